This is an optimization exercise on Yosys and OpenROAD, whose aim is small area, a short achievable clock period and few clock cycles per item, not a production implementation.
Where RTL was checked, it was by simulation tests only, not by an equivalence proof against the original.
The runs stand in the order in which they began. Some may have run side by side, so a run need not build on the results above it, and the first need not be the original design.
Some runs may be left out. An edit can pass the tests and still lose a function that they never use.
The RTL of run 3 was laid out without a check of its function.

**config.mk**
```make
export PLATFORM = sky130hd
export DESIGN_NAME = layernorm
export DESIGN_NICKNAME = layernorm
export VERILOG_FILES = /design/flow/design.v
export SDC_FILE = /design/flow/constraint.sdc
export NUM_CORES = 4
export LEC_CHECK = 0
export CAP_MARGIN = 20
export CELL_PAD_IN_SITES_DETAIL_PLACEMENT = 1
export CELL_PAD_IN_SITES_GLOBAL_PLACEMENT = 2
export CORE_MARGIN = 2
export CORE_UTILIZATION = 25
export PLACE_DENSITY = 0.35
export SETUP_SLACK_MARGIN = 3
export SLEW_MARGIN = 20
export SYNTH_MEMORY_MAX_BITS = 16384
```
**constraint.sdc**
```tcl
create_clock -name core_clock -period 65.0 [get_ports {clk_i}]
set_input_delay 13.0000 -clock core_clock [delete_from_list [all_inputs] [get_ports {clk_i}]]
set_output_delay 13.0000 -clock core_clock [all_outputs]
set_load 0.01 [all_outputs]
```
**design.v**
```verilog
module fp16_add_comb (
  input  wire [15:0] a_i,
  input  wire [15:0] b_i,
  output wire [15:0] sum_o
);
  wire        a_sign = a_i[15];
  wire [4:0]  a_exp  = a_i[14:10];
  wire [9:0]  a_mant = a_i[9:0];
  wire        b_sign = b_i[15];
  wire [4:0]  b_exp  = b_i[14:10];
  wire [9:0]  b_mant = b_i[9:0];
  wire a_is_zero = (a_exp == 5'd0);
  wire b_is_zero = (b_exp == 5'd0);
  wire a_is_inf  = (a_exp == 5'd31) && (a_mant == 10'd0);
  wire b_is_inf  = (b_exp == 5'd31) && (b_mant == 10'd0);
  wire a_is_nan  = (a_exp == 5'd31) && (a_mant != 10'd0);
  wire b_is_nan  = (b_exp == 5'd31) && (b_mant != 10'd0);
  wire [10:0] a_full = a_is_zero ? 11'd0 : {1'b1, a_mant};
  wire [10:0] b_full = b_is_zero ? 11'd0 : {1'b1, b_mant};
  wire a_ge_b = (a_exp > b_exp) || ((a_exp == b_exp) && (a_full >= b_full));
  wire        lg_sign = a_ge_b ? a_sign : b_sign;
  wire [4:0]  lg_exp  = a_ge_b ? a_exp  : b_exp;
  wire [10:0] lg_mant = a_ge_b ? a_full : b_full;
  wire        sm_sign = a_ge_b ? b_sign : a_sign;
  wire [10:0] sm_mant = a_ge_b ? b_full : a_full;
  wire [4:0]  sm_exp  = a_ge_b ? b_exp  : a_exp;
  wire [4:0] exp_diff = lg_exp - sm_exp;
  wire [13:0] lg_ext = {1'b0, lg_mant, 2'b00};
  wire [26:0] sm_wide = {1'b0, sm_mant, 2'b00, 13'b0};
  wire [26:0] sm_shifted = sm_wide >> exp_diff;
  wire [13:0] sm_ext = sm_shifted[26:13];
  wire        sticky  = |sm_shifted[12:0];
  wire eff_sub = lg_sign ^ sm_sign;
  wire [14:0] mant_sum = eff_sub ? ({1'b0, lg_ext} - {1'b0, sm_ext}) :
                                   ({1'b0, lg_ext} + {1'b0, sm_ext});
  reg [3:0] lod;
  reg       sum_is_zero;
  integer i;
  always @(*) begin
    lod = 4'd0;
    sum_is_zero = (mant_sum[14:0] == 15'd0);
    for (i = 0; i < 15; i = i + 1) begin
      if (mant_sum[i]) lod = i[3:0];
    end
  end
  wire overflow = (lod == 4'd13) || (lod == 4'd14);
  wire [3:0] rshift_amt = (lod > 4'd12) ? (lod - 4'd12) : 4'd0;
  wire [3:0] lshift_amt = (lod < 4'd12) ? (4'd12 - lod) : 4'd0;
  wire [14:0] norm_mant = sum_is_zero ? 15'd0 :
                          overflow    ? (mant_sum >> rshift_amt) :
                                        (mant_sum << lshift_amt);
  wire signed [6:0] lg_exp_s = $signed({2'b0, lg_exp});
  wire signed [6:0] rsh_s    = $signed({3'b0, rshift_amt});
  wire signed [6:0] lsh_s    = $signed({3'b0, lshift_amt});
  wire signed [6:0] exp_adj_s = sum_is_zero ? 7'sd0 :
                                overflow    ? (lg_exp_s + rsh_s) :
                                              (lg_exp_s - lsh_s);
  wire [9:0] trunc_mant = norm_mant[11:2];
  wire       guard_bit  = norm_mant[1];
  wire       round_bit  = norm_mant[0];
  wire       extra_sticky = overflow ? |mant_sum[0] : 1'b0;
  wire       sticky_bit   = sticky | extra_sticky;
  wire       use_sticky = sticky_bit & ~eff_sub;
  wire       round_up = guard_bit & (round_bit | use_sticky | trunc_mant[0]);
  wire [10:0] rounded_mant = {1'b0, trunc_mant} + {10'd0, round_up};
  wire        round_ovf = rounded_mant[10];
  wire signed [6:0] final_exp_s = round_ovf ? (exp_adj_s + 7'sd1) : exp_adj_s;
  wire [15:0] normal_result = {lg_sign, final_exp_s[4:0], rounded_mant[9:0]};
  wire exp_overflow = (final_exp_s >= 7'sd31);
  wire [15:0] inf_result = {lg_sign, 5'd31, 10'd0};
  wire exp_underflow = (final_exp_s <= 7'sd0) && !sum_is_zero;
  wire [15:0] zero_result = {lg_sign, 15'd0};
  wire [15:0] nan_result = 16'h7E00;
  reg [15:0] result;
  always @(*) begin
    if (a_is_nan || b_is_nan) begin
      result = nan_result;
    end else if (a_is_inf && b_is_inf && eff_sub) begin
      result = nan_result;
    end else if (a_is_inf || b_is_inf) begin
      result = a_is_inf ? {a_sign, 5'd31, 10'd0} : {b_sign, 5'd31, 10'd0};
    end else if (a_is_zero && b_is_zero) begin
      result = {a_sign & b_sign, 15'd0};
    end else if (a_is_zero) begin
      result = b_i;
    end else if (b_is_zero) begin
      result = a_i;
    end else if (sum_is_zero) begin
      result = 16'd0;
    end else if (exp_underflow) begin
      result = zero_result;
    end else if (exp_overflow) begin
      result = inf_result;
    end else begin
      result = normal_result;
    end
  end
  assign sum_o = result;
endmodule
module fp16_mul_comb (
  input  wire [15:0] a_i,
  input  wire [15:0] b_i,
  output wire [15:0] prod_o
);
  wire        a_sign = a_i[15];
  wire [4:0]  a_exp  = a_i[14:10];
  wire [9:0]  a_mant = a_i[9:0];
  wire        b_sign = b_i[15];
  wire [4:0]  b_exp  = b_i[14:10];
  wire [9:0]  b_mant = b_i[9:0];
  wire res_sign = a_sign ^ b_sign;
  wire a_is_zero = (a_exp == 5'd0);
  wire b_is_zero = (b_exp == 5'd0);
  wire a_is_inf  = (a_exp == 5'd31) && (a_mant == 10'd0);
  wire b_is_inf  = (b_exp == 5'd31) && (b_mant == 10'd0);
  wire a_is_nan  = (a_exp == 5'd31) && (a_mant != 10'd0);
  wire b_is_nan  = (b_exp == 5'd31) && (b_mant != 10'd0);
  wire [10:0] a_full = {1'b1, a_mant};
  wire [10:0] b_full = {1'b1, b_mant};
  wire [21:0] mant_prod = a_full * b_full;
  wire signed [7:0] exp_raw = $signed({1'b0, a_exp}) + $signed({1'b0, b_exp}) - 8'sd15;
  wire norm_shift = mant_prod[21];
  wire [9:0] trunc_mant = norm_shift ? mant_prod[20:11] : mant_prod[19:10];
  wire       guard_bit  = norm_shift ? mant_prod[10]     : mant_prod[9];
  wire       round_bit  = norm_shift ? mant_prod[9]      : mant_prod[8];
  wire       sticky_bit = norm_shift ? |mant_prod[8:0]   : |mant_prod[7:0];
  wire round_up = guard_bit & (round_bit | sticky_bit | trunc_mant[0]);
  wire [10:0] rounded = {1'b0, trunc_mant} + {10'd0, round_up};
  wire round_ovf = rounded[10];
  wire signed [7:0] final_exp = exp_raw + {7'd0, norm_shift} + {7'd0, round_ovf};
  wire [15:0] normal_result = {res_sign, final_exp[4:0], rounded[9:0]};
  wire [15:0] inf_result    = {res_sign, 5'd31, 10'd0};
  wire [15:0] nan_result    = 16'h7E00;
  wire [15:0] zero_result   = {res_sign, 15'd0};
  wire exp_overflow  = (final_exp >= 8'sd31);
  wire exp_underflow = (final_exp <= 8'sd0);
  reg [15:0] result;
  always @(*) begin
    if (a_is_nan || b_is_nan) begin
      result = nan_result;
    end else if ((a_is_inf && b_is_zero) || (b_is_inf && a_is_zero)) begin
      result = nan_result;
    end else if (a_is_inf || b_is_inf) begin
      result = inf_result;
    end else if (a_is_zero || b_is_zero) begin
      result = zero_result;
    end else if (exp_underflow) begin
      result = zero_result;
    end else if (exp_overflow) begin
      result = inf_result;
    end else begin
      result = normal_result;
    end
  end
  assign prod_o = result;
endmodule
module fp16_from_int8 (
  input  wire [7:0]  val_i,
  output wire [15:0] fp16_o
);
  wire       is_neg = val_i[7];
  wire [7:0] abs_val = is_neg ? (~val_i + 8'd1) : val_i;
  wire       is_zero = (val_i == 8'd0);
  reg [3:0] lod;
  integer i;
  always @(*) begin
    lod = 4'd0;
    for (i = 0; i < 8; i = i + 1) begin
      if (abs_val[i]) lod = i[3:0];
    end
  end
  wire [4:0] exp_val = lod[3:0] + 5'd15;
  wire [3:0] mant_shift = 4'd10 - lod;
  wire [9:0] mant_val = (abs_val << mant_shift) & 10'h3FF;  
  assign fp16_o = is_zero ? 16'd0 : {is_neg, exp_val, mant_val};
endmodule
module fp16_rsqrt_comb (
  input  wire [15:0] val_i,
  output reg  [15:0] result_o
);
  wire [4:0] e = val_i[14:10];
  wire [9:0] f = val_i[9:0];
  wire is_zero = (e == 5'd0);
  wire is_inf  = (e == 5'd31);
  wire parity = ~e[0];
  reg [15:0] lut_mem [0:511];
  initial $readmemh("inv_sqrt_lut.hex", lut_mem);
  wire [15:0] lut_out = lut_mem[{parity, f[9:2]}];
  wire k_is_15 = lut_out[15];
  wire signed [6:0] base = $signed({2'b0, 5'd15}) -
                            $signed({2'b0, e}) +
                            $signed({6'd0, parity});
  wire signed [6:0] half_base = base >>> 1;
  wire signed [6:0] out_e_s = half_base + (k_is_15 ? 7'sd15 : 7'sd14);
  wire [9:0] raw_frac   = lut_out[13:4];
  wire       guard       = lut_out[3];
  wire       round_bit   = lut_out[2];
  wire       sticky      = |lut_out[1:0];
  wire       round_up    = guard & (round_bit | sticky | raw_frac[0]);
  wire [10:0] rounded    = {1'b0, raw_frac} + {10'd0, round_up};
  wire        round_ovf  = rounded[10];
  wire [9:0] out_frac = k_is_15   ? 10'd0 :
                         round_ovf ? 10'd0 : rounded[9:0];
  wire signed [6:0] out_e_adj = round_ovf ? (out_e_s + 7'sd1) : out_e_s;
  always @(*) begin
    if (is_zero) begin
      result_o = 16'h7C00;
    end else if (is_inf) begin
      result_o = 16'h0000;
    end else if (out_e_adj <= 7'sd0) begin
      result_o = 16'h0000;
    end else if (out_e_adj >= 7'sd31) begin
      result_o = 16'h7C00;
    end else begin
      result_o = {1'b0, out_e_adj[4:0], out_frac};
    end
  end
endmodule
module layernorm #(
  parameter DIM = 64
) (
  input  wire        clk_i,
  input  wire        rst_i,
  input  wire        start_i,
  input  wire [DIM*16-1:0] x_i,
  output reg  [5:0]  w_sel_o,
  output reg  [6:0]  w_addr_o,
  input  wire [7:0]  w_data_i,
  input  wire [5:0]  gamma_sel_i,
  input  wire [15:0] gamma_scale_i,
  input  wire [15:0] beta_scale_i,
  output reg  [DIM*16-1:0] y_o,
  output reg               done_o,
  output reg               busy_o
);
  localparam [4:0]  INV_N_EXP = 5'd15 - $clog2(DIM);
  localparam [15:0] INV_N = {1'b0, INV_N_EXP, 10'd0};
  reg  [7:0]  k;
  reg  [4:0]  jsel;
  reg         sum_ph;     
  reg         norm_ph;    
  reg         gam_ph;     
  reg  [15:0] xr_a, xr_b;
  reg  [15:0] acc;
  reg  [15:0] sq_a, sq_b;
  reg  [15:0] neg_mean;
  reg  [15:0] inv_std;
  reg  [15:0] scale_r;
  reg  [7:0]  wd_r;
  wire [15:0] x_a = x_i[jsel*32      +: 16];
  wire [15:0] x_b = x_i[jsel*32 + 16 +: 16];
  wire [15:0] d_a, d_b;
  fp16_add_comb u_sub_a (.a_i(xr_a), .b_i(neg_mean), .sum_o(d_a));
  fp16_add_comb u_sub_b (.a_i(xr_b), .b_i(neg_mean), .sum_o(d_b));
  wire [15:0] gamma_tap = y_o[31:16];
  wire [15:0] m_a, m_b;
  fp16_mul_comb u_mul_a (.a_i(norm_ph ? sq_a : d_a), .b_i(norm_ph ? inv_std : d_a), .prod_o(m_a));
  fp16_mul_comb u_mul_b (.a_i(norm_ph ? m_a : d_b), .b_i(norm_ph ? gamma_tap : d_b), .prod_o(m_b));
  wire [15:0] deq_fp16;
  fp16_from_int8 u_deq (.val_i(wd_r), .fp16_o(deq_fp16));
  wire [15:0] deq;
  fp16_mul_comb u_mul_g (.a_i(deq_fp16), .b_i(scale_r), .prod_o(deq));
  wire [15:0] p_a = sum_ph ? xr_a : sq_a;
  wire [15:0] p_b = sum_ph ? xr_b : sq_b;
  wire [15:0] c1, c2;
  fp16_add_comb u_add1 (.a_i(acc), .b_i(p_a), .sum_o(c1));
  fp16_add_comb u_add2 (.a_i(norm_ph ? deq : c1), .b_i(p_b), .sum_o(c2));
  wire [15:0] mean_w;
  fp16_mul_comb u_mean (.a_i(c2), .b_i(INV_N), .prod_o(mean_w));
  wire [15:0] var_w;
  fp16_mul_comb u_var (.a_i(acc), .b_i(INV_N), .prod_o(var_w));
  wire [15:0] rsq;
  fp16_rsqrt_comb u_rsqrt (.val_i(var_w), .result_o(rsq));
  always @(posedge clk_i) begin
    y_o <= {(gam_ph ? deq : c2), y_o[DIM*16-1:16]};
  end
  always @(posedge clk_i) begin
    xr_a <= x_a;
    xr_b <= x_b;
    wd_r <= w_data_i;
    if (k == 8'd0 || k == 8'd32 || k == 8'd33) acc <= 16'd0;
    else acc <= c2;
    if (k == 8'd32) neg_mean <= {~mean_w[15], mean_w[14:0]};
    if (k == 8'd66) inv_std <= rsq;
    sq_a <= norm_ph ? (k[0] ? d_b : d_a) : m_a;
    sq_b <= m_b;
    if (k == 8'd0) scale_r <= gamma_scale_i;
    else if (k == 8'd67) scale_r <= beta_scale_i;
  end
  always @(posedge clk_i) begin
    if (rst_i) begin
      k       <= 8'd0;
      done_o  <= 1'b0;
      busy_o  <= 1'b0;
    end else begin
      done_o <= 1'b0;
      if (k == 8'd0) begin
        if (start_i) begin
          k      <= 8'd1;
          busy_o <= 1'b1;
        end
      end else if (k == 8'd131) begin
        k      <= 8'd0;
        done_o <= 1'b1;
        busy_o <= 1'b0;
      end else begin
        k <= k + 8'd1;
      end
    end
  end
  always @(posedge clk_i) begin
    if (rst_i) begin
      jsel    <= 5'd0;
      sum_ph  <= 1'b1;
      norm_ph <= 1'b0;
      gam_ph  <= 1'b1;
      w_sel_o <= 6'd0;
      w_addr_o <= 7'd0;
    end else begin
      if (k == 8'd0 || k == 8'd131) begin
        jsel    <= start_i && k == 8'd0 ? 5'd1 : 5'd0;
        sum_ph  <= 1'b1;
        norm_ph <= 1'b0;
        gam_ph  <= 1'b1;
        w_sel_o <= gamma_sel_i;
        w_addr_o <= 7'd0;
      end else begin
        if (k < 8'd63) jsel <= k[4:0] + 5'd1;
        else jsel <= k[5:1];           
        sum_ph  <= (k + 8'd1) <= 8'd32;
        norm_ph <= (k + 8'd1) >= 8'd66;
        gam_ph  <= (k + 8'd1) <= 8'd67;
        w_addr_o <= {1'b0, k[5:0] - 6'd1};
        if (k == 8'd65) w_sel_o <= w_sel_o + 6'd1;
      end
    end
  end
endmodule
```
**inv_sqrt_lut.hex**
```
8000
7fc0
7f81
7f42
7f03
7ec5
7e87
7e49
7e0c
7dcf
7d92
7d56
7d1a
7cde
7ca3
7c68
7c2e
7bf3
7bb9
7b80
7b46
7b0d
7ad5
7a9c
7a64
7a2c
79f5
79be
7987
7950
791a
78e4
78ae
7878
7843
780e
77da
77a5
7771
773d
770a
76d6
76a3
7670
763e
760b
75d9
75a8
7576
7545
7514
74e3
74b2
7482
7452
7422
73f2
73c3
7393
7364
7336
7307
72d9
72aa
727d
724f
7221
71f4
71c7
719a
716e
7141
7115
70e9
70bd
7091
7066
703b
7010
6fe5
6fba
6f90
6f66
6f3b
6f12
6ee8
6ebe
6e95
6e6c
6e43
6e1a
6df1
6dc9
6da0
6d78
6d50
6d29
6d01
6cda
6cb2
6c8b
6c64
6c3d
6c17
6bf0
6bca
6ba4
6b7e
6b58
6b32
6b0d
6ae8
6ac2
6a9d
6a78
6a54
6a2f
6a0b
69e6
69c2
699e
697a
6956
6933
690f
68ec
68c9
68a6
6883
6860
683e
681b
67f9
67d6
67b4
6792
6771
674f
672d
670c
66ea
66c9
66a8
6687
6666
6646
6625
6605
65e4
65c4
65a4
6584
6564
6544
6525
6505
64e6
64c7
64a7
6488
6469
644a
642c
640d
63ef
63d0
63b2
6394
6376
6358
633a
631c
62fe
62e1
62c3
62a6
6289
626c
624f
6232
6215
61f8
61db
61bf
61a2
6186
616a
614e
6132
6116
60fa
60de
60c2
60a7
608b
6070
6054
6039
601e
6003
5fe8
5fcd
5fb2
5f98
5f7d
5f63
5f48
5f2e
5f13
5ef9
5edf
5ec5
5eab
5e91
5e78
5e5e
5e44
5e2b
5e11
5df8
5ddf
5dc5
5dac
5d93
5d7a
5d61
5d49
5d30
5d17
5cff
5ce6
5cce
5cb5
5c9d
5c85
5c6d
5c55
5c3d
5c25
5c0d
5bf5
5bde
5bc6
5bae
5b97
5b7f
5b68
5b51
5b3a
5b23
5b0b
5af4
5ade
5ac7
5ab0
5a99
5a82
5a55
5a28
59fc
59d0
59a3
5978
594c
5921
58f6
58cb
58a0
5876
584c
5822
57f8
57cf
57a5
577c
5754
572b
5703
56db
56b3
568b
5664
563d
5615
55ef
55c8
55a2
557b
5555
5530
550a
54e4
54bf
549a
5475
5451
542c
5408
53e4
53c0
539c
5378
5355
5332
530f
52ec
52c9
52a7
5284
5262
5240
521e
51fc
51db
51b9
5198
5177
5156
5135
5115
50f4
50d4
50b4
5094
5074
5054
5035
5015
4ff6
4fd7
4fb8
4f99
4f7a
4f5c
4f3d
4f1f
4f01
4ee3
4ec5
4ea7
4e8a
4e6c
4e4f
4e31
4e14
4df7
4dda
4dbe
4da1
4d85
4d68
4d4c
4d30
4d14
4cf8
4cdc
4cc1
4ca5
4c8a
4c6e
4c53
4c38
4c1d
4c02
4be7
4bcd
4bb2
4b98
4b7e
4b63
4b49
4b2f
4b15
4afc
4ae2
4ac8
4aaf
4a95
4a7c
4a63
4a4a
4a31
4a18
49ff
49e7
49ce
49b6
499d
4985
496d
4955
493d
4925
490d
48f5
48dd
48c6
48ae
4897
4880
4868
4851
483a
4823
480c
47f6
47df
47c8
47b2
479b
4785
476f
4758
4742
472c
4716
4700
46eb
46d5
46bf
46aa
4694
467f
4669
4654
463f
462a
4615
4600
45eb
45d6
45c1
45ad
4598
4583
456f
455b
4546
4532
451e
450a
44f6
44e2
44ce
44ba
44a6
4492
447f
446b
4458
4444
4431
441e
440a
43f7
43e4
43d1
43be
43ab
4398
4385
4373
4360
434d
433b
4328
4316
4303
42f1
42df
42cc
42ba
42a8
4296
4284
4272
4260
424e
423d
422b
4219
4208
41f6
41e5
41d3
41c2
41b1
419f
418e
417d
416c
415b
414a
4139
4128
4117
4106
40f5
40e5
40d4
40c3
40b3
40a2
4092
4082
4071
4061
4051
4040
4030
4020
4010
```
**run.sh**
```bash
#!/bin/bash
# synth_recipe.tcl (not shown) runs the flow's synth.tcl, then flattens the netlist and writes it again
# the make line also repeats each setting of config.mk as NAME=value (left out here)
make -C /OpenROAD-flow-scripts/flow DESIGN_CONFIG=/design/flow/config.mk WORK_HOME=/design/flow/orfs CLKGATE_MAP_FILE= SYNTH_SCRIPT=/design/flow/synth_recipe.tcl finish
```
==> results.toml, run 1 <==
[run_status]
result_of_the_run = "aborted with a tool error"
failing_step = "I/O pin placement (3_2_place_iop)"
run.stop_error = "[ERROR PPL-0024] Number of IO pins (2112) exceeds maximum number of available positions (2076). Increase the die perimeter from 2291.70um to 2872.32um."

[yosys]
synth-main-ff-cell = "dfxtp_1"
muxShareOfSynthArea_pct = 12.7
syn_inst = 9021
ys.warnings.count = 5
synthXorXnorAreaFrac_pct = 3.28
synth_sequential_area_ratio_pct = 30.0
ys_types = 131
syn_area_per_cell_um2 = 8.97
mappedNetlistNets = 10800
simple_gate_share_of_the_synthesized_area_pct = 16.4
synthesis.area_um2 = 80900
synthAdderAreaFrac_pct = 14.0
synth-edff-count = 47
ys_seq_elements = 1189
asyncSetResetFlopFracSynth_pct = 0
synth_top_family_by_area = "compound AO/OA/AOI/OAI gates"
compound_gate_portion_of_the_synthesized_area_pct = 18.5

[floorplanning]
floorplan.die.height_um = 573
row_count = 208
initial_core_util_pct = 25.2
chipWidth_um = 573
synthesized netlist by cell type (52+ instances only):
cell type | instances | area [um^2]
or3_1 | 53 | 332
and2_1 | 132 | 826
nand2_1 | 842 | 3160
inv_1 | 578 | 2170
clkbuf_1 | 395 | 1480
o22ai_1 | 61 | 382
a21o_1 | 103 | 773
nor3_1 | 184 | 921
and3_1 | 66 | 413
nand2b_1 | 77 | 482
nor2_1 | 903 | 3390
nor2b_1 | 65 | 407
mux2_2 | 88 | 991
nand4_1 | 74 | 463
buf_1 | 59 | 221
mux4_2 | 332 | 7480
a21oi_1 | 566 | 2830
fa_1 | 261 | 5230
dfxtp_1 | 1142 | 22900
xor2_1 | 102 | 893
o211ai_1 | 109 | 818
o21ai_0 | 479 | 2400
a211oi_1 | 135 | 1010
o21bai_1 | 74 | 556
mux2i_1 | 171 | 1710
nand3_1 | 183 | 916
nor4_1 | 65 | 407
ha_1 | 490 | 6130
xnor2_1 | 199 | 1740
o21a_1 | 52 | 390
a31oi_1 | 93 | 582
kinds of logic after synthesis:
family	count (synthesis)
XOR/XNOR	302
multiplexers	596
AND/OR/NAND/NOR	2837
AO/OA/AOI/OAI	2254
other	1
adder cells (fa/ha/maj)	752
buffers and inverters	1090
flip-flops	1189
Testbench counts, summed over its fixed seeds: cycles 33,800, items 256.
==> inputs of run 2 (changes only) <==
--- a/design.v
+++ b/design.v
@@ -238,6 +238,7 @@
   reg  [7:0]  k;
   reg  [4:0]  jsel;
   reg         sum_ph;     
+  reg         d_ph;       
   reg         norm_ph;    
   reg         gam_ph;     
   reg  [15:0] xr_a, xr_b;
@@ -252,19 +253,18 @@
   wire [15:0] d_a, d_b;
   fp16_add_comb u_sub_a (.a_i(xr_a), .b_i(neg_mean), .sum_o(d_a));
   fp16_add_comb u_sub_b (.a_i(xr_b), .b_i(neg_mean), .sum_o(d_b));
-  wire [15:0] gamma_tap = y_o[31:16];
-  wire [15:0] m_a, m_b;
-  fp16_mul_comb u_mul_a (.a_i(norm_ph ? sq_a : d_a), .b_i(norm_ph ? inv_std : d_a), .prod_o(m_a));
-  fp16_mul_comb u_mul_b (.a_i(norm_ph ? m_a : d_b), .b_i(norm_ph ? gamma_tap : d_b), .prod_o(m_b));
   wire [15:0] deq_fp16;
   fp16_from_int8 u_deq (.val_i(wd_r), .fp16_o(deq_fp16));
-  wire [15:0] deq;
-  fp16_mul_comb u_mul_g (.a_i(deq_fp16), .b_i(scale_r), .prod_o(deq));
+  wire [15:0] gamma_tap = y_o[15:0];
+  wire [15:0] m_g, m_a, m_b;
+  fp16_mul_comb u_mul_g (.a_i(norm_ph ? acc : deq_fp16), .b_i(norm_ph ? inv_std : scale_r), .prod_o(m_g));
+  fp16_mul_comb u_mul_a (.a_i(norm_ph ? m_g : d_a), .b_i(norm_ph ? gamma_tap : d_a), .prod_o(m_a));
+  fp16_mul_comb u_mul_b (.a_i(norm_ph ? deq_fp16 : d_b), .b_i(norm_ph ? scale_r : d_b), .prod_o(m_b));
   wire [15:0] p_a = sum_ph ? xr_a : sq_a;
   wire [15:0] p_b = sum_ph ? xr_b : sq_b;
   wire [15:0] c1, c2;
   fp16_add_comb u_add1 (.a_i(acc), .b_i(p_a), .sum_o(c1));
-  fp16_add_comb u_add2 (.a_i(norm_ph ? deq : c1), .b_i(p_b), .sum_o(c2));
+  fp16_add_comb u_add2 (.a_i(norm_ph ? sq_a : c1), .b_i(p_b), .sum_o(c2));
   wire [15:0] mean_w;
   fp16_mul_comb u_mean (.a_i(c2), .b_i(INV_N), .prod_o(mean_w));
   wire [15:0] var_w;
@@ -272,20 +272,21 @@
   wire [15:0] rsq;
   fp16_rsqrt_comb u_rsqrt (.val_i(var_w), .result_o(rsq));
   always @(posedge clk_i) begin
-    y_o <= {(gam_ph ? deq : c2), y_o[DIM*16-1:16]};
+    y_o <= {(gam_ph ? m_g : c2), y_o[DIM*16-1:16]};
   end
   always @(posedge clk_i) begin
     xr_a <= x_a;
     xr_b <= x_b;
     wd_r <= w_data_i;
     if (k == 8'd0 || k == 8'd32 || k == 8'd33) acc <= 16'd0;
+    else if (d_ph) acc <= k[0] ? d_b : d_a;
     else acc <= c2;
     if (k == 8'd32) neg_mean <= {~mean_w[15], mean_w[14:0]};
     if (k == 8'd66) inv_std <= rsq;
-    sq_a <= norm_ph ? (k[0] ? d_b : d_a) : m_a;
+    sq_a <= m_a;
     sq_b <= m_b;
     if (k == 8'd0) scale_r <= gamma_scale_i;
-    else if (k == 8'd67) scale_r <= beta_scale_i;
+    else if (k == 8'd66) scale_r <= beta_scale_i;
   end
   always @(posedge clk_i) begin
     if (rst_i) begin
@@ -311,6 +312,7 @@
   always @(posedge clk_i) begin
     if (rst_i) begin
       jsel    <= 5'd0;
+      d_ph    <= 1'b0;
       sum_ph  <= 1'b1;
       norm_ph <= 1'b0;
       gam_ph  <= 1'b1;
@@ -319,6 +321,7 @@
     end else begin
       if (k == 8'd0 || k == 8'd131) begin
         jsel    <= start_i && k == 8'd0 ? 5'd1 : 5'd0;
+        d_ph    <= 1'b0;
         sum_ph  <= 1'b1;
         norm_ph <= 1'b0;
         gam_ph  <= 1'b1;
@@ -328,10 +331,11 @@
         if (k < 8'd63) jsel <= k[4:0] + 5'd1;
         else jsel <= k[5:1];           
         sum_ph  <= (k + 8'd1) <= 8'd32;
-        norm_ph <= (k + 8'd1) >= 8'd66;
-        gam_ph  <= (k + 8'd1) <= 8'd67;
-        w_addr_o <= {1'b0, k[5:0] - 6'd1};
-        if (k == 8'd65) w_sel_o <= w_sel_o + 6'd1;
+        d_ph    <= (k + 8'd1) >= 8'd66;
+        norm_ph <= (k + 8'd1) >= 8'd67;
+        gam_ph  <= (k + 8'd1) <= 8'd66;
+        w_addr_o <= {1'b0, k[5:0]};
+        if (k == 8'd64) w_sel_o <= w_sel_o + 6'd1;
       end
     end
   end
--- a/config.mk
+++ b/config.mk
@@ -8,8 +8,8 @@
 export CAP_MARGIN = 20
 export CELL_PAD_IN_SITES_DETAIL_PLACEMENT = 1
 export CELL_PAD_IN_SITES_GLOBAL_PLACEMENT = 2
-export CORE_MARGIN = 2
-export CORE_UTILIZATION = 25
+export CORE_AREA = 4 4 1096 341
+export DIE_AREA = 0 0 1100 345
 export PLACE_DENSITY = 0.35
 export SETUP_SLACK_MARGIN = 3
 export SLEW_MARGIN = 20
==> results.toml, run 2 <==
[timing]
unrepaired_setup_endpoints_after_global_routing = "false"
final.hold.worst_slack_ns = 0.288
min_period_ns = 34.22
layout_worst_path_cycle_share_pct = 52.6
timing.slew.headroom_pct = 9.78
timing_worst_slew_pin_value_ns = 1.35
report.final.slew_viol_count = 0
max_freq_mhz = 29.2
fin_tns_setup_ns = 0
final-setup-viol-count = 0
finClkSkew_ns = 0.113
hold_viol = 0

[clock_tree]
cts_buffers = 112
holdBufCountCts = 0
cts.path.max_buffers = 4
cts.sink_count = 1190
clk_pin_slew_worst_paths_ns = 0.08
clkLatencyLatePin_ns = 0.96
clock-root-buffer = "clkbuf_16"
cts.repair.resized = 0
htree_levels = 3
postCtsSetupBuffers = 0
cts_tree = "yes"

[yosys]
synth_top_cell_area_share_pct = 28.4
asyncSetResetFlopFracSynth_pct = 0
synth.top_cells.by_count = "dfxtp_1 (1143), nand2_1 (900), nor2_1 (846), inv_1 (669), a21oi_1 (601)"
syn_inst = 8978
synth-main-ff-cell = "dfxtp_1"
syn_area_per_cell_um2 = 8.97
synth.most_common_cell = "dfxtp_1"
ys_seq_elements = 1190
synth_sequential_area_ratio_pct = 30.2
mappedNetlistNets = 10800
synth-edff-count = 47
ys_types = 133
ys.warnings.count = 5
post_synthesis_cell_type_with_the_largest_combined_area = "dfxtp_1"
synthesis.area_um2 = 80500
netlist_top_cells_area = "dfxtp_1 (28%), mux4_2 (9.5%), ha_1 (7.6%), fa_1 (6.5%), nand2_1 (4.2%)"

[cells_and_area]
stdcell_count = 16100
fin_nets = 12800
stdcell_area_um2 = 112000
layout-area-overhead-vs-synth_pct = 39.6
top_library_cells_by_usage_in_the_layout_fill_and_taps_aside = "clkdlybuf4s50_1 (2110), dfxtp_1 (1133), nand2_1 (899)"
largest_register_ffs = 1024
final_layout_size_suffix_gt1_share_pct = 10.1
regMostFlops = "y_o"
final_common_cell = "clkdlybuf4s50_1"
fill_cells = 41700

[setup_path]
worstSetupEndpointType = "flip-flop"
critPathSlowestCell = "nor4_1"
worstPathArrival_ns = 34.81
rr_worst_depth = 130
timing.critical_path.from = "acc[10]$_SDFF_PP0_"
rrSetupSlack_ns = 30.78
critPathMaxFanout = 26
r2r_end = "neg_mean[3]$_SDFFCE_PP0P_"
r2r_start = "acc[10]$_SDFF_PP0_"
cp_data_required_time_ns = 65.59
timing.critical_path.from_type = "flip-flop"
worst_path_largest_cell_delay_ns = 0.88
cell_repeated_most_along_the_worst_path = "nor2_1"
critical_path_class = "reg2reg"

[global_routing]
antenna_found_initial = 141
via_count_of_the_first_global_routing_pass = 80900
grt_start_max_net_pins = 95
grt_first_pass_wirelength_mm = 785
gr-usage-all-layers_pct = 29.9
grt_remaining_overflow = 0

[worst_hold_path]
worst_hold_startpoint = "y_o[978]$_DFF_P_"
holdCritPathClass = "reg2reg"
worst_hold_path_ep = "y_o[962]$_DFF_P_"
min_delay_path_depth = 0

[placement]
gp_routability_congestion = 1.02
place_inst = 15800
io_buffers = 2110
dpl-instance-area_um2 = 108000
place_hpwl_mm = 509

[routing]
wire_length_after_detailed_routing_mm = 594
post_drt_wl_per_cell_um = 36.9
vias = 84000
route.antenna.remaining_nets = 0
post-route-drc-count = 0
drt_pre_antenna_iters = 7
dr.first_iter.drc_count = 9756
post_drt_via_cell_ratio = 5.22

[run_status]
result_of_the_run = "finished clean"

[floorplanning]
row_count = 123
die_area_um2 = 380000
chipWidth_mm = 1.10
core-area_um2 = 365000
initial_core_util_pct = 22.1
i_o_pin_cnt = 2112
floorplan.die.height_um = 345

[flow_run]
max_cap_violations = 0
==> run 2: worst max path at each step <==
stage	to	slack (ns)
after global routing	neg_mean[4]$_SDFFCE_PP0P_	28.72
after CTS	neg_mean[3]$_SDFFCE_PP0P_	31.68
after global placement	neg_mean[9]$_SDFFCE_PP1P_	32.62
after detailed placement	neg_mean[9]$_SDFFCE_PP1P_	31.84
final	neg_mean[3]$_SDFFCE_PP0P_	30.78
after floorplan	neg_mean[9]$_SDFFCE_PP1P_	36.49
==> run 2: logic make-up (layout without fill, tap and decap cells) <==
group,Yosys count,count (layout),share of synthesized area [%]
XOR/XNOR,298,298,3.25
AO/OA/AOI/OAI,2147,2147,17.6
other,1,75,0.00466
AND/OR/NAND/NOR,2774,2774,15.8
adder cells (fa/ha/maj),752,752,14.1
flip-flops,1190,1190,30.2
multiplexers,644,644,13.4
buffers and inverters,1172,3282,5.59
==> run 2: layout make-up <==
type	count	area [um^2]	share of cell area [%]
Antenna cell	74	185	0.165
Inverter	698	2620	2.33
Clock buffer	146	3150	2.80
Multi-Input combinational cell	6616	52100	46.3
Tap cell	4937	6180	5.49
Clock inverter	57	719	0.640
Sequential cell	1190	24300	21.6
Timing Repair Buffer	2381	23200	20.6
==> run 2: stage by stage <==
step | worst slack [ns] | util, %
2_1_floorplan | 36.49 | -
3_3_place_gp | 32.62 | 29.7
3_5_place_dp | 31.84 | 29.7
4_1_cts | 31.68 | 30.7
5_1_grt | 28.72 | 30.7
6_report | 30.78 | 30.8
==> run 2: layer usage <==
| layer | track usage, % | up-vias | wire (um) |
|---|---|---|---|
| met5 | 0 | - | 710 |
| met4 | 3.44 | 42 | 7960 |
| met3 | 11.4 | 328 | 64900 |
| met2 | 36.7 | 3626 | 210000 |
| met1 | 48.4 | 43800 | 310000 |
| li1 | - | 36200 | - |
==> run 2: worst max-delay path, delay by kind of cell (launching register included) <==
family                     cells  cell delay [ns]
muxes                          8             2.33
buffers and inverters         18             4.26
DFF                            1             0.46
adders and majority gates     13             4.21
xor gates and xnor gates       3             0.55
AOI/OAI and AO/OA             40            10.59
and+or+nand+nor               48            11.32
Testbench counts for the RTL of run 2, summed over its fixed seeds: cycles 33,800, items 256.
Power of run 2 is left out: the tool's default activity adds up to more than one toggle a clock period on the data nets, which glitch-free logic cannot reach.
==> inputs of run 3 (changes only) <==
--- a/design.v
+++ b/design.v
@@ -11,72 +11,94 @@
   wire [9:0]  b_mant = b_i[9:0];
   wire a_is_zero = (a_exp == 5'd0);
   wire b_is_zero = (b_exp == 5'd0);
-  wire a_is_inf  = (a_exp == 5'd31) && (a_mant == 10'd0);
-  wire b_is_inf  = (b_exp == 5'd31) && (b_mant == 10'd0);
-  wire a_is_nan  = (a_exp == 5'd31) && (a_mant != 10'd0);
-  wire b_is_nan  = (b_exp == 5'd31) && (b_mant != 10'd0);
-  wire [10:0] a_full = a_is_zero ? 11'd0 : {1'b1, a_mant};
-  wire [10:0] b_full = b_is_zero ? 11'd0 : {1'b1, b_mant};
-  wire a_ge_b = (a_exp > b_exp) || ((a_exp == b_exp) && (a_full >= b_full));
-  wire        lg_sign = a_ge_b ? a_sign : b_sign;
-  wire [4:0]  lg_exp  = a_ge_b ? a_exp  : b_exp;
-  wire [10:0] lg_mant = a_ge_b ? a_full : b_full;
-  wire        sm_sign = a_ge_b ? b_sign : a_sign;
-  wire [10:0] sm_mant = a_ge_b ? b_full : a_full;
-  wire [4:0]  sm_exp  = a_ge_b ? b_exp  : a_exp;
-  wire [4:0] exp_diff = lg_exp - sm_exp;
-  wire [13:0] lg_ext = {1'b0, lg_mant, 2'b00};
-  wire [26:0] sm_wide = {1'b0, sm_mant, 2'b00, 13'b0};
-  wire [26:0] sm_shifted = sm_wide >> exp_diff;
-  wire [13:0] sm_ext = sm_shifted[26:13];
-  wire        sticky  = |sm_shifted[12:0];
-  wire eff_sub = lg_sign ^ sm_sign;
-  wire [14:0] mant_sum = eff_sub ? ({1'b0, lg_ext} - {1'b0, sm_ext}) :
-                                   ({1'b0, lg_ext} + {1'b0, sm_ext});
-  reg [3:0] lod;
-  reg       sum_is_zero;
-  integer i;
-  always @(*) begin
-    lod = 4'd0;
-    sum_is_zero = (mant_sum[14:0] == 15'd0);
-    for (i = 0; i < 15; i = i + 1) begin
-      if (mant_sum[i]) lod = i[3:0];
+  wire a_max     = (a_exp == 5'd31);
+  wire b_max     = (b_exp == 5'd31);
+  wire a_is_inf  = a_max && (a_mant == 10'd0);
+  wire b_is_inf  = b_max && (b_mant == 10'd0);
+  wire a_is_nan  = a_max && (a_mant != 10'd0);
+  wire b_is_nan  = b_max && (b_mant != 10'd0);
+  wire eff_sub   = a_sign ^ b_sign;
+  wire [5:0] dab = {1'b0, a_exp} - {1'b0, b_exp};
+  wire [5:0] dba = {1'b0, b_exp} - {1'b0, a_exp};
+  wire       a_exp_ge = ~dab[5];
+  wire [4:0] d = a_exp_ge ? dab[4:0] : dba[4:0];
+  wire [4:0]  lg_exp  = a_exp_ge ? a_exp : b_exp;
+  wire [10:0] lg_full = a_exp_ge ? {1'b1, a_mant} : {1'b1, b_mant};
+  wire [10:0] sm_full = a_exp_ge ? {1'b1, b_mant} : {1'b1, a_mant};
+  wire        lg_sign_e = a_exp_ge ? a_sign : b_sign;
+  wire [12:0] sm_w = {sm_full, 2'b00};
+  wire [12:0] sm_al = (d > 5'd13) ? 13'd0 : (sm_w >> d);
+  reg sticky;
+  integer s;
+  always @(*) begin
+    sticky = 1'b0;
+    for (s = 0; s < 13; s = s + 1)
+      if (s < d) sticky = sticky | sm_w[s];
+  end
+  wire [13:0] lg_w = {1'b0, lg_full, 2'b00};
+  wire [13:0] f_sum = eff_sub ? (lg_w - {1'b0, sm_al}) : (lg_w + {1'b0, sm_al});
+  wire f_ovf = f_sum[13];              
+  wire f_top = f_sum[12];              
+  reg [9:0] f_trunc;
+  reg       f_guard, f_round, f_stk;
+  reg [5:0] f_exp;                    
+  always @(*) begin
+    if (f_ovf) begin
+      f_trunc = f_sum[12:3];
+      f_guard = f_sum[2];
+      f_round = f_sum[1];
+      f_stk   = (sticky | f_sum[0]) & ~eff_sub;
+    end else if (f_top) begin
+      f_trunc = f_sum[11:2];
+      f_guard = f_sum[1];
+      f_round = f_sum[0];
+      f_stk   = sticky & ~eff_sub;
+    end else begin
+      f_trunc = {f_sum[10:1]};
+      f_guard = f_sum[0];
+      f_round = 1'b0;
+      f_stk   = 1'b0;
     end
   end
-  wire overflow = (lod == 4'd13) || (lod == 4'd14);
-  wire [3:0] rshift_amt = (lod > 4'd12) ? (lod - 4'd12) : 4'd0;
-  wire [3:0] lshift_amt = (lod < 4'd12) ? (4'd12 - lod) : 4'd0;
-  wire [14:0] norm_mant = sum_is_zero ? 15'd0 :
-                          overflow    ? (mant_sum >> rshift_amt) :
-                                        (mant_sum << lshift_amt);
-  wire signed [6:0] lg_exp_s = $signed({2'b0, lg_exp});
-  wire signed [6:0] rsh_s    = $signed({3'b0, rshift_amt});
-  wire signed [6:0] lsh_s    = $signed({3'b0, lshift_amt});
-  wire signed [6:0] exp_adj_s = sum_is_zero ? 7'sd0 :
-                                overflow    ? (lg_exp_s + rsh_s) :
-                                              (lg_exp_s - lsh_s);
-  wire [9:0] trunc_mant = norm_mant[11:2];
-  wire       guard_bit  = norm_mant[1];
-  wire       round_bit  = norm_mant[0];
-  wire       extra_sticky = overflow ? |mant_sum[0] : 1'b0;
-  wire       sticky_bit   = sticky | extra_sticky;
-  wire       use_sticky = sticky_bit & ~eff_sub;
-  wire       round_up = guard_bit & (round_bit | use_sticky | trunc_mant[0]);
-  wire [10:0] rounded_mant = {1'b0, trunc_mant} + {10'd0, round_up};
-  wire        round_ovf = rounded_mant[10];
-  wire signed [6:0] final_exp_s = round_ovf ? (exp_adj_s + 7'sd1) : exp_adj_s;
-  wire [15:0] normal_result = {lg_sign, final_exp_s[4:0], rounded_mant[9:0]};
-  wire exp_overflow = (final_exp_s >= 7'sd31);
-  wire [15:0] inf_result = {lg_sign, 5'd31, 10'd0};
-  wire exp_underflow = (final_exp_s <= 7'sd0) && !sum_is_zero;
-  wire [15:0] zero_result = {lg_sign, 15'd0};
-  wire [15:0] nan_result = 16'h7E00;
+  wire [5:0] lg_exp_p1 = {1'b0, lg_exp} + 6'd1;
+  wire [5:0] lg_exp_m1 = {1'b0, lg_exp} - 6'd1;
+  always @(*) begin
+    if (f_ovf)      f_exp = lg_exp_p1;
+    else if (f_top) f_exp = {1'b0, lg_exp};
+    else            f_exp = lg_exp_m1;
+  end
+  wire        f_rup  = f_guard & (f_round | f_stk | f_trunc[0]);
+  wire [10:0] f_rnd  = {1'b0, f_trunc} + {10'd0, f_rup};
+  wire [5:0]  f_exp2 = f_exp + {5'd0, f_rnd[10]};
+  wire        f_oflow = (f_exp2 >= 6'd31);
+  wire        f_uflow = (f_exp2 == 6'd0);
+  wire [14:0] f_res = {f_exp2[4:0], f_rnd[9:0]};
+  wire [11:0] n_lg  = {lg_full, 1'b0};
+  wire [11:0] n_sm  = d[0] ? {1'b0, sm_full} : {sm_full, 1'b0};
+  wire [12:0] n_d1  = {1'b0, n_lg} - {1'b0, n_sm};
+  wire [12:0] n_d2  = {1'b0, n_sm} - {1'b0, n_lg};
+  wire        n_neg = n_d1[12];       
+  wire [11:0] n_mag = n_neg ? n_d2[11:0] : n_d1[11:0];
+  wire        n_zero = (n_mag == 12'd0);
+  reg [3:0] n_lz;
+  integer t;
+  always @(*) begin
+    n_lz = 4'd12;
+    for (t = 0; t < 12; t = t + 1)
+      if (n_mag[t]) n_lz = 4'd11 - t[3:0];
+  end
+  wire [11:0] n_norm = n_mag << n_lz;
+  wire signed [6:0] n_exp_s = $signed({2'b0, lg_exp}) - $signed({3'b0, n_lz});
+  wire        n_uflow = (n_exp_s <= 7'sd0);
+  wire [14:0] n_res = {n_exp_s[4:0], n_norm[10:1]};
+  wire        near = eff_sub & ((d == 5'd0) | ((d == 5'd1) & (n_lz >= 4'd2)));
+  wire        res_sign = near ? (n_neg ? ~lg_sign_e : lg_sign_e) : lg_sign_e;
   reg [15:0] result;
   always @(*) begin
     if (a_is_nan || b_is_nan) begin
-      result = nan_result;
+      result = 16'h7E00;
     end else if (a_is_inf && b_is_inf && eff_sub) begin
-      result = nan_result;
+      result = 16'h7E00;
     end else if (a_is_inf || b_is_inf) begin
       result = a_is_inf ? {a_sign, 5'd31, 10'd0} : {b_sign, 5'd31, 10'd0};
     end else if (a_is_zero && b_is_zero) begin
@@ -85,14 +107,14 @@
       result = b_i;
     end else if (b_is_zero) begin
       result = a_i;
-    end else if (sum_is_zero) begin
-      result = 16'd0;
-    end else if (exp_underflow) begin
-      result = zero_result;
-    end else if (exp_overflow) begin
-      result = inf_result;
+    end else if (near) begin
+      if (n_zero)       result = 16'd0;
+      else if (n_uflow) result = {res_sign, 15'd0};
+      else              result = {res_sign, n_res};
     end else begin
-      result = normal_result;
+      if (f_uflow)      result = {res_sign, 15'd0};
+      else if (f_oflow) result = {res_sign, 5'd31, 10'd0};
+      else              result = {res_sign, f_res};
     end
   end
   assign sum_o = result;
@@ -156,23 +178,269 @@
 endmodule
 module fp16_from_int8 (
   input  wire [7:0]  val_i,
-  output wire [15:0] fp16_o
+  output reg  [15:0] fp16_o
 );
-  wire       is_neg = val_i[7];
-  wire [7:0] abs_val = is_neg ? (~val_i + 8'd1) : val_i;
-  wire       is_zero = (val_i == 8'd0);
-  reg [3:0] lod;
-  integer i;
-  always @(*) begin
-    lod = 4'd0;
-    for (i = 0; i < 8; i = i + 1) begin
-      if (abs_val[i]) lod = i[3:0];
-    end
+  always @(*) begin
+    case (val_i)
+      8'd0: fp16_o = 16'h0000;
+      8'd1: fp16_o = 16'h3c00;
+      8'd2: fp16_o = 16'h4000;
+      8'd3: fp16_o = 16'h4200;
+      8'd4: fp16_o = 16'h4400;
+      8'd5: fp16_o = 16'h4500;
+      8'd6: fp16_o = 16'h4600;
+      8'd7: fp16_o = 16'h4700;
+      8'd8: fp16_o = 16'h4800;
+      8'd9: fp16_o = 16'h4880;
+      8'd10: fp16_o = 16'h4900;
+      8'd11: fp16_o = 16'h4980;
+      8'd12: fp16_o = 16'h4a00;
+      8'd13: fp16_o = 16'h4a80;
+      8'd14: fp16_o = 16'h4b00;
+      8'd15: fp16_o = 16'h4b80;
+      8'd16: fp16_o = 16'h4c00;
+      8'd17: fp16_o = 16'h4c40;
+      8'd18: fp16_o = 16'h4c80;
+      8'd19: fp16_o = 16'h4cc0;
+      8'd20: fp16_o = 16'h4d00;
+      8'd21: fp16_o = 16'h4d40;
+      8'd22: fp16_o = 16'h4d80;
+      8'd23: fp16_o = 16'h4dc0;
+      8'd24: fp16_o = 16'h4e00;
+      8'd25: fp16_o = 16'h4e40;
+      8'd26: fp16_o = 16'h4e80;
+      8'd27: fp16_o = 16'h4ec0;
+      8'd28: fp16_o = 16'h4f00;
+      8'd29: fp16_o = 16'h4f40;
+      8'd30: fp16_o = 16'h4f80;
+      8'd31: fp16_o = 16'h4fc0;
+      8'd32: fp16_o = 16'h5000;
+      8'd33: fp16_o = 16'h5020;
+      8'd34: fp16_o = 16'h5040;
+      8'd35: fp16_o = 16'h5060;
+      8'd36: fp16_o = 16'h5080;
+      8'd37: fp16_o = 16'h50a0;
+      8'd38: fp16_o = 16'h50c0;
+      8'd39: fp16_o = 16'h50e0;
+      8'd40: fp16_o = 16'h5100;
+      8'd41: fp16_o = 16'h5120;
+      8'd42: fp16_o = 16'h5140;
+      8'd43: fp16_o = 16'h5160;
+      8'd44: fp16_o = 16'h5180;
+      8'd45: fp16_o = 16'h51a0;
+      8'd46: fp16_o = 16'h51c0;
+      8'd47: fp16_o = 16'h51e0;
+      8'd48: fp16_o = 16'h5200;
+      8'd49: fp16_o = 16'h5220;
+      8'd50: fp16_o = 16'h5240;
+      8'd51: fp16_o = 16'h5260;
+      8'd52: fp16_o = 16'h5280;
+      8'd53: fp16_o = 16'h52a0;
+      8'd54: fp16_o = 16'h52c0;
+      8'd55: fp16_o = 16'h52e0;
+      8'd56: fp16_o = 16'h5300;
+      8'd57: fp16_o = 16'h5320;
+      8'd58: fp16_o = 16'h5340;
+      8'd59: fp16_o = 16'h5360;
+      8'd60: fp16_o = 16'h5380;
+      8'd61: fp16_o = 16'h53a0;
+      8'd62: fp16_o = 16'h53c0;
+      8'd63: fp16_o = 16'h53e0;
+      8'd64: fp16_o = 16'h5400;
+      8'd65: fp16_o = 16'h5410;
+      8'd66: fp16_o = 16'h5420;
+      8'd67: fp16_o = 16'h5430;
+      8'd68: fp16_o = 16'h5440;
+      8'd69: fp16_o = 16'h5450;
+      8'd70: fp16_o = 16'h5460;
+      8'd71: fp16_o = 16'h5470;
+      8'd72: fp16_o = 16'h5480;
+      8'd73: fp16_o = 16'h5490;
+      8'd74: fp16_o = 16'h54a0;
+      8'd75: fp16_o = 16'h54b0;
+      8'd76: fp16_o = 16'h54c0;
+      8'd77: fp16_o = 16'h54d0;
+      8'd78: fp16_o = 16'h54e0;
+      8'd79: fp16_o = 16'h54f0;
+      8'd80: fp16_o = 16'h5500;
+      8'd81: fp16_o = 16'h5510;
+      8'd82: fp16_o = 16'h5520;
+      8'd83: fp16_o = 16'h5530;
+      8'd84: fp16_o = 16'h5540;
+      8'd85: fp16_o = 16'h5550;
+      8'd86: fp16_o = 16'h5560;
+      8'd87: fp16_o = 16'h5570;
+      8'd88: fp16_o = 16'h5580;
+      8'd89: fp16_o = 16'h5590;
+      8'd90: fp16_o = 16'h55a0;
+      8'd91: fp16_o = 16'h55b0;
+      8'd92: fp16_o = 16'h55c0;
+      8'd93: fp16_o = 16'h55d0;
+      8'd94: fp16_o = 16'h55e0;
+      8'd95: fp16_o = 16'h55f0;
+      8'd96: fp16_o = 16'h5600;
+      8'd97: fp16_o = 16'h5610;
+      8'd98: fp16_o = 16'h5620;
+      8'd99: fp16_o = 16'h5630;
+      8'd100: fp16_o = 16'h5640;
+      8'd101: fp16_o = 16'h5650;
+      8'd102: fp16_o = 16'h5660;
+      8'd103: fp16_o = 16'h5670;
+      8'd104: fp16_o = 16'h5680;
+      8'd105: fp16_o = 16'h5690;
+      8'd106: fp16_o = 16'h56a0;
+      8'd107: fp16_o = 16'h56b0;
+      8'd108: fp16_o = 16'h56c0;
+      8'd109: fp16_o = 16'h56d0;
+      8'd110: fp16_o = 16'h56e0;
+      8'd111: fp16_o = 16'h56f0;
+      8'd112: fp16_o = 16'h5700;
+      8'd113: fp16_o = 16'h5710;
+      8'd114: fp16_o = 16'h5720;
+      8'd115: fp16_o = 16'h5730;
+      8'd116: fp16_o = 16'h5740;
+      8'd117: fp16_o = 16'h5750;
+      8'd118: fp16_o = 16'h5760;
+      8'd119: fp16_o = 16'h5770;
+      8'd120: fp16_o = 16'h5780;
+      8'd121: fp16_o = 16'h5790;
+      8'd122: fp16_o = 16'h57a0;
+      8'd123: fp16_o = 16'h57b0;
+      8'd124: fp16_o = 16'h57c0;
+      8'd125: fp16_o = 16'h57d0;
+      8'd126: fp16_o = 16'h57e0;
+      8'd127: fp16_o = 16'h57f0;
+      8'd128: fp16_o = 16'hd800;
+      8'd129: fp16_o = 16'hd7f0;
+      8'd130: fp16_o = 16'hd7e0;
+      8'd131: fp16_o = 16'hd7d0;
+      8'd132: fp16_o = 16'hd7c0;
+      8'd133: fp16_o = 16'hd7b0;
+      8'd134: fp16_o = 16'hd7a0;
+      8'd135: fp16_o = 16'hd790;
+      8'd136: fp16_o = 16'hd780;
+      8'd137: fp16_o = 16'hd770;
+      8'd138: fp16_o = 16'hd760;
+      8'd139: fp16_o = 16'hd750;
+      8'd140: fp16_o = 16'hd740;
+      8'd141: fp16_o = 16'hd730;
+      8'd142: fp16_o = 16'hd720;
+      8'd143: fp16_o = 16'hd710;
+      8'd144: fp16_o = 16'hd700;
+      8'd145: fp16_o = 16'hd6f0;
+      8'd146: fp16_o = 16'hd6e0;
+      8'd147: fp16_o = 16'hd6d0;
+      8'd148: fp16_o = 16'hd6c0;
+      8'd149: fp16_o = 16'hd6b0;
+      8'd150: fp16_o = 16'hd6a0;
+      8'd151: fp16_o = 16'hd690;
+      8'd152: fp16_o = 16'hd680;
+      8'd153: fp16_o = 16'hd670;
+      8'd154: fp16_o = 16'hd660;
+      8'd155: fp16_o = 16'hd650;
+      8'd156: fp16_o = 16'hd640;
+      8'd157: fp16_o = 16'hd630;
+      8'd158: fp16_o = 16'hd620;
+      8'd159: fp16_o = 16'hd610;
+      8'd160: fp16_o = 16'hd600;
+      8'd161: fp16_o = 16'hd5f0;
+      8'd162: fp16_o = 16'hd5e0;
+      8'd163: fp16_o = 16'hd5d0;
+      8'd164: fp16_o = 16'hd5c0;
+      8'd165: fp16_o = 16'hd5b0;
+      8'd166: fp16_o = 16'hd5a0;
+      8'd167: fp16_o = 16'hd590;
+      8'd168: fp16_o = 16'hd580;
+      8'd169: fp16_o = 16'hd570;
+      8'd170: fp16_o = 16'hd560;
+      8'd171: fp16_o = 16'hd550;
+      8'd172: fp16_o = 16'hd540;
+      8'd173: fp16_o = 16'hd530;
+      8'd174: fp16_o = 16'hd520;
+      8'd175: fp16_o = 16'hd510;
+      8'd176: fp16_o = 16'hd500;
+      8'd177: fp16_o = 16'hd4f0;
+      8'd178: fp16_o = 16'hd4e0;
+      8'd179: fp16_o = 16'hd4d0;
+      8'd180: fp16_o = 16'hd4c0;
+      8'd181: fp16_o = 16'hd4b0;
+      8'd182: fp16_o = 16'hd4a0;
+      8'd183: fp16_o = 16'hd490;
+      8'd184: fp16_o = 16'hd480;
+      8'd185: fp16_o = 16'hd470;
+      8'd186: fp16_o = 16'hd460;
+      8'd187: fp16_o = 16'hd450;
+      8'd188: fp16_o = 16'hd440;
+      8'd189: fp16_o = 16'hd430;
+      8'd190: fp16_o = 16'hd420;
+      8'd191: fp16_o = 16'hd410;
+      8'd192: fp16_o = 16'hd400;
+      8'd193: fp16_o = 16'hd3e0;
+      8'd194: fp16_o = 16'hd3c0;
+      8'd195: fp16_o = 16'hd3a0;
+      8'd196: fp16_o = 16'hd380;
+      8'd197: fp16_o = 16'hd360;
+      8'd198: fp16_o = 16'hd340;
+      8'd199: fp16_o = 16'hd320;
+      8'd200: fp16_o = 16'hd300;
+      8'd201: fp16_o = 16'hd2e0;
+      8'd202: fp16_o = 16'hd2c0;
+      8'd203: fp16_o = 16'hd2a0;
+      8'd204: fp16_o = 16'hd280;
+      8'd205: fp16_o = 16'hd260;
+      8'd206: fp16_o = 16'hd240;
+      8'd207: fp16_o = 16'hd220;
+      8'd208: fp16_o = 16'hd200;
+      8'd209: fp16_o = 16'hd1e0;
+      8'd210: fp16_o = 16'hd1c0;
+      8'd211: fp16_o = 16'hd1a0;
+      8'd212: fp16_o = 16'hd180;
+      8'd213: fp16_o = 16'hd160;
+      8'd214: fp16_o = 16'hd140;
+      8'd215: fp16_o = 16'hd120;
+      8'd216: fp16_o = 16'hd100;
+      8'd217: fp16_o = 16'hd0e0;
+      8'd218: fp16_o = 16'hd0c0;
+      8'd219: fp16_o = 16'hd0a0;
+      8'd220: fp16_o = 16'hd080;
+      8'd221: fp16_o = 16'hd060;
+      8'd222: fp16_o = 16'hd040;
+      8'd223: fp16_o = 16'hd020;
+      8'd224: fp16_o = 16'hd000;
+      8'd225: fp16_o = 16'hcfc0;
+      8'd226: fp16_o = 16'hcf80;
+      8'd227: fp16_o = 16'hcf40;
+      8'd228: fp16_o = 16'hcf00;
+      8'd229: fp16_o = 16'hcec0;
+      8'd230: fp16_o = 16'hce80;
+      8'd231: fp16_o = 16'hce40;
+      8'd232: fp16_o = 16'hce00;
+      8'd233: fp16_o = 16'hcdc0;
+      8'd234: fp16_o = 16'hcd80;
+      8'd235: fp16_o = 16'hcd40;
+      8'd236: fp16_o = 16'hcd00;
+      8'd237: fp16_o = 16'hccc0;
+      8'd238: fp16_o = 16'hcc80;
+      8'd239: fp16_o = 16'hcc40;
+      8'd240: fp16_o = 16'hcc00;
+      8'd241: fp16_o = 16'hcb80;
+      8'd242: fp16_o = 16'hcb00;
+      8'd243: fp16_o = 16'hca80;
+      8'd244: fp16_o = 16'hca00;
+      8'd245: fp16_o = 16'hc980;
+      8'd246: fp16_o = 16'hc900;
+      8'd247: fp16_o = 16'hc880;
+      8'd248: fp16_o = 16'hc800;
+      8'd249: fp16_o = 16'hc700;
+      8'd250: fp16_o = 16'hc600;
+      8'd251: fp16_o = 16'hc500;
+      8'd252: fp16_o = 16'hc400;
+      8'd253: fp16_o = 16'hc200;
+      8'd254: fp16_o = 16'hc000;
+      8'd255: fp16_o = 16'hbc00;
+      default: fp16_o = 16'h0000;
+    endcase
   end
-  wire [4:0] exp_val = lod[3:0] + 5'd15;
-  wire [3:0] mant_shift = 4'd10 - lod;
-  wire [9:0] mant_val = (abs_val << mant_shift) & 10'h3FF;  
-  assign fp16_o = is_zero ? 16'd0 : {is_neg, exp_val, mant_val};
 endmodule
 module fp16_rsqrt_comb (
   input  wire [15:0] val_i,
==> flow/run.sh (new file) <==
#!/bin/bash
set -euo pipefail
MARGIN=$(cat flow/margin.txt)
bash standard.sh SETUP_SLACK_MARGIN=$MARGIN finish > standard.log 2>&1
==> flow/margin.txt (new file) <==
45
==> standard.sh (new file) <==
#!/bin/bash
# synth_recipe.tcl (not shown) runs the flow's synth.tcl, then flattens the netlist and writes it again
# the make line also repeats each setting of config.mk as NAME=value (left out here)
make -C /OpenROAD-flow-scripts/flow DESIGN_CONFIG=/design/flow/config.mk WORK_HOME=/design/flow/orfs CLKGATE_MAP_FILE= SYNTH_SCRIPT=/design/flow/synth_recipe.tcl "${@:-finish}"
removed: run.sh
==> results.toml, run 3 <==
[floorplanning]
chipWidth_mm = 1.10
i_o_pin_cnt = 2112
initial_core_util_pct = 22.9
row_count = 123
die_area_um2 = 380000
floorplan.die.height_um = 345
core-area_um2 = 365000

[setup_path]
critical_path_class = "reg2reg"
r2r_end = "sq_b[0]$_SDFF_PP0_"
cp_data_required_time_ns = 65.79
worstSetupEndpointType = "flip-flop"
rr_worst_depth = 85
worst_path_largest_cell_delay_ns = 0.65
rrSetupSlack_ns = 45.61
worstPathArrival_ns = 20.18
timing.critical_path.from_type = "flip-flop"
critPathCapture = "sq_b[0]$_SDFF_PP0_"
critPathMaxFanout = 20
critPathSlowestCell = "nand2_1"
timing.critical_path.from = "neg_mean[13]$_SDFFCE_PP1P_"
cell_repeated_most_along_the_worst_path = "o21bai_1"
r2r_start = "neg_mean[13]$_SDFFCE_PP1P_"

[yosys]
ys_types = 136
synth_sequential_area_ratio_pct = 29.2
syn_inst = 9354
mappedNetlistNets = 11200
synth_top_cell_area_share_pct = 27.5
netlist_top_cells_area = "dfxtp_1 (28%), mux4_2 (8.9%), ha_1 (7.7%), fa_1 (6.5%), a21oi_1 (3.9%)"
syn_area_per_cell_um2 = 8.92
post_synthesis_cell_type_with_the_largest_combined_area = "dfxtp_1"
asyncSetResetFlopFracSynth_pct = 0
ys_seq_elements = 1194
synth.top_cells.by_count = "dfxtp_1 (1147), nand2_1 (802), nor2_1 (768), inv_1 (763), a21oi_1 (650)"
ys.warnings.count = 5
synth-main-ff-cell = "dfxtp_1"
synth-edff-count = 47
synth.most_common_cell = "dfxtp_1"
synthesis.area_um2 = 83500

[timing]
min_period_ns = 19.39
timing_worst_slew_pin_value_ns = 1.24
report.final.slew_viol_count = 0
layout_worst_path_cycle_share_pct = 29.8
timing.slew.headroom_pct = 17.1
unrepaired_setup_endpoints_after_global_routing = "true"
max_freq_mhz = 51.6
fin_tns_setup_ns = 0
final-setup-viol-count = 0
postLayoutSetupSlackWorst_ns = 45.61
hold_viol = 0
finClkSkew_ns = 0.0683

[placement]
place_worst_setup_slack_ns = 39.78
gp_routability_congestion = 1.01
dpl-instance-area_um2 = 111000
place_hpwl_mm = 521
io_buffers = 2110

[clock_tree]
cts.sink_count = 1194
cts_buffers = 107
cts_tree = "yes"
cts.path.max_buffers = 4
clock-root-buffer = "clkbuf_16"
clkLatencyLatePin_ns = 0.93
clk_pin_slew_worst_paths_ns = 0.12
htree_levels = 3

[global_routing]
grt_first_pass_wirelength_mm = 817
via_count_of_the_first_global_routing_pass = 86300
antenna_found_initial = 154
grt_start_max_net_pins = 69
gr-usage-all-layers_pct = 30.9
grt_remaining_overflow = 0

[flow_run]
max_cap_violations = 0

[routing]
route.antenna.remaining_nets = 0
post_drt_wl_per_cell_um = 37.0
dr.first_iter.drc_count = 10100
wire_length_after_detailed_routing_mm = 616
vias = 89000
post-route-drc-count = 0
post_drt_via_cell_ratio = 5.34
drt_pre_antenna_iters = 6

[cells_and_area]
stdcell_area_um2 = 120000
final_common_cell = "clkdlybuf4s50_1"
layout-area-overhead-vs-synth_pct = 43.6
largest_register_ffs = 1024
top_library_cells_by_usage_in_the_layout_fill_and_taps_aside = "clkdlybuf4s50_1 (2110), dfxtp_1 (1131), nand2_1 (778)"
regMostFlops = "y_o"
fin_nets = 13500
final_layout_size_suffix_gt1_share_pct = 14.9

[run_status]
result_of_the_run = "finished clean"

[worst_hold_path]
holdCritPathClass = "reg2reg"
## run 3: metal layers
| metal | global-route usage [%] | wire length (um) |
|---|---|---|
| met1 | 48.7 | 313000 |
| met2 | 39.2 | 224000 |
| met3 | 11.6 | 67400 |
| met4 | 4.33 | 10000 |
| met5 | 2.76 | 1320 |
## run 3: final cells by class
| type | count | area [um^2] |
|---|---|---|
| sequential | 1194 | 24400 |
| clock buffer | 136 | 2960 |
| tap | 4937 | 6180 |
| clock inverter | 58 | 671 |
| antenna | 36 | 90.1 |
| inverter | 777 | 2980 |
| fill | 41500 | 245000 |
| timing repair buffer | 2656 | 25700 |
| multi-input combinational | 6876 | 56900 |
## run 3: how the worst min path moves through the flow
| stage | from | to | slack [ns] | cells past startpoint |
|---|---|---|---|---|
| global route | y_o[442]$_DFF_P_ | y_o[426]$_DFF_P_ | 0.32 | 0 |
| CTS | y_o[77]$_DFF_P_ | y_o[61]$_DFF_P_ | 0.31 | 0 |
| global placement | y_o[776]$_DFF_P_ | y_o[760]$_DFF_P_ | 0.33 | 0 |
| floorplan | y_o[16]$_DFF_P_ | y_o[0]$_DFF_P_ | 0.38 | 0 |
| detailed placement | y_o[124]$_DFF_P_ | y_o[108]$_DFF_P_ | 0.34 | 0 |
| finish | y_o[442]$_DFF_P_ | y_o[426]$_DFF_P_ | 0.29 | 0 |
## run 3: cells by family (layout without fill, tap and decap cells)
| family | Yosys count | after routing | synth area share, % |
|---|---|---|---|
| AND/OR/NAND/NOR | 2661 | 2663 | 15.0 |
| AO/OA/AOI/OAI | 2521 | 2522 | 20.1 |
| buffers and inverters | 1287 | 3627 | 5.89 |
| flip-flops | 1194 | 1194 | 29.2 |
| adder cells (fa/ha/maj) | 789 | 789 | 14.3 |
| multiplexers | 640 | 640 | 12.8 |
| XOR/XNOR | 261 | 261 | 2.75 |
| other | 1 | 37 | 0.00449 |
## run 3: through the flow
| step | utilization [%] | hold WS (ns) | instances |
|---|---|---|---|
| 5_1_grt | 32.8 | 0.325 | 16600 |
| 6_report | 32.8 | 0.287 | 16700 |
| 4_1_cts | 32.1 | 0.305 | 16500 |
| 3_5_place_dp | 30.5 | 0.335 | 16200 |
| 2_1_floorplan | - | 0.382 | 9354 |
| 3_3_place_gp | 30.5 | 0.332 | 16200 |
## run 3: worst max-delay path: cells and delay by family, from the launching register on
family,cells,cell delay [ns]
buffers and inverters,13,1.81
XOR/XNOR,3,0.45
adder cells (fa/ha/maj),12,4.01
multiplexers,4,1.39
AND/OR/NAND/NOR,15,3.38
flip-flops,1,0.42
AO/OA/AOI/OAI,38,7.70
## run 3: what timing repair did
action                     CTS  global route
setup buffers               99           130
pin swaps                   46            92
setup endpoints to repair   78            72
gates cloned                 4             8
hold buffers                 0             0
gates resized for setup    366           307
Power of run 3 is left out for the same reason.
==> inputs of run 4 (changes only) <==
--- a/design.v
+++ b/design.v
@@ -139,7 +139,190 @@
   wire b_is_nan  = (b_exp == 5'd31) && (b_mant != 10'd0);
   wire [10:0] a_full = {1'b1, a_mant};
   wire [10:0] b_full = {1'b1, b_mant};
-  wire [21:0] mant_prod = a_full * b_full;
+  wire s1, c2, s3, c4, s5, c6, s7, c8, s9, c10, s11, c12, s13, c14, s15, c16, s17, c18, s19, c20, s21, c22, s23, c24, s25, c26, s27, c28, s29, c30, s31, c32, s33, c34, s35, c36, s37, c38, s39, c40, s41, c42, s43, c44, s45, c46, s47, c48, s49, c50, s51, c52, s53, c54, s55, c56, s57, c58, s59, c60, s61, c62, s63, c64, s65, c66, s67, c68, s69, c70, s71, c72, s73, c74, s75, c76, s77, c78, s79, c80, s81, c82, s83, c84, s85, c86, s87, c88, s89, c90, s91, c92, s93, c94, s95, c96, s97, c98, s99, c100, s101, c102, s103, c104, s105, c106, s107, c108, s109, c110, s111, c112, s113, c114, s115, c116, s117, c118, s119, c120, s121, c122, s123, c124, s125, c126, s127, c128, s129, c130, s131, c132, s133, c134, s135, c136, s137, c138, s139, c140, s141, c142, s143, c144, s145, c146, s147, c148, s149, c150, s151, c152, s153, c154, s155, c156, s157, c158, s159, c160, s161, c162, s163, c164, s165, c166, s167, c168, s169, c170, s171, c172, s173, c174, s175, c176, s177, c178, s179, c180;
+  assign s1 = (a_full[0] & b_full[9]) ^ (a_full[1] & b_full[8]);
+  assign c2 = (a_full[0] & b_full[9]) & (a_full[1] & b_full[8]);
+  assign s3 = (a_full[0] & b_full[10]) ^ (a_full[1] & b_full[9]) ^ (a_full[2] & b_full[8]);
+  assign c4 = ((a_full[0] & b_full[10]) & (a_full[1] & b_full[9])) | ((a_full[0] & b_full[10]) & (a_full[2] & b_full[8])) | ((a_full[1] & b_full[9]) & (a_full[2] & b_full[8]));
+  assign s5 = (a_full[3] & b_full[7]) ^ (a_full[4] & b_full[6]);
+  assign c6 = (a_full[3] & b_full[7]) & (a_full[4] & b_full[6]);
+  assign s7 = (a_full[1] & b_full[10]) ^ (a_full[2] & b_full[9]) ^ (a_full[3] & b_full[8]);
+  assign c8 = ((a_full[1] & b_full[10]) & (a_full[2] & b_full[9])) | ((a_full[1] & b_full[10]) & (a_full[3] & b_full[8])) | ((a_full[2] & b_full[9]) & (a_full[3] & b_full[8]));
+  assign s9 = (a_full[4] & b_full[7]) ^ (a_full[5] & b_full[6]);
+  assign c10 = (a_full[4] & b_full[7]) & (a_full[5] & b_full[6]);
+  assign s11 = (a_full[2] & b_full[10]) ^ (a_full[3] & b_full[9]) ^ (a_full[4] & b_full[8]);
+  assign c12 = ((a_full[2] & b_full[10]) & (a_full[3] & b_full[9])) | ((a_full[2] & b_full[10]) & (a_full[4] & b_full[8])) | ((a_full[3] & b_full[9]) & (a_full[4] & b_full[8]));
+  assign s13 = (a_full[0] & b_full[6]) ^ (a_full[1] & b_full[5]);
+  assign c14 = (a_full[0] & b_full[6]) & (a_full[1] & b_full[5]);
+  assign s15 = (a_full[0] & b_full[7]) ^ (a_full[1] & b_full[6]) ^ (a_full[2] & b_full[5]);
+  assign c16 = ((a_full[0] & b_full[7]) & (a_full[1] & b_full[6])) | ((a_full[0] & b_full[7]) & (a_full[2] & b_full[5])) | ((a_full[1] & b_full[6]) & (a_full[2] & b_full[5]));
+  assign s17 = (a_full[3] & b_full[4]) ^ (a_full[4] & b_full[3]);
+  assign c18 = (a_full[3] & b_full[4]) & (a_full[4] & b_full[3]);
+  assign s19 = (a_full[0] & b_full[8]) ^ (a_full[1] & b_full[7]) ^ (a_full[2] & b_full[6]);
+  assign c20 = ((a_full[0] & b_full[8]) & (a_full[1] & b_full[7])) | ((a_full[0] & b_full[8]) & (a_full[2] & b_full[6])) | ((a_full[1] & b_full[7]) & (a_full[2] & b_full[6]));
+  assign s21 = (a_full[3] & b_full[5]) ^ (a_full[4] & b_full[4]) ^ (a_full[5] & b_full[3]);
+  assign c22 = ((a_full[3] & b_full[5]) & (a_full[4] & b_full[4])) | ((a_full[3] & b_full[5]) & (a_full[5] & b_full[3])) | ((a_full[4] & b_full[4]) & (a_full[5] & b_full[3]));
+  assign s23 = (a_full[6] & b_full[2]) ^ (a_full[7] & b_full[1]);
+  assign c24 = (a_full[6] & b_full[2]) & (a_full[7] & b_full[1]);
+  assign s25 = s1 ^ (a_full[2] & b_full[7]) ^ (a_full[3] & b_full[6]);
+  assign c26 = (s1 & (a_full[2] & b_full[7])) | (s1 & (a_full[3] & b_full[6])) | ((a_full[2] & b_full[7]) & (a_full[3] & b_full[6]));
+  assign s27 = (a_full[4] & b_full[5]) ^ (a_full[5] & b_full[4]) ^ (a_full[6] & b_full[3]);
+  assign c28 = ((a_full[4] & b_full[5]) & (a_full[5] & b_full[4])) | ((a_full[4] & b_full[5]) & (a_full[6] & b_full[3])) | ((a_full[5] & b_full[4]) & (a_full[6] & b_full[3]));
+  assign s29 = (a_full[7] & b_full[2]) ^ (a_full[8] & b_full[1]) ^ (a_full[9] & b_full[0]);
+  assign c30 = ((a_full[7] & b_full[2]) & (a_full[8] & b_full[1])) | ((a_full[7] & b_full[2]) & (a_full[9] & b_full[0])) | ((a_full[8] & b_full[1]) & (a_full[9] & b_full[0]));
+  assign s31 = s3 ^ s5 ^ (a_full[5] & b_full[5]);
+  assign c32 = (s3 & s5) | (s3 & (a_full[5] & b_full[5])) | (s5 & (a_full[5] & b_full[5]));
+  assign s33 = (a_full[6] & b_full[4]) ^ (a_full[7] & b_full[3]) ^ (a_full[8] & b_full[2]);
+  assign c34 = ((a_full[6] & b_full[4]) & (a_full[7] & b_full[3])) | ((a_full[6] & b_full[4]) & (a_full[8] & b_full[2])) | ((a_full[7] & b_full[3]) & (a_full[8] & b_full[2]));
+  assign s35 = (a_full[9] & b_full[1]) ^ (a_full[10] & b_full[0]) ^ c2;
+  assign c36 = ((a_full[9] & b_full[1]) & (a_full[10] & b_full[0])) | ((a_full[9] & b_full[1]) & c2) | ((a_full[10] & b_full[0]) & c2);
+  assign s37 = s7 ^ s9 ^ (a_full[6] & b_full[5]);
+  assign c38 = (s7 & s9) | (s7 & (a_full[6] & b_full[5])) | (s9 & (a_full[6] & b_full[5]));
+  assign s39 = (a_full[7] & b_full[4]) ^ (a_full[8] & b_full[3]) ^ (a_full[9] & b_full[2]);
+  assign c40 = ((a_full[7] & b_full[4]) & (a_full[8] & b_full[3])) | ((a_full[7] & b_full[4]) & (a_full[9] & b_full[2])) | ((a_full[8] & b_full[3]) & (a_full[9] & b_full[2]));
+  assign s41 = (a_full[10] & b_full[1]) ^ c4 ^ c6;
+  assign c42 = ((a_full[10] & b_full[1]) & c4) | ((a_full[10] & b_full[1]) & c6) | (c4 & c6);
+  assign s43 = s11 ^ (a_full[5] & b_full[7]) ^ (a_full[6] & b_full[6]);
+  assign c44 = (s11 & (a_full[5] & b_full[7])) | (s11 & (a_full[6] & b_full[6])) | ((a_full[5] & b_full[7]) & (a_full[6] & b_full[6]));
+  assign s45 = (a_full[7] & b_full[5]) ^ (a_full[8] & b_full[4]) ^ (a_full[9] & b_full[3]);
+  assign c46 = ((a_full[7] & b_full[5]) & (a_full[8] & b_full[4])) | ((a_full[7] & b_full[5]) & (a_full[9] & b_full[3])) | ((a_full[8] & b_full[4]) & (a_full[9] & b_full[3]));
+  assign s47 = (a_full[10] & b_full[2]) ^ c8 ^ c10;
+  assign c48 = ((a_full[10] & b_full[2]) & c8) | ((a_full[10] & b_full[2]) & c10) | (c8 & c10);
+  assign s49 = (a_full[3] & b_full[10]) ^ (a_full[4] & b_full[9]) ^ (a_full[5] & b_full[8]);
+  assign c50 = ((a_full[3] & b_full[10]) & (a_full[4] & b_full[9])) | ((a_full[3] & b_full[10]) & (a_full[5] & b_full[8])) | ((a_full[4] & b_full[9]) & (a_full[5] & b_full[8]));
+  assign s51 = (a_full[6] & b_full[7]) ^ (a_full[7] & b_full[6]) ^ (a_full[8] & b_full[5]);
+  assign c52 = ((a_full[6] & b_full[7]) & (a_full[7] & b_full[6])) | ((a_full[6] & b_full[7]) & (a_full[8] & b_full[5])) | ((a_full[7] & b_full[6]) & (a_full[8] & b_full[5]));
+  assign s53 = (a_full[9] & b_full[4]) ^ (a_full[10] & b_full[3]) ^ c12;
+  assign c54 = ((a_full[9] & b_full[4]) & (a_full[10] & b_full[3])) | ((a_full[9] & b_full[4]) & c12) | ((a_full[10] & b_full[3]) & c12);
+  assign s55 = (a_full[4] & b_full[10]) ^ (a_full[5] & b_full[9]) ^ (a_full[6] & b_full[8]);
+  assign c56 = ((a_full[4] & b_full[10]) & (a_full[5] & b_full[9])) | ((a_full[4] & b_full[10]) & (a_full[6] & b_full[8])) | ((a_full[5] & b_full[9]) & (a_full[6] & b_full[8]));
+  assign s57 = (a_full[7] & b_full[7]) ^ (a_full[8] & b_full[6]) ^ (a_full[9] & b_full[5]);
+  assign c58 = ((a_full[7] & b_full[7]) & (a_full[8] & b_full[6])) | ((a_full[7] & b_full[7]) & (a_full[9] & b_full[5])) | ((a_full[8] & b_full[6]) & (a_full[9] & b_full[5]));
+  assign s59 = (a_full[5] & b_full[10]) ^ (a_full[6] & b_full[9]) ^ (a_full[7] & b_full[8]);
+  assign c60 = ((a_full[5] & b_full[10]) & (a_full[6] & b_full[9])) | ((a_full[5] & b_full[10]) & (a_full[7] & b_full[8])) | ((a_full[6] & b_full[9]) & (a_full[7] & b_full[8]));
+  assign s61 = (a_full[0] & b_full[4]) ^ (a_full[1] & b_full[3]);
+  assign c62 = (a_full[0] & b_full[4]) & (a_full[1] & b_full[3]);
+  assign s63 = (a_full[0] & b_full[5]) ^ (a_full[1] & b_full[4]) ^ (a_full[2] & b_full[3]);
+  assign c64 = ((a_full[0] & b_full[5]) & (a_full[1] & b_full[4])) | ((a_full[0] & b_full[5]) & (a_full[2] & b_full[3])) | ((a_full[1] & b_full[4]) & (a_full[2] & b_full[3]));
+  assign s65 = (a_full[3] & b_full[2]) ^ (a_full[4] & b_full[1]);
+  assign c66 = (a_full[3] & b_full[2]) & (a_full[4] & b_full[1]);
+  assign s67 = s13 ^ (a_full[2] & b_full[4]) ^ (a_full[3] & b_full[3]);
+  assign c68 = (s13 & (a_full[2] & b_full[4])) | (s13 & (a_full[3] & b_full[3])) | ((a_full[2] & b_full[4]) & (a_full[3] & b_full[3]));
+  assign s69 = (a_full[4] & b_full[2]) ^ (a_full[5] & b_full[1]) ^ (a_full[6] & b_full[0]);
+  assign c70 = ((a_full[4] & b_full[2]) & (a_full[5] & b_full[1])) | ((a_full[4] & b_full[2]) & (a_full[6] & b_full[0])) | ((a_full[5] & b_full[1]) & (a_full[6] & b_full[0]));
+  assign s71 = s15 ^ s17 ^ (a_full[5] & b_full[2]);
+  assign c72 = (s15 & s17) | (s15 & (a_full[5] & b_full[2])) | (s17 & (a_full[5] & b_full[2]));
+  assign s73 = (a_full[6] & b_full[1]) ^ (a_full[7] & b_full[0]) ^ c14;
+  assign c74 = ((a_full[6] & b_full[1]) & (a_full[7] & b_full[0])) | ((a_full[6] & b_full[1]) & c14) | ((a_full[7] & b_full[0]) & c14);
+  assign s75 = s19 ^ s21 ^ s23;
+  assign c76 = (s19 & s21) | (s19 & s23) | (s21 & s23);
+  assign s77 = (a_full[8] & b_full[0]) ^ c16 ^ c18;
+  assign c78 = ((a_full[8] & b_full[0]) & c16) | ((a_full[8] & b_full[0]) & c18) | (c16 & c18);
+  assign s79 = s25 ^ s27 ^ s29;
+  assign c80 = (s25 & s27) | (s25 & s29) | (s27 & s29);
+  assign s81 = c20 ^ c22 ^ c24;
+  assign c82 = (c20 & c22) | (c20 & c24) | (c22 & c24);
+  assign s83 = s31 ^ s33 ^ s35;
+  assign c84 = (s31 & s33) | (s31 & s35) | (s33 & s35);
+  assign s85 = c26 ^ c28 ^ c30;
+  assign c86 = (c26 & c28) | (c26 & c30) | (c28 & c30);
+  assign s87 = s37 ^ s39 ^ s41;
+  assign c88 = (s37 & s39) | (s37 & s41) | (s39 & s41);
+  assign s89 = c32 ^ c34 ^ c36;
+  assign c90 = (c32 & c34) | (c32 & c36) | (c34 & c36);
+  assign s91 = s43 ^ s45 ^ s47;
+  assign c92 = (s43 & s45) | (s43 & s47) | (s45 & s47);
+  assign s93 = c38 ^ c40 ^ c42;
+  assign c94 = (c38 & c40) | (c38 & c42) | (c40 & c42);
+  assign s95 = s49 ^ s51 ^ s53;
+  assign c96 = (s49 & s51) | (s49 & s53) | (s51 & s53);
+  assign s97 = c44 ^ c46 ^ c48;
+  assign c98 = (c44 & c46) | (c44 & c48) | (c46 & c48);
+  assign s99 = s55 ^ s57 ^ (a_full[10] & b_full[4]);
+  assign c100 = (s55 & s57) | (s55 & (a_full[10] & b_full[4])) | (s57 & (a_full[10] & b_full[4]));
+  assign s101 = c50 ^ c52 ^ c54;
+  assign c102 = (c50 & c52) | (c50 & c54) | (c52 & c54);
+  assign s103 = s59 ^ (a_full[8] & b_full[7]) ^ (a_full[9] & b_full[6]);
+  assign c104 = (s59 & (a_full[8] & b_full[7])) | (s59 & (a_full[9] & b_full[6])) | ((a_full[8] & b_full[7]) & (a_full[9] & b_full[6]));
+  assign s105 = (a_full[10] & b_full[5]) ^ c56 ^ c58;
+  assign c106 = ((a_full[10] & b_full[5]) & c56) | ((a_full[10] & b_full[5]) & c58) | (c56 & c58);
+  assign s107 = (a_full[6] & b_full[10]) ^ (a_full[7] & b_full[9]) ^ (a_full[8] & b_full[8]);
+  assign c108 = ((a_full[6] & b_full[10]) & (a_full[7] & b_full[9])) | ((a_full[6] & b_full[10]) & (a_full[8] & b_full[8])) | ((a_full[7] & b_full[9]) & (a_full[8] & b_full[8]));
+  assign s109 = (a_full[9] & b_full[7]) ^ (a_full[10] & b_full[6]) ^ c60;
+  assign c110 = ((a_full[9] & b_full[7]) & (a_full[10] & b_full[6])) | ((a_full[9] & b_full[7]) & c60) | ((a_full[10] & b_full[6]) & c60);
+  assign s111 = (a_full[7] & b_full[10]) ^ (a_full[8] & b_full[9]) ^ (a_full[9] & b_full[8]);
+  assign c112 = ((a_full[7] & b_full[10]) & (a_full[8] & b_full[9])) | ((a_full[7] & b_full[10]) & (a_full[9] & b_full[8])) | ((a_full[8] & b_full[9]) & (a_full[9] & b_full[8]));
+  assign s113 = (a_full[0] & b_full[3]) ^ (a_full[1] & b_full[2]);
+  assign c114 = (a_full[0] & b_full[3]) & (a_full[1] & b_full[2]);
+  assign s115 = s61 ^ (a_full[2] & b_full[2]) ^ (a_full[3] & b_full[1]);
+  assign c116 = (s61 & (a_full[2] & b_full[2])) | (s61 & (a_full[3] & b_full[1])) | ((a_full[2] & b_full[2]) & (a_full[3] & b_full[1]));
+  assign s117 = s63 ^ s65 ^ (a_full[5] & b_full[0]);
+  assign c118 = (s63 & s65) | (s63 & (a_full[5] & b_full[0])) | (s65 & (a_full[5] & b_full[0]));
+  assign s119 = s67 ^ s69 ^ c64;
+  assign c120 = (s67 & s69) | (s67 & c64) | (s69 & c64);
+  assign s121 = s71 ^ s73 ^ c68;
+  assign c122 = (s71 & s73) | (s71 & c68) | (s73 & c68);
+  assign s123 = s75 ^ s77 ^ c72;
+  assign c124 = (s75 & s77) | (s75 & c72) | (s77 & c72);
+  assign s125 = s79 ^ s81 ^ c76;
+  assign c126 = (s79 & s81) | (s79 & c76) | (s81 & c76);
+  assign s127 = s83 ^ s85 ^ c80;
+  assign c128 = (s83 & s85) | (s83 & c80) | (s85 & c80);
+  assign s129 = s87 ^ s89 ^ c84;
+  assign c130 = (s87 & s89) | (s87 & c84) | (s89 & c84);
+  assign s131 = s91 ^ s93 ^ c88;
+  assign c132 = (s91 & s93) | (s91 & c88) | (s93 & c88);
+  assign s133 = s95 ^ s97 ^ c92;
+  assign c134 = (s95 & s97) | (s95 & c92) | (s97 & c92);
+  assign s135 = s99 ^ s101 ^ c96;
+  assign c136 = (s99 & s101) | (s99 & c96) | (s101 & c96);
+  assign s137 = s103 ^ s105 ^ c100;
+  assign c138 = (s103 & s105) | (s103 & c100) | (s105 & c100);
+  assign s139 = s107 ^ s109 ^ c104;
+  assign c140 = (s107 & s109) | (s107 & c104) | (s109 & c104);
+  assign s141 = s111 ^ (a_full[10] & b_full[7]) ^ c108;
+  assign c142 = (s111 & (a_full[10] & b_full[7])) | (s111 & c108) | ((a_full[10] & b_full[7]) & c108);
+  assign s143 = (a_full[8] & b_full[10]) ^ (a_full[9] & b_full[9]) ^ (a_full[10] & b_full[8]);
+  assign c144 = ((a_full[8] & b_full[10]) & (a_full[9] & b_full[9])) | ((a_full[8] & b_full[10]) & (a_full[10] & b_full[8])) | ((a_full[9] & b_full[9]) & (a_full[10] & b_full[8]));
+  assign s145 = (a_full[0] & b_full[2]) ^ (a_full[1] & b_full[1]);
+  assign c146 = (a_full[0] & b_full[2]) & (a_full[1] & b_full[1]);
+  assign s147 = s113 ^ (a_full[2] & b_full[1]) ^ (a_full[3] & b_full[0]);
+  assign c148 = (s113 & (a_full[2] & b_full[1])) | (s113 & (a_full[3] & b_full[0])) | ((a_full[2] & b_full[1]) & (a_full[3] & b_full[0]));
+  assign s149 = s115 ^ (a_full[4] & b_full[0]) ^ c114;
+  assign c150 = (s115 & (a_full[4] & b_full[0])) | (s115 & c114) | ((a_full[4] & b_full[0]) & c114);
+  assign s151 = s117 ^ c62 ^ c116;
+  assign c152 = (s117 & c62) | (s117 & c116) | (c62 & c116);
+  assign s153 = s119 ^ c66 ^ c118;
+  assign c154 = (s119 & c66) | (s119 & c118) | (c66 & c118);
+  assign s155 = s121 ^ c70 ^ c120;
+  assign c156 = (s121 & c70) | (s121 & c120) | (c70 & c120);
+  assign s157 = s123 ^ c74 ^ c122;
+  assign c158 = (s123 & c74) | (s123 & c122) | (c74 & c122);
+  assign s159 = s125 ^ c78 ^ c124;
+  assign c160 = (s125 & c78) | (s125 & c124) | (c78 & c124);
+  assign s161 = s127 ^ c82 ^ c126;
+  assign c162 = (s127 & c82) | (s127 & c126) | (c82 & c126);
+  assign s163 = s129 ^ c86 ^ c128;
+  assign c164 = (s129 & c86) | (s129 & c128) | (c86 & c128);
+  assign s165 = s131 ^ c90 ^ c130;
+  assign c166 = (s131 & c90) | (s131 & c130) | (c90 & c130);
+  assign s167 = s133 ^ c94 ^ c132;
+  assign c168 = (s133 & c94) | (s133 & c132) | (c94 & c132);
+  assign s169 = s135 ^ c98 ^ c134;
+  assign c170 = (s135 & c98) | (s135 & c134) | (c98 & c134);
+  assign s171 = s137 ^ c102 ^ c136;
+  assign c172 = (s137 & c102) | (s137 & c136) | (c102 & c136);
+  assign s173 = s139 ^ c106 ^ c138;
+  assign c174 = (s139 & c106) | (s139 & c138) | (c106 & c138);
+  assign s175 = s141 ^ c110 ^ c140;
+  assign c176 = (s141 & c110) | (s141 & c140) | (c110 & c140);
+  assign s177 = s143 ^ c112 ^ c142;
+  assign c178 = (s143 & c112) | (s143 & c142) | (c112 & c142);
+  assign s179 = (a_full[9] & b_full[10]) ^ (a_full[10] & b_full[9]) ^ c144;
+  assign c180 = ((a_full[9] & b_full[10]) & (a_full[10] & b_full[9])) | ((a_full[9] & b_full[10]) & c144) | ((a_full[10] & b_full[9]) & c144);
+  wire [21:0] row0 = {1'b0, (a_full[10] & b_full[10]), s179, s177, s175, s173, s171, s169, s167, s165, s163, s161, s159, s157, s155, s153, s151, s149, s147, s145, (a_full[0] & b_full[1]), (a_full[0] & b_full[0])};
+  wire [21:0] row1 = {1'b0, c180, c178, c176, c174, c172, c170, c168, c166, c164, c162, c160, c158, c156, c154, c152, c150, c148, c146, (a_full[2] & b_full[0]), (a_full[1] & b_full[0]), 1'b0};
+  wire [21:0] mant_prod = row0 + row1;
   wire signed [7:0] exp_raw = $signed({1'b0, a_exp}) + $signed({1'b0, b_exp}) - 8'sd15;
   wire norm_shift = mant_prod[21];
   wire [9:0] trunc_mant = norm_shift ? mant_prod[20:11] : mant_prod[19:10];
==> flow/margin.txt (replaced) <==
48
--- a/config.mk
+++ b/config.mk
@@ -5,6 +5,7 @@
 export SDC_FILE = /design/flow/constraint.sdc
 export NUM_CORES = 4
 export LEC_CHECK = 0
+export ABC_AREA = 1
 export CAP_MARGIN = 20
 export CELL_PAD_IN_SITES_DETAIL_PLACEMENT = 1
 export CELL_PAD_IN_SITES_GLOBAL_PLACEMENT = 2
==> results.toml, run 4 <==
[cells_and_area]
fin_nets = 14900
top_library_cells_by_usage_in_the_layout_fill_and_taps_aside = "clkdlybuf4s50_1 (2110), nand2_1 (1655), nor2_1 (1277)"
final_common_cell = "clkdlybuf4s50_1"
stdcell_area_um2 = 117000
utilization_pct = 32.0
stdcell_count = 18200
largest_register_ffs = 1024
final_layout_size_suffix_gt1_share_pct = 14.3
regMostFlops = "y_o"
layout-area-overhead-vs-synth_pct = 52.0

[global_routing]
grt_first_pass_wirelength_mm = 799
gr-usage-all-layers_pct = 30.1
grt_start_max_net_pins = 119
via_count_of_the_first_global_routing_pass = 87400
grt_remaining_overflow = 0
antenna_found_initial = 90

[floorplanning]
row_count = 123
core-area_um2 = 365000
die_area_um2 = 380000
initial_core_util_pct = 21.0
i_o_pin_cnt = 2112
chipWidth_mm = 1.10
floorplan.die.height_um = 345

[yosys]
ys_types = 81
ys.warnings.count = 5
synth_top_cell_area_share_pct = 29.9
synth.most_common_cell = "nand2_1"
ys_seq_elements = 1194
syn_inst = 10700
syn_area_per_cell_um2 = 7.21
post_synthesis_cell_type_with_the_largest_combined_area = "dfxtp_1"
synth-main-ff-cell = "dfxtp_1"
asyncSetResetFlopFracSynth_pct = 0
synth_sequential_area_ratio_pct = 31.7
synthesis.area_um2 = 76900
netlist_top_cells_area = "dfxtp_1 (30%), nand2_1 (8.7%), o21ai_0 (8.3%), fa_1 (7.2%), ha_1 (6.9%)"
synth-edff-count = 47
synth.top_cells.by_count = "nand2_1 (1787), nor2_1 (1364), o21ai_0 (1280), inv_1 (1278), dfxtp_1 (1147)"
mappedNetlistNets = 12400

[placement]
io_buffers = 2110
gp_routability_congestion = 0.948
place_inst = 17500
place_hpwl_mm = 502
dpl-instance-area_um2 = 104000

[setup_path]
worst_path_largest_cell_delay_ns = 0.60
cp_data_required_time_ns = 65.83
critPathSlowestCell = "fa_1"
cp_num_buf_inv = 39
critPathMaxFanout = 9
worstPathArrival_ns = 17.71
timing.critical_path.from_type = "flip-flop"
cp_top_family = "simple AND/OR/NAND/NOR gates"
cell_repeated_most_along_the_worst_path = "buf_4"
critical_path_class = "reg2reg"
rrSetupSlack_ns = 48.12
worstSetupEndpointType = "flip-flop"

[clock_tree]
clkLatencyLatePin_ns = 0.92
cts_tree = "yes"
holdBufCountCts = 0
clk_pin_slew_worst_paths_ns = 0.07
cts.path.max_buffers = 4
cts.sink_count = 1194
clock-root-buffer = "clkbuf_16"
htree_levels = 3
cts_buffers = 110

[timing]
timing.slew.headroom_pct = 7.40
final-setup-viol-count = 0
layout_worst_path_cycle_share_pct = 26.0
timing_worst_slew_pin_value_ns = 1.38
hold_viol = 0
finClkSkew_ns = 0.0822
fin_tns_setup_ns = 0
unrepaired_setup_endpoints_after_global_routing = "true"
report.final.slew_viol_count = 0
max_freq_mhz = 59.3
min_period_ns = 16.88

[routing]
vias = 90100
wire_length_after_detailed_routing_mm = 600
route.antenna.remaining_nets = 0
post_drt_wl_per_cell_um = 33.0
dr.first_iter.drc_count = 9132
post_drt_via_cell_ratio = 4.96
drt_pre_antenna_iters = 5
post-route-drc-count = 0

[flow_run]
max_cap_violations = 0

[worst_hold_path]
holdCritPathClass = "reg2reg"

[run_status]
result_of_the_run = "finished clean"
==> run 4: changes by cell type after synthesis, sizes merged, moves of 133 or more <==
cell / before / now
mux2i: 192 / 11
inv: 767 / 1317
mux4: 331 / 0
o21ai: 570 / 1365
nor2: 770 / 1388
nand3: 197 / 530
xnor2: 174 / 41
nand2: 803 / 1851
a21oi: 655 / 502
o221ai: 38 / 230
==> run 4: cell type report <==
cell class | instances | area (um^2)
sequential | 1194 | 24400
timing repair inverter | 3 | 23.8
clock buffer | 155 | 3210
clock inverter | 43 | 566
antenna | 32 | 80.1
inverter | 1345 | 5290
tap | 4937 | 6180
multi-input combinational | 7678 | 50000
timing repair buffer | 2798 | 27000
fill | 43500 | 248000
==> run 4: stage by stage <==
step	setup WS [ns]	hold slack, ns
after global routing	47.23	0.335
after global placement	42.17	0.331
after floorplan	48.06	0.382
after detailed placement	42.36	0.335
after CTS	48.01	0.330
final	48.12	0.333
==> run 4: what timing repair did <==
| item | 4_1_cts | 5_1_grt |
|---|---|---|
| pin swaps | 206 | 240 |
| setup endpoints to repair | 78 | 78 |
| cloned | 23 | 4 |
| resized for setup | 776 | 460 |
| buffers inserted | 285 | 168 |
==> run 4: logic make-up after synthesis <==
| logic type | after synthesis | share of synthesized area, % |
|---|---|---|
| buf+inv | 1802 | 8.94 |
| simple gates | 4100 | 22.5 |
| other cells | 1 | 0.00488 |
| xor+xnor | 229 | 2.64 |
| fa+ha+maj | 699 | 14.1 |
| compound gates | 2623 | 20.0 |
| flops | 1194 | 31.7 |
| mux | 12 | 0.158 |
==> run 4: worst paths after layout <==
path / depth (start not counted) / endpoint / start
min reg2reg: 0 / y_o[303]$_DFF_P_ / y_o[319]$_DFF_P_
max reg2reg: 113 / sq_a[4]$_SDFF_PP0_ / neg_mean[12]$_SDFFCE_PP1P_
max: 113 / sq_a[4]$_SDFF_PP0_ / neg_mean[12]$_SDFFCE_PP1P_
min: 0 / y_o[303]$_DFF_P_ / y_o[319]$_DFF_P_
==> run 4: routing by layer <==
layer | vias up | GRT usage, % | part of all wire (%)
li1 | 40500 | - | -
met1 | 45900 | 48.1 | 52
met2 | 3284 | 40.8 | 39
met3 | 310 | 7.41 | 8.5
met4 | 24 | 2.95 | 1.1
met5 | - | 0 | 0.027
Testbench counts for the RTL of run 4, summed over its fixed seeds: cycles 33,800, items 256.
Power of run 4 is left out for the same reason.
==> inputs of run 5 (changes only) <==
==> flow/run.sh (replaced) <==
#!/bin/bash
# The standard layout (standard.sh, unchanged synthesis and SDC), with
#  - every input and output port still buffered, with a plain buf_1 instead
#    of the delay buffer buffer_ports picks by default.
# The clock period and constraints are the design's.
set -euo pipefail
MARGIN=$(cat flow/margin.txt)
bash standard.sh SETUP_SLACK_MARGIN=$MARGIN \
  "BUFFER_PORTS_ARGS=-buffer_cell sky130_fd_sc_hd__buf_1" finish > standard.log 2>&1
==> flow/margin.txt (replaced) <==
49
==> results.toml, run 5 <==
[setup_path]
worstPathArrival_ns = 17.43
worst_path_largest_cell_delay_ns = 0.59
timing.critical_path.from_type = "flip-flop"
cell_repeated_most_along_the_worst_path = "buf_4"
critPathMaxFanout = 8
rr_worst_depth = 118
cp_data_required_time_ns = 65.78
worstSetupEndpointType = "flip-flop"
critPathSlowestCell = "fa_1"
critical_path_class = "reg2reg"

[clock_tree]
clk_pin_slew_worst_paths_ns = 0.10
cts_buffers = 107
htree_levels = 3
cts_tree = "yes"
holdBufCountCts = 0
clkLatencyLatePin_ns = 0.92
clock-root-buffer = "clkbuf_16"
cts.path.max_buffers = 4
cts.sink_count = 1194

[routing]
post-route-drc-count = 0
drt_pre_antenna_iters = 5
vias = 90900
route.antenna.remaining_nets = 0
post_drt_wl_per_cell_um = 32.8
wire_length_after_detailed_routing_mm = 601
post_drt_via_cell_ratio = 4.95
dr.first_iter.drc_count = 9314

[worst_hold_path]
holdCritPathClass = "reg2reg"
min_delay_path_depth = 0

[placement]
io_buffers = 2110
place_hpwl_mm = 502
dpl-instance-area_um2 = 91300
gp_routability_congestion = 0.957

[cells_and_area]
fin_nets = 15100
final_common_cell = "buf_1"
stdcell_area_um2 = 106000
area.sequential_um2 = 24400
regMostFlops = "y_o"
utilization_pct = 28.9
fill_cells = 44800
area_of_combinational_cells_with_multiple_inputs_um2 = 50800
top_library_cells_by_usage_in_the_layout_fill_and_taps_aside = "buf_1 (2110), nand2_1 (1634), nor2_1 (1257)"
final_layout_size_suffix_gt1_share_pct = 16.1
largest_register_ffs = 1024
layout-area-overhead-vs-synth_pct = 37.5

[yosys]
synth.most_common_cell = "nand2_1"
ys_seq_elements = 1194
synth-main-ff-cell = "dfxtp_1"
ys.warnings.count = 5
synth.top_cells.by_count = "nand2_1 (1787), nor2_1 (1364), o21ai_0 (1280), inv_1 (1278), dfxtp_1 (1147)"
syn_area_per_cell_um2 = 7.21
mappedNetlistNets = 12400
post_synthesis_cell_type_with_the_largest_combined_area = "dfxtp_1"
synthesis.area_um2 = 76900
synth-edff-count = 47
netlist_top_cells_area = "dfxtp_1 (30%), nand2_1 (8.7%), o21ai_0 (8.3%), fa_1 (7.2%), ha_1 (6.9%)"
syn_inst = 10700
ys_types = 81
asyncSetResetFlopFracSynth_pct = 0
synth_sequential_area_ratio_pct = 31.7
synth_top_cell_area_share_pct = 29.9

[run_status]
result_of_the_run = "finished clean"

[floorplanning]
chipWidth_mm = 1.10
row_count = 123
floorplan.die.height_um = 345
initial_core_util_pct = 21.0
i_o_pin_cnt = 2112
die_area_um2 = 380000
core-area_um2 = 365000

[global_routing]
gr-usage-all-layers_pct = 30.1
antenna_found_initial = 92
grt_start_max_net_pins = 144
grt_first_pass_wirelength_mm = 799
via_count_of_the_first_global_routing_pass = 88500
grt_remaining_overflow = 0

[timing]
unrepaired_setup_endpoints_after_global_routing = "true"
fin_tns_setup_ns = 0
timing.slew.headroom_pct = 8.83
hold_viol = 0
min_period_ns = 16.65
final.hold.worst_slack_ns = 0.316
finClkSkew_ns = 0.0921
layout_worst_path_cycle_share_pct = 25.6
timing_worst_slew_pin_value_ns = 1.35
report.final.slew_viol_count = 0
max_freq_mhz = 60.0
final-setup-viol-count = 0

[flow_run]
max_cap_violations = 0
[run 5: per-layer routing]
layer	routed length, um	GRT usage [%]	vias up
met1	309000	47.7	46400
met5	239	0	-
li1	-	-	40800
met4	7890	3.27	36
met3	60900	10.2	329
met2	222000	39.2	3307
[run 5: path summary, 6_finish.rpt]
kind,start,to,slack [ns]
worst max-delay path,neg_mean[12]$_SDFFCE_PP1P_,sq_a[8]$_SDFF_PP0_,48.35
worst min-delay path,y_o[600]$_DFF_P_,y_o[584]$_DFF_P_,0.32
worst max register to register,neg_mean[12]$_SDFFCE_PP1P_,sq_a[8]$_SDFF_PP0_,48.35
worst min register to register,y_o[600]$_DFF_P_,y_o[584]$_DFF_P_,0.32
[run 5: final cells by class]
class | count | area share [%]
well taps | 4937 | 5.85
repair buffers | 2947 | 14.3
diodes | 43 | 0.102
repair inverters | 4 | 0.0272
multi-input cells | 7679 | 48.1
clock inverters | 44 | 0.602
flip-flops and latches | 1194 | 23.1
inverters | 1345 | 5.02
clock buffers | 148 | 2.92
[run 5: through the flow]
step / instances / setup WS [ns]
5_1_grt: 18300 / 47.48
3_3_place_gp: 17500 / 42.84
6_report: 18300 / 48.35
2_1_floorplan: 10700 / 49.02
4_1_cts: 18100 / 47.88
3_5_place_dp: 17500 / 42.83
[run 5: worst max-delay path: cells and delay by family, from the launching register on]
kind / cells / cell delay (ns)
AOI/OAI and AO/OA: 17 / 2.57
xor gates and xnor gates: 2 / 0.29
adders and majority gates: 10 / 3.64
buffers and inverters: 51 / 5.78
DFF: 1 / 0.48
muxes: 1 / 0.32
and+or+nand+nor: 37 / 3.42
[run 5: logic make-up (layout without fill, tap and decap cells)]
logic type,count (synthesis),in the layout,synth area share [%]
compound gates,2623,2623,20.0
xor+xnor,229,229,2.64
fa+ha+maj,699,699,14.1
buf+inv,1802,4488,8.94
flops,1194,1194,31.7
mux,12,12,0.158
other cells,1,44,0.00488
simple gates,4100,4115,22.5
[run 5: repair_timing]
item                       in CTS  in global routing
setup buffers                 390                201
cloned                         29                  2
setup endpoints to repair      78                 78
gates resized for setup       952                501
pin swaps                     262                354
Power of run 5 is left out for the same reason.
==> inputs of run 6 (changes only) <==
==> flow/margin.txt (replaced) <==
48
==> results.toml, run 6 <==
[run_status]
result_of_the_run = "finished clean"

[clock_tree]
clk_pin_slew_worst_paths_ns = 0.12
cts.path.max_buffers = 4
clkLatencyLatePin_ns = 0.92
htree_levels = 3
cts.sink_count = 1194
holdBufCountCts = 0
clock-root-buffer = "clkbuf_16"
cts_buffers = 108
cts_tree = "yes"

[setup_path]
r2r_start = "acc[4]$_SDFF_PP0_"
r2r_end = "sq_a[8]$_SDFF_PP0_"
timing.critical_path.from = "acc[4]$_SDFF_PP0_"
rr_worst_depth = 101
timing.critical_path.from_type = "flip-flop"
worst_path_largest_cell_delay_ns = 0.59
rrSetupSlack_ns = 48.28
critical_path_class = "reg2reg"
worstSetupEndpointType = "flip-flop"
worstPathArrival_ns = 17.49
cp_data_required_time_ns = 65.77
critPathMaxFanout = 8
critPathSlowestCell = "fa_2"
cell_repeated_most_along_the_worst_path = "buf_4"

[global_routing]
met1_usage_pct = 46.2
gr-usage-all-layers_pct = 29.4
grt-busiest-layer = "met1"
via_count_of_the_first_global_routing_pass = 87500
antenna_found_initial = 128
grt_start_max_net_pins = 103
grt_util_met2_pct = 38.8
met3_usage_pct = 9.08
grt_remaining_overflow = 0
grt_first_pass_wirelength_mm = 781

[floorplanning]
initial_core_util_pct = 21.0
floorplan.die.height_um = 345
i_o_pin_cnt = 2112
chipWidth_mm = 1.10
row_count = 123
core-area_um2 = 365000
die_area_um2 = 380000

[cells_and_area]
fill_cells = 44800
final_common_cell = "buf_1"
top_library_cells_by_usage_in_the_layout_fill_and_taps_aside = "buf_1 (2111), nand2_1 (1650), nor2_1 (1274)"
fin_nets = 14900
largest_register_ffs = 1024
layout-area-overhead-vs-synth_pct = 35.8
final_layout_size_suffix_gt1_share_pct = 14.8
regMostFlops = "y_o"

[timing]
fin_tns_setup_ns = 0
max_freq_mhz = 59.8
report.final.slew_viol_count = 0
finClkSkew_ns = 0.0497
final.hold.worst_slack_ns = 0.304
final-setup-viol-count = 0
timing.slew.headroom_pct = 8.92
layout_worst_path_cycle_share_pct = 25.7
timing_worst_slew_pin_value_ns = 1.35
hold_viol = 0
unrepaired_setup_endpoints_after_global_routing = "true"
min_period_ns = 16.72

[yosys]
ys.warnings.count = 5
synthesis.area_um2 = 76900
synth_sequential_area_ratio_pct = 31.7
ys_types = 81
synth-edff-count = 47
syn_inst = 10700
syn_area_per_cell_um2 = 7.21
synth_top_cell_area_share_pct = 29.9
synth.most_common_cell = "nand2_1"
ys_seq_elements = 1194
synth-main-ff-cell = "dfxtp_1"
asyncSetResetFlopFracSynth_pct = 0
post_synthesis_cell_type_with_the_largest_combined_area = "dfxtp_1"
synth.top_cells.by_count = "nand2_1 (1787), nor2_1 (1364), o21ai_0 (1280), inv_1 (1278), dfxtp_1 (1147)"
mappedNetlistNets = 12400
netlist_top_cells_area = "dfxtp_1 (30%), nand2_1 (8.7%), o21ai_0 (8.3%), fa_1 (7.2%), ha_1 (6.9%)"

[routing]
vias = 90000
drt_pre_antenna_iters = 5
dr.first_iter.drc_count = 9038
wire_length_after_detailed_routing_mm = 590
post_drt_via_cell_ratio = 4.93
post_drt_wl_per_cell_um = 32.3
route.antenna.remaining_nets = 0
post-route-drc-count = 0

[worst_hold_path]
worst_hold_startpoint = "y_o[555]$_DFF_P_"
min_delay_path_depth = 0
holdCritPathClass = "reg2reg"
worst_hold_path_ep = "y_o[539]$_DFF_P_"

[placement]
gp_routability_congestion = 0.953
io_buffers = 2110
place_hpwl_mm = 494

[flow_run]
max_cap_violations = 0
==> run 6: cell families after synthesis <==
family | share of synthesized area, %
simple gates | 22.5
compound gates | 20.0
xor+xnor | 2.64
other cells | 0.00488
buf+inv | 8.94
flops | 31.7
mux | 0.158
fa+ha+maj | 14.1
==> run 6: worst max-delay path by stage <==
stage | endpoint | slack [ns] | depth (start not counted)
global route | sq_a[3]$_SDFF_PP0_ | 47.40 | 111
floorplan | sq_a[0]$_SDFF_PP0_ | 48.06 | 101
global placement | neg_mean[3]$_SDFFCE_PP0P_ | 42.95 | 111
detailed placement | neg_mean[6]$_SDFFCE_PP0P_ | 42.99 | 110
finish | sq_a[8]$_SDFF_PP0_ | 48.28 | 101
CTS | sq_b[1]$_SDFF_PP0_ | 48.00 | 99
==> run 6: worst max-delay path: cells and delay by family, from the launching register on <==
| family | cells | cell delay [ns] |
|---|---|---|
| fa+ha+maj | 16 | 6.26 |
| buf+inv | 38 | 4.20 |
| simple gates | 36 | 3.78 |
| flops | 1 | 0.35 |
| compound gates | 8 | 1.25 |
| xor+xnor | 3 | 0.76 |
==> run 6: layer usage <==
metal  up-vias  wire length, um
met5         -              271
met1     45600           304000
met4        30             9950
li1      40700                -
met3       430            53200
met2      3286           223000
==> run 6: what timing repair did <==
action / CTS / global route
gates cloned: 22 / 6
pin swaps: 161 / 314
setup buffers: 250 / 239
resized for setup: 658 / 653
setup endpoints to repair: 78 / 78
endpoints found under the hold margin: 0 / 0
==> run 6: per-stage QoR <==
| stage | worst slack, ns | utilization, % | cell area, um^2 | std cells |
|---|---|---|---|---|
| 3_3_place_gp | 42.95 | 24.9 | 91000 | 17500 |
| 3_5_place_dp | 42.99 | 24.9 | 91100 | 17500 |
| 6_report | 48.28 | 28.6 | 104000 | 18300 |
| 5_1_grt | 47.40 | 28.6 | 104000 | 18200 |
| 4_1_cts | 48.00 | 27.3 | 99700 | 17900 |
| 2_1_floorplan | 48.06 | - | 76900 | 10700 |
==> run 6: cell type report <==
type	count	area [um^2]	share of cell area, %
multi-input combinational	7679	50400	48.3
sequential	1194	24400	23.4
timing repair buffer	2835	14100	13.5
tap	4937	6180	5.92
inverter	1345	5310	5.09
clock buffer	138	2960	2.83
clock inverter	55	827	0.793
antenna	64	160	0.154
timing repair inverter	4	28.8	0.0276
Power of run 6 is left out for the same reason.
==> inputs of run 7 (changes only) <==
--- a/config.mk
+++ b/config.mk
@@ -11,7 +11,7 @@
 export CELL_PAD_IN_SITES_GLOBAL_PLACEMENT = 2
 export CORE_AREA = 4 4 1096 341
 export DIE_AREA = 0 0 1100 345
-export PLACE_DENSITY = 0.35
+export PLACE_DENSITY = 0.5
 export SETUP_SLACK_MARGIN = 3
 export SLEW_MARGIN = 20
 export SYNTH_MEMORY_MAX_BITS = 16384
==> results.toml, run 7 <==
[clock_tree]
cts.sink_count = 1194
clk_pin_slew_worst_paths_ns = 0.08
htree_levels = 3
cts_buffers = 100
clkLatencyLatePin_ns = 0.86
clock-root-buffer = "clkbuf_16"
holdBufCountCts = 0
cts.path.max_buffers = 4
cts_tree = "yes"

[timing]
report.final.slew_viol_count = 0
finClkSkew_ns = 0.0889
max_freq_mhz = 58.7
unrepaired_setup_endpoints_after_global_routing = "true"
timing.slew.headroom_pct = 14.7
final-setup-viol-count = 0
final.hold.worst_slack_ns = 0.290
timing_worst_slew_pin_value_ns = 1.27
min_period_ns = 17.02
fin_tns_setup_ns = 0
layout_worst_path_cycle_share_pct = 26.2
hold_viol = 0

[setup_path]
critPathSlowestCell = "fa_1"
worst_path_largest_cell_delay_ns = 0.58
rr_worst_depth = 112
worstSetupEndpointType = "flip-flop"
critPathMaxFanout = 8
critical_path_class = "reg2reg"
worstPathArrival_ns = 17.73
timing.critical_path.from_type = "flip-flop"
cp_data_required_time_ns = 65.71

[cells_and_area]
top_library_cells_by_usage_in_the_layout_fill_and_taps_aside = "buf_1 (2110), nand2_1 (1651), nor2_1 (1265)"
final_common_cell = "buf_1"
regMostFlops = "y_o"
layout-area-overhead-vs-synth_pct = 34.8
stdcell_count = 18200
utilization_pct = 28.4
fill_cells = 44800
largest_register_ffs = 1024
fin_nets = 14900
final_layout_size_suffix_gt1_share_pct = 14.5
area_of_combinational_cells_with_multiple_inputs_um2 = 50100
area.sequential_um2 = 24400

[global_routing]
grt_start_max_net_pins = 146
antenna_found_initial = 90
via_count_of_the_first_global_routing_pass = 86300
grt_first_pass_wirelength_mm = 752
grt_remaining_overflow = 0
gr-usage-all-layers_pct = 28.0

[routing]
vias = 89300
wire_length_after_detailed_routing_mm = 562
post-route-drc-count = 0
post_drt_wl_per_cell_um = 30.9
route.antenna.remaining_nets = 0
post_drt_via_cell_ratio = 4.90
dr.first_iter.drc_count = 9267
drt_pre_antenna_iters = 6

[placement]
place_hpwl_mm = 469
io_buffers = 2110
place_inst = 17500
gp_routability_congestion = 0.971

[yosys]
ys.warnings.count = 5
synth_sequential_area_ratio_pct = 31.7
synth.most_common_cell = "nand2_1"
ys_types = 81
synth-main-ff-cell = "dfxtp_1"
synth_top_cell_area_share_pct = 29.9
syn_inst = 10700
asyncSetResetFlopFracSynth_pct = 0
synth.top_cells.by_count = "nand2_1 (1787), nor2_1 (1364), o21ai_0 (1280), inv_1 (1278), dfxtp_1 (1147)"
syn_area_per_cell_um2 = 7.21
mappedNetlistNets = 12400
synthesis.area_um2 = 76900
netlist_top_cells_area = "dfxtp_1 (30%), nand2_1 (8.7%), o21ai_0 (8.3%), fa_1 (7.2%), ha_1 (6.9%)"
post_synthesis_cell_type_with_the_largest_combined_area = "dfxtp_1"
synth-edff-count = 47
ys_seq_elements = 1194

[floorplanning]
chipWidth_mm = 1.10
die_area_um2 = 380000
row_count = 123
i_o_pin_cnt = 2112
core-area_um2 = 365000
initial_core_util_pct = 21.0
floorplan.die.height_um = 345

[worst_hold_path]
min_delay_path_depth = 0
holdCritPathClass = "reg2reg"

[run_status]
result_of_the_run = "finished clean"

[flow_run]
max_cap_violations = 0
run 7: cell counts after synthesis:
Identical to the previous run, type by type.
run 7: layout make-up:
| cell class | instances | share of cell area, % |
|---|---|---|
| diodes | 49 | 0.118 |
| multi-input cells | 7680 | 48.3 |
| well taps | 4937 | 5.96 |
| flip-flops and latches | 1194 | 23.6 |
| clock buffers | 132 | 2.71 |
| clock inverters | 42 | 0.512 |
| repair buffers | 2839 | 13.7 |
| inverters | 1345 | 5.09 |
| repair inverters | 3 | 0.0242 |
run 7: critical path, delay by kind of cell (launching register included):
kind	cells	cell delay (ns)
AND/OR/NAND/NOR	52	5.93
XOR/XNOR	3	0.41
multiplexers	1	0.34
flip-flops	1	0.46
AO/OA/AOI/OAI	23	3.46
buffers and inverters	19	1.66
adder cells (fa/ha/maj)	14	4.51
run 7: path summary, 6_finish.rpt:
check                                   from            endpoint  slack (ns)
setup / recovery  neg_mean[12]$_SDFFCE_PP1P_  sq_a[0]$_SDFF_PP0_       47.98
setup reg to reg  neg_mean[12]$_SDFFCE_PP1P_  sq_a[0]$_SDFF_PP0_       47.98
hold reg to reg             y_o[134]$_DFF_P_    y_o[118]$_DFF_P_        0.29
hold / removal              y_o[134]$_DFF_P_    y_o[118]$_DFF_P_        0.29
run 7: per-stage QoR:
stage,setup WS [ns],area [um^2]
floorplan,48.06,76900
finish,47.98,104000
global placement,42.84,91000
CTS,47.74,99100
global route,47.00,104000
detailed placement,42.86,91100
run 7: logic make-up (layout without fill, tap and decap cells):
| group | Yosys count | after routing | synth area share [%] |
|---|---|---|---|
| AOI/OAI and AO/OA | 2623 | 2623 | 20.0 |
| other | 1 | 50 | 0.00488 |
| xor gates and xnor gates | 229 | 229 | 2.64 |
| adders and majority gates | 699 | 699 | 14.1 |
| DFF | 1194 | 1194 | 31.7 |
| and+or+nand+nor | 4100 | 4116 | 22.5 |
| buffers and inverters | 1802 | 4361 | 8.94 |
| muxes | 12 | 12 | 0.158 |
run 7: routing by layer:
metal	wire (um)	global-route usage (%)
met4	7660	3.36
met3	49800	7.80
met2	216000	37.7
met5	432	0
met1	289000	44.4
run 7: timing repair:
action / 4_1_cts / 5_1_grt
resized for setup: 646 / 627
cloned: 20 / 11
endpoints found under the setup margin: 78 / 76
pin swaps: 127 / 281
buffers inserted: 261 / 217
Power of run 7 is left out for the same reason.
==> inputs of run 8 (changes only) <==
--- a/config.mk
+++ b/config.mk
@@ -9,9 +9,9 @@
 export CAP_MARGIN = 20
 export CELL_PAD_IN_SITES_DETAIL_PLACEMENT = 1
 export CELL_PAD_IN_SITES_GLOBAL_PLACEMENT = 2
-export CORE_AREA = 4 4 1096 341
-export DIE_AREA = 0 0 1100 345
-export PLACE_DENSITY = 0.5
+export CORE_AREA = 4 4 718 718
+export DIE_AREA = 0 0 722 722
+export PLACE_DENSITY = 0.35
 export SETUP_SLACK_MARGIN = 3
 export SLEW_MARGIN = 20
 export SYNTH_MEMORY_MAX_BITS = 16384
==> results.toml, run 8 <==
[cells_and_area]
final_common_cell = "buf_1"
regMostFlops = "y_o"
stdcell_area_um2 = 106000
fin_nets = 14900
largest_register_ffs = 1024
final_layout_size_suffix_gt1_share_pct = 13.8
layout-area-overhead-vs-synth_pct = 38.3
top_library_cells_by_usage_in_the_layout_fill_and_taps_aside = "buf_1 (2110), nand2_1 (1676), nor2_1 (1270)"

[yosys]
synth_top_cell_area_share_pct = 29.9
ys_types = 81
synth-main-ff-cell = "dfxtp_1"
synthesis.area_um2 = 76900
asyncSetResetFlopFracSynth_pct = 0
syn_area_per_cell_um2 = 7.21
netlist_top_cells_area = "dfxtp_1 (30%), nand2_1 (8.7%), o21ai_0 (8.3%), fa_1 (7.2%), ha_1 (6.9%)"
ys.warnings.count = 5
post_synthesis_cell_type_with_the_largest_combined_area = "dfxtp_1"
syn_inst = 10700
synth-edff-count = 47
ys_seq_elements = 1194
mappedNetlistNets = 12400
synth_sequential_area_ratio_pct = 31.7
synth.most_common_cell = "nand2_1"
synth.top_cells.by_count = "nand2_1 (1787), nor2_1 (1364), o21ai_0 (1280), inv_1 (1278), dfxtp_1 (1147)"

[setup_path]
cp_top_family = "simple AND/OR/NAND/NOR gates"
timing.critical_path.from_type = "flip-flop"
cell_repeated_most_along_the_worst_path = "nand2_2"
worst_path_largest_cell_delay_ns = 0.57
cp_data_required_time_ns = 65.74
critPathMaxFanout = 11
critPathSlowestCell = "fa_1"
worstPathArrival_ns = 17.63
worstSetupEndpointType = "flip-flop"
critical_path_class = "reg2reg"
cp_num_buf_inv = 22

[timing]
fin_tns_setup_ns = 0
max_freq_mhz = 59.2
min_period_ns = 16.89
timing_worst_slew_pin_value_ns = 1.35
report.final.slew_viol_count = 0
timing.slew.headroom_pct = 9.10
finClkSkew_ns = 0.0749
unrepaired_setup_endpoints_after_global_routing = "true"
final-setup-viol-count = 0
hold_viol = 0
layout_worst_path_cycle_share_pct = 26.0

[clock_tree]
clock-root-buffer = "clkbuf_16"
cts_buffers = 152
htree_levels = 4
clkLatencyLatePin_ns = 0.87
cts.path.max_buffers = 4
holdBufCountCts = 0
clk_pin_slew_worst_paths_ns = 0.06
cts.sink_count = 1194
cts_tree = "yes"

[floorplanning]
floorplan.die.height_um = 722
row_count = 261
initial_core_util_pct = 15.2
i_o_pin_cnt = 2112
die_area_um2 = 521000
core-area_um2 = 507000
chipWidth_um = 722

[routing]
post_drt_via_cell_ratio = 4.46
wire_length_after_detailed_routing_mm = 656
post-route-drc-count = 0
post_drt_wl_per_cell_um = 32.8
vias = 89300
dr.first_iter.drc_count = 6036
drt_pre_antenna_iters = 9
route.antenna.remaining_nets = 0

[run_status]
result_of_the_run = "finished clean"

[global_routing]
via_count_of_the_first_global_routing_pass = 92700
grt_first_pass_wirelength_mm = 863
grt_start_max_net_pins = 149
grt_remaining_overflow = 0
antenna_found_initial = 215
gr-usage-all-layers_pct = 24.0

[placement]
place_hpwl_mm = 555
dpl-instance-area_um2 = 93200
io_buffers = 2110
gp_routability_congestion = 0.914

[flow_run]
max_cap_violations = 0

[worst_hold_path]
holdCritPathClass = "reg2reg"
==> run 8: layer usage <==
metal / GRT usage (%) / part of all wire [%]
met5: 0 / 0.077
met4: 3.60 / 1.8
met1: 33.0 / 46
met3: 3.43 / 4.8
met2: 40.4 / 47
==> run 8: final cells by class <==
cell class | count | area [um^2]
clock buffers | 219 | 4440
repair inverters | 4 | 30.0
multi-input cells | 7678 | 49500
repair buffers | 2747 | 13400
well taps | 6706 | 8390
inverters | 1345 | 5300
clock inverters | 48 | 558
fillers | 61300 | 400000
diodes | 55 | 138
flip-flops and latches | 1194 | 24400
==> run 8: stage by stage <==
stage          setup WS (ns)  hold slack (ns)  utilization, %  instances
3_3_place_gp           41.47            0.332            18.4      19200
2_1_floorplan          48.06            0.382               -      10700
3_5_place_dp           41.64            0.334            18.4      19200
5_1_grt                46.99            0.297            21.0      20000
6_report               48.11            0.304            21.0      20000
4_1_cts                47.65            0.302            20.5      19800
==> run 8: final timing paths <==
check             cells past startpoint                  to  slack [ns]                       start
setup / recovery                    111  sq_a[4]$_SDFF_PP0_       48.11  neg_mean[12]$_SDFFCE_PP1P_
hold / removal                        0    y_o[165]$_DFF_P_        0.30            y_o[181]$_DFF_P_
setup reg to reg                    111  sq_a[4]$_SDFF_PP0_       48.11  neg_mean[12]$_SDFFCE_PP1P_
hold reg to reg                       0    y_o[165]$_DFF_P_        0.30            y_o[181]$_DFF_P_
==> run 8: repair_timing <==
| item | CTS | global route |
|---|---|---|
| resized for setup | 765 | 388 |
| cloned | 23 | 7 |
| endpoints found under the setup margin | 78 | 76 |
| setup buffers | 284 | 114 |
| pin swaps | 181 | 196 |
==> run 8: kinds of logic after synthesis <==
| logic type | after synthesis | share of synthesized area, % |
|---|---|---|
| XOR/XNOR | 229 | 2.64 |
| adder cells (fa/ha/maj) | 699 | 14.1 |
| buffers and inverters | 1802 | 8.94 |
| AO/OA/AOI/OAI | 2623 | 20.0 |
| other | 1 | 0.00488 |
| flip-flops | 1194 | 31.7 |
| AND/OR/NAND/NOR | 4100 | 22.5 |
| multiplexers | 12 | 0.158 |
Power of run 8 is left out for the same reason.
==> inputs of run 9 (changes only) <==
--- a/design.v
+++ b/design.v
@@ -324,21 +324,24 @@
   wire [21:0] row1 = {1'b0, c180, c178, c176, c174, c172, c170, c168, c166, c164, c162, c160, c158, c156, c154, c152, c150, c148, c146, (a_full[2] & b_full[0]), (a_full[1] & b_full[0]), 1'b0};
   wire [21:0] mant_prod = row0 + row1;
   wire signed [7:0] exp_raw = $signed({1'b0, a_exp}) + $signed({1'b0, b_exp}) - 8'sd15;
-  wire norm_shift = mant_prod[21];
-  wire [9:0] trunc_mant = norm_shift ? mant_prod[20:11] : mant_prod[19:10];
-  wire       guard_bit  = norm_shift ? mant_prod[10]     : mant_prod[9];
-  wire       round_bit  = norm_shift ? mant_prod[9]      : mant_prod[8];
-  wire       sticky_bit = norm_shift ? |mant_prod[8:0]   : |mant_prod[7:0];
-  wire round_up = guard_bit & (round_bit | sticky_bit | trunc_mant[0]);
-  wire [10:0] rounded = {1'b0, trunc_mant} + {10'd0, round_up};
-  wire round_ovf = rounded[10];
-  wire signed [7:0] final_exp = exp_raw + {7'd0, norm_shift} + {7'd0, round_ovf};
-  wire [15:0] normal_result = {res_sign, final_exp[4:0], rounded[9:0]};
+  wire       ns = mant_prod[21];
+  wire       rup1 = mant_prod[10] & (mant_prod[9] | (|mant_prod[8:0]) | mant_prod[11]);
+  wire       rup0 = mant_prod[9]  & (mant_prod[8] | (|mant_prod[7:0]) | mant_prod[10]);
+  wire [10:0] rnd1 = {1'b0, mant_prod[20:11]} + {10'd0, rup1};
+  wire [10:0] rnd0 = {1'b0, mant_prod[19:10]} + {10'd0, rup0};
+  wire signed [7:0] fe0 = exp_raw;
+  wire signed [7:0] fe1 = exp_raw + 8'sd1;
+  wire signed [7:0] fe2 = exp_raw + 8'sd2;
+  wire rs2 = ns & rnd1[10];
+  wire rs1 = ns ? ~rnd1[10] : rnd0[10];
+  wire [4:0] fexp = rs2 ? fe2[4:0] : rs1 ? fe1[4:0] : fe0[4:0];
+  wire uflow = rs2 ? (fe2 <= 8'sd0) : rs1 ? (fe1 <= 8'sd0) : (fe0 <= 8'sd0);
+  wire oflow = rs2 ? (fe2 >= 8'sd31) : rs1 ? (fe1 >= 8'sd31) : (fe0 >= 8'sd31);
+  wire [9:0] fman = ns ? rnd1[9:0] : rnd0[9:0];
+  wire [15:0] normal_result = {res_sign, fexp, fman};
   wire [15:0] inf_result    = {res_sign, 5'd31, 10'd0};
   wire [15:0] nan_result    = 16'h7E00;
   wire [15:0] zero_result   = {res_sign, 15'd0};
-  wire exp_overflow  = (final_exp >= 8'sd31);
-  wire exp_underflow = (final_exp <= 8'sd0);
   reg [15:0] result;
   always @(*) begin
     if (a_is_nan || b_is_nan) begin
@@ -349,9 +352,9 @@
       result = inf_result;
     end else if (a_is_zero || b_is_zero) begin
       result = zero_result;
-    end else if (exp_underflow) begin
+    end else if (uflow) begin
       result = zero_result;
-    end else if (exp_overflow) begin
+    end else if (oflow) begin
       result = inf_result;
     end else begin
       result = normal_result;
@@ -694,6 +697,7 @@
   reg         gam_ph;     
   reg  [15:0] xr_a, xr_b;
   reg  [15:0] acc;
+  reg  [15:0] d_r;
   reg  [15:0] sq_a, sq_b;
   reg  [15:0] neg_mean;
   reg  [15:0] inv_std;
@@ -708,14 +712,14 @@
   fp16_from_int8 u_deq (.val_i(wd_r), .fp16_o(deq_fp16));
   wire [15:0] gamma_tap = y_o[15:0];
   wire [15:0] m_g, m_a, m_b;
-  fp16_mul_comb u_mul_g (.a_i(norm_ph ? acc : deq_fp16), .b_i(norm_ph ? inv_std : scale_r), .prod_o(m_g));
+  fp16_mul_comb u_mul_g (.a_i(norm_ph ? d_r : deq_fp16), .b_i(norm_ph ? inv_std : scale_r), .prod_o(m_g));
   fp16_mul_comb u_mul_a (.a_i(norm_ph ? m_g : d_a), .b_i(norm_ph ? gamma_tap : d_a), .prod_o(m_a));
   fp16_mul_comb u_mul_b (.a_i(norm_ph ? deq_fp16 : d_b), .b_i(norm_ph ? scale_r : d_b), .prod_o(m_b));
   wire [15:0] p_a = sum_ph ? xr_a : sq_a;
   wire [15:0] p_b = sum_ph ? xr_b : sq_b;
   wire [15:0] c1, c2;
   fp16_add_comb u_add1 (.a_i(acc), .b_i(p_a), .sum_o(c1));
-  fp16_add_comb u_add2 (.a_i(norm_ph ? sq_a : c1), .b_i(p_b), .sum_o(c2));
+  fp16_add_comb u_add2 (.a_i(c1), .b_i(p_b), .sum_o(c2));
   wire [15:0] mean_w;
   fp16_mul_comb u_mean (.a_i(c2), .b_i(INV_N), .prod_o(mean_w));
   wire [15:0] var_w;
@@ -730,8 +734,9 @@
     xr_b <= x_b;
     wd_r <= w_data_i;
     if (k == 8'd0 || k == 8'd32 || k == 8'd33) acc <= 16'd0;
-    else if (d_ph) acc <= k[0] ? d_b : d_a;
+    else if (d_ph) acc <= 16'h8000;
     else acc <= c2;
+    d_r <= k[0] ? d_b : d_a;
     if (k == 8'd32) neg_mean <= {~mean_w[15], mean_w[14:0]};
     if (k == 8'd66) inv_std <= rsq;
     sq_a <= m_a;
==> flow/margin.txt (replaced) <==
50
--- a/config.mk
+++ b/config.mk
@@ -9,8 +9,8 @@
 export CAP_MARGIN = 20
 export CELL_PAD_IN_SITES_DETAIL_PLACEMENT = 1
 export CELL_PAD_IN_SITES_GLOBAL_PLACEMENT = 2
-export CORE_AREA = 4 4 718 718
-export DIE_AREA = 0 0 722 722
+export CORE_AREA = 4 4 1096 341
+export DIE_AREA = 0 0 1100 345
 export PLACE_DENSITY = 0.35
 export SETUP_SLACK_MARGIN = 3
 export SLEW_MARGIN = 20
==> results.toml, run 9 <==
[yosys]
post_synthesis_cell_type_with_the_largest_combined_area = "dfxtp_1"
muxShareOfSynthArea_pct = 0.192
synthXorXnorAreaFrac_pct = 2.54
ys_seq_elements = 1210
compound_gate_portion_of_the_synthesized_area_pct = 20.0
asyncSetResetFlopFracSynth_pct = 0
simple_gate_share_of_the_synthesized_area_pct = 22.7
synthesis.area_um2 = 78300
synthAdderAreaFrac_pct = 14.0
synth_sequential_area_ratio_pct = 31.5
ys.warnings.count = 5
synth.most_common_cell = "nand2_1"
syn_area_per_cell_um2 = 7.16
netlist_top_cells_area = "dfxtp_1 (30%), nand2_1 (8.6%), o21ai_0 (8.2%), ha_1 (7.0%), nor2_1 (7.0%)"
synth-edff-count = 47
ys_types = 86
syn_inst = 10900
mappedNetlistNets = 12700
synth-main-ff-cell = "dfxtp_1"
synth.top_cells.by_count = "nand2_1 (1797), nor2_1 (1456), inv_1 (1356), o21ai_0 (1290), dfxtp_1 (1163)"
synth_top_family_by_area = "simple AND/OR/NAND/NOR gates"
synth_top_cell_area_share_pct = 29.7

[placement]
place_hpwl_mm = 488
dpl-instance-area_um2 = 92400
io_buffers = 2110
gp_routability_congestion = 0.950

[setup_path]
critPathCapture = "xr_a[13]$_DFF_P_"
rr_worst_depth = 92
rrSetupSlack_ns = 49.84
timing.critical_path.from_type = "input pin"
critical_path_class = "in2reg"
critPathMaxFanout = 1
cp_data_required_time_ns = 65.64
r2r_start = "neg_mean[12]$_SDFFCE_PP1P_"
r2r_end = "sq_b[3]$_SDFF_PP0_"
timing.critical_path.from = "x_i[877]"
worstPathArrival_ns = 15.81
worstSetupEndpointType = "flip-flop"

[routing]
vias = 92100
route.antenna.remaining_nets = 0
post_drt_via_cell_ratio = 4.94
dr.first_iter.drc_count = 9185
post_drt_wl_per_cell_um = 31.4
post-route-drc-count = 0
wire_length_after_detailed_routing_mm = 586
drt_pre_antenna_iters = 5

[clock_tree]
cts.path.max_buffers = 4
clock-root-buffer = "clkbuf_16"
clk_pin_slew_worst_paths_ns = 0.08
cts_buffers = 105
clkLatencyLatePin_ns = 0.91
htree_levels = 3
cts_tree = "yes"
holdBufCountCts = 0
cts.sink_count = 1210

[timing]
min_period_ns = 15.18
finClkSkew_ns = 0.0806
final-setup-viol-count = 0
report.final.slew_viol_count = 0
timing.slew.headroom_pct = 14.4
fin_tns_setup_ns = 0
max_freq_mhz = 65.9
hold_viol = 0
timing_worst_slew_pin_value_ns = 1.27
unrepaired_setup_endpoints_after_global_routing = "true"
layout_worst_path_cycle_share_pct = 23.3

[cells_and_area]
fill_cells = 44700
fin_nets = 15400
largest_register_ffs = 1024
top_library_cells_by_usage_in_the_layout_fill_and_taps_aside = "buf_1 (2110), nand2_1 (1556), nor2_1 (1340)"
layout-area-overhead-vs-synth_pct = 38.9
final_layout_size_suffix_gt1_share_pct = 17.4
stdcell_area_um2 = 109000
final_common_cell = "buf_1"
regMostFlops = "y_o"

[global_routing]
gr-usage-all-layers_pct = 29.2
grt_remaining_overflow = 0
grt_first_pass_wirelength_mm = 784
grt_start_max_net_pins = 117
antenna_found_initial = 92
via_count_of_the_first_global_routing_pass = 89700

[worst_hold_path]
holdCritPathClass = "reg2reg"
min_delay_path_depth = 0

[floorplanning]
initial_core_util_pct = 21.5
chipWidth_mm = 1.10
die_area_um2 = 380000
row_count = 123
i_o_pin_cnt = 2112
core-area_um2 = 365000
floorplan.die.height_um = 345

[flow_run]
max_cap_violations = 0

[run_status]
result_of_the_run = "finished clean"
==> run 9: changes by cell type in the layout (fill, tap and decap cells not counted), moves of 31 or more <==
cell | before | now
clkbuf_16 | 157 | 108
nand2_4 | 55 | 89
inv_2 | 93 | 126
nor2_1 | 1270 | 1340
nand2_1 | 1676 | 1556
o21ai_0 | 1147 | 1106
nand2_2 | 117 | 203
xor2_1 | 171 | 132
buf_4 | 565 | 756
a21oi_1 | 448 | 417
==> run 9: layout make-up <==
type	count	area [um^2]	share of cell area, %
Multi-Input combinational cell	7888	53100	48.8
Sequential cell	1210	24700	22.7
Inverter	1394	5520	5.08
Clock buffer	138	2920	2.69
Timing Repair Buffer	2981	15500	14.2
Tap cell	4937	6180	5.68
Clock inverter	50	639	0.588
Antenna cell	59	148	0.136
Timing Repair inverter	4	27.5	0.0253
==> run 9: cells by family after synthesis <==
kind of cell / Yosys count
other cells: 1
fa+ha+maj: 712
mux: 15
compound gates: 2665
flops: 1210
xor+xnor: 227
simple gates: 4251
buf+inv: 1854
==> run 9: what timing repair did <==
| item | 4_1_cts | 5_1_grt |
|---|---|---|
| resized for setup | 1000 | 782 |
| pin swaps | 287 | 356 |
| gates cloned | 27 | 5 |
| endpoints found under the setup margin | 78 | 78 |
| setup buffers | 386 | 263 |
| endpoints found under the hold margin | 0 | 0 |
==> run 9: worst max-delay path: stages <==
cell and delay [ns]:
buf_1 0.08, nor2_2 0.58, o22ai_1 0.60, o21ai_0 1.09, a32oi_1 0.43
==> run 9: layer usage <==
metal	vias up	global-route usage (%)	share of wire [%]
met5	-	0	0.020
met4	18	3.61	1.4
met3	330	6.60	7.7
met2	2952	41.0	40
met1	47000	45.7	51
li1	41900	-	-
==> run 9: through the flow <==
| stage | util, % | instances | worst slack, ns | hold WS (ns) |
|---|---|---|---|---|
| 5_1_grt | 29.8 | 18600 | 49.21 | 0.295 |
| 4_1_cts | 28.3 | 18300 | 50.00 | 0.297 |
| 3_3_place_gp | 25.3 | 17700 | 44.27 | 0.331 |
| 6_report | 29.8 | 18700 | 49.82 | 0.310 |
| 3_5_place_dp | 25.3 | 17700 | 44.19 | 0.334 |
| 2_1_floorplan | - | 10900 | 50.20 | 0.382 |
==> run 9: worst min-delay path by stage <==
stage | start | end
after floorplan | y_o[16]$_DFF_P_ | y_o[0]$_DFF_P_
after global placement | y_o[536]$_DFF_P_ | y_o[520]$_DFF_P_
after detailed placement | y_o[562]$_DFF_P_ | y_o[546]$_DFF_P_
after CTS | y_o[83]$_DFF_P_ | y_o[67]$_DFF_P_
after global routing | y_o[83]$_DFF_P_ | y_o[67]$_DFF_P_
final | y_o[83]$_DFF_P_ | y_o[67]$_DFF_P_
Testbench counts for the RTL of run 9, summed over its fixed seeds: cycles 33,800, items 256.
Power of run 9 is left out for the same reason.
==> inputs of run 10 (changes only) <==
--- a/flow/run.sh
+++ b/flow/run.sh
@@ -5,5 +5,5 @@
 # The clock period and constraints are the design's.
 set -euo pipefail
 MARGIN=$(cat flow/margin.txt)
-bash standard.sh SETUP_SLACK_MARGIN=$MARGIN \
+bash standard.sh SETUP_SLACK_MARGIN=$MARGIN TNS_END_PERCENT=0 \
   "BUFFER_PORTS_ARGS=-buffer_cell sky130_fd_sc_hd__buf_1" finish > standard.log 2>&1
==> flow/margin.txt (replaced) <==
49
==> results.toml, run 10 <==
[floorplanning]
floorplan.die.height_um = 345
initial_core_util_pct = 21.5
chipWidth_mm = 1.10
row_count = 123
i_o_pin_cnt = 2112
core-area_um2 = 365000
die_area_um2 = 380000

[global_routing]
grt_start_max_net_pins = 117
met1_usage_pct = 45.2
met3_usage_pct = 6.73
grt_first_pass_wirelength_mm = 773
gr-usage-all-layers_pct = 28.9
antenna_found_initial = 96
grt_util_met2_pct = 40.6
grt_remaining_overflow = 0
via_count_of_the_first_global_routing_pass = 87800
grt-busiest-layer = "met1"

[setup_path]
critPathSlowestCell = "fa_1"
worstSetupEndpointType = "flip-flop"
cell_repeated_most_along_the_worst_path = "nand2_1"
worstPathArrival_ns = 16.24
critical_path_class = "reg2reg"
critPathMaxFanout = 10
worst_path_largest_cell_delay_ns = 0.55
cp_data_required_time_ns = 65.77
timing.critical_path.from_type = "flip-flop"

[cells_and_area]
final_common_cell = "buf_1"
area.sequential_um2 = 24700
final_layout_size_suffix_gt1_share_pct = 12.9
top_library_cells_by_usage_in_the_layout_fill_and_taps_aside = "buf_1 (2110), nand2_1 (1668), nor2_1 (1383)"
layout-area-overhead-vs-synth_pct = 32.6
regMostFlops = "y_o"
area_of_combinational_cells_with_multiple_inputs_um2 = 50700
largest_register_ffs = 1024
fin_nets = 15100
fill_cells = 44900

[yosys]
post_synthesis_cell_type_with_the_largest_combined_area = "dfxtp_1"
mappedNetlistNets = 12700
syn_area_per_cell_um2 = 7.16
synth_top_cell_area_share_pct = 29.7
ys_types = 86
asyncSetResetFlopFracSynth_pct = 0
synth-main-ff-cell = "dfxtp_1"
synth-edff-count = 47
synth.top_cells.by_count = "nand2_1 (1797), nor2_1 (1456), inv_1 (1356), o21ai_0 (1290), dfxtp_1 (1163)"
syn_inst = 10900
ys.warnings.count = 5
synth_sequential_area_ratio_pct = 31.5
ys_seq_elements = 1210
synthesis.area_um2 = 78300
synth.most_common_cell = "nand2_1"
netlist_top_cells_area = "dfxtp_1 (30%), nand2_1 (8.6%), o21ai_0 (8.2%), ha_1 (7.0%), nor2_1 (7.0%)"

[routing]
drt_pre_antenna_iters = 8
post-route-drc-count = 0
route.antenna.remaining_nets = 0
dr.first_iter.drc_count = 9030
post_drt_wl_per_cell_um = 31.4
vias = 90600
wire_length_after_detailed_routing_mm = 579
post_drt_via_cell_ratio = 4.92

[placement]
place_hpwl_mm = 488
gp_routability_congestion = 0.950
io_buffers = 2110

[timing]
timing_worst_slew_pin_value_ns = 1.33
final-setup-viol-count = 0
unrepaired_setup_endpoints_after_global_routing = "true"
layout_worst_path_cycle_share_pct = 23.8
timing.slew.headroom_pct = 10.8
max_freq_mhz = 64.7
hold_viol = 0
finClkSkew_ns = 0.0753
fin_tns_setup_ns = 0
report.final.slew_viol_count = 0
min_period_ns = 15.46

[run_status]
result_of_the_run = "finished clean"

[clock_tree]
cts_tree = "yes"
cts.path.max_buffers = 4
htree_levels = 3
clk_pin_slew_worst_paths_ns = 0.08
cts_buffers = 105
cts.sink_count = 1210
clock-root-buffer = "clkbuf_16"
clkLatencyLatePin_ns = 0.90

[flow_run]
max_cap_violations = 0

[worst_hold_path]
holdCritPathClass = "reg2reg"
==> run 10: cell counts after synthesis <==
Identical to the previous run, type by type.
==> run 10: cell families (layout without fill, tap and decap cells) <==
group | after synthesis | after routing | synth area share (%)
other cells | 1 | 66 | 0.00479
fa+ha+maj | 712 | 712 | 14.0
flops | 1210 | 1210 | 31.5
compound gates | 2665 | 2665 | 20.0
buf+inv | 1854 | 4315 | 9.04
xor+xnor | 227 | 227 | 2.54
mux | 15 | 15 | 0.192
simple gates | 4251 | 4267 | 22.7
==> run 10: path summary, 6_finish.rpt <==
check	from	to	slack, ns	cells after the start
worst max-delay path	neg_mean[11]$_SDFFCE_PP1P_	sq_b[5]$_SDFF_PP0_	49.54	96
worst min-delay path	y_o[83]$_DFF_P_	y_o[67]$_DFF_P_	0.31	0
worst max register to register	neg_mean[11]$_SDFFCE_PP1P_	sq_b[5]$_SDFF_PP0_	49.54	96
worst min register to register	y_o[83]$_DFF_P_	y_o[67]$_DFF_P_	0.31	0
==> run 10: worst max-delay path, delay by kind of cell (launching register included) <==
kind / cells / cell delay, ns
buffers and inverters: 26 / 2.96
flip-flops: 1 / 0.39
AND/OR/NAND/NOR: 38 / 4.76
XOR/XNOR: 3 / 0.65
AO/OA/AOI/OAI: 18 / 2.71
adder cells (fa/ha/maj): 11 / 3.89
==> run 10: timing repair <==
| item | in CTS | in global routing |
|---|---|---|
| cloned | 15 | 13 |
| pin swaps | 80 | 236 |
| setup endpoints to repair | 78 | 78 |
| setup buffers | 158 | 242 |
| hold buffers | 0 | 0 |
| resized for setup | 437 | 638 |
==> run 10: final cells by class <==
class | count | area share [%]
Multi-Input combinational cell | 7887 | 48.8
Sequential cell | 1210 | 23.8
Timing Repair Buffer | 2729 | 12.7
Tap cell | 4937 | 5.95
Inverter | 1394 | 5.21
Clock buffer | 138 | 2.81
Clock inverter | 50 | 0.615
Antenna cell | 65 | 0.157
Timing Repair inverter | 4 | 0.0265
==> run 10: per-layer routing <==
metal / vias to the layer above / part of all wire (%) / wire, um
li1: 41300 / - / -
met1: 46000 / 51 / 295000
met2: 2942 / 40 / 230000
met3: 322 / 7.8 / 45300
met4: 20 / 1.2 / 6840
met5: - / 0.12 / 683
==> run 10: metrics by stage <==
stage / cells / util, % / setup WS, ns / hold WS, ns / cell area (um^2)
2_1_floorplan: 10900 / - / 50.20 / 0.382 / 78300
3_3_place_gp: 17700 / 25.3 / 44.27 / 0.331 / 92400
3_5_place_dp: 17700 / 25.3 / 44.19 / 0.334 / 92400
4_1_cts: 18100 / 27.1 / 49.00 / 0.297 / 99100
5_1_grt: 18400 / 28.4 / 48.78 / 0.294 / 104000
6_report: 18400 / 28.4 / 49.54 / 0.309 / 104000
Power of run 10 is left out for the same reason.
==> inputs of run 11 (changes only) <==
--- a/flow/run.sh
+++ b/flow/run.sh
@@ -5,5 +5,5 @@
 # The clock period and constraints are the design's.
 set -euo pipefail
 MARGIN=$(cat flow/margin.txt)
-bash standard.sh SETUP_SLACK_MARGIN=$MARGIN TNS_END_PERCENT=0 \
+bash standard.sh SETUP_SLACK_MARGIN=$MARGIN \
   "BUFFER_PORTS_ARGS=-buffer_cell sky130_fd_sc_hd__buf_1" finish > standard.log 2>&1
==> results.toml, run 11 <==
[setup_path]
worstSetupEndpointType = "flip-flop"
worstPathArrival_ns = 16.02
cp_num_buf_inv = 18
cp_top_family = "simple AND/OR/NAND/NOR gates"
worst-path-stages = 112
timing.critical_path.from_type = "flip-flop"
cp_data_required_time_ns = 65.60
critical_path_class = "reg2reg"
critPathSlowestCell = "fa_2"
worst_path_largest_cell_delay_ns = 0.37
critPathMaxFanout = 10
rr_worst_depth = 112

[floorplanning]
initial_core_util_pct = 21.5
die_area_um2 = 380000
row_count = 123
floorplan.die.height_um = 345
chipWidth_mm = 1.10
core-area_um2 = 365000
i_o_pin_cnt = 2112

[cells_and_area]
regMostFlops = "y_o"
top_library_cells_by_usage_in_the_layout_fill_and_taps_aside = "buf_1 (2110), nand2_1 (1662), nor2_1 (1380)"
largest_register_ffs = 1024
final_common_cell = "buf_1"
area_of_combinational_cells_with_multiple_inputs_um2 = 50700
area.sequential_um2 = 24700
fin_nets = 15100
final_layout_size_suffix_gt1_share_pct = 13.0
fill_cells = 44900
layout-area-overhead-vs-synth_pct = 32.7

[global_routing]
via_count_of_the_first_global_routing_pass = 87800
antenna_found_initial = 97
grt_start_max_net_pins = 117
grt_remaining_overflow = 0
grt_first_pass_wirelength_mm = 773
gr-usage-all-layers_pct = 28.9

[timing]
fin_tns_setup_ns = 0
report.final.slew_viol_count = 0
timing.slew.headroom_pct = 10.7
layout_worst_path_cycle_share_pct = 23.7
timing_worst_slew_pin_value_ns = 1.33
max_freq_mhz = 64.8
final-setup-viol-count = 0
min_period_ns = 15.43
hold_viol = 0
unrepaired_setup_endpoints_after_global_routing = "false"
finClkSkew_ns = 0.0786

[yosys]
synth.most_common_cell = "nand2_1"
mappedNetlistNets = 12700
syn_inst = 10900
synth_sequential_area_ratio_pct = 31.5
synthesis.area_um2 = 78300
synth_top_cell_area_share_pct = 29.7
synth-main-ff-cell = "dfxtp_1"
post_synthesis_cell_type_with_the_largest_combined_area = "dfxtp_1"
ys.warnings.count = 5
synth.top_cells.by_count = "nand2_1 (1797), nor2_1 (1456), inv_1 (1356), o21ai_0 (1290), dfxtp_1 (1163)"
netlist_top_cells_area = "dfxtp_1 (30%), nand2_1 (8.6%), o21ai_0 (8.2%), ha_1 (7.0%), nor2_1 (7.0%)"
ys_types = 86
synth-edff-count = 47
syn_area_per_cell_um2 = 7.16
ys_seq_elements = 1210
asyncSetResetFlopFracSynth_pct = 0

[worst_hold_path]
min_delay_path_depth = 0
holdCritPathClass = "reg2reg"

[routing]
dr.first_iter.drc_count = 9041
wire_length_after_detailed_routing_mm = 579
post_drt_wl_per_cell_um = 31.4
post-route-drc-count = 0
post_drt_via_cell_ratio = 4.92
route.antenna.remaining_nets = 0
drt_pre_antenna_iters = 5
vias = 90600

[placement]
io_buffers = 2110
gp_routability_congestion = 0.950
place_hpwl_mm = 488

[clock_tree]
cts.path.max_buffers = 4
clkLatencyLatePin_ns = 0.90
clock-root-buffer = "clkbuf_16"
cts_buffers = 105
holdBufCountCts = 0
cts.sink_count = 1210
htree_levels = 3
clk_pin_slew_worst_paths_ns = 0.11
cts_tree = "yes"

[run_status]
result_of_the_run = "finished clean"

[flow_run]
max_cap_violations = 0
-- run 11: kinds of logic (layout without fill, tap and decap cells) --
family | after synthesis | count (layout) | share of synthesized area, %
xor+xnor | 227 | 227 | 2.54
mux | 15 | 15 | 0.192
buf+inv | 1854 | 4313 | 9.04
fa+ha+maj | 712 | 712 | 14.0
flops | 1210 | 1210 | 31.5
other cells | 1 | 69 | 0.00479
simple gates | 4251 | 4267 | 22.7
compound gates | 2665 | 2666 | 20.0
-- run 11: final timing paths --
check	startpoint	slack (ns)	endpoint
worst max-delay path	sum_ph$_SDFF_PP1_	49.57	neg_mean[4]$_SDFFCE_PP0P_
worst min-delay path	y_o[83]$_DFF_P_	0.31	y_o[67]$_DFF_P_
worst max register to register	sum_ph$_SDFF_PP1_	49.57	neg_mean[4]$_SDFFCE_PP0P_
worst min register to register	y_o[83]$_DFF_P_	0.31	y_o[67]$_DFF_P_
-- run 11: per-stage QoR --
step,cell area [um^2],cells,hold WS [ns],setup slack (ns),utilization [%]
finish,104000,18400,0.311,49.57,28.5
global route,104000,18400,0.294,48.79,28.4
CTS,99100,18100,0.297,49.01,27.1
detailed placement,92400,17700,0.334,44.19,25.3
global placement,92400,17700,0.331,44.27,25.3
floorplan,78300,10900,0.382,50.20,-
-- run 11: final cells by class --
cell class / instances / share of cell area, %
Antenna cell: 68 / 0.164
Clock buffer: 138 / 2.81
Clock inverter: 50 / 0.615
Inverter: 1394 / 5.22
Multi-Input combinational cell: 7888 / 48.8
Sequential cell: 1210 / 23.8
Tap cell: 4937 / 5.94
Timing Repair Buffer: 2728 / 12.6
Timing Repair inverter: 3 / 0.0193
-- run 11: routing by layer --
metal / global-route usage, % / part of all wire [%] / vias to the layer above
met1: 45.2 / 51 / 46000
met4: 2.88 / 1.2 / 18
li1: - / - / 41400
met3: 6.78 / 7.9 / 328
met5: 0 / 0.019 / -
met2: 40.7 / 40 / 2931
-- run 11: what timing repair did --
| action | 4_1_cts | 5_1_grt |
|---|---|---|
| endpoints found under the setup margin | 78 | 78 |
| cloned | 15 | 14 |
| pin swaps | 80 | 236 |
| buffers inserted | 160 | 238 |
| resized for setup | 438 | 659 |
Power of run 11 is left out for the same reason.
==> inputs of run 12 (changes only) <==
--- a/design.v
+++ b/design.v
@@ -637,25 +637,530 @@
   wire is_zero = (e == 5'd0);
   wire is_inf  = (e == 5'd31);
   wire parity = ~e[0];
-  reg [15:0] lut_mem [0:511];
-  initial $readmemh("inv_sqrt_lut.hex", lut_mem);
-  wire [15:0] lut_out = lut_mem[{parity, f[9:2]}];
-  wire k_is_15 = lut_out[15];
+  reg [1:0] eadd_m14;
+  reg [9:0] out_frac;
+  always @(*) begin
+    case ({parity, f[9:2]})
+      9'd0: begin eadd_m14 = 2'd1; out_frac = 10'd0; end
+      9'd1: begin eadd_m14 = 2'd0; out_frac = 10'd1020; end
+      9'd2: begin eadd_m14 = 2'd0; out_frac = 10'd1016; end
+      9'd3: begin eadd_m14 = 2'd0; out_frac = 10'd1012; end
+      9'd4: begin eadd_m14 = 2'd0; out_frac = 10'd1008; end
+      9'd5: begin eadd_m14 = 2'd0; out_frac = 10'd1004; end
+      9'd6: begin eadd_m14 = 2'd0; out_frac = 10'd1000; end
+      9'd7: begin eadd_m14 = 2'd0; out_frac = 10'd997; end
+      9'd8: begin eadd_m14 = 2'd0; out_frac = 10'd993; end
+      9'd9: begin eadd_m14 = 2'd0; out_frac = 10'd989; end
+      9'd10: begin eadd_m14 = 2'd0; out_frac = 10'd985; end
+      9'd11: begin eadd_m14 = 2'd0; out_frac = 10'd981; end
+      9'd12: begin eadd_m14 = 2'd0; out_frac = 10'd978; end
+      9'd13: begin eadd_m14 = 2'd0; out_frac = 10'd974; end
+      9'd14: begin eadd_m14 = 2'd0; out_frac = 10'd970; end
+      9'd15: begin eadd_m14 = 2'd0; out_frac = 10'd966; end
+      9'd16: begin eadd_m14 = 2'd0; out_frac = 10'd963; end
+      9'd17: begin eadd_m14 = 2'd0; out_frac = 10'd959; end
+      9'd18: begin eadd_m14 = 2'd0; out_frac = 10'd956; end
+      9'd19: begin eadd_m14 = 2'd0; out_frac = 10'd952; end
+      9'd20: begin eadd_m14 = 2'd0; out_frac = 10'd948; end
+      9'd21: begin eadd_m14 = 2'd0; out_frac = 10'd945; end
+      9'd22: begin eadd_m14 = 2'd0; out_frac = 10'd941; end
+      9'd23: begin eadd_m14 = 2'd0; out_frac = 10'd938; end
+      9'd24: begin eadd_m14 = 2'd0; out_frac = 10'd934; end
+      9'd25: begin eadd_m14 = 2'd0; out_frac = 10'd931; end
+      9'd26: begin eadd_m14 = 2'd0; out_frac = 10'd927; end
+      9'd27: begin eadd_m14 = 2'd0; out_frac = 10'd924; end
+      9'd28: begin eadd_m14 = 2'd0; out_frac = 10'd920; end
+      9'd29: begin eadd_m14 = 2'd0; out_frac = 10'd917; end
+      9'd30: begin eadd_m14 = 2'd0; out_frac = 10'd914; end
+      9'd31: begin eadd_m14 = 2'd0; out_frac = 10'd910; end
+      9'd32: begin eadd_m14 = 2'd0; out_frac = 10'd907; end
+      9'd33: begin eadd_m14 = 2'd0; out_frac = 10'd904; end
+      9'd34: begin eadd_m14 = 2'd0; out_frac = 10'd900; end
+      9'd35: begin eadd_m14 = 2'd0; out_frac = 10'd897; end
+      9'd36: begin eadd_m14 = 2'd0; out_frac = 10'd894; end
+      9'd37: begin eadd_m14 = 2'd0; out_frac = 10'd890; end
+      9'd38: begin eadd_m14 = 2'd0; out_frac = 10'd887; end
+      9'd39: begin eadd_m14 = 2'd0; out_frac = 10'd884; end
+      9'd40: begin eadd_m14 = 2'd0; out_frac = 10'd881; end
+      9'd41: begin eadd_m14 = 2'd0; out_frac = 10'd877; end
+      9'd42: begin eadd_m14 = 2'd0; out_frac = 10'd874; end
+      9'd43: begin eadd_m14 = 2'd0; out_frac = 10'd871; end
+      9'd44: begin eadd_m14 = 2'd0; out_frac = 10'd868; end
+      9'd45: begin eadd_m14 = 2'd0; out_frac = 10'd865; end
+      9'd46: begin eadd_m14 = 2'd0; out_frac = 10'd862; end
+      9'd47: begin eadd_m14 = 2'd0; out_frac = 10'd858; end
+      9'd48: begin eadd_m14 = 2'd0; out_frac = 10'd855; end
+      9'd49: begin eadd_m14 = 2'd0; out_frac = 10'd852; end
+      9'd50: begin eadd_m14 = 2'd0; out_frac = 10'd849; end
+      9'd51: begin eadd_m14 = 2'd0; out_frac = 10'd846; end
+      9'd52: begin eadd_m14 = 2'd0; out_frac = 10'd843; end
+      9'd53: begin eadd_m14 = 2'd0; out_frac = 10'd840; end
+      9'd54: begin eadd_m14 = 2'd0; out_frac = 10'd837; end
+      9'd55: begin eadd_m14 = 2'd0; out_frac = 10'd834; end
+      9'd56: begin eadd_m14 = 2'd0; out_frac = 10'd831; end
+      9'd57: begin eadd_m14 = 2'd0; out_frac = 10'd828; end
+      9'd58: begin eadd_m14 = 2'd0; out_frac = 10'd825; end
+      9'd59: begin eadd_m14 = 2'd0; out_frac = 10'd822; end
+      9'd60: begin eadd_m14 = 2'd0; out_frac = 10'd819; end
+      9'd61: begin eadd_m14 = 2'd0; out_frac = 10'd816; end
+      9'd62: begin eadd_m14 = 2'd0; out_frac = 10'd814; end
+      9'd63: begin eadd_m14 = 2'd0; out_frac = 10'd811; end
+      9'd64: begin eadd_m14 = 2'd0; out_frac = 10'd808; end
+      9'd65: begin eadd_m14 = 2'd0; out_frac = 10'd805; end
+      9'd66: begin eadd_m14 = 2'd0; out_frac = 10'd802; end
+      9'd67: begin eadd_m14 = 2'd0; out_frac = 10'd799; end
+      9'd68: begin eadd_m14 = 2'd0; out_frac = 10'd796; end
+      9'd69: begin eadd_m14 = 2'd0; out_frac = 10'd794; end
+      9'd70: begin eadd_m14 = 2'd0; out_frac = 10'd791; end
+      9'd71: begin eadd_m14 = 2'd0; out_frac = 10'd788; end
+      9'd72: begin eadd_m14 = 2'd0; out_frac = 10'd785; end
+      9'd73: begin eadd_m14 = 2'd0; out_frac = 10'd783; end
+      9'd74: begin eadd_m14 = 2'd0; out_frac = 10'd780; end
+      9'd75: begin eadd_m14 = 2'd0; out_frac = 10'd777; end
+      9'd76: begin eadd_m14 = 2'd0; out_frac = 10'd774; end
+      9'd77: begin eadd_m14 = 2'd0; out_frac = 10'd772; end
+      9'd78: begin eadd_m14 = 2'd0; out_frac = 10'd769; end
+      9'd79: begin eadd_m14 = 2'd0; out_frac = 10'd766; end
+      9'd80: begin eadd_m14 = 2'd0; out_frac = 10'd764; end
+      9'd81: begin eadd_m14 = 2'd0; out_frac = 10'd761; end
+      9'd82: begin eadd_m14 = 2'd0; out_frac = 10'd758; end
+      9'd83: begin eadd_m14 = 2'd0; out_frac = 10'd756; end
+      9'd84: begin eadd_m14 = 2'd0; out_frac = 10'd753; end
+      9'd85: begin eadd_m14 = 2'd0; out_frac = 10'd750; end
+      9'd86: begin eadd_m14 = 2'd0; out_frac = 10'd748; end
+      9'd87: begin eadd_m14 = 2'd0; out_frac = 10'd745; end
+      9'd88: begin eadd_m14 = 2'd0; out_frac = 10'd743; end
+      9'd89: begin eadd_m14 = 2'd0; out_frac = 10'd740; end
+      9'd90: begin eadd_m14 = 2'd0; out_frac = 10'd738; end
+      9'd91: begin eadd_m14 = 2'd0; out_frac = 10'd735; end
+      9'd92: begin eadd_m14 = 2'd0; out_frac = 10'd733; end
+      9'd93: begin eadd_m14 = 2'd0; out_frac = 10'd730; end
+      9'd94: begin eadd_m14 = 2'd0; out_frac = 10'd728; end
+      9'd95: begin eadd_m14 = 2'd0; out_frac = 10'd725; end
+      9'd96: begin eadd_m14 = 2'd0; out_frac = 10'd723; end
+      9'd97: begin eadd_m14 = 2'd0; out_frac = 10'd720; end
+      9'd98: begin eadd_m14 = 2'd0; out_frac = 10'd718; end
+      9'd99: begin eadd_m14 = 2'd0; out_frac = 10'd715; end
+      9'd100: begin eadd_m14 = 2'd0; out_frac = 10'd713; end
+      9'd101: begin eadd_m14 = 2'd0; out_frac = 10'd710; end
+      9'd102: begin eadd_m14 = 2'd0; out_frac = 10'd708; end
+      9'd103: begin eadd_m14 = 2'd0; out_frac = 10'd705; end
+      9'd104: begin eadd_m14 = 2'd0; out_frac = 10'd703; end
+      9'd105: begin eadd_m14 = 2'd0; out_frac = 10'd701; end
+      9'd106: begin eadd_m14 = 2'd0; out_frac = 10'd698; end
+      9'd107: begin eadd_m14 = 2'd0; out_frac = 10'd696; end
+      9'd108: begin eadd_m14 = 2'd0; out_frac = 10'd694; end
+      9'd109: begin eadd_m14 = 2'd0; out_frac = 10'd691; end
+      9'd110: begin eadd_m14 = 2'd0; out_frac = 10'd689; end
+      9'd111: begin eadd_m14 = 2'd0; out_frac = 10'd686; end
+      9'd112: begin eadd_m14 = 2'd0; out_frac = 10'd684; end
+      9'd113: begin eadd_m14 = 2'd0; out_frac = 10'd682; end
+      9'd114: begin eadd_m14 = 2'd0; out_frac = 10'd680; end
+      9'd115: begin eadd_m14 = 2'd0; out_frac = 10'd677; end
+      9'd116: begin eadd_m14 = 2'd0; out_frac = 10'd675; end
+      9'd117: begin eadd_m14 = 2'd0; out_frac = 10'd673; end
+      9'd118: begin eadd_m14 = 2'd0; out_frac = 10'd670; end
+      9'd119: begin eadd_m14 = 2'd0; out_frac = 10'd668; end
+      9'd120: begin eadd_m14 = 2'd0; out_frac = 10'd666; end
+      9'd121: begin eadd_m14 = 2'd0; out_frac = 10'd664; end
+      9'd122: begin eadd_m14 = 2'd0; out_frac = 10'd661; end
+      9'd123: begin eadd_m14 = 2'd0; out_frac = 10'd659; end
+      9'd124: begin eadd_m14 = 2'd0; out_frac = 10'd657; end
+      9'd125: begin eadd_m14 = 2'd0; out_frac = 10'd655; end
+      9'd126: begin eadd_m14 = 2'd0; out_frac = 10'd653; end
+      9'd127: begin eadd_m14 = 2'd0; out_frac = 10'd650; end
+      9'd128: begin eadd_m14 = 2'd0; out_frac = 10'd648; end
+      9'd129: begin eadd_m14 = 2'd0; out_frac = 10'd646; end
+      9'd130: begin eadd_m14 = 2'd0; out_frac = 10'd644; end
+      9'd131: begin eadd_m14 = 2'd0; out_frac = 10'd642; end
+      9'd132: begin eadd_m14 = 2'd0; out_frac = 10'd640; end
+      9'd133: begin eadd_m14 = 2'd0; out_frac = 10'd637; end
+      9'd134: begin eadd_m14 = 2'd0; out_frac = 10'd635; end
+      9'd135: begin eadd_m14 = 2'd0; out_frac = 10'd633; end
+      9'd136: begin eadd_m14 = 2'd0; out_frac = 10'd631; end
+      9'd137: begin eadd_m14 = 2'd0; out_frac = 10'd629; end
+      9'd138: begin eadd_m14 = 2'd0; out_frac = 10'd627; end
+      9'd139: begin eadd_m14 = 2'd0; out_frac = 10'd625; end
+      9'd140: begin eadd_m14 = 2'd0; out_frac = 10'd623; end
+      9'd141: begin eadd_m14 = 2'd0; out_frac = 10'd621; end
+      9'd142: begin eadd_m14 = 2'd0; out_frac = 10'd618; end
+      9'd143: begin eadd_m14 = 2'd0; out_frac = 10'd616; end
+      9'd144: begin eadd_m14 = 2'd0; out_frac = 10'd614; end
+      9'd145: begin eadd_m14 = 2'd0; out_frac = 10'd612; end
+      9'd146: begin eadd_m14 = 2'd0; out_frac = 10'd610; end
+      9'd147: begin eadd_m14 = 2'd0; out_frac = 10'd608; end
+      9'd148: begin eadd_m14 = 2'd0; out_frac = 10'd606; end
+      9'd149: begin eadd_m14 = 2'd0; out_frac = 10'd604; end
+      9'd150: begin eadd_m14 = 2'd0; out_frac = 10'd602; end
+      9'd151: begin eadd_m14 = 2'd0; out_frac = 10'd600; end
+      9'd152: begin eadd_m14 = 2'd0; out_frac = 10'd598; end
+      9'd153: begin eadd_m14 = 2'd0; out_frac = 10'd596; end
+      9'd154: begin eadd_m14 = 2'd0; out_frac = 10'd594; end
+      9'd155: begin eadd_m14 = 2'd0; out_frac = 10'd592; end
+      9'd156: begin eadd_m14 = 2'd0; out_frac = 10'd590; end
+      9'd157: begin eadd_m14 = 2'd0; out_frac = 10'd588; end
+      9'd158: begin eadd_m14 = 2'd0; out_frac = 10'd586; end
+      9'd159: begin eadd_m14 = 2'd0; out_frac = 10'd584; end
+      9'd160: begin eadd_m14 = 2'd0; out_frac = 10'd583; end
+      9'd161: begin eadd_m14 = 2'd0; out_frac = 10'd581; end
+      9'd162: begin eadd_m14 = 2'd0; out_frac = 10'd579; end
+      9'd163: begin eadd_m14 = 2'd0; out_frac = 10'd577; end
+      9'd164: begin eadd_m14 = 2'd0; out_frac = 10'd575; end
+      9'd165: begin eadd_m14 = 2'd0; out_frac = 10'd573; end
+      9'd166: begin eadd_m14 = 2'd0; out_frac = 10'd571; end
+      9'd167: begin eadd_m14 = 2'd0; out_frac = 10'd569; end
+      9'd168: begin eadd_m14 = 2'd0; out_frac = 10'd567; end
+      9'd169: begin eadd_m14 = 2'd0; out_frac = 10'd566; end
+      9'd170: begin eadd_m14 = 2'd0; out_frac = 10'd564; end
+      9'd171: begin eadd_m14 = 2'd0; out_frac = 10'd562; end
+      9'd172: begin eadd_m14 = 2'd0; out_frac = 10'd560; end
+      9'd173: begin eadd_m14 = 2'd0; out_frac = 10'd558; end
+      9'd174: begin eadd_m14 = 2'd0; out_frac = 10'd556; end
+      9'd175: begin eadd_m14 = 2'd0; out_frac = 10'd554; end
+      9'd176: begin eadd_m14 = 2'd0; out_frac = 10'd553; end
+      9'd177: begin eadd_m14 = 2'd0; out_frac = 10'd551; end
+      9'd178: begin eadd_m14 = 2'd0; out_frac = 10'd549; end
+      9'd179: begin eadd_m14 = 2'd0; out_frac = 10'd547; end
+      9'd180: begin eadd_m14 = 2'd0; out_frac = 10'd545; end
+      9'd181: begin eadd_m14 = 2'd0; out_frac = 10'd544; end
+      9'd182: begin eadd_m14 = 2'd0; out_frac = 10'd542; end
+      9'd183: begin eadd_m14 = 2'd0; out_frac = 10'd540; end
+      9'd184: begin eadd_m14 = 2'd0; out_frac = 10'd538; end
+      9'd185: begin eadd_m14 = 2'd0; out_frac = 10'd536; end
+      9'd186: begin eadd_m14 = 2'd0; out_frac = 10'd535; end
+      9'd187: begin eadd_m14 = 2'd0; out_frac = 10'd533; end
+      9'd188: begin eadd_m14 = 2'd0; out_frac = 10'd531; end
+      9'd189: begin eadd_m14 = 2'd0; out_frac = 10'd529; end
+      9'd190: begin eadd_m14 = 2'd0; out_frac = 10'd528; end
+      9'd191: begin eadd_m14 = 2'd0; out_frac = 10'd526; end
+      9'd192: begin eadd_m14 = 2'd0; out_frac = 10'd524; end
+      9'd193: begin eadd_m14 = 2'd0; out_frac = 10'd522; end
+      9'd194: begin eadd_m14 = 2'd0; out_frac = 10'd521; end
+      9'd195: begin eadd_m14 = 2'd0; out_frac = 10'd519; end
+      9'd196: begin eadd_m14 = 2'd0; out_frac = 10'd517; end
+      9'd197: begin eadd_m14 = 2'd0; out_frac = 10'd516; end
+      9'd198: begin eadd_m14 = 2'd0; out_frac = 10'd514; end
+      9'd199: begin eadd_m14 = 2'd0; out_frac = 10'd512; end
+      9'd200: begin eadd_m14 = 2'd0; out_frac = 10'd510; end
+      9'd201: begin eadd_m14 = 2'd0; out_frac = 10'd509; end
+      9'd202: begin eadd_m14 = 2'd0; out_frac = 10'd507; end
+      9'd203: begin eadd_m14 = 2'd0; out_frac = 10'd506; end
+      9'd204: begin eadd_m14 = 2'd0; out_frac = 10'd504; end
+      9'd205: begin eadd_m14 = 2'd0; out_frac = 10'd502; end
+      9'd206: begin eadd_m14 = 2'd0; out_frac = 10'd500; end
+      9'd207: begin eadd_m14 = 2'd0; out_frac = 10'd499; end
+      9'd208: begin eadd_m14 = 2'd0; out_frac = 10'd497; end
+      9'd209: begin eadd_m14 = 2'd0; out_frac = 10'd496; end
+      9'd210: begin eadd_m14 = 2'd0; out_frac = 10'd494; end
+      9'd211: begin eadd_m14 = 2'd0; out_frac = 10'd492; end
+      9'd212: begin eadd_m14 = 2'd0; out_frac = 10'd491; end
+      9'd213: begin eadd_m14 = 2'd0; out_frac = 10'd489; end
+      9'd214: begin eadd_m14 = 2'd0; out_frac = 10'd488; end
+      9'd215: begin eadd_m14 = 2'd0; out_frac = 10'd486; end
+      9'd216: begin eadd_m14 = 2'd0; out_frac = 10'd484; end
+      9'd217: begin eadd_m14 = 2'd0; out_frac = 10'd483; end
+      9'd218: begin eadd_m14 = 2'd0; out_frac = 10'd481; end
+      9'd219: begin eadd_m14 = 2'd0; out_frac = 10'd480; end
+      9'd220: begin eadd_m14 = 2'd0; out_frac = 10'd478; end
+      9'd221: begin eadd_m14 = 2'd0; out_frac = 10'd476; end
+      9'd222: begin eadd_m14 = 2'd0; out_frac = 10'd475; end
+      9'd223: begin eadd_m14 = 2'd0; out_frac = 10'd473; end
+      9'd224: begin eadd_m14 = 2'd0; out_frac = 10'd472; end
+      9'd225: begin eadd_m14 = 2'd0; out_frac = 10'd470; end
+      9'd226: begin eadd_m14 = 2'd0; out_frac = 10'd469; end
+      9'd227: begin eadd_m14 = 2'd0; out_frac = 10'd467; end
+      9'd228: begin eadd_m14 = 2'd0; out_frac = 10'd465; end
+      9'd229: begin eadd_m14 = 2'd0; out_frac = 10'd464; end
+      9'd230: begin eadd_m14 = 2'd0; out_frac = 10'd462; end
+      9'd231: begin eadd_m14 = 2'd0; out_frac = 10'd461; end
+      9'd232: begin eadd_m14 = 2'd0; out_frac = 10'd459; end
+      9'd233: begin eadd_m14 = 2'd0; out_frac = 10'd458; end
+      9'd234: begin eadd_m14 = 2'd0; out_frac = 10'd456; end
+      9'd235: begin eadd_m14 = 2'd0; out_frac = 10'd455; end
+      9'd236: begin eadd_m14 = 2'd0; out_frac = 10'd453; end
+      9'd237: begin eadd_m14 = 2'd0; out_frac = 10'd452; end
+      9'd238: begin eadd_m14 = 2'd0; out_frac = 10'd450; end
+      9'd239: begin eadd_m14 = 2'd0; out_frac = 10'd449; end
+      9'd240: begin eadd_m14 = 2'd0; out_frac = 10'd447; end
+      9'd241: begin eadd_m14 = 2'd0; out_frac = 10'd446; end
+      9'd242: begin eadd_m14 = 2'd0; out_frac = 10'd444; end
+      9'd243: begin eadd_m14 = 2'd0; out_frac = 10'd443; end
+      9'd244: begin eadd_m14 = 2'd0; out_frac = 10'd441; end
+      9'd245: begin eadd_m14 = 2'd0; out_frac = 10'd440; end
+      9'd246: begin eadd_m14 = 2'd0; out_frac = 10'd438; end
+      9'd247: begin eadd_m14 = 2'd0; out_frac = 10'd437; end
+      9'd248: begin eadd_m14 = 2'd0; out_frac = 10'd436; end
+      9'd249: begin eadd_m14 = 2'd0; out_frac = 10'd434; end
+      9'd250: begin eadd_m14 = 2'd0; out_frac = 10'd433; end
+      9'd251: begin eadd_m14 = 2'd0; out_frac = 10'd431; end
+      9'd252: begin eadd_m14 = 2'd0; out_frac = 10'd430; end
+      9'd253: begin eadd_m14 = 2'd0; out_frac = 10'd428; end
+      9'd254: begin eadd_m14 = 2'd0; out_frac = 10'd427; end
+      9'd255: begin eadd_m14 = 2'd0; out_frac = 10'd426; end
+      9'd256: begin eadd_m14 = 2'd0; out_frac = 10'd424; end
+      9'd257: begin eadd_m14 = 2'd0; out_frac = 10'd421; end
+      9'd258: begin eadd_m14 = 2'd0; out_frac = 10'd418; end
+      9'd259: begin eadd_m14 = 2'd0; out_frac = 10'd416; end
+      9'd260: begin eadd_m14 = 2'd0; out_frac = 10'd413; end
+      9'd261: begin eadd_m14 = 2'd0; out_frac = 10'd410; end
+      9'd262: begin eadd_m14 = 2'd0; out_frac = 10'd408; end
+      9'd263: begin eadd_m14 = 2'd0; out_frac = 10'd405; end
+      9'd264: begin eadd_m14 = 2'd0; out_frac = 10'd402; end
+      9'd265: begin eadd_m14 = 2'd0; out_frac = 10'd399; end
+      9'd266: begin eadd_m14 = 2'd0; out_frac = 10'd397; end
+      9'd267: begin eadd_m14 = 2'd0; out_frac = 10'd394; end
+      9'd268: begin eadd_m14 = 2'd0; out_frac = 10'd391; end
+      9'd269: begin eadd_m14 = 2'd0; out_frac = 10'd389; end
+      9'd270: begin eadd_m14 = 2'd0; out_frac = 10'd386; end
+      9'd271: begin eadd_m14 = 2'd0; out_frac = 10'd384; end
+      9'd272: begin eadd_m14 = 2'd0; out_frac = 10'd381; end
+      9'd273: begin eadd_m14 = 2'd0; out_frac = 10'd378; end
+      9'd274: begin eadd_m14 = 2'd0; out_frac = 10'd376; end
+      9'd275: begin eadd_m14 = 2'd0; out_frac = 10'd373; end
+      9'd276: begin eadd_m14 = 2'd0; out_frac = 10'd371; end
+      9'd277: begin eadd_m14 = 2'd0; out_frac = 10'd368; end
+      9'd278: begin eadd_m14 = 2'd0; out_frac = 10'd366; end
+      9'd279: begin eadd_m14 = 2'd0; out_frac = 10'd363; end
+      9'd280: begin eadd_m14 = 2'd0; out_frac = 10'd361; end
+      9'd281: begin eadd_m14 = 2'd0; out_frac = 10'd358; end
+      9'd282: begin eadd_m14 = 2'd0; out_frac = 10'd356; end
+      9'd283: begin eadd_m14 = 2'd0; out_frac = 10'd353; end
+      9'd284: begin eadd_m14 = 2'd0; out_frac = 10'd351; end
+      9'd285: begin eadd_m14 = 2'd0; out_frac = 10'd348; end
+      9'd286: begin eadd_m14 = 2'd0; out_frac = 10'd346; end
+      9'd287: begin eadd_m14 = 2'd0; out_frac = 10'd344; end
+      9'd288: begin eadd_m14 = 2'd0; out_frac = 10'd341; end
+      9'd289: begin eadd_m14 = 2'd0; out_frac = 10'd339; end
+      9'd290: begin eadd_m14 = 2'd0; out_frac = 10'd337; end
+      9'd291: begin eadd_m14 = 2'd0; out_frac = 10'd334; end
+      9'd292: begin eadd_m14 = 2'd0; out_frac = 10'd332; end
+      9'd293: begin eadd_m14 = 2'd0; out_frac = 10'd330; end
+      9'd294: begin eadd_m14 = 2'd0; out_frac = 10'd327; end
+      9'd295: begin eadd_m14 = 2'd0; out_frac = 10'd325; end
+      9'd296: begin eadd_m14 = 2'd0; out_frac = 10'd323; end
+      9'd297: begin eadd_m14 = 2'd0; out_frac = 10'd320; end
+      9'd298: begin eadd_m14 = 2'd0; out_frac = 10'd318; end
+      9'd299: begin eadd_m14 = 2'd0; out_frac = 10'd316; end
+      9'd300: begin eadd_m14 = 2'd0; out_frac = 10'd314; end
+      9'd301: begin eadd_m14 = 2'd0; out_frac = 10'd312; end
+      9'd302: begin eadd_m14 = 2'd0; out_frac = 10'd309; end
+      9'd303: begin eadd_m14 = 2'd0; out_frac = 10'd307; end
+      9'd304: begin eadd_m14 = 2'd0; out_frac = 10'd305; end
+      9'd305: begin eadd_m14 = 2'd0; out_frac = 10'd303; end
+      9'd306: begin eadd_m14 = 2'd0; out_frac = 10'd301; end
+      9'd307: begin eadd_m14 = 2'd0; out_frac = 10'd298; end
+      9'd308: begin eadd_m14 = 2'd0; out_frac = 10'd296; end
+      9'd309: begin eadd_m14 = 2'd0; out_frac = 10'd294; end
+      9'd310: begin eadd_m14 = 2'd0; out_frac = 10'd292; end
+      9'd311: begin eadd_m14 = 2'd0; out_frac = 10'd290; end
+      9'd312: begin eadd_m14 = 2'd0; out_frac = 10'd288; end
+      9'd313: begin eadd_m14 = 2'd0; out_frac = 10'd286; end
+      9'd314: begin eadd_m14 = 2'd0; out_frac = 10'd284; end
+      9'd315: begin eadd_m14 = 2'd0; out_frac = 10'd282; end
+      9'd316: begin eadd_m14 = 2'd0; out_frac = 10'd279; end
+      9'd317: begin eadd_m14 = 2'd0; out_frac = 10'd277; end
+      9'd318: begin eadd_m14 = 2'd0; out_frac = 10'd275; end
+      9'd319: begin eadd_m14 = 2'd0; out_frac = 10'd273; end
+      9'd320: begin eadd_m14 = 2'd0; out_frac = 10'd271; end
+      9'd321: begin eadd_m14 = 2'd0; out_frac = 10'd269; end
+      9'd322: begin eadd_m14 = 2'd0; out_frac = 10'd267; end
+      9'd323: begin eadd_m14 = 2'd0; out_frac = 10'd265; end
+      9'd324: begin eadd_m14 = 2'd0; out_frac = 10'd263; end
+      9'd325: begin eadd_m14 = 2'd0; out_frac = 10'd261; end
+      9'd326: begin eadd_m14 = 2'd0; out_frac = 10'd259; end
+      9'd327: begin eadd_m14 = 2'd0; out_frac = 10'd257; end
+      9'd328: begin eadd_m14 = 2'd0; out_frac = 10'd255; end
+      9'd329: begin eadd_m14 = 2'd0; out_frac = 10'd253; end
+      9'd330: begin eadd_m14 = 2'd0; out_frac = 10'd252; end
+      9'd331: begin eadd_m14 = 2'd0; out_frac = 10'd250; end
+      9'd332: begin eadd_m14 = 2'd0; out_frac = 10'd248; end
+      9'd333: begin eadd_m14 = 2'd0; out_frac = 10'd246; end
+      9'd334: begin eadd_m14 = 2'd0; out_frac = 10'd244; end
+      9'd335: begin eadd_m14 = 2'd0; out_frac = 10'd242; end
+      9'd336: begin eadd_m14 = 2'd0; out_frac = 10'd240; end
+      9'd337: begin eadd_m14 = 2'd0; out_frac = 10'd238; end
+      9'd338: begin eadd_m14 = 2'd0; out_frac = 10'd236; end
+      9'd339: begin eadd_m14 = 2'd0; out_frac = 10'd234; end
+      9'd340: begin eadd_m14 = 2'd0; out_frac = 10'd233; end
+      9'd341: begin eadd_m14 = 2'd0; out_frac = 10'd231; end
+      9'd342: begin eadd_m14 = 2'd0; out_frac = 10'd229; end
+      9'd343: begin eadd_m14 = 2'd0; out_frac = 10'd227; end
+      9'd344: begin eadd_m14 = 2'd0; out_frac = 10'd225; end
+      9'd345: begin eadd_m14 = 2'd0; out_frac = 10'd223; end
+      9'd346: begin eadd_m14 = 2'd0; out_frac = 10'd222; end
+      9'd347: begin eadd_m14 = 2'd0; out_frac = 10'd220; end
+      9'd348: begin eadd_m14 = 2'd0; out_frac = 10'd218; end
+      9'd349: begin eadd_m14 = 2'd0; out_frac = 10'd216; end
+      9'd350: begin eadd_m14 = 2'd0; out_frac = 10'd214; end
+      9'd351: begin eadd_m14 = 2'd0; out_frac = 10'd213; end
+      9'd352: begin eadd_m14 = 2'd0; out_frac = 10'd211; end
+      9'd353: begin eadd_m14 = 2'd0; out_frac = 10'd209; end
+      9'd354: begin eadd_m14 = 2'd0; out_frac = 10'd208; end
+      9'd355: begin eadd_m14 = 2'd0; out_frac = 10'd206; end
+      9'd356: begin eadd_m14 = 2'd0; out_frac = 10'd204; end
+      9'd357: begin eadd_m14 = 2'd0; out_frac = 10'd202; end
+      9'd358: begin eadd_m14 = 2'd0; out_frac = 10'd201; end
+      9'd359: begin eadd_m14 = 2'd0; out_frac = 10'd199; end
+      9'd360: begin eadd_m14 = 2'd0; out_frac = 10'd197; end
+      9'd361: begin eadd_m14 = 2'd0; out_frac = 10'd196; end
+      9'd362: begin eadd_m14 = 2'd0; out_frac = 10'd194; end
+      9'd363: begin eadd_m14 = 2'd0; out_frac = 10'd192; end
+      9'd364: begin eadd_m14 = 2'd0; out_frac = 10'd190; end
+      9'd365: begin eadd_m14 = 2'd0; out_frac = 10'd189; end
+      9'd366: begin eadd_m14 = 2'd0; out_frac = 10'd187; end
+      9'd367: begin eadd_m14 = 2'd0; out_frac = 10'd186; end
+      9'd368: begin eadd_m14 = 2'd0; out_frac = 10'd184; end
+      9'd369: begin eadd_m14 = 2'd0; out_frac = 10'd182; end
+      9'd370: begin eadd_m14 = 2'd0; out_frac = 10'd181; end
+      9'd371: begin eadd_m14 = 2'd0; out_frac = 10'd179; end
+      9'd372: begin eadd_m14 = 2'd0; out_frac = 10'd177; end
+      9'd373: begin eadd_m14 = 2'd0; out_frac = 10'd176; end
+      9'd374: begin eadd_m14 = 2'd0; out_frac = 10'd174; end
+      9'd375: begin eadd_m14 = 2'd0; out_frac = 10'd172; end
+      9'd376: begin eadd_m14 = 2'd0; out_frac = 10'd171; end
+      9'd377: begin eadd_m14 = 2'd0; out_frac = 10'd169; end
+      9'd378: begin eadd_m14 = 2'd0; out_frac = 10'd168; end
+      9'd379: begin eadd_m14 = 2'd0; out_frac = 10'd166; end
+      9'd380: begin eadd_m14 = 2'd0; out_frac = 10'd165; end
+      9'd381: begin eadd_m14 = 2'd0; out_frac = 10'd163; end
+      9'd382: begin eadd_m14 = 2'd0; out_frac = 10'd162; end
+      9'd383: begin eadd_m14 = 2'd0; out_frac = 10'd160; end
+      9'd384: begin eadd_m14 = 2'd0; out_frac = 10'd158; end
+      9'd385: begin eadd_m14 = 2'd0; out_frac = 10'd157; end
+      9'd386: begin eadd_m14 = 2'd0; out_frac = 10'd155; end
+      9'd387: begin eadd_m14 = 2'd0; out_frac = 10'd154; end
+      9'd388: begin eadd_m14 = 2'd0; out_frac = 10'd152; end
+      9'd389: begin eadd_m14 = 2'd0; out_frac = 10'd151; end
+      9'd390: begin eadd_m14 = 2'd0; out_frac = 10'd149; end
+      9'd391: begin eadd_m14 = 2'd0; out_frac = 10'd148; end
+      9'd392: begin eadd_m14 = 2'd0; out_frac = 10'd146; end
+      9'd393: begin eadd_m14 = 2'd0; out_frac = 10'd145; end
+      9'd394: begin eadd_m14 = 2'd0; out_frac = 10'd143; end
+      9'd395: begin eadd_m14 = 2'd0; out_frac = 10'd142; end
+      9'd396: begin eadd_m14 = 2'd0; out_frac = 10'd140; end
+      9'd397: begin eadd_m14 = 2'd0; out_frac = 10'd139; end
+      9'd398: begin eadd_m14 = 2'd0; out_frac = 10'd137; end
+      9'd399: begin eadd_m14 = 2'd0; out_frac = 10'd136; end
+      9'd400: begin eadd_m14 = 2'd0; out_frac = 10'd134; end
+      9'd401: begin eadd_m14 = 2'd0; out_frac = 10'd133; end
+      9'd402: begin eadd_m14 = 2'd0; out_frac = 10'd132; end
+      9'd403: begin eadd_m14 = 2'd0; out_frac = 10'd130; end
+      9'd404: begin eadd_m14 = 2'd0; out_frac = 10'd129; end
+      9'd405: begin eadd_m14 = 2'd0; out_frac = 10'd127; end
+      9'd406: begin eadd_m14 = 2'd0; out_frac = 10'd126; end
+      9'd407: begin eadd_m14 = 2'd0; out_frac = 10'd124; end
+      9'd408: begin eadd_m14 = 2'd0; out_frac = 10'd123; end
+      9'd409: begin eadd_m14 = 2'd0; out_frac = 10'd122; end
+      9'd410: begin eadd_m14 = 2'd0; out_frac = 10'd120; end
+      9'd411: begin eadd_m14 = 2'd0; out_frac = 10'd119; end
+      9'd412: begin eadd_m14 = 2'd0; out_frac = 10'd118; end
+      9'd413: begin eadd_m14 = 2'd0; out_frac = 10'd116; end
+      9'd414: begin eadd_m14 = 2'd0; out_frac = 10'd115; end
+      9'd415: begin eadd_m14 = 2'd0; out_frac = 10'd113; end
+      9'd416: begin eadd_m14 = 2'd0; out_frac = 10'd112; end
+      9'd417: begin eadd_m14 = 2'd0; out_frac = 10'd111; end
+      9'd418: begin eadd_m14 = 2'd0; out_frac = 10'd109; end
+      9'd419: begin eadd_m14 = 2'd0; out_frac = 10'd108; end
+      9'd420: begin eadd_m14 = 2'd0; out_frac = 10'd107; end
+      9'd421: begin eadd_m14 = 2'd0; out_frac = 10'd105; end
+      9'd422: begin eadd_m14 = 2'd0; out_frac = 10'd104; end
+      9'd423: begin eadd_m14 = 2'd0; out_frac = 10'd103; end
+      9'd424: begin eadd_m14 = 2'd0; out_frac = 10'd101; end
+      9'd425: begin eadd_m14 = 2'd0; out_frac = 10'd100; end
+      9'd426: begin eadd_m14 = 2'd0; out_frac = 10'd99; end
+      9'd427: begin eadd_m14 = 2'd0; out_frac = 10'd97; end
+      9'd428: begin eadd_m14 = 2'd0; out_frac = 10'd96; end
+      9'd429: begin eadd_m14 = 2'd0; out_frac = 10'd95; end
+      9'd430: begin eadd_m14 = 2'd0; out_frac = 10'd93; end
+      9'd431: begin eadd_m14 = 2'd0; out_frac = 10'd92; end
+      9'd432: begin eadd_m14 = 2'd0; out_frac = 10'd91; end
+      9'd433: begin eadd_m14 = 2'd0; out_frac = 10'd90; end
+      9'd434: begin eadd_m14 = 2'd0; out_frac = 10'd88; end
+      9'd435: begin eadd_m14 = 2'd0; out_frac = 10'd87; end
+      9'd436: begin eadd_m14 = 2'd0; out_frac = 10'd86; end
+      9'd437: begin eadd_m14 = 2'd0; out_frac = 10'd84; end
+      9'd438: begin eadd_m14 = 2'd0; out_frac = 10'd83; end
+      9'd439: begin eadd_m14 = 2'd0; out_frac = 10'd82; end
+      9'd440: begin eadd_m14 = 2'd0; out_frac = 10'd81; end
+      9'd441: begin eadd_m14 = 2'd0; out_frac = 10'd79; end
+      9'd442: begin eadd_m14 = 2'd0; out_frac = 10'd78; end
+      9'd443: begin eadd_m14 = 2'd0; out_frac = 10'd77; end
+      9'd444: begin eadd_m14 = 2'd0; out_frac = 10'd76; end
+      9'd445: begin eadd_m14 = 2'd0; out_frac = 10'd74; end
+      9'd446: begin eadd_m14 = 2'd0; out_frac = 10'd73; end
+      9'd447: begin eadd_m14 = 2'd0; out_frac = 10'd72; end
+      9'd448: begin eadd_m14 = 2'd0; out_frac = 10'd71; end
+      9'd449: begin eadd_m14 = 2'd0; out_frac = 10'd70; end
+      9'd450: begin eadd_m14 = 2'd0; out_frac = 10'd68; end
+      9'd451: begin eadd_m14 = 2'd0; out_frac = 10'd67; end
+      9'd452: begin eadd_m14 = 2'd0; out_frac = 10'd66; end
+      9'd453: begin eadd_m14 = 2'd0; out_frac = 10'd65; end
+      9'd454: begin eadd_m14 = 2'd0; out_frac = 10'd63; end
+      9'd455: begin eadd_m14 = 2'd0; out_frac = 10'd62; end
+      9'd456: begin eadd_m14 = 2'd0; out_frac = 10'd61; end
+      9'd457: begin eadd_m14 = 2'd0; out_frac = 10'd60; end
+      9'd458: begin eadd_m14 = 2'd0; out_frac = 10'd59; end
+      9'd459: begin eadd_m14 = 2'd0; out_frac = 10'd58; end
+      9'd460: begin eadd_m14 = 2'd0; out_frac = 10'd56; end
+      9'd461: begin eadd_m14 = 2'd0; out_frac = 10'd55; end
+      9'd462: begin eadd_m14 = 2'd0; out_frac = 10'd54; end
+      9'd463: begin eadd_m14 = 2'd0; out_frac = 10'd53; end
+      9'd464: begin eadd_m14 = 2'd0; out_frac = 10'd52; end
+      9'd465: begin eadd_m14 = 2'd0; out_frac = 10'd50; end
+      9'd466: begin eadd_m14 = 2'd0; out_frac = 10'd49; end
+      9'd467: begin eadd_m14 = 2'd0; out_frac = 10'd48; end
+      9'd468: begin eadd_m14 = 2'd0; out_frac = 10'd47; end
+      9'd469: begin eadd_m14 = 2'd0; out_frac = 10'd46; end
+      9'd470: begin eadd_m14 = 2'd0; out_frac = 10'd45; end
+      9'd471: begin eadd_m14 = 2'd0; out_frac = 10'd44; end
+      9'd472: begin eadd_m14 = 2'd0; out_frac = 10'd42; end
+      9'd473: begin eadd_m14 = 2'd0; out_frac = 10'd41; end
+      9'd474: begin eadd_m14 = 2'd0; out_frac = 10'd40; end
+      9'd475: begin eadd_m14 = 2'd0; out_frac = 10'd39; end
+      9'd476: begin eadd_m14 = 2'd0; out_frac = 10'd38; end
+      9'd477: begin eadd_m14 = 2'd0; out_frac = 10'd37; end
+      9'd478: begin eadd_m14 = 2'd0; out_frac = 10'd36; end
+      9'd479: begin eadd_m14 = 2'd0; out_frac = 10'd35; end
+      9'd480: begin eadd_m14 = 2'd0; out_frac = 10'd34; end
+      9'd481: begin eadd_m14 = 2'd0; out_frac = 10'd32; end
+      9'd482: begin eadd_m14 = 2'd0; out_frac = 10'd31; end
+      9'd483: begin eadd_m14 = 2'd0; out_frac = 10'd30; end
+      9'd484: begin eadd_m14 = 2'd0; out_frac = 10'd29; end
+      9'd485: begin eadd_m14 = 2'd0; out_frac = 10'd28; end
+      9'd486: begin eadd_m14 = 2'd0; out_frac = 10'd27; end
+      9'd487: begin eadd_m14 = 2'd0; out_frac = 10'd26; end
+      9'd488: begin eadd_m14 = 2'd0; out_frac = 10'd25; end
+      9'd489: begin eadd_m14 = 2'd0; out_frac = 10'd24; end
+      9'd490: begin eadd_m14 = 2'd0; out_frac = 10'd23; end
+      9'd491: begin eadd_m14 = 2'd0; out_frac = 10'd22; end
+      9'd492: begin eadd_m14 = 2'd0; out_frac = 10'd21; end
+      9'd493: begin eadd_m14 = 2'd0; out_frac = 10'd20; end
+      9'd494: begin eadd_m14 = 2'd0; out_frac = 10'd18; end
+      9'd495: begin eadd_m14 = 2'd0; out_frac = 10'd17; end
+      9'd496: begin eadd_m14 = 2'd0; out_frac = 10'd16; end
+      9'd497: begin eadd_m14 = 2'd0; out_frac = 10'd15; end
+      9'd498: begin eadd_m14 = 2'd0; out_frac = 10'd14; end
+      9'd499: begin eadd_m14 = 2'd0; out_frac = 10'd13; end
+      9'd500: begin eadd_m14 = 2'd0; out_frac = 10'd12; end
+      9'd501: begin eadd_m14 = 2'd0; out_frac = 10'd11; end
+      9'd502: begin eadd_m14 = 2'd0; out_frac = 10'd10; end
+      9'd503: begin eadd_m14 = 2'd0; out_frac = 10'd9; end
+      9'd504: begin eadd_m14 = 2'd0; out_frac = 10'd8; end
+      9'd505: begin eadd_m14 = 2'd0; out_frac = 10'd7; end
+      9'd506: begin eadd_m14 = 2'd0; out_frac = 10'd6; end
+      9'd507: begin eadd_m14 = 2'd0; out_frac = 10'd5; end
+      9'd508: begin eadd_m14 = 2'd0; out_frac = 10'd4; end
+      9'd509: begin eadd_m14 = 2'd0; out_frac = 10'd3; end
+      9'd510: begin eadd_m14 = 2'd0; out_frac = 10'd2; end
+      9'd511: begin eadd_m14 = 2'd0; out_frac = 10'd1; end
+      default: begin eadd_m14 = 2'd0; out_frac = 10'd0; end
+    endcase
+  end
   wire signed [6:0] base = $signed({2'b0, 5'd15}) -
                             $signed({2'b0, e}) +
                             $signed({6'd0, parity});
   wire signed [6:0] half_base = base >>> 1;
-  wire signed [6:0] out_e_s = half_base + (k_is_15 ? 7'sd15 : 7'sd14);
-  wire [9:0] raw_frac   = lut_out[13:4];
-  wire       guard       = lut_out[3];
-  wire       round_bit   = lut_out[2];
-  wire       sticky      = |lut_out[1:0];
-  wire       round_up    = guard & (round_bit | sticky | raw_frac[0]);
-  wire [10:0] rounded    = {1'b0, raw_frac} + {10'd0, round_up};
-  wire        round_ovf  = rounded[10];
-  wire [9:0] out_frac = k_is_15   ? 10'd0 :
-                         round_ovf ? 10'd0 : rounded[9:0];
-  wire signed [6:0] out_e_adj = round_ovf ? (out_e_s + 7'sd1) : out_e_s;
+  wire signed [6:0] out_e_adj = half_base + 7'sd14 + $signed({5'd0, eadd_m14});
   always @(*) begin
     if (is_zero) begin
       result_o = 16'h7C00;
@@ -687,8 +1192,6 @@
   output reg               done_o,
   output reg               busy_o
 );
-  localparam [4:0]  INV_N_EXP = 5'd15 - $clog2(DIM);
-  localparam [15:0] INV_N = {1'b0, INV_N_EXP, 10'd0};
   reg  [7:0]  k;
   reg  [4:0]  jsel;
   reg         sum_ph;     
@@ -721,9 +1224,9 @@
   fp16_add_comb u_add1 (.a_i(acc), .b_i(p_a), .sum_o(c1));
   fp16_add_comb u_add2 (.a_i(c1), .b_i(p_b), .sum_o(c2));
   wire [15:0] mean_w;
-  fp16_mul_comb u_mean (.a_i(c2), .b_i(INV_N), .prod_o(mean_w));
+  fp16_scale_inv_n #(.SH($clog2(DIM))) u_mean (.a_i(c2), .prod_o(mean_w));
   wire [15:0] var_w;
-  fp16_mul_comb u_var (.a_i(acc), .b_i(INV_N), .prod_o(var_w));
+  fp16_scale_inv_n #(.SH($clog2(DIM))) u_var (.a_i(acc), .prod_o(var_w));
   wire [15:0] rsq;
   fp16_rsqrt_comb u_rsqrt (.val_i(var_w), .result_o(rsq));
   always @(posedge clk_i) begin
@@ -796,3 +1299,19 @@
     end
   end
 endmodule
+module fp16_scale_inv_n #(
+  parameter SH = 6
+) (
+  input  wire [15:0] a_i,
+  output reg  [15:0] prod_o
+);
+  wire [4:0] a_exp = a_i[14:10];
+  always @(*) begin
+    if (a_exp == 5'd31)
+      prod_o = (a_i[9:0] != 10'd0) ? 16'h7E00 : {a_i[15], 5'd31, 10'd0};
+    else if (a_exp <= SH)
+      prod_o = {a_i[15], 15'd0};
+    else
+      prod_o = {a_i[15], a_exp - SH[4:0], a_i[9:0]};
+  end
+endmodule
==> flow/margin.txt (replaced) <==
50
removed: inv_sqrt_lut.hex
==> results.toml, run 12 <==
[global_routing]
antenna_found_initial = 110
via_count_of_the_first_global_routing_pass = 87400
grt_remaining_overflow = 0
gr-usage-all-layers_pct = 28.5
grt_first_pass_wirelength_mm = 762
grt_start_max_net_pins = 148

[yosys]
asyncSetResetFlopFracSynth_pct = 0
synth.top_cells.by_count = "nand2_1 (1875), nor2_1 (1390), inv_1 (1328), o21ai_0 (1178), dfxtp_1 (1163)"
ys_types = 82
ys_seq_elements = 1210
synth.most_common_cell = "nand2_1"
syn_inst = 10700
syn_area_per_cell_um2 = 7.19
post_synthesis_cell_type_with_the_largest_combined_area = "dfxtp_1"
synth-edff-count = 47
mappedNetlistNets = 12400
netlist_top_cells_area = "dfxtp_1 (30%), nand2_1 (9.2%), o21ai_0 (7.7%), fa_1 (7.1%), ha_1 (6.9%)"
synth_top_cell_area_share_pct = 30.4
synth-main-ff-cell = "dfxtp_1"
synth_sequential_area_ratio_pct = 32.2
ys.warnings.count = 6
synthesis.area_um2 = 76600

[routing]
vias = 89700
post_drt_via_cell_ratio = 4.87
post-route-drc-count = 0
drt_pre_antenna_iters = 5
route.antenna.remaining_nets = 0
detail_route.wirelength.met1_mm = 304
wl_met2_mm = 210
wl_met3_mm = 47.6
post_drt_wl_per_cell_um = 30.9
top_signal_layer_used = "met5"
wire_length_after_detailed_routing_mm = 570
dr.first_iter.drc_count = 8852

[clock_tree]
htree_levels = 3
clkLatencyLatePin_ns = 0.93
clk_pin_slew_worst_paths_ns = 0.07
clock-root-buffer = "clkbuf_16"
cts_buffers = 108
cts.path.max_buffers = 4
cts_tree = "yes"
cts.sink_count = 1210

[timing]
max_freq_mhz = 64.1
final-setup-viol-count = 0
layout_worst_path_cycle_share_pct = 24.0
fin_tns_setup_ns = 0
min_period_ns = 15.60
report.final.slew_viol_count = 0
hold_viol = 0
timing_worst_slew_pin_value_ns = 1.30
timing.slew.headroom_pct = 13.3
unrepaired_setup_endpoints_after_global_routing = "true"
postLayoutSetupSlackWorst_ns = 49.40
finClkSkew_ns = 0.128

[floorplanning]
core-area_um2 = 365000
chipWidth_mm = 1.10
i_o_pin_cnt = 2112
floorplan.die.height_um = 345
initial_core_util_pct = 21.0
row_count = 123
die_area_um2 = 380000

[worst_hold_path]
worst_hold_startpoint = "y_o[758]$_DFF_P_"
min_delay_path_depth = 0
worst_hold_path_ep = "y_o[742]$_DFF_P_"
holdCritPathClass = "reg2reg"

[setup_path]
cp_num_buf_inv = 25
rr_worst_depth = 95
r2r_start = "sum_ph$_SDFF_PP1_"
critical_path_class = "reg2reg"
worst_path_largest_cell_delay_ns = 0.47
worstSetupEndpointType = "flip-flop"
critPathSlowestCell = "a32oi_4"
r2r_end = "neg_mean[2]$_SDFFCE_PP0P_"
worstPathArrival_ns = 16.17
cp_data_required_time_ns = 65.57
critPathMaxFanout = 12
cp_top_family = "simple AND/OR/NAND/NOR gates"
timing.critical_path.from_type = "flip-flop"
rrSetupSlack_ns = 49.40

[flow_run]
max_cap_violations = 0

[cells_and_area]
largest_register_ffs = 1024
utilization_pct = 29.4
final_layout_size_suffix_gt1_share_pct = 17.2
fill_cells = 44800
top_library_cells_by_usage_in_the_layout_fill_and_taps_aside = "buf_1 (2110), nand2_1 (1657), nor2_1 (1268)"
stdcell_count = 18400
final_common_cell = "buf_1"
regMostFlops = "y_o"
fin_nets = 15100
layout-area-overhead-vs-synth_pct = 40.0

[placement]
place_worst_setup_slack_ns = 42.90
place_hpwl_mm = 475
gp_routability_congestion = 0.928
place_inst = 17500
io_buffers = 2110

[run_status]
result_of_the_run = "finished clean"
## run 12: cell families after synthesis
group	share of synthesized area [%]
buf+inv	9.09
mux	0.131
other cells	0.00489
compound gates	19.3
flops	32.2
simple gates	22.8
fa+ha+maj	13.9
xor+xnor	2.53
## run 12: layer usage
layer / global-route usage, % / up-vias
li1: - / 40900
met1: 46.7 / 45800
met2: 36.6 / 2713
met3: 7.36 / 314
met4: 3.60 / 24
met5: 0 / -
## run 12: layout make-up
type	instances	area [um^2]	share of cell area (%)
Antenna cell	44	110	0.103
Clock buffer	139	3030	2.83
Clock inverter	54	703	0.655
Inverter	1375	5440	5.07
Multi-Input combinational cell	7630	50800	47.4
Sequential cell	1210	24700	23.1
Tap cell	4937	6180	5.76
Timing Repair Buffer	3052	16300	15.2
Timing Repair inverter	2	15.0	0.0140
## run 12: worst max-delay path by stage
stage	startpoint	slack [ns]	end	cells after the start
after floorplan	sum_ph$_SDFF_PP1_	50.16	neg_mean[0]$_SDFFCE_PP0P_	116
after CTS	sum_ph$_SDFF_PP1_	49.31	neg_mean[1]$_SDFFCE_PP0P_	116
after detailed placement	sum_ph$_SDFF_PP1_	42.90	neg_mean[6]$_SDFFCE_PP0P_	111
after global routing	sum_ph$_SDFF_PP1_	48.67	neg_mean[2]$_SDFFCE_PP0P_	114
final	sum_ph$_SDFF_PP1_	49.40	neg_mean[2]$_SDFFCE_PP0P_	95
after global placement	sum_ph$_SDFF_PP1_	43.30	neg_mean[6]$_SDFFCE_PP0P_	112
## run 12: stage by stage
stage / hold WS [ns] / area, um^2
2_1_floorplan: 0.382 / 76600
3_3_place_gp: 0.330 / 90800
3_5_place_dp: 0.334 / 90800
4_1_cts: 0.250 / 103000
5_1_grt: 0.251 / 107000
6_report: 0.254 / 107000
## run 12: timing repair
action                                  CTS  global route
endpoints found under the hold margin     0             0
pin swaps                               304           352
setup endpoints to repair                86            78
gates resized for setup                1038           619
buffers inserted                        543           168
gates cloned                             22             4
hold buffers                              0             0
Testbench counts for the RTL of run 12, summed over its fixed seeds: cycles 33,800, items 256.
Power of run 12 is left out for the same reason.
==> inputs of run 13 (changes only) <==
==> flow/margin.txt (replaced) <==
48.5
--- a/config.mk
+++ b/config.mk
@@ -6,12 +6,12 @@
 export NUM_CORES = 4
 export LEC_CHECK = 0
 export ABC_AREA = 1
-export CAP_MARGIN = 20
+export CAP_MARGIN = 30
 export CELL_PAD_IN_SITES_DETAIL_PLACEMENT = 1
 export CELL_PAD_IN_SITES_GLOBAL_PLACEMENT = 2
 export CORE_AREA = 4 4 1096 341
 export DIE_AREA = 0 0 1100 345
 export PLACE_DENSITY = 0.35
 export SETUP_SLACK_MARGIN = 3
-export SLEW_MARGIN = 20
+export SLEW_MARGIN = 30
 export SYNTH_MEMORY_MAX_BITS = 16384
==> results.toml, run 13 <==
[setup_path]
timing.critical_path.from = "xr_a[13]$_DFF_P_"
critPathMaxFanout = 21
cell_repeated_most_along_the_worst_path = "nand2_1"
cp_data_required_time_ns = 65.56
cp_num_buf_inv = 21
r2r_start = "xr_a[13]$_DFF_P_"
timing.critical_path.from_type = "flip-flop"
worstPathArrival_ns = 16.35
critical_path_class = "reg2reg"
cp_top_family = "simple AND/OR/NAND/NOR gates"
worst_path_largest_cell_delay_ns = 0.62
worstSetupEndpointType = "flip-flop"
critPathSlowestCell = "o21ai_1"

[yosys]
ys.warnings.count = 6
ys_types = 82
syn_inst = 10700
netlist_top_cells_area = "dfxtp_1 (30%), nand2_1 (9.2%), o21ai_0 (7.7%), fa_1 (7.1%), ha_1 (6.9%)"
synth_sequential_area_ratio_pct = 32.2
synthesis.area_um2 = 76600
synth-main-ff-cell = "dfxtp_1"
synth.top_cells.by_count = "nand2_1 (1875), nor2_1 (1390), inv_1 (1328), o21ai_0 (1178), dfxtp_1 (1163)"
mappedNetlistNets = 12400
syn_area_per_cell_um2 = 7.19
asyncSetResetFlopFracSynth_pct = 0
synth-edff-count = 47
synth.most_common_cell = "nand2_1"
post_synthesis_cell_type_with_the_largest_combined_area = "dfxtp_1"
synth_top_cell_area_share_pct = 30.4
ys_seq_elements = 1210

[timing]
timing.slew.headroom_pct = 17.0
min_period_ns = 15.78
max_freq_mhz = 63.4
layout_worst_path_cycle_share_pct = 24.3
finClkSkew_ns = 0.153
unrepaired_setup_endpoints_after_global_routing = "false"
timing_worst_slew_pin_value_ns = 1.24
postLayoutSetupSlackWorst_ns = 49.22
report.final.slew_viol_count = 0
fin_tns_setup_ns = 0
hold_viol = 0
final-setup-viol-count = 0
final.hold.worst_slack_ns = 0.240

[floorplanning]
core-area_um2 = 365000
die_area_um2 = 380000
chipWidth_mm = 1.10
i_o_pin_cnt = 2112
row_count = 123
initial_core_util_pct = 21.0
floorplan.die.height_um = 345

[cells_and_area]
fin_nets = 14800
final_common_cell = "buf_1"
fill_cells = 44800
utilization_pct = 27.8
regMostFlops = "y_o"
top_library_cells_by_usage_in_the_layout_fill_and_taps_aside = "buf_1 (2110), nand2_1 (1762), nor2_1 (1316)"
final_layout_size_suffix_gt1_share_pct = 12.0
layout-area-overhead-vs-synth_pct = 32.5
largest_register_ffs = 1024

[routing]
post_drt_via_cell_ratio = 4.84
post_drt_wl_per_cell_um = 31.1
drt_pre_antenna_iters = 8
post-route-drc-count = 0
route.antenna.remaining_nets = 0
vias = 87400
dr.first_iter.drc_count = 8514
wire_length_after_detailed_routing_mm = 561

[placement]
gp_routability_congestion = 0.928
place_hpwl_mm = 475
io_buffers = 2110
place_worst_setup_slack_ns = 42.93

[worst_hold_path]
holdCritPathClass = "reg2reg"
worst_hold_startpoint = "y_o[277]$_DFF_P_"

[flow_run]
max_cap_violations = 0

[clock_tree]
cts_buffers = 109
cts.sink_count = 1210
htree_levels = 3
cts.path.max_buffers = 4
clkLatencyLatePin_ns = 0.95
cts_tree = "yes"
clk_pin_slew_worst_paths_ns = 0.08
clock-root-buffer = "clkbuf_16"
holdBufCountCts = 0

[global_routing]
grt_remaining_overflow = 0
gr-usage-all-layers_pct = 28.0
antenna_found_initial = 108
grt_start_max_net_pins = 148
grt_first_pass_wirelength_mm = 746
via_count_of_the_first_global_routing_pass = 84600

[run_status]
result_of_the_run = "finished clean"
-- run 13: cell counts after synthesis --
No cell type changed its count.
-- run 13: repair_timing --
item	in CTS	in global routing
cloned	14	7
setup buffers	168	163
endpoints found under the setup margin	78	76
pin swaps	83	200
resized for setup	435	502
-- run 13: final cells by class --
class | instances | area [um^2] | share of cell area, %
Timing Repair inverter | 2 | 12.5 | 0.0123
Tap cell | 4937 | 6180 | 6.08
Inverter | 1375 | 5340 | 5.26
Multi-Input combinational cell | 7629 | 48600 | 47.9
Sequential cell | 1210 | 24700 | 24.4
Antenna cell | 33 | 82.6 | 0.0813
Timing Repair Buffer | 2672 | 12900 | 12.7
Clock buffer | 141 | 3040 | 2.99
Clock inverter | 53 | 643 | 0.633
-- run 13: metal layers --
layer / vias up / GRT usage (%) / wire (um)
li1: 40100 / - / -
met1: 44200 / 45.1 / 294000
met2: 2802 / 35.9 / 205000
met3: 305 / 9.07 / 53800
met4: 22 / 3.07 / 6730
met5: - / 0 / 125
-- run 13: worst reg2reg max path, delay by kind of cell, from the launching register on --
family,cells,cell delay [ns]
AO/OA/AOI/OAI,25,4.61
flip-flops,1,0.39
adder cells (fa/ha/maj),9,2.11
buffers and inverters,21,2.92
XOR/XNOR,4,0.67
AND/OR/NAND/NOR,33,4.70
-- run 13: path summary, 6_finish.rpt --
| kind | to | slack, ns | cells past startpoint |
|---|---|---|---|
| worst max-delay path | neg_mean[2]$_SDFFCE_PP0P_ | 49.22 | 92 |
| worst min-delay path | y_o[261]$_DFF_P_ | 0.24 | 0 |
| worst max register to register | neg_mean[2]$_SDFFCE_PP0P_ | 49.22 | 92 |
| worst min register to register | y_o[261]$_DFF_P_ | 0.24 | 0 |
-- run 13: through the flow --
stage          cell area [um^2]  cells
2_1_floorplan             76600  10700
3_3_place_gp              90800  17500
3_5_place_dp              90900  17500
4_1_cts                   97900  17800
5_1_grt                  101000  18000
6_report                 102000  18100
-- run 13: logic make-up after synthesis --
logic type	share of synthesized area (%)
muxes	0.131
AOI/OAI and AO/OA	19.3
buffers and inverters	9.09
and+or+nand+nor	22.8
adders and majority gates	13.9
other	0.00489
DFF	32.2
xor gates and xnor gates	2.53
Power of run 13 is left out for the same reason.
==> inputs of run 14 (changes only) <==
==> flow/margin.txt (replaced) <==
49
==> results.toml, run 14 <==
[placement]
gp_routability_congestion = 0.928
place_inst = 17500
place_hpwl_mm = 475
io_buffers = 2110

[floorplanning]
initial_core_util_pct = 21.0
chipWidth_mm = 1.10
i_o_pin_cnt = 2112
row_count = 123
die_area_um2 = 380000
floorplan.die.height_um = 345
core-area_um2 = 365000

[global_routing]
grt_start_max_net_pins = 148
via_count_of_the_first_global_routing_pass = 85200
grt_first_pass_wirelength_mm = 749
grt_remaining_overflow = 0
antenna_found_initial = 112
gr-usage-all-layers_pct = 28.1

[setup_path]
worstPathArrival_ns = 16.24
timing.critical_path.from_type = "flip-flop"
cp_data_required_time_ns = 65.58
r2r_start = "sum_ph$_SDFF_PP1_"
r2r_end = "neg_mean[2]$_SDFFCE_PP0P_"
rrSetupSlack_ns = 49.33
critPathSlowestCell = "a32oi_4"
critPathMaxFanout = 21
cell_repeated_most_along_the_worst_path = "nand2_1"
critical_path_class = "reg2reg"
worst_path_largest_cell_delay_ns = 0.41
rr_worst_depth = 92
worstSetupEndpointType = "flip-flop"

[worst_hold_path]
worst_hold_startpoint = "y_o[277]$_DFF_P_"
min_delay_path_depth = 0
holdCritPathClass = "reg2reg"
worst_hold_path_ep = "y_o[261]$_DFF_P_"

[routing]
wire_length_after_detailed_routing_mm = 563
post_drt_via_cell_ratio = 4.83
post-route-drc-count = 0
drt_pre_antenna_iters = 6
route.antenna.remaining_nets = 0
vias = 87900
dr.first_iter.drc_count = 8582
post_drt_wl_per_cell_um = 31.0

[yosys]
syn_inst = 10700
synthXorXnorAreaFrac_pct = 2.53
synth_top_family_by_area = "simple AND/OR/NAND/NOR gates"
ys.warnings.count = 6
synth-main-ff-cell = "dfxtp_1"
simple_gate_share_of_the_synthesized_area_pct = 22.8
ys_types = 82
synth_top_cell_area_share_pct = 30.4
asyncSetResetFlopFracSynth_pct = 0
synthAdderAreaFrac_pct = 13.9
synth.top_cells.by_count = "nand2_1 (1875), nor2_1 (1390), inv_1 (1328), o21ai_0 (1178), dfxtp_1 (1163)"
post_synthesis_cell_type_with_the_largest_combined_area = "dfxtp_1"
synthesis.area_um2 = 76600
muxShareOfSynthArea_pct = 0.131
synth-edff-count = 47
ys_seq_elements = 1210
compound_gate_portion_of_the_synthesized_area_pct = 19.3
netlist_top_cells_area = "dfxtp_1 (30%), nand2_1 (9.2%), o21ai_0 (7.7%), fa_1 (7.1%), ha_1 (6.9%)"
synth.most_common_cell = "nand2_1"
synth_sequential_area_ratio_pct = 32.2
syn_area_per_cell_um2 = 7.19
mappedNetlistNets = 12400

[timing]
finClkSkew_ns = 0.143
min_period_ns = 15.67
final-setup-viol-count = 0
timing_worst_slew_pin_value_ns = 1.38
layout_worst_path_cycle_share_pct = 24.1
fin_tns_setup_ns = 0
report.final.slew_viol_count = 0
max_freq_mhz = 63.8
timing.slew.headroom_pct = 7.35
final.hold.worst_slack_ns = 0.247
unrepaired_setup_endpoints_after_global_routing = "true"
hold_viol = 0

[clock_tree]
holdBufCountCts = 0
cts.sink_count = 1210
clk_pin_slew_worst_paths_ns = 0.08
htree_levels = 3
clock-root-buffer = "clkbuf_16"
cts.path.max_buffers = 4
cts_buffers = 109
clkLatencyLatePin_ns = 0.94
cts_tree = "yes"

[cells_and_area]
fill_cells = 44700
final_common_cell = "buf_1"
area_of_combinational_cells_with_multiple_inputs_um2 = 49600
fin_nets = 14900
top_library_cells_by_usage_in_the_layout_fill_and_taps_aside = "buf_1 (2110), nand2_1 (1712), nor2_1 (1294)"
layout-area-overhead-vs-synth_pct = 35.1
regMostFlops = "y_o"
largest_register_ffs = 1024
final_layout_size_suffix_gt1_share_pct = 14.1
stdcell_count = 18200
area.sequential_um2 = 24700
utilization_pct = 28.4

[run_status]
result_of_the_run = "finished clean"

[flow_run]
max_cap_violations = 0
## run 14: cell families after synthesis
logic type | count (synthesis)
compound gates | 2503
buf+inv | 1822
flops | 1210
mux | 10
other cells | 1
simple gates | 4197
xor+xnor | 219
fa+ha+maj | 692
## run 14: worst max-delay path by stage
stage                      startpoint                         to  depth (start not counted)
finish              sum_ph$_SDFF_PP1_  neg_mean[2]$_SDFFCE_PP0P_                         92
global route        sum_ph$_SDFF_PP1_  neg_mean[2]$_SDFFCE_PP0P_                        106
CTS                 sum_ph$_SDFF_PP1_  neg_mean[8]$_SDFFCE_PP0P_                        115
detailed placement  sum_ph$_SDFF_PP1_  neg_mean[8]$_SDFFCE_PP0P_                        111
global placement    sum_ph$_SDFF_PP1_  neg_mean[6]$_SDFFCE_PP0P_                        112
floorplan           sum_ph$_SDFF_PP1_  neg_mean[0]$_SDFFCE_PP0P_                        116
## run 14: routing by layer
metal | global-route usage [%] | wire length [um]
met2 | 36.1 | 207000
met4 | 3.08 | 6450
met3 | 9.21 | 54200
met1 | 45.2 | 295000
met5 | 0 | 128
## run 14: area by class of cell
| class | instances | share of cell area [%] |
|---|---|---|
| multi-input combinational | 7629 | 47.9 |
| sequential | 1210 | 23.9 |
| timing repair buffer | 2787 | 13.4 |
| tap | 4937 | 5.97 |
| inverter | 1375 | 5.20 |
| clock buffer | 141 | 2.94 |
| clock inverter | 53 | 0.621 |
| antenna | 39 | 0.0943 |
| timing repair inverter | 2 | 0.0145 |
## run 14: critical path, delay by kind of cell (launching register included)
family / cells / cell delay (ns)
AND/OR/NAND/NOR: 38 / 5.00
XOR/XNOR: 4 / 0.79
AO/OA/AOI/OAI: 23 / 4.20
buffers and inverters: 18 / 2.47
adder cells (fa/ha/maj): 9 / 2.37
flip-flops: 1 / 0.39
## run 14: timing repair
item / in CTS / in global routing
setup endpoints to repair: 78 / 76
buffers inserted: 234 / 211
pin swaps: 131 / 309
gates cloned: 15 / 7
gates resized for setup: 603 / 625
hold endpoints to repair: 0 / 0
## run 14: through the flow
step	setup WS, ns	instance area (um^2)
after detailed placement	42.93	90900
after global routing	48.69	103000
final	49.33	104000
after floorplan	50.16	76600
after CTS	49.01	99100
after global placement	43.30	90800
Power of run 14 is left out for the same reason.
==> inputs of run 15 (changes only) <==
==> design.v: back to that of run 9 <==
==> inv_sqrt_lut.hex: back to that of run 1 <==
==> config.mk (replaced) <==
export PLATFORM = sky130hd
export DESIGN_NAME = layernorm
export DESIGN_NICKNAME = layernorm
export VERILOG_FILES = /design/flow/design.v
export SDC_FILE = /design/flow/constraint.sdc
export NUM_CORES = 4
export LEC_CHECK = 0
export ABC_AREA = 1
export CAP_MARGIN = 20
export CELL_PAD_IN_SITES_DETAIL_PLACEMENT = 0
export CELL_PAD_IN_SITES_GLOBAL_PLACEMENT = 0
export CORE_AREA = 4 4 1096 341
export DIE_AREA = 0 0 1100 345
export PLACE_DENSITY = 0.35
export SETUP_SLACK_MARGIN = 3
export SLEW_MARGIN = 20
export SYNTH_MEMORY_MAX_BITS = 16384
==> results.toml, run 15 <==
[yosys]
netlist_top_cells_area = "dfxtp_1 (30%), nand2_1 (8.6%), o21ai_0 (8.2%), ha_1 (7.0%), nor2_1 (7.0%)"
syn_inst = 10900
synth-edff-count = 47
synthesis.area_um2 = 78300
ys_types = 86
synth.most_common_cell = "nand2_1"
ys.warnings.count = 5
synth_top_cell_area_share_pct = 29.7
synth_sequential_area_ratio_pct = 31.5
post_synthesis_cell_type_with_the_largest_combined_area = "dfxtp_1"
synth-main-ff-cell = "dfxtp_1"
asyncSetResetFlopFracSynth_pct = 0
syn_area_per_cell_um2 = 7.16
synth.top_cells.by_count = "nand2_1 (1797), nor2_1 (1456), inv_1 (1356), o21ai_0 (1290), dfxtp_1 (1163)"
ys_seq_elements = 1210
mappedNetlistNets = 12700

[floorplanning]
initial_core_util_pct = 21.5
row_count = 123
chipWidth_mm = 1.10
floorplan.die.height_um = 345
die_area_um2 = 380000
core-area_um2 = 365000
i_o_pin_cnt = 2112

[routing]
route.antenna.remaining_nets = 0
post_drt_via_cell_ratio = 4.97
vias = 91300
post_drt_wl_per_cell_um = 30.2
post-route-drc-count = 0
drt_pre_antenna_iters = 6
dr.first_iter.drc_count = 11700
wire_length_after_detailed_routing_mm = 554

[run_status]
result_of_the_run = "finished clean"

[setup_path]
critPathSlowestCell = "fa_1"
worstSetupEndpointType = "flip-flop"
worstPathArrival_ns = 16.35
cell_repeated_most_along_the_worst_path = "nand2_2"
worst_path_largest_cell_delay_ns = 0.56
rrSetupSlack_ns = 49.49
critical_path_class = "reg2reg"
timing.critical_path.from_type = "flip-flop"
cp_data_required_time_ns = 65.84
rr_worst_depth = 89
critPathMaxFanout = 12
r2r_start = "neg_mean[10]$_SDFFCE_PP1P_"
r2r_end = "sq_b[3]$_SDFF_PP0_"

[clock_tree]
holdBufCountCts = 0
clkLatencyLatePin_ns = 0.92
clk_pin_slew_worst_paths_ns = 0.08
cts.path.max_buffers = 4
cts_tree = "yes"
htree_levels = 3
cts.sink_count = 1210
cts_buffers = 108
clock-root-buffer = "clkbuf_16"

[global_routing]
grt_first_pass_wirelength_mm = 729
antenna_found_initial = 104
grt_start_max_net_pins = 147
gr-usage-all-layers_pct = 27.4
grt_remaining_overflow = 0
via_count_of_the_first_global_routing_pass = 82500

[cells_and_area]
final_layout_size_suffix_gt1_share_pct = 12.2
top_library_cells_by_usage_in_the_layout_fill_and_taps_aside = "buf_1 (2110), nand2_1 (1679), nor2_1 (1385)"
regMostFlops = "y_o"
utilization_pct = 28.3
layout-area-overhead-vs-synth_pct = 32.0
final_common_cell = "buf_1"
largest_register_ffs = 1024
fill_cells = 40900
fin_nets = 15100

[placement]
io_buffers = 2110
place_hpwl_mm = 466
gp_routability_congestion = 1.01

[timing]
finClkSkew_ns = 0.113
unrepaired_setup_endpoints_after_global_routing = "false"
timing.slew.headroom_pct = 6.51
timing_worst_slew_pin_value_ns = 1.39
final-setup-viol-count = 0
report.final.slew_viol_count = 0
min_period_ns = 15.51
layout_worst_path_cycle_share_pct = 23.9
hold_viol = 0
fin_tns_setup_ns = 0
max_freq_mhz = 64.5

[flow_run]
max_cap_violations = 0

[worst_hold_path]
worst_hold_path_ep = "y_o[754]$_DFF_P_"
holdCritPathClass = "reg2reg"
min_delay_path_depth = 0
worst_hold_startpoint = "y_o[770]$_DFF_P_"
run 15: worst max-delay path: cells and delay by family (launching register included):
family	cells	cell delay [ns]
compound gates	19	2.78
flops	1	0.50
xor+xnor	1	0.19
buf+inv	20	2.48
simple gates	38	5.37
fa+ha+maj	11	4.02
run 15: area by class of cell:
type | count | area (um^2) | share of cell area, %
timing repair inverter | 2 | 15.0 | 0.0145
clock inverter | 52 | 664 | 0.642
multi-input combinational | 7883 | 50300 | 48.6
clock buffer | 145 | 3030 | 2.93
timing repair buffer | 2688 | 13000 | 12.5
tap | 4937 | 6180 | 5.97
sequential | 1210 | 24700 | 23.9
inverter | 1394 | 5420 | 5.24
antenna | 56 | 140 | 0.136
run 15: worst max path at each step:
stage / from / to
2_1_floorplan: sum_ph$_SDFF_PP1_ / neg_mean[7]$_SDFFCE_PP0P_
3_3_place_gp: sum_ph$_SDFF_PP1_ / neg_mean[7]$_SDFFCE_PP0P_
3_5_place_dp: sum_ph$_SDFF_PP1_ / neg_mean[7]$_SDFFCE_PP0P_
4_1_cts: neg_mean[12]$_SDFFCE_PP1P_ / sq_b[1]$_SDFF_PP0_
5_1_grt: neg_mean[11]$_SDFFCE_PP1P_ / sq_b[0]$_SDFF_PP0_
6_report: neg_mean[10]$_SDFFCE_PP1P_ / sq_b[3]$_SDFF_PP0_
run 15: cells by family after synthesis:
kind of cell	synth area share, %
buffers and inverters	9.04
muxes	0.192
DFF	31.5
adders and majority gates	14.0
xor gates and xnor gates	2.54
other	0.00479
and+or+nand+nor	22.7
AOI/OAI and AO/OA	20.0
run 15: per-layer routing:
metal | track usage (%) | routed length [um] | vias to the layer above
met3 | 7.69 | 56700 | 406
met4 | 5.13 | 14100 | 20
met1 | 44.3 | 282000 | 45600
met2 | 34.8 | 201000 | 4064
met5 | 0 | 652 | -
li1 | - | - | 41300
run 15: through the flow:
step | area [um^2] | worst slack, ns | instances | hold WS [ns]
2_1_floorplan | 78300 | 50.20 | 10900 | 0.382
3_3_place_gp | 92200 | 44.07 | 17700 | 0.332
3_5_place_dp | 92200 | 44.09 | 17700 | 0.333
4_1_cts | 98700 | 49.01 | 18100 | 0.272
5_1_grt | 103000 | 48.81 | 18300 | 0.282
6_report | 103000 | 49.49 | 18400 | 0.278
run 15: timing repair:
item,CTS,global route
gates cloned,11,14
setup buffers,148,218
setup endpoints to repair,78,78
endpoints found under the hold margin,0,0
resized for setup,364,650
pin swaps,59,230
Testbench counts for the RTL of run 15, summed over its fixed seeds: cycles 33,800, items 256.
Power of run 15 is left out for the same reason.
==> inputs of run 16 (changes only) <==
--- a/config.mk
+++ b/config.mk
@@ -11,7 +11,7 @@
 export CELL_PAD_IN_SITES_GLOBAL_PLACEMENT = 0
 export CORE_AREA = 4 4 1096 341
 export DIE_AREA = 0 0 1100 345
-export PLACE_DENSITY = 0.35
+export PLACE_DENSITY = 0.45
 export SETUP_SLACK_MARGIN = 3
 export SLEW_MARGIN = 20
 export SYNTH_MEMORY_MAX_BITS = 16384
==> results.toml, run 16 <==
[cells_and_area]
area_of_combinational_cells_with_multiple_inputs_um2 = 50000
fin_nets = 15000
area.sequential_um2 = 24700
largest_register_ffs = 1024
final_common_cell = "buf_1"
stdcell_count = 18300
regMostFlops = "y_o"
utilization_pct = 28.0
layout-area-overhead-vs-synth_pct = 30.4
top_library_cells_by_usage_in_the_layout_fill_and_taps_aside = "buf_1 (2110), nand2_1 (1684), nor2_1 (1390)"
fill_cells = 40800
final_layout_size_suffix_gt1_share_pct = 11.4

[floorplanning]
row_count = 123
initial_core_util_pct = 21.5
die_area_um2 = 380000
chipWidth_mm = 1.10
floorplan.die.height_um = 345
core-area_um2 = 365000
i_o_pin_cnt = 2112

[yosys]
synthesis.area_um2 = 78300
mappedNetlistNets = 12700
compound_gate_portion_of_the_synthesized_area_pct = 20.0
muxShareOfSynthArea_pct = 0.192
synth-main-ff-cell = "dfxtp_1"
synth-edff-count = 47
asyncSetResetFlopFracSynth_pct = 0
ys_types = 86
ys_seq_elements = 1210
synthAdderAreaFrac_pct = 14.0
simple_gate_share_of_the_synthesized_area_pct = 22.7
synth_top_cell_area_share_pct = 29.7
synth.top_cells.by_count = "nand2_1 (1797), nor2_1 (1456), inv_1 (1356), o21ai_0 (1290), dfxtp_1 (1163)"
post_synthesis_cell_type_with_the_largest_combined_area = "dfxtp_1"
synthXorXnorAreaFrac_pct = 2.54
synth_sequential_area_ratio_pct = 31.5
synth.most_common_cell = "nand2_1"
synth_top_family_by_area = "simple AND/OR/NAND/NOR gates"
netlist_top_cells_area = "dfxtp_1 (30%), nand2_1 (8.6%), o21ai_0 (8.2%), ha_1 (7.0%), nor2_1 (7.0%)"
ys.warnings.count = 5
syn_inst = 10900
syn_area_per_cell_um2 = 7.16

[global_routing]
antenna_found_initial = 104
grt-busiest-layer = "met1"
met1_usage_pct = 45.8
gr-usage-all-layers_pct = 28.8
grt_remaining_overflow = 0
grt_first_pass_wirelength_mm = 760
via_count_of_the_first_global_routing_pass = 83000
grt_util_met2_pct = 35.6
met3_usage_pct = 10.1
grt_start_max_net_pins = 136

[routing]
vias = 93400
drt_pre_antenna_iters = 6
dr.first_iter.drc_count = 12900
post_drt_via_cell_ratio = 5.10
post_drt_wl_per_cell_um = 31.8
route.antenna.remaining_nets = 0
post-route-drc-count = 0
wire_length_after_detailed_routing_mm = 582

[timing]
hold_viol = 0
timing.slew.headroom_pct = 7.22
timing_worst_slew_pin_value_ns = 1.38
unrepaired_setup_endpoints_after_global_routing = "true"
final-setup-viol-count = 0
layout_worst_path_cycle_share_pct = 23.8
max_freq_mhz = 64.5
postLayoutSetupSlackWorst_ns = 49.51
finClkSkew_ns = 0.0907
min_period_ns = 15.49
report.final.slew_viol_count = 0
fin_tns_setup_ns = 0

[clock_tree]
cts_tree = "yes"
cts.sink_count = 1210
cts.path.max_buffers = 4
clock-root-buffer = "clkbuf_16"
cts_buffers = 102
clkLatencyLatePin_ns = 0.89
holdBufCountCts = 0
clk_pin_slew_worst_paths_ns = 0.08
htree_levels = 3

[placement]
place_inst = 17700
io_buffers = 2110
place_hpwl_mm = 493
gp_routability_congestion = 1.04
place_worst_setup_slack_ns = 44.11

[setup_path]
worst_path_largest_cell_delay_ns = 0.56
critPathSlowestCell = "fa_1"
timing.critical_path.from_type = "flip-flop"
worstPathArrival_ns = 16.21
critical_path_class = "reg2reg"
cp_top_family = "simple AND/OR/NAND/NOR gates"
worstSetupEndpointType = "flip-flop"
critPathMaxFanout = 7
cp_data_required_time_ns = 65.72
cp_num_buf_inv = 20

[run_status]
result_of_the_run = "finished clean"

[worst_hold_path]
holdCritPathClass = "reg2reg"

[flow_run]
max_cap_violations = 0
[run 16: cells by family after synthesis]
| group | count (synthesis) |
|---|---|
| simple gates | 4251 |
| compound gates | 2665 |
| buf+inv | 1854 |
| flops | 1210 |
| fa+ha+maj | 712 |
| xor+xnor | 227 |
| mux | 15 |
| other cells | 1 |
[run 16: routing by layer]
layer  up-vias  share of wire [%]
li1      41100                  -
met1     46700                 50
met2      5016                 36
met3       501                 12
met4        22                2.7
met5         -              0.024
[run 16: area by class of cell]
type / count / area share (%)
sequential: 1210 / 24.2
tap: 4937 / 6.05
clock buffer: 130 / 2.74
multi-input combinational: 7882 / 49.0
inverter: 1394 / 5.29
antenna: 74 / 0.181
clock inverter: 54 / 0.612
timing repair buffer: 2620 / 11.9
timing repair inverter: 3 / 0.0196
[run 16: repair_timing]
item	CTS	global route
pin swaps	55	192
gates cloned	14	11
resized for setup	346	564
setup endpoints to repair	78	78
buffers inserted	107	188
[run 16: path summary, 6_finish.rpt]
kind,start,slack (ns),cells past startpoint,endpoint
worst max register to register,neg_mean[14]$_SDFFCE_PP1P_,49.51,92,sq_b[1]$_SDFF_PP0_
worst min-delay path,y_o[26]$_DFF_P_,0.30,0,y_o[10]$_DFF_P_
worst min register to register,y_o[26]$_DFF_P_,0.30,0,y_o[10]$_DFF_P_
worst max-delay path,neg_mean[14]$_SDFFCE_PP1P_,49.51,92,sq_b[1]$_SDFF_PP0_
[run 16: stage by stage]
stage	cell area [um^2]	hold slack, ns
final	102000	0.304
after global routing	102000	0.309
after CTS	98100	0.279
after detailed placement	92300	0.333
after global placement	92300	0.332
after floorplan	78300	0.382
Power of run 16 is left out for the same reason.
==> inputs of run 17 (changes only) <==
==> design.v: back to that of run 12 <==
--- a/config.mk
+++ b/config.mk
@@ -6,12 +6,12 @@
 export NUM_CORES = 4
 export LEC_CHECK = 0
 export ABC_AREA = 1
-export CAP_MARGIN = 20
+export CAP_MARGIN = 30
 export CELL_PAD_IN_SITES_DETAIL_PLACEMENT = 0
 export CELL_PAD_IN_SITES_GLOBAL_PLACEMENT = 0
 export CORE_AREA = 4 4 1096 341
 export DIE_AREA = 0 0 1100 345
 export PLACE_DENSITY = 0.45
 export SETUP_SLACK_MARGIN = 3
-export SLEW_MARGIN = 20
+export SLEW_MARGIN = 30
 export SYNTH_MEMORY_MAX_BITS = 16384
removed: inv_sqrt_lut.hex
==> results.toml, run 17 <==
[run_status]
result_of_the_run = "finished clean"

[setup_path]
worstSetupEndpointType = "flip-flop"
critPathMaxFanout = 12
cp_data_required_time_ns = 65.63
worstPathArrival_ns = 16.17
critPathSlowestCell = "fa_1"
worst_path_largest_cell_delay_ns = 0.59
critical_path_class = "reg2reg"
cp_num_buf_inv = 20
cp_top_family = "simple AND/OR/NAND/NOR gates"
timing.critical_path.from_type = "flip-flop"
cell_repeated_most_along_the_worst_path = "nand2_2"

[timing]
min_period_ns = 15.54
finClkSkew_ns = 0.0970
timing_worst_slew_pin_value_ns = 1.25
hold_viol = 0
max_freq_mhz = 64.4
final-setup-viol-count = 0
report.final.slew_viol_count = 0
postLayoutSetupSlackWorst_ns = 49.46
fin_tns_setup_ns = 0
timing.slew.headroom_pct = 16.0
layout_worst_path_cycle_share_pct = 23.9
unrepaired_setup_endpoints_after_global_routing = "true"
final.hold.worst_slack_ns = 0.279

[cells_and_area]
regMostFlops = "y_o"
final_layout_size_suffix_gt1_share_pct = 12.0
largest_register_ffs = 1024
fill_cells = 40800
top_library_cells_by_usage_in_the_layout_fill_and_taps_aside = "buf_1 (2105), nand2_1 (1754), nor2_1 (1305)"
area_of_combinational_cells_with_multiple_inputs_um2 = 48800
final_common_cell = "buf_1"
layout-area-overhead-vs-synth_pct = 31.8
fin_nets = 14700
area.sequential_um2 = 24700

[yosys]
ys_seq_elements = 1210
synth_sequential_area_ratio_pct = 32.2
synth_top_family_by_area = "simple AND/OR/NAND/NOR gates"
syn_inst = 10700
synth-edff-count = 47
synthXorXnorAreaFrac_pct = 2.53
synth-main-ff-cell = "dfxtp_1"
synth.top_cells.by_count = "nand2_1 (1875), nor2_1 (1390), inv_1 (1328), o21ai_0 (1178), dfxtp_1 (1163)"
ys_types = 82
synthesis.area_um2 = 76600
asyncSetResetFlopFracSynth_pct = 0
ys.warnings.count = 6
simple_gate_share_of_the_synthesized_area_pct = 22.8
mappedNetlistNets = 12400
muxShareOfSynthArea_pct = 0.131
netlist_top_cells_area = "dfxtp_1 (30%), nand2_1 (9.2%), o21ai_0 (7.7%), fa_1 (7.1%), ha_1 (6.9%)"
syn_area_per_cell_um2 = 7.19
synth_top_cell_area_share_pct = 30.4
post_synthesis_cell_type_with_the_largest_combined_area = "dfxtp_1"
synthAdderAreaFrac_pct = 13.9
compound_gate_portion_of_the_synthesized_area_pct = 19.3
synth.most_common_cell = "nand2_1"

[clock_tree]
cts_buffers = 103
cts_tree = "yes"
clk_pin_slew_worst_paths_ns = 0.09
clock-root-buffer = "clkbuf_16"
clkLatencyLatePin_ns = 0.90
htree_levels = 3
cts.path.max_buffers = 4
cts.sink_count = 1210

[routing]
dr.first_iter.drc_count = 12600
route.antenna.remaining_nets = 0
post-route-drc-count = 0
drt_pre_antenna_iters = 7
post_drt_wl_per_cell_um = 28.1
wire_length_after_detailed_routing_mm = 505
post_drt_via_cell_ratio = 4.96
vias = 89200

[placement]
place_hpwl_mm = 422
place_worst_setup_slack_ns = 43.69
io_buffers = 2110
gp_routability_congestion = 1.03

[global_routing]
antenna_found_initial = 88
via_count_of_the_first_global_routing_pass = 79100
grt_first_pass_wirelength_mm = 667
grt_remaining_overflow = 0
gr-usage-all-layers_pct = 24.8
grt_start_max_net_pins = 173

[floorplanning]
row_count = 123
die_area_um2 = 380000
i_o_pin_cnt = 2112
chipWidth_mm = 1.10
initial_core_util_pct = 21.0
floorplan.die.height_um = 345
core-area_um2 = 365000

[flow_run]
max_cap_violations = 0

[worst_hold_path]
holdCritPathClass = "reg2reg"
## run 17: cell count changes in the layout (fill, tap and decap cells not counted), moves of 19 or more
cell,before,now
o21ai_0,1147,1043
a31oi_1,87,66
o21ai_2,84,65
nand4_1,121,93
diode_2,74,47
inv_1,1272,1233
nor2_1,1390,1305
ha_1,377,358
nand3_1,517,498
nand2_1,1684,1754
buf_4,466,445
o22ai_1,113,92
## run 17: final cells by class
cell class                 count  area share (%)
antenna                       47           0.116
clock buffer                 127            2.82
clock inverter                60           0.809
inverter                    1375            5.28
multi-input combinational   7634            48.4
sequential                  1210            24.5
tap                         4937            6.12
timing repair buffer        2600            12.0
timing repair inverter         2          0.0124
## run 17: worst paths after layout
path                         startpoint             endpoint  slack, ns  cells past startpoint
max          neg_mean[11]$_SDFFCE_PP1P_  sq_a[11]$_SDFF_PP1_      49.46                     94
min                    y_o[261]$_DFF_P_     y_o[245]$_DFF_P_       0.28                      0
min reg2reg            y_o[261]$_DFF_P_     y_o[245]$_DFF_P_       0.28                      0
max reg2reg  neg_mean[11]$_SDFFCE_PP1P_  sq_a[11]$_SDFF_PP1_      49.46                     94
## run 17: through the flow
stage / util (%) / instances / area (um^2)
after floorplan: - / 10700 / 76600
after global placement: 24.7 / 17400 / 90400
after detailed placement: 24.8 / 17400 / 90500
after CTS: 26.5 / 17700 / 96700
after global routing: 27.6 / 18000 / 101000
final: 27.7 / 18000 / 101000
## run 17: cell families after synthesis
logic type,count (synthesis)
AOI/OAI and AO/OA,2503
buffers and inverters,1822
other,1
DFF,1210
and+or+nand+nor,4197
muxes,10
adders and majority gates,692
xor gates and xnor gates,219
## run 17: worst register-to-register path, delay by kind of cell, from the launching register on
kind            cells  cell delay (ns)
compound gates     16             2.82
xor+xnor            2             0.52
fa+ha+maj          11             4.09
buf+inv            20             1.90
flops               1             0.34
simple gates       45             5.64
## run 17: layer usage
| metal | vias up | part of all wire (%) | global-route usage [%] |
|---|---|---|---|
| met5 | - | 0.044 | 0 |
| met4 | 32 | 3.8 | 7.57 |
| met3 | 555 | 13 | 10.4 |
| met2 | 4636 | 36 | 30.4 |
| met1 | 43900 | 48 | 37.8 |
| li1 | 40000 | - | - |
## run 17: timing repair
item / in CTS / in global routing
setup endpoints to repair: 78 / 76
buffers inserted: 104 / 211
pin swaps: 62 / 201
cloned: 12 / 14
hold buffers: 0 / 0
gates resized for setup: 380 / 606
Testbench counts for the RTL of run 17, summed over its fixed seeds: cycles 33,800, items 256.
Power of run 17 is left out for the same reason.
==> inputs of run 18 (changes only) <==
--- a/config.mk
+++ b/config.mk
@@ -11,7 +11,7 @@
 export CELL_PAD_IN_SITES_GLOBAL_PLACEMENT = 0
 export CORE_AREA = 4 4 1096 341
 export DIE_AREA = 0 0 1100 345
-export PLACE_DENSITY = 0.45
+export PLACE_DENSITY = 0.55
 export SETUP_SLACK_MARGIN = 3
 export SLEW_MARGIN = 30
 export SYNTH_MEMORY_MAX_BITS = 16384
==> results.toml, run 18 <==
[yosys]
synth-edff-count = 47
synth.most_common_cell = "nand2_1"
ys_seq_elements = 1210
ys.warnings.count = 6
synth_top_cell_area_share_pct = 30.4
asyncSetResetFlopFracSynth_pct = 0
syn_area_per_cell_um2 = 7.19
synth_sequential_area_ratio_pct = 32.2
synth-main-ff-cell = "dfxtp_1"
post_synthesis_cell_type_with_the_largest_combined_area = "dfxtp_1"
mappedNetlistNets = 12400
synthesis.area_um2 = 76600
synth.top_cells.by_count = "nand2_1 (1875), nor2_1 (1390), inv_1 (1328), o21ai_0 (1178), dfxtp_1 (1163)"
ys_types = 82
netlist_top_cells_area = "dfxtp_1 (30%), nand2_1 (9.2%), o21ai_0 (7.7%), fa_1 (7.1%), ha_1 (6.9%)"
syn_inst = 10700

[cells_and_area]
layout-area-overhead-vs-synth_pct = 32.7
utilization_pct = 27.8
fill_cells = 40700
final_common_cell = "buf_1"
fin_nets = 14800
regMostFlops = "y_o"
largest_register_ffs = 1024
final_layout_size_suffix_gt1_share_pct = 12.4
top_library_cells_by_usage_in_the_layout_fill_and_taps_aside = "buf_1 (2106), nand2_1 (1746), nor2_1 (1318)"

[setup_path]
timing.critical_path.from_type = "flip-flop"
cell_repeated_most_along_the_worst_path = "buf_4"
critPathSlowestCell = "o21a_1"
worst-path-stages = 108
critical_path_class = "reg2reg"
r2r_end = "neg_mean[4]$_SDFFCE_PP0P_"
critPathMaxFanout = 16
cp_data_required_time_ns = 65.60
cp_top_family = "simple AND/OR/NAND/NOR gates"
rr_worst_depth = 108
worst_path_largest_cell_delay_ns = 0.84
r2r_start = "sum_ph$_SDFF_PP1_"
worstSetupEndpointType = "flip-flop"
worstPathArrival_ns = 16.28
rrSetupSlack_ns = 49.32
cp_num_buf_inv = 32

[timing]
min_period_ns = 15.68
layout_worst_path_cycle_share_pct = 24.1
finClkSkew_ns = 0.0830
unrepaired_setup_endpoints_after_global_routing = "false"
postLayoutSetupSlackWorst_ns = 49.32
max_freq_mhz = 63.8
final-setup-viol-count = 0
timing.slew.headroom_pct = 17.0
hold_viol = 0
report.final.slew_viol_count = 0
fin_tns_setup_ns = 0
timing_worst_slew_pin_value_ns = 1.23

[floorplanning]
initial_core_util_pct = 21.0
row_count = 123
die_area_um2 = 380000
chipWidth_mm = 1.10
floorplan.die.height_um = 345
i_o_pin_cnt = 2112
core-area_um2 = 365000

[global_routing]
via_count_of_the_first_global_routing_pass = 81200
grt_remaining_overflow = 0
grt_start_max_net_pins = 172
antenna_found_initial = 89
gr-usage-all-layers_pct = 26.0
grt_first_pass_wirelength_mm = 694

[worst_hold_path]
worst_hold_path_ep = "y_o[190]$_DFF_P_"
holdCritPathClass = "reg2reg"
min_delay_path_depth = 0
worst_hold_startpoint = "y_o[206]$_DFF_P_"

[routing]
route.antenna.remaining_nets = 0
post_drt_via_cell_ratio = 5.01
post_drt_wl_per_cell_um = 29.2
vias = 90800
dr.first_iter.drc_count = 12300
wire_length_after_detailed_routing_mm = 529
drt_pre_antenna_iters = 6
post-route-drc-count = 0

[clock_tree]
cts_tree = "yes"
cts.path.max_buffers = 4
clock-root-buffer = "clkbuf_16"
cts_buffers = 103
clk_pin_slew_worst_paths_ns = 0.08
htree_levels = 3
cts.sink_count = 1210
clkLatencyLatePin_ns = 0.90

[placement]
place_hpwl_mm = 442
gp_routability_congestion = 1.08
io_buffers = 2110
place_worst_setup_slack_ns = 43.20

[run_status]
result_of_the_run = "finished clean"

[flow_run]
max_cap_violations = 0
## run 18: metal layers
metal,track usage [%],part of all wire [%],vias up
li1,-,-,40200
met1,38.7,46,44700
met2,32.3,36,5235
met3,9.97,13,648
met4,10.5,5.0,30
met5,0,0.035,-
## run 18: kinds of logic (layout without fill, tap and decap cells)
| group | count (synthesis) | in the layout | share of synthesized area, % |
|---|---|---|---|
| AOI/OAI and AO/OA | 2503 | 2504 | 19.3 |
| DFF | 1210 | 1210 | 32.2 |
| other | 1 | 88 | 0.00489 |
| adders and majority gates | 692 | 692 | 13.9 |
| and+or+nand+nor | 4197 | 4209 | 22.8 |
| xor gates and xnor gates | 219 | 219 | 2.53 |
| buffers and inverters | 1822 | 4240 | 9.09 |
| muxes | 10 | 10 | 0.131 |
## run 18: through the flow
| step | cells | cell area, um^2 | hold slack [ns] |
|---|---|---|---|
| 3_5_place_dp | 17400 | 90500 | 0.333 |
| 5_1_grt | 18000 | 102000 | 0.275 |
| 2_1_floorplan | 10700 | 76600 | 0.382 |
| 6_report | 18100 | 102000 | 0.285 |
| 4_1_cts | 17800 | 97100 | 0.284 |
| 3_3_place_gp | 17400 | 90400 | 0.331 |
## run 18: worst max-delay path by stage
stage                            start                         to
global route         sum_ph$_SDFF_PP1_  neg_mean[4]$_SDFFCE_PP0P_
detailed placement   sum_ph$_SDFF_PP1_  neg_mean[4]$_SDFFCE_PP0P_
floorplan            sum_ph$_SDFF_PP1_  neg_mean[0]$_SDFFCE_PP0P_
global placement     sum_ph$_SDFF_PP1_  neg_mean[7]$_SDFFCE_PP0P_
finish               sum_ph$_SDFF_PP1_  neg_mean[4]$_SDFFCE_PP0P_
CTS                 norm_ph$_SDFF_PP0_        sq_a[10]$_SDFF_PP1_
## run 18: what timing repair did
action | 4_1_cts | 5_1_grt
hold buffers | 0 | 0
hold endpoints to repair | 0 | 0
setup endpoints to repair | 78 | 78
pin swaps | 76 | 240
resized for setup | 386 | 621
cloned | 16 | 13
buffers inserted | 158 | 226
## run 18: cell type report
cell class              count  area, um^2  share of cell area [%]
well taps                4937        6180                    6.07
inverters                1375        5320                    5.23
multi-input cells        7635       48900                    48.1
diodes                     87         218                   0.214
clock buffers             123        2780                    2.74
clock inverters            62         733                   0.721
repair inverters            2        15.0                  0.0148
repair buffers           2678       12800                    12.6
flip-flops and latches   1210       24700                    24.3
Power of run 18 is left out for the same reason.

==> separate check: timing with driven ports <==
The results above use ideal ports. As a check the final layouts listed here were re-extracted and re-timed, cells and wires unchanged. Step 1 assumes that a clkbuf_16 drives the clock port and a buf_2 every other input. Step 2 adds t to the input delays and takes it off the output delays; t is the mean of the earliest and latest rising clock arrival at the registers after step 1. Input paths then give back, and output paths get back, about the clock's delay inside the block. Three values: no drivers, after step 1, after step 2; two values: the first two.
| run | t, ns | setup slack, ns | worst hold slack (ns) | worst setup path at the end |
|---|---|---|---|---|
| run 2 | 1.034 | 30.782 / 30.782 / 30.782 | 0.288 / 0.288 / 0.288 | register to register |
| run 3 | 1.002 | 45.611 / 45.611 / 45.611 | 0.287 / 0.287 / 0.287 | register to register |
| run 4 | 1.009 | 48.123 / 48.123 / 48.123 | 0.333 / 0.333 / 0.333 | register to register |
| run 5 | 0.998 | 48.347 / 48.347 / 48.347 | 0.316 / 0.316 / 0.316 | register to register |
| run 6 | 1.014 | 48.279 / 48.279 / 48.279 | 0.304 / 0.304 / 0.304 | register to register |
| run 7 | 0.948 | 47.978 / 47.978 / 47.978 | 0.290 / 0.290 / 0.290 | register to register |
| run 8 | 0.956 | 48.112 / 48.112 / 48.112 | 0.304 / 0.304 / 0.304 | register to register |
| run 9 | 0.997 | 49.825 / 49.838 / 48.903 | 0.310 / 0.310 / 0.310 | input to register |
| run 10 | 0.990 | 49.536 / 49.536 / 48.930 | 0.309 / 0.309 / 0.309 | input to register |
| run 11 | 0.996 | 49.570 / 49.570 / 48.933 | 0.311 / 0.311 / 0.311 | input to register |
| run 12 | 0.994 | 49.401 / 49.401 / 49.332 | 0.254 / 0.254 / 0.254 | input to register |
| run 13 | 1.006 | 49.217 / 49.217 / 49.217 | 0.240 / 0.240 / 0.240 | register to register |
| run 14 | 1.005 | 49.332 / 49.332 / 49.332 | 0.247 / 0.247 / 0.247 | register to register |
| run 15 | 0.972 | 49.487 / 49.487 / 48.985 | 0.278 / 0.278 / 0.278 | input to register |
| run 16 | 0.965 | 49.508 / 49.508 / 49.335 | 0.304 / 0.304 / 0.304 | input to register |
| run 17 | 0.992 | 49.462 / 49.462 / 49.462 | 0.279 / 0.279 / 0.279 | register to register |
| run 18 | 0.966 | 49.316 / 49.316 / 49.187 | 0.285 / 0.285 / 0.285 | input to register |
After both steps every run listed still meets setup and hold. For run 9, which loses most, drivers alone change the setup slack by +0.013 ns; drivers and shift together by -0.922 ns.
